This is an optimization exercise on Yosys and OpenROAD, whose aim is small area and a short achievable clock period, not a production implementation.
At most, simulation tests tie the RTL to the original design; equivalence was not proved.
The runs stand in the order in which they began. Some may have run side by side, so a run need not build on the results above it, and the first need not be the original design.
Not every run is shown, and edits may drop behaviour that the tests do not exercise.
No functional check of the RTL was part of runs 2 to 10 and 27.
No activity file was given, so power comes from the tool's default toggle rates.

==> flow/design.v <==
`timescale 1ns / 1ps
module Register(I, E, FunSel, Clock, Q);
    input wire[15:0] I;
    input wire E;
    input wire[2:0] FunSel;
    input wire Clock;
    output reg[15:0] Q;
    always @(posedge Clock) begin
        if(E == 0)
            begin 
            Q <= Q;
            end
        else
            begin
                if(FunSel == 3'b000) 
                    Q <= Q - 1;
                else if(FunSel == 3'b001) 
                    Q <= Q + 1;
                else if(FunSel == 3'b010)
                    Q <= I;
                else if(FunSel == 3'b011) 
                    Q <= 8'b0000000;
                else if(FunSel == 3'b100)
                    begin
                        Q[15:8] <= 8'b0000000;
                        Q[7:0] <= I[7:0];
                    end
                else if(FunSel == 3'b101) 
                    Q[7:0] <= I[7:0];
                else if(FunSel == 3'b110)
                    Q[15:8] <= I[7:0];
                else if(FunSel == 3'b111)
                    begin
                        Q[15:8] <= {8{I[7]}};
                        Q[7:0] <= I[7:0];
                    end                 
            end
    end
endmodule
`timescale 1ns / 1ps
module RegisterFile(I, OutASel, OutBSel, FunSel, RegSel, ScrSel, Clock, OutA, OutB);
    input wire [15:0] I;
    input wire [2:0] OutASel, OutBSel;
    input wire [2:0] FunSel;
    input wire [3:0] RegSel, ScrSel;
    input wire Clock;
    output reg [15:0] OutA, OutB;
    wire ENR1,ENR2,ENR3,ENR4,ENS1,ENS2,ENS3,ENS4;
    wire [15:0] QR1, QR2, QR3, QR4, QS1, QS2, QS3, QS4;
    assign {ENR1,ENR2,ENR3,ENR4} = ~RegSel;
    assign {ENS1,ENS2,ENS3,ENS4} = ~ScrSel;
    Register R1 (.I(I), .E(ENR1), .FunSel(FunSel), .Clock(Clock), .Q(QR1));
    Register R2 (.I(I), .E(ENR2), .FunSel(FunSel), .Clock(Clock), .Q(QR2));
    Register R3 (.I(I), .E(ENR3), .FunSel(FunSel), .Clock(Clock), .Q(QR3));
    Register R4 (.I(I), .E(ENR4), .FunSel(FunSel), .Clock(Clock), .Q(QR4));
    Register S1 (.I(I), .E(ENS1), .FunSel(FunSel), .Clock(Clock), .Q(QS1));
    Register S2 (.I(I), .E(ENS2), .FunSel(FunSel), .Clock(Clock), .Q(QS2));
    Register S3 (.I(I), .E(ENS3), .FunSel(FunSel), .Clock(Clock), .Q(QS3));
    Register S4 (.I(I), .E(ENS4), .FunSel(FunSel), .Clock(Clock), .Q(QS4));
    always @(*) begin
        case (OutASel)
            3'b000: OutA <= QR1;
            3'b001: OutA <= QR2;
            3'b010: OutA <= QR3;
            3'b011: OutA <= QR4;
            3'b100: OutA <= QS1;
            3'b101: OutA <= QS2;
            3'b110: OutA <= QS3;
            3'b111: OutA <= QS4;
        endcase
        case (OutBSel)
            3'b000: OutB <= QR1;
            3'b001: OutB <= QR2;
            3'b010: OutB <= QR3;
            3'b011: OutB <= QR4;
            3'b100: OutB <= QS1;
            3'b101: OutB <= QS2;
            3'b110: OutB <= QS3;
            3'b111: OutB <= QS4;
        endcase
    end
endmodule
`timescale 1ns / 1ps
module AddressRegisterFile(I, OutCSel, OutDSel, FunSel, RegSel, Clock, OutC, OutD);
    input wire [15:0] I;
    input wire [1:0] OutCSel, OutDSel;
    input wire [2:0] FunSel, RegSel;
    input wire Clock;
    output reg [15:0] OutC, OutD;
    wire EPC,EAR,ESP;
    wire [15:0] QPC, QAR, QSP;
    assign {EPC,EAR,ESP} = ~RegSel;
    Register PC (.I(I), .E(EPC), .FunSel(FunSel), .Clock(Clock), .Q(QPC));
    Register AR (.I(I), .E(EAR), .FunSel(FunSel), .Clock(Clock), .Q(QAR));
    Register SP (.I(I), .E(ESP), .FunSel(FunSel), .Clock(Clock), .Q(QSP));
    always @(*) begin
        case (OutCSel)
            2'b00: OutC <= QPC;
            2'b01: OutC <= QPC;
            2'b10: OutC <= QAR;
            2'b11: OutC <= QSP;
        endcase
        case (OutDSel)
            2'b00: OutD <= QPC;
            2'b01: OutD <= QPC;
            2'b10: OutD <= QAR;
            2'b11: OutD <= QSP;
        endcase
    end
endmodule
`timescale 1ns / 1ps
module InstructionRegister(I, Write, LH, Clock, IROut);
	input [7:0] I;
	input Write, LH, Clock;
	output reg [15:0] IROut;
    always @(posedge Clock) begin
        if(Write == 0) IROut <= IROut;
        else begin
            if(LH == 0)
                IROut[7:0] <= I;
            else
                IROut[15:8] <= I;
        end
    end
endmodule
`timescale 1ns / 1ps
module ArithmeticLogicUnit(A, B, FunSel, WF, Clock, ALUOut, FlagsOut);
    input wire [15:0] A, B;
    input wire [4:0] FunSel;
    input wire WF, Clock;
    output reg [15:0] ALUOut;
    output reg [3:0] FlagsOut;
    wire C = FlagsOut[2];
    wire N = FlagsOut[1];
    wire O = FlagsOut[0];
    reg carry_out;
    reg [3:0] NewFlags;
    always @(*) begin
        ALUOut = 16'd0;
        carry_out = 1'b0;
        case (FunSel)
           5'b00000: ALUOut[7:0] = A[7:0];                                               
           5'b00001: ALUOut[7:0] = B[7:0];                                               
           5'b00010: ALUOut[7:0] = ~A[7:0];                                              
           5'b00011: ALUOut[7:0] = ~B[7:0];                                              
           5'b00100: {carry_out, ALUOut[7:0]} = {1'b0, A[7:0]} + {1'b0, B[7:0]};         
           5'b00101: {carry_out, ALUOut[7:0]} = {1'b0, A[7:0]} + {1'b0, B[7:0]} + {8'b0, C};  
           5'b00110: {carry_out, ALUOut[7:0]} = {1'b0, A[7:0]} + {1'b0, ~B[7:0]} + 9'd1;  
           5'b00111: ALUOut[7:0] = A[7:0] & B[7:0];                                      
           5'b01000: ALUOut[7:0] = A[7:0] | B[7:0];                                      
           5'b01001: ALUOut[7:0] = A[7:0] ^ B[7:0];                                      
           5'b01010: ALUOut[7:0] = ~(A[7:0] & B[7:0]);                                   
           5'b01011: ALUOut[7:0] = {A[6:0], 1'b0};                                       
           5'b01100: ALUOut[7:0] = {1'b0, A[7:1]};                                       
           5'b01101: ALUOut[7:0] = {A[7], A[7:1]};                                       
           5'b01110: ALUOut[7:0] = {A[6:0], A[7]};                                       
           5'b01111: ALUOut[7:0] = {A[0], A[7:1]};                                       
           5'b10000: ALUOut = A;
           5'b10001: ALUOut = B;
           5'b10010: ALUOut = ~A;
           5'b10011: ALUOut = ~B;
           5'b10100: {carry_out, ALUOut} = {1'b0, A} + {1'b0, B};
           5'b10101: {carry_out, ALUOut} = {1'b0, A} + {1'b0, B} + {16'b0, C};
           5'b10110: {carry_out, ALUOut} = {1'b0, A} + {1'b0, ~B} + 17'd1;
           5'b10111: ALUOut = A & B;
           5'b11000: ALUOut = A | B;
           5'b11001: ALUOut = A ^ B;
           5'b11010: ALUOut = ~(A & B);
           5'b11011: ALUOut = {A[14:0], 1'b0};
           5'b11100: ALUOut = {1'b0, A[15:1]};
           5'b11101: ALUOut = {A[15], A[15:1]};
           5'b11110: ALUOut = {A[14:0], C};                                              
           5'b11111: ALUOut = {C, A[15:1]};                                              
        endcase
    end
    always @(*) begin
        case (FunSel)
           5'b00000, 5'b00001, 5'b00010, 5'b00011,
           5'b00111, 5'b01000, 5'b01001, 5'b01010:
               NewFlags = {ALUOut[7:0] == 8'd0, C, ALUOut[7], O};
           5'b00100, 5'b00101:
               NewFlags = {ALUOut[7:0] == 8'd0, carry_out, ALUOut[7], (A[7] == B[7]) && (A[7] != ALUOut[7])};
           5'b00110:
               NewFlags = {ALUOut[7:0] == 8'd0, ~carry_out, ALUOut[7], (A[7] != B[7]) && (A[7] != ALUOut[7])};
           5'b01011, 5'b01110:
               NewFlags = {ALUOut[7:0] == 8'd0, A[7], ALUOut[7], O};
           5'b01100:
               NewFlags = {ALUOut[7:0] == 8'd0, A[0], 1'b0, O};
           5'b01101:
               NewFlags = {ALUOut[7:0] == 8'd0, A[0], N, O};
           5'b01111:
               NewFlags = {ALUOut[7:0] == 8'd0, A[0], ALUOut[7], O};
           5'b10000, 5'b10001, 5'b10010, 5'b10011,
           5'b10111, 5'b11000, 5'b11001, 5'b11010:
               NewFlags = {ALUOut == 16'd0, C, ALUOut[15], O};
           5'b10100, 5'b10101:
               NewFlags = {ALUOut == 16'd0, carry_out, ALUOut[15], (A[15] == B[15]) && (A[15] != ALUOut[15])};
           5'b10110:
               NewFlags = {ALUOut == 16'd0, ~carry_out, ALUOut[15], (A[15] != B[15]) && (A[15] != ALUOut[15])};
           5'b11011, 5'b11110:
               NewFlags = {ALUOut == 16'd0, A[15], ALUOut[15], O};
           5'b11100:
               NewFlags = {ALUOut == 16'd0, A[0], 1'b0, O};
           5'b11101:
               NewFlags = {ALUOut == 16'd0, A[0], N, O};
           default:  
               NewFlags = {ALUOut == 16'd0, A[0], ALUOut[15], O};
        endcase
    end
    always @(posedge Clock) begin
        if (WF)
            FlagsOut <= NewFlags;
    end
endmodule
`timescale 1ns / 1ps
module ArithmeticLogicUnitSystem(
    RF_OutASel, RF_OutBSel, RF_FunSel, RF_RegSel, RF_ScrSel,
    ALU_FunSel, ALU_WF,
    ARF_OutCSel, ARF_OutDSel, ARF_FunSel, ARF_RegSel,
    IR_LH, IR_Write,
    MemOut,
    MuxASel, MuxBSel, MuxCSel, Clock,
    OutA, OutB, ALUOut, Flags_out, OutC, Address, IROut, MuxCOut);
    input wire [2:0] RF_OutASel, RF_OutBSel, RF_FunSel;
    input wire [3:0] RF_RegSel, RF_ScrSel;
    output wire [15:0] OutA, OutB;
    input wire [4:0] ALU_FunSel;
    input wire ALU_WF;
    output wire [15:0] ALUOut;
    output wire [3:0] Flags_out;
    input wire [1:0] ARF_OutCSel, ARF_OutDSel;
    input wire [2:0] ARF_FunSel, ARF_RegSel;
    output wire [15:0] OutC;
    wire [15:0] OutD;
    input wire IR_LH;
    input wire IR_Write;
    output wire [15:0] IROut;
    output wire [15:0] Address;
    input wire [7:0] MemOut;
    input wire [1:0] MuxASel;
    wire [15:0] MuxAOut;
    input wire [1:0] MuxBSel;
    wire [15:0] MuxBOut;
    input wire MuxCSel;
    output wire [7:0] MuxCOut;
    input wire Clock;
    assign Address = OutD;
    assign MuxCOut = (MuxCSel == 1'b0) ? ALUOut[7:0] : ALUOut[15:8];
        ArithmeticLogicUnit ALU(
            .A(OutA),
            .B(OutB),
            .FunSel(ALU_FunSel),
            .WF(ALU_WF),
            .Clock(Clock),
            .ALUOut(ALUOut),
            .FlagsOut(Flags_out)
        );
        assign MuxAOut = (MuxASel == 2'b00) ? ALUOut :
                         (MuxASel == 2'b01) ? OutC :
                         (MuxASel == 2'b10) ? {{8{1'b0}}, MemOut} :
                         IROut;
        assign MuxBOut = (MuxBSel == 2'b00) ? ALUOut :
                 (MuxBSel == 2'b01) ? OutC :
                 (MuxBSel == 2'b10) ? {{8{1'b0}}, MemOut} :
                 IROut;
        InstructionRegister IR(
            .I(MemOut),
            .Write(IR_Write),
            .LH(IR_LH),
            .Clock(Clock),
            .IROut(IROut)
        );
        RegisterFile RF(
            .I(MuxAOut),
            .OutASel(RF_OutASel),
            .OutBSel(RF_OutBSel),
            .FunSel(RF_FunSel),
            .RegSel(RF_RegSel),
            .ScrSel(RF_ScrSel),
            .Clock(Clock),
            .OutA(OutA),
            .OutB(OutB)
        );
        AddressRegisterFile ARF(
            .I(MuxBOut),
            .OutCSel(ARF_OutCSel),
            .OutDSel(ARF_OutDSel),
            .FunSel(ARF_FunSel),
            .RegSel(ARF_RegSel),
            .Clock(Clock),
            .OutC(OutC),
            .OutD(OutD)
        );
endmodule
==> flow/run.sh <==
#!/bin/bash
# synth_recipe.tcl (not shown) runs the flow's synth.tcl, then flattens the netlist and writes it again
# the make line also repeats each setting of config.mk as NAME=value (left out here)
make -C /OpenROAD-flow-scripts/flow DESIGN_CONFIG=/design/flow/config.mk WORK_HOME=/design/flow/orfs CLKGATE_MAP_FILE= SYNTH_SCRIPT=/design/flow/synth_recipe.tcl finish
==> flow/config.mk <==
export PLATFORM = sky130hd
export DESIGN_NAME = ArithmeticLogicUnitSystem
export DESIGN_NICKNAME = ArithmeticLogicUnitSystem
export VERILOG_FILES = /design/flow/design.v
export SDC_FILE = /design/flow/constraint.sdc
export NUM_CORES = 4
export LEC_CHECK = 0
export CAP_MARGIN = 20
export CORE_MARGIN = 2
export CORE_UTILIZATION = 40
export SETUP_SLACK_MARGIN = 0.2
export SLEW_MARGIN = 20
==> flow/constraint.sdc <==
create_clock -name core_clock -period 9.0 [get_ports {Clock}]
set_input_delay 1.8000 -clock core_clock [delete_from_list [all_inputs] [get_ports {Clock}]]
set_output_delay 1.8000 -clock core_clock [all_outputs]
set_load 0.01 [all_outputs]
==> flow_summary.json, run 1 <==
{
  "synth_ff_type": "edfxtp_1",
  "synth_cells": 2905,
  "hp-class": "reg -> reg",
  "die_w_um": 241.3,
  "power_frac_seq_pct": 32.2,
  "critical_path_buf_inv_count": 5,
  "cp-start-kind": "input port",
  "grt_pass1_wl_um": 150500,
  "internal-power_mw": 2.402,
  "cap_violations": 0,
  "grt-ovfl-total": 0,
  "cts_buffers": 17,
  "met2_length_um": 45670,
  "rrSetupSlack_ns": 2.63,
  "synth_cell_types": 93,
  "first_pass_iters": 8,
  "combPwrFrac_pct": 47.1,
  "path_clk_slew_ns": 0.09,
  "crit_fanout": 29,
  "slew_viol_final": 0,
  "crit_family": "compound AO/OA/AOI/OAI gates",
  "finalHoldViolCount": 0,
  "drc_errors": 0,
  "critPathRequiredTime_ns": 7.20,
  "via_per_inst": 6.630,
  "cts_tree": "built",
  "placedInstanceArea_um2": 25180,
  "num-nets-final": 3101,
  "cts_sinks": 196,
  "worst_slew_pin_slew_ns": 1.148,
  "critPathKind": "in -> out",
  "p_total_mw": 4.289,
  "crit_path_max_incr_delay_ns": 0.56,
  "root_buffer": "clkbuf_16",
  "wire_per_inst_um": 27.71,
  "avgSynthCellArea_um2": 7.751,
  "vdd_ir_drop_max_v": 0.0001745,
  "io_pins": 157,
  "fin_area_um2": 26010,
  "yosysTopAreaCell": "edfxtp_1",
  "crit_chain": "clkdlybuf4s50_1, buf_4, buf_12, mux2_2, a32oi_1, a31o_2, ha_1, a21oi_2, o21ai_1, o211a_1, a211o_1, nand2b_1, or4_4, o211a_1, or3_1, buf_4, clkdlybuf4s50_1",
  "post-route-min-period_ns": 8.650,
  "first_global_vias": 22850,
  "fmax_mhz": 115.6,
  "wl_met3_um": 9883,
  "status": "no timing/DRC/antenna violations",
  "top_layer_used": "met5",
  "ys_seq_area_share_pct": 26.14,
  "max_slew_margin_pct": 23.33,
  "finalSetupViolCount": 0,
  "synth_top_cells_by_area": "edfxtp_1, nand2_1, nor2_1",
  "drive_gt1_share_pct": 10.67,
  "die-area_um2": 58210,
  "arrival_ns": 6.85,
  "skew_ns": 0.02091,
  "wl_met1_um": 43800,
  "p_sw_share_pct": 43.98,
  "cp_slowest_cell": "or4_4",
  "rsz0062_at_grt": "no",
  "grt_max_degree": 79,
  "yosys.area.top_type_share_pct": 26.14,
  "hold_buffers": 0,
  "design.core.area_um2": 55420,
  "port_buffers": 156,
  "power_frac_clock_pct": 20.8,
  "dp_hpwl_um": 80630,
  "worstSetupEndpointType": "primary output",
  "antenna_left": 0,
  "track_usage_pct": 34.85,
  "synth_nets": 3028,
  "vias": 24790,
  "min_period_over_period_pct": 96.11,
  "p_leak_nw": 9.630,
  "power_density_nw_per_um2": 164.9,
  "antenna_found_initial": 3,
  "start_util_pct": 40.63,
  "p_switching_mw": 1.886,
  "routed_wirelength_um": 103600,
  "async_flop_share_pct": 0,
  "synth_seq_cells": 196,
  "netlist_area_um2": 22520,
  "clock_latency_ns": 0.53,
  "diodes": 0,
  "ys.warnings.count": 5,
  "gp_congestion": 1.021,
  "die_y_um": 241.3,
  "synth_edf_count": 196,
  "cts_max_path_buffers": 2,
  "row_count": 86,
  "first_iter_violations": 3669,
  "htreeDepth": 4,
  "areaGrowthSynthToFinish_pct": 15.51
}
-- path summary, 6_finish.rpt --
check / from / to / depth (start not counted)
hold reg to reg: RF.S1.Q[3] / RF.S1.Q[3] / 1
hold / removal: RF.S1.Q[3] / RF.S1.Q[3] / 1
setup reg to reg: RF.S1.Q[0] / RF.R1.Q[3] / 20
setup / recovery: RF_OutASel[2] / ALUOut[15] / 17
-- cell usage in the layout (no fill, tap or decap), types with 17 or more instances in the layout --
master           count
or3_1               50
edfxtp_1           196
xor2_1              52
and3_1              44
clkdlybuf4s50_1    147
a22oi_1             68
a221o_1             30
nand4_1             25
nor4_1              27
or2_2               17
nor2b_1             34
nand2_1            296
nand3b_1            17
inv_1              112
nor2_1             286
buf_4              152
o22ai_1             53
mux2_2              29
o221ai_1            48
o21ai_0            139
ha_1                69
a21oi_1            211
a31oi_1             27
o211ai_1            17
a211oi_1            23
nand3_1            109
clkbuf_16           18
xnor2_1            108
mux2i_1             96
nand2b_1            26
a221oi_1            30
and2_1              32
nor3_1              79
-- routing by layer --
metal / track usage [%] / vias to the layer above
met2: 54.00 / 1508
met1: 48.34 / 12100
li1: - / 10950
met4: 13.82 / 2
met3: 5.823 / 231
met5: 0 / -
-- layout make-up --
class	count	area [µm²]
fill	5569	29410
tap	748	935.9
clock buffer	18	429.2
sequential	196	5886
timing repair buffer	314	2803
inverter	118	446.7
multi-input combinational	2331	15310
clock inverter	14	200.2
-- stage by stage --
stage / util, % / hold WS [ns] / TNS (ns) / worst slack [ns] / instances
finish: 46.93 / 0.7177 / 0 / 0.3501 / 3739
global route: 46.93 / 0.7540 / 0 / 0.2055 / 3739
CTS: 46.66 / 0.7140 / 0 / 0.2303 / 3736
detailed placement: 45.44 / 0.6997 / -0.1590 / -0.07037 / 3704
global placement: 45.44 / 0.6603 / -0.06731 / -0.03441 / 3704
floorplan: - / 0.6227 / 0 / 0.9285 / 2905
-- cell families (layout without fill, tap and decap cells) --
| logic type | count (synthesis) | after routing | synth area share [%] |
|---|---|---|---|
| simple gates | 1109 | 1109 | 23.84 |
| compound gates | 846 | 846 | 25.66 |
| buf+inv | 378 | 464 | 6.640 |
| flops | 196 | 196 | 26.14 |
| xor+xnor | 162 | 162 | 6.424 |
| mux | 140 | 140 | 7.113 |
| fa+ha+maj | 74 | 74 | 4.179 |
-- power by group through the flow --
stage	clock network [mW]	logic, mW	registers, mW
floorplan	0	1.26	1.22
global placement	0	1.92	1.39
detailed placement	0	1.93	1.39
CTS	0.895	1.94	1.37
global route	0.923	2.15	1.40
finish	0.890	2.02	1.38
-- worst reg2reg max path, stage by stage (launching register included) --
cell and delay, ns:
edfxtp_1 0.52, inv_1 0.16, o311ai_0 0.34, a22oi_1 0.20, inv_1 0.12, ha_1 0.17
inv_1 0.06, fa_1 0.45, buf_4 0.18, xnor2_1 0.21, and3_1 0.38, xnor3_1 0.27
and2_1 0.19, nor4_1 0.39, o211ai_1 0.41, buf_4 0.33, o221ai_1 0.52, o21a_1 0.53
nand2_1 0.41, o21ai_0 0.20, a21oi_1 0.07
-- sequential cells by signal (all words and copies together), names as in the netlist --
name and cells:
RF.S3.Q 16, RF.R4.Q 16, RF.S1.Q 16, ARF.AR.Q 16, RF.R2.Q 16, RF.R3.Q 16
ALU.FlagsOut 4, RF.R1.Q 16, IR.IROut 16, RF.S4.Q 16, ARF.SP.Q 16, RF.S2.Q 16
ARF.PC.Q 16
-- Yosys cell counts (53+ instances only) --
cell      number
mux2i_1       97
a22oi_1       68
edfxtp_1     196
nor2_1       292
inv_1        113
nand3_1      109
ha_1          72
a21oi_1      215
nand2_1      296
o22ai_1       55
clkbuf_1     206
o21ai_0      139
nor3_1        80
or3_1         53
xnor2_1      108
-- repair_timing --
item                       CTS  global route
setup endpoints to repair    5            10
buffers inserted             0             2
cloned                       0             1
pin swaps                    0             3
gates resized for setup      9            28
==> run 2, diff against run 1 <==
==> flow/design.v (replaced) <==
`timescale 1ns / 1ps
module Register(Clock, L, ld_lo, ld_hi, inc, dec, Q);
    input wire Clock;
    input wire [15:0] L;
    input wire ld_lo, ld_hi, inc, dec;
    output reg [15:0] Q;
    wire id = inc | dec;
    wire [16:0] c;
    wire [15:0] s;
    assign s[0] = Q[0] ^ id;
    assign c[1] = Q[0] & id;
    genvar i;
    generate
        for (i = 1; i < 16; i = i + 1) begin : g_fa
            wire ci = (i == 8) ? ((inc & (&Q[7:0])) | (dec & (|Q[7:0]))) : c[i];
            assign s[i]   = Q[i] ^ dec ^ ci;
            assign c[i+1] = (Q[i] & dec) | (Q[i] & ci) | (dec & ci);
        end
    endgenerate
    always @(posedge Clock) begin
        Q[7:0]  <= ld_lo ? L[7:0]  : s[7:0];
        Q[15:8] <= ld_hi ? L[15:8] : s[15:8];
    end
endmodule
`timescale 1ns / 1ps
module RegLoadCtl(I, FunSel, L, ld_lo, ld_hi, inc, dec);
    input wire [15:0] I;
    input wire [2:0] FunSel;
    output wire [15:0] L;
    output wire ld_lo, ld_hi, inc, dec;
    wire f_clr = (FunSel == 3'b011);
    wire f_ld  = (FunSel == 3'b010);
    wire f_hi  = (FunSel == 3'b110);
    wire f_sx  = (FunSel == 3'b111);
    assign L[7:0]  = f_clr ? 8'h00 : I[7:0];
    assign L[15:8] = ({8{f_ld}} & I[15:8]) | ({8{f_hi}} & I[7:0]) | ({8{f_sx & I[7]}});
    assign inc   = (FunSel == 3'b001);
    assign dec   = (FunSel == 3'b000);
    assign ld_lo = (FunSel[2] | FunSel[1]) & ~f_hi;              
    assign ld_hi = (FunSel[2] | FunSel[1]) & (FunSel != 3'b101);  
endmodule
module RegisterFile(I, OutASel, OutBSel, FunSel, RegSel, ScrSel, Clock, OutA, OutB);
    input wire [15:0] I;
    input wire [2:0] OutASel, OutBSel;
    input wire [2:0] FunSel;
    input wire [3:0] RegSel, ScrSel;
    input wire Clock;
    output wire [15:0] OutA, OutB;
    wire [15:0] L;
    wire lo, hi, inc, dec;
    RegLoadCtl ctl(.I(I), .FunSel(FunSel), .L(L), .ld_lo(lo), .ld_hi(hi), .inc(inc), .dec(dec));
    wire [7:0] en = ~{RegSel, ScrSel};
    wire [15:0] Q [0:7];
    genvar r;
    generate
        for (r = 0; r < 8; r = r + 1) begin : g_r
            Register R(.Clock(Clock), .L(L),
                       .ld_lo(en[7-r] & lo), .ld_hi(en[7-r] & hi),
                       .inc(en[7-r] & inc), .dec(en[7-r] & dec), .Q(Q[r]));
        end
    endgenerate
    reg [15:0] a, b;
    integer k;
    always @(*) begin
        a = 16'h0;
        b = 16'h0;
        for (k = 0; k < 8; k = k + 1) begin
            a = a | ({16{OutASel == k}} & Q[k]);
            b = b | ({16{OutBSel == k}} & Q[k]);
        end
    end
    assign OutA = a;
    assign OutB = b;
endmodule
`timescale 1ns / 1ps
module AddressRegisterFile(I, OutCSel, OutDSel, FunSel, RegSel, Clock, OutC, OutD);
    input wire [15:0] I;
    input wire [1:0] OutCSel, OutDSel;
    input wire [2:0] FunSel, RegSel;
    input wire Clock;
    output wire [15:0] OutC, OutD;
    wire [15:0] L;
    wire lo, hi, inc, dec;
    RegLoadCtl ctl(.I(I), .FunSel(FunSel), .L(L), .ld_lo(lo), .ld_hi(hi), .inc(inc), .dec(dec));
    wire [2:0] en = ~RegSel;  
    wire [15:0] QPC, QAR, QSP;
    Register PC(.Clock(Clock), .L(L), .ld_lo(en[2] & lo), .ld_hi(en[2] & hi),
                .inc(en[2] & inc), .dec(en[2] & dec), .Q(QPC));
    Register AR(.Clock(Clock), .L(L), .ld_lo(en[1] & lo), .ld_hi(en[1] & hi),
                .inc(en[1] & inc), .dec(en[1] & dec), .Q(QAR));
    Register SP(.Clock(Clock), .L(L), .ld_lo(en[0] & lo), .ld_hi(en[0] & hi),
                .inc(en[0] & inc), .dec(en[0] & dec), .Q(QSP));
    assign OutC = ({16{~OutCSel[1]}} & QPC) | ({16{OutCSel == 2'b10}} & QAR) | ({16{OutCSel == 2'b11}} & QSP);
    assign OutD = ({16{~OutDSel[1]}} & QPC) | ({16{OutDSel == 2'b10}} & QAR) | ({16{OutDSel == 2'b11}} & QSP);
endmodule
`timescale 1ns / 1ps
module InstructionRegister(I, Write, LH, Clock, IROut);
    input wire [7:0] I;
    input wire Write, LH, Clock;
    output reg [15:0] IROut;
    always @(posedge Clock) begin
        if (Write & ~LH) IROut[7:0]  <= I;
        if (Write &  LH) IROut[15:8] <= I;
    end
endmodule
`timescale 1ns / 1ps
module ArithmeticLogicUnit(A, B, FunSel, WF, Clock, ALUOut, FlagsOut);
    input wire [15:0] A, B;
    input wire [4:0] FunSel;
    input wire WF, Clock;
    output wire [15:0] ALUOut;
    output reg [3:0] FlagsOut;    
    wire C = FlagsOut[2];
    wire N = FlagsOut[1];
    wire O = FlagsOut[0];
    wire w = FunSel[4];
    wire [3:0] op = FunSel[3:0];
    wire sub = (op == 4'd6);
    wire [15:0] Bx = B ^ {16{sub}};
    wire cin = sub | ((op == 4'd5) & C);
    wire [8:0]  lo = {1'b0, A[7:0]} + {1'b0, Bx[7:0]} + {8'd0, cin};
    wire [8:0]  hi = {1'b0, A[15:8]} + {1'b0, Bx[15:8]} + {8'd0, lo[8]};
    wire [15:0] sum = {hi[7:0], lo[7:0]};
    reg [3:0] t;
    always @(*) begin
        case (op)
            4'd0:  t = 4'b1100;  
            4'd1:  t = 4'b1010;  
            4'd2:  t = 4'b0011;  
            4'd3:  t = 4'b0101;  
            4'd7:  t = 4'b1000;  
            4'd8:  t = 4'b1110;  
            4'd9:  t = 4'b0110;  
            4'd10: t = 4'b0111;  
            default: t = 4'b0000;
        endcase
    end
    wire [15:0] lg = ({16{t[3]}} & A & B) | ({16{t[2]}} & A & ~B) |
                     ({16{t[1]}} & ~A & B) | ({16{t[0]}} & ~A & ~B);
    wire s_add = (op == 4'd4) | (op == 4'd5) | sub;
    wire s_shl = (op == 4'd11) | (op == 4'd14);
    wire s_shr = (op == 4'd12) | (op == 4'd13) | (op == 4'd15);
    wire lsb  = (op == 4'd14) & (w ? C : A[7]);                   
    wire msb16 = (op == 4'd13) ? A[15] : ((op == 4'd15) & C);     
    wire msb8  = (op == 4'd13) ? A[7]  : ((op == 4'd15) & A[0]);  
    wire [15:0] shl = {A[14:0], lsb};
    wire [15:0] shr = {msb16, A[15:9], w ? A[8] : msb8, A[7:1]};
    wire [15:0] r = ({16{s_add}} & sum) | lg | ({16{s_shl}} & shl) | ({16{s_shr}} & shr);
    assign ALUOut = {r[15:8] & {8{w}}, r[7:0]};
    wire cout = w ? hi[8] : lo[8];
    wire am = w ? A[15] : A[7];
    wire bm = w ? Bx[15] : Bx[7];
    wire rm = w ? ALUOut[15] : ALUOut[7];
    wire Zn = ~|ALUOut;
    wire Cn = s_add ? (cout ^ sub) : s_shl ? am : s_shr ? A[0] : C;
    wire Nn = (op == 4'd13) ? N : rm;
    wire On = s_add ? ((am == bm) & (rm != am)) : O;
    always @(posedge Clock)
        if (WF) FlagsOut <= {Zn, Cn, Nn, On};
endmodule
`timescale 1ns / 1ps
module ArithmeticLogicUnitSystem(
    RF_OutASel, RF_OutBSel, RF_FunSel, RF_RegSel, RF_ScrSel,
    ALU_FunSel, ALU_WF,
    ARF_OutCSel, ARF_OutDSel, ARF_FunSel, ARF_RegSel,
    IR_LH, IR_Write,
    MemOut,
    MuxASel, MuxBSel, MuxCSel, Clock,
    OutA, OutB, ALUOut, Flags_out, OutC, Address, IROut, MuxCOut);
    input wire [2:0] RF_OutASel, RF_OutBSel, RF_FunSel;
    input wire [3:0] RF_RegSel, RF_ScrSel;
    output wire [15:0] OutA, OutB;
    input wire [4:0] ALU_FunSel;
    input wire ALU_WF;
    output wire [15:0] ALUOut;
    output wire [3:0] Flags_out;
    input wire [1:0] ARF_OutCSel, ARF_OutDSel;
    input wire [2:0] ARF_FunSel, ARF_RegSel;
    output wire [15:0] OutC;
    wire [15:0] OutD;
    input wire IR_LH;
    input wire IR_Write;
    output wire [15:0] IROut;
    output wire [15:0] Address;
    input wire [7:0] MemOut;
    input wire [1:0] MuxASel;
    wire [15:0] MuxAOut;
    input wire [1:0] MuxBSel;
    wire [15:0] MuxBOut;
    input wire MuxCSel;
    output wire [7:0] MuxCOut;
    input wire Clock;
    assign Address = OutD;
    assign MuxCOut = (MuxCSel == 1'b0) ? ALUOut[7:0] : ALUOut[15:8];
        ArithmeticLogicUnit ALU(
            .A(OutA),
            .B(OutB),
            .FunSel(ALU_FunSel),
            .WF(ALU_WF),
            .Clock(Clock),
            .ALUOut(ALUOut),
            .FlagsOut(Flags_out)
        );
        assign MuxAOut = (MuxASel == 2'b00) ? ALUOut :
                         (MuxASel == 2'b01) ? OutC :
                         (MuxASel == 2'b10) ? {{8{1'b0}}, MemOut} :
                         IROut;
        assign MuxBOut = (MuxBSel == 2'b00) ? ALUOut :
                 (MuxBSel == 2'b01) ? OutC :
                 (MuxBSel == 2'b10) ? {{8{1'b0}}, MemOut} :
                 IROut;
        InstructionRegister IR(
            .I(MemOut),
            .Write(IR_Write),
            .LH(IR_LH),
            .Clock(Clock),
            .IROut(IROut)
        );
        RegisterFile RF(
            .I(MuxAOut),
            .OutASel(RF_OutASel),
            .OutBSel(RF_OutBSel),
            .FunSel(RF_FunSel),
            .RegSel(RF_RegSel),
            .ScrSel(RF_ScrSel),
            .Clock(Clock),
            .OutA(OutA),
            .OutB(OutB)
        );
        AddressRegisterFile ARF(
            .I(MuxBOut),
            .OutCSel(ARF_OutCSel),
            .OutDSel(ARF_OutDSel),
            .FunSel(ARF_FunSel),
            .RegSel(ARF_RegSel),
            .Clock(Clock),
            .OutC(OutC),
            .OutD(OutD)
        );
endmodule
==> run 2 against run 1 <==
Against the previous run:
- register-to-register slack improved by 0.23 ns
- global-route usage fell by 4.3 points
- maximum frequency fell by 0.14%
- sequential share of layout area shrank 2.4 points
- routed wire length down 36%
- clock skew fell by 0.0064 ns
- sequential cell count unchanged
- die area down 24%
- worst hold slack improved by 0.0053 ns
- largest cell class unchanged
==> flow_summary.json, run 2 <==
{
  "status": "no timing/DRC/antenna violations",
  "power_frac_seq_pct": 33.2,
  "design.core.area_um2": 41850,
  "cap_violations": 0,
  "netlist_area_um2": 16910,
  "yosysMostFrequentCell": "nor2_1",
  "dp_hpwl_um": 52690,
  "rrSetupSlack_ns": 2.86,
  "synth_seq_cells": 196,
  "avgSynthCellArea_um2": 9.408,
  "finalHoldViolCount": 0,
  "vdd_ir_drop_max_v": 0.0002289,
  "cts_max_path_buffers": 2,
  "antenna_found_initial": 4,
  "synth_ff_type": "dfxtp_1",
  "yosysTopAreaCell": "dfxtp_1",
  "grt-ovfl-total": 0,
  "cp_slowest_cell": "fa_2",
  "rsz0062_at_grt": "yes",
  "ys_seq_area_share_pct": 24.38,
  "r2r_cells": 23,
  "num-nets-final": 2216,
  "ys.warnings.count": 4,
  "row_count": 75,
  "die-area_um2": 43950,
  "vias": 15770,
  "final_common_cell": "nor2_1",
  "min_period_over_period_pct": 96.24,
  "post-route-min-period_ns": 8.662,
  "cts_buffers": 17,
  "crit_fanout": 4,
  "critPathKind": "in -> out",
  "crit_path_max_incr_delay_ns": 0.39,
  "track_usage_pct": 30.55,
  "crit_family": "compound AO/OA/AOI/OAI gates",
  "areaGrowthSynthToFinish_pct": 20.29,
  "grt_pass1_wl_um": 99350,
  "combPwrFrac_pct": 51.5,
  "crit_chain": "dlygate4sd2_1, buf_4, and2_1, a22oi_1, o21a_2, xor2_1, fa_2, fa_2, a211oi_2, o21bai_1, a21o_1, a21o_1, a21o_1, fa_2, inv_1, fa_1, nor2b_1, o31a_1, o21a_1, o21a_1, o311ai_4, and2_4, mux2_2, dlygate4sd2_1",
  "r2r-start": "RF.g_r[7].R.Q[0]",
  "registers.top_by_ff_count": "RF.g_r.R.Q",
  "min_to": "ARF.AR.Q[15]",
  "first_iter_violations": 1536,
  "first_pass_iters": 6,
  "holdWs_ns": 0.7231,
  "drc_errors": 0,
  "p_leak_nw": 8.368,
  "p_sw_share_pct": 44.51,
  "synth_edf_count": 20,
  "synth_cells": 1798,
  "hp-class": "reg -> reg",
  "yosys.area.top_type_share_pct": 20.83,
  "hold_start": "ARF.AR.Q[15]",
  "port_buffers": 156,
  "layout_common_cells": "nor2_1, dfxtp_1, clkdlybuf4s50_1",
  "p_switching_mw": 2.369,
  "root_buffer": "clkbuf_16",
  "htreeDepth": 4,
  "die_y_um": 209.6,
  "via_per_inst": 6.202,
  "cp-start-kind": "input port",
  "synth_cell_types": 76,
  "finalSetupViolCount": 0,
  "reg2reg_to": "RF.g_r[7].R.Q[14]",
  "hold_depth": 3,
  "path_clk_slew_ns": 0.08,
  "power_frac_clock_pct": 15.3,
  "cts_sinks": 196,
  "first_global_vias": 15170,
  "skew_ns": 0.01452,
  "slew_viol_final": 0,
  "gp_congestion": 0.9676,
  "die_w_um": 209.6,
  "stdcell_count": 2543,
  "async_flop_share_pct": 0,
  "synth_nets": 2024,
  "cts_tree": "built",
  "clock_latency_ns": 0.50,
  "antenna_left": 0,
  "cp_num_cells": 24,
  "routed_wirelength_um": 66800,
  "drive_gt1_share_pct": 16.18,
  "io_pins": 157,
  "fmax_mhz": 115.5,
  "internal-power_mw": 2.953,
  "wire_per_inst_um": 26.27,
  "worst_slew_pin_slew_ns": 1.211,
  "critPathRequiredTime_ns": 7.20,
  "synthTopCellsByCount": "nor2_1, dfxtp_1, fa_1, a21oi_1, mux2i_1",
  "worstSetupEndpointType": "primary output",
  "max_slew_margin_pct": 19.24,
  "arrival_ns": 6.86,
  "place_inst": 2506,
  "largest_register_ffs": 128,
  "critical_path_buf_inv_count": 4,
  "start_util_pct": 40.42,
  "synth_top_cells_by_area": "dfxtp_1, fa_1, mux2i_1",
  "grt_max_degree": 33,
  "power_density_nw_per_um2": 261.6
}
## run 2: logic make-up (layout without fill, tap and decap cells)
| logic type | count (synthesis) | after routing | synth area share, % |
|---|---|---|---|
| XOR/XNOR | 78 | 78 | 4.039 |
| buffers and inverters | 167 | 372 | 4.120 |
| AND/OR/NAND/NOR | 498 | 498 | 14.21 |
| flip-flops | 196 | 196 | 24.38 |
| adder cells (fa/ha/maj) | 177 | 177 | 19.13 |
| AO/OA/AOI/OAI | 466 | 466 | 18.57 |
| other | 0 | 1 | 0 |
| multiplexers | 216 | 216 | 15.55 |
## run 2: area by class of cell
cell class / instances / area, µm²
Inverter: 58 / 217.7
Sequential cell: 196 / 4124
Multi-Input combinational cell: 1435 / 12220
Fill cell: 4002 / 21510
Antenna cell: 1 / 2.502
Tap cell: 539 / 674.4
Clock buffer: 22 / 474.2
Clock inverter: 10 / 118.9
Timing Repair Buffer: 282 / 2516
## run 2: timing repair
item,4_1_cts,5_1_grt
resized for setup,23,15
hold buffers,0,0
pin swaps,4,4
endpoints found under the setup margin,15,13
buffers inserted,2,2
## run 2: layer usage
layer	vias up	global-route usage, %	share of wire, %
met3	164	5.357	8.6
met2	795	48.13	45
met4	2	13.84	4.6
met1	7811	41.14	41
li1	6999	-	-
met5	-	0	0.010
## run 2: worst min-delay path: stages (launching register included)
cell and delay [ns]:
dfxtp_1 0.38, xor2_1 0.10, xnor2_1 0.14, mux2i_1 0.06
## run 2: how the worst max path moves through the flow
| stage | from | endpoint |
|---|---|---|
| floorplan | ALU_FunSel[0] | MuxCOut[6] |
| global placement | RF_OutBSel[1] | MuxCOut[7] |
| detailed placement | RF_OutBSel[1] | MuxCOut[6] |
| CTS | RF_OutBSel[0] | MuxCOut[4] |
| global route | RF_OutBSel[2] | MuxCOut[6] |
| finish | RF_OutBSel[2] | MuxCOut[6] |
## run 2: power by group through the flow
stage          combinational (mW)  clock [mW]  sequential, mW
2_1_floorplan                1.64           0            1.50
3_3_place_gp                 2.62           0            1.76
3_5_place_dp                 2.67           0            1.77
4_1_cts                      2.69       0.830            1.75
5_1_grt                      2.97       0.856            1.79
6_report                     2.74       0.817            1.77
## run 2: metrics by stage
stage	utilization (%)	area (µm²)	setup WS, ns	power [mW]	TNS (ns)
2_1_floorplan	-	16920	0.3439	3.142	0
3_3_place_gp	46.92	19640	-0.4363	4.383	-2.935
3_5_place_dp	46.92	19640	-0.5820	4.434	-4.051
4_1_cts	48.45	20280	0.2004	5.271	0
5_1_grt	48.61	20340	0.1479	5.622	0
6_report	48.62	20350	0.3383	5.323	0
==> run 3, diff against run 2 <==
--- a/flow/config.mk
+++ b/flow/config.mk
@@ -8,5 +8,5 @@
 export CAP_MARGIN = 20
 export CORE_MARGIN = 2
 export CORE_UTILIZATION = 40
-export SETUP_SLACK_MARGIN = 0.2
+export SETUP_SLACK_MARGIN = 2.5
 export SLEW_MARGIN = 20
==> run 3 against run 2 <==
Against the previous run:
- total power up 8.8%
- routed wire length up 4.1%
- register-to-register slack better by 0.13 ns
- worst hold slack worse by 0.0062 ns
- utilization up 2.9 points
- synthesized cell count unchanged
- sequential power about the same
- sequential share of layout area down 1.1 points
- worst setup slack better by 0.29 ns
- die area unchanged
==> flow_summary.json, run 3 <==
{
  "rrSetupSlack_ns": 2.99,
  "cap_violations": 0,
  "synth_ff_type": "dfxtp_1",
  "drc_errors": 0,
  "registers.top_by_ff_count": "RF.g_r.R.Q",
  "cp-start-kind": "input port",
  "post-place-ws_ns": -0.3399,
  "netlist_area_um2": 16910,
  "hp-class": "reg -> reg",
  "p_leak_nw": 8.873,
  "worstSetupEndpointType": "primary output",
  "htreeDepth": 4,
  "critPathKind": "in -> out",
  "synthAdderAreaFrac_pct": 19.13,
  "synth_top_family_by_area": "adder cells",
  "synth_nets": 2024,
  "first_iter_violations": 1762,
  "drive_gt1_share_pct": 23.73,
  "antenna_found_initial": 3,
  "num-nets-final": 2265,
  "hold_buffers": 0,
  "crit_path_max_incr_delay_ns": 0.49,
  "diodes": 0,
  "row_count": 75,
  "place_inst": 2494,
  "dp_hpwl_um": 53230,
  "cp_slowest_cell": "mux4_2",
  "finalSetupViolCount": 0,
  "ys.warnings.count": 4,
  "yosysTopAreaCell": "dfxtp_1",
  "path_clk_slew_ns": 0.08,
  "layout_common_cells": "nor2_1, dfxtp_1, buf_4",
  "grt-ovfl-total": 0,
  "worst_slew_pin_slew_ns": 1.210,
  "critPathRequiredTime_ns": 7.20,
  "die_w_um": 209.6,
  "routed_wirelength_um": 69550,
  "cts_max_path_buffers": 2,
  "n_fill_cell": 3839,
  "port_buffers": 156,
  "gp_congestion": 0.9865,
  "track_usage_pct": 31.42,
  "crit_top_cell": "fa_2",
  "fmax_mhz": 119.5,
  "max_slew_margin_pct": 19.34,
  "synth_edf_count": 20,
  "synth_seq_cells": 196,
  "min_period_over_period_pct": 92.98,
  "synth_cell_types": 76,
  "post-route-min-period_ns": 8.368,
  "slew_viol_final": 0,
  "via_per_inst": 6.254,
  "layout_setup_ws_ns": 0.6321,
  "final_common_cell": "nor2_1",
  "rsz0062_at_grt": "yes",
  "synth-simple-area-share_pct": 14.21,
  "finalHoldViolCount": 0,
  "root_buffer": "clkbuf_16",
  "ys_seq_area_share_pct": 24.38,
  "stdcell_count": 2591,
  "avgSynthCellArea_um2": 9.408,
  "crit_fanout": 4,
  "power_density_nw_per_um2": 268.8,
  "antenna_left": 0,
  "crit_chain": "buf_12, mux4_2, mux2_4, fa_2, fa_2, a211oi_2, o21bai_1, a21o_1, a21o_1, a21o_1, fa_2, inv_2, fa_2, nor2b_2, o31a_1, o21a_1, o21a_1, o311ai_4, and2_4, mux2_4, buf_6",
  "areaGrowthSynthToFinish_pct": 27.35,
  "yosysMostFrequentCell": "nor2_1",
  "first_global_vias": 15660,
  "async_flop_share_pct": 0,
  "synth_compound_area_share_pct": 18.57,
  "cts_sinks": 196,
  "die-area_um2": 43950,
  "design.core.area_um2": 41850,
  "vdd_ir_drop_max_v": 0.0001967,
  "arrival_ns": 6.57,
  "wire_per_inst_um": 26.84,
  "largest_register_ffs": 128,
  "synth_top_cells_by_area": "dfxtp_1, fa_1, mux2i_1",
  "grt_max_degree": 33,
  "status": "no timing/DRC/antenna violations",
  "grt_pass1_wl_um": 102000,
  "clock_latency_ns": 0.48,
  "die_y_um": 209.6,
  "yosys.area.top_type_share_pct": 20.83,
  "synth-xor-area-share_pct": 4.039,
  "vias": 16200,
  "synth_cells": 1798,
  "synthTopCellsByCount": "nor2_1, dfxtp_1, fa_1, a21oi_1, mux2i_1",
  "crit_family": "compound AO/OA/AOI/OAI gates",
  "cts_tree": "built",
  "cts_buffers": 17,
  "synthMuxAreaShare_pct": 15.55,
  "critical_path_buf_inv_count": 3,
  "io_pins": 157,
  "first_pass_iters": 7,
  "start_util_pct": 40.42,
  "skew_ns": 0.01437
}
run 3: changes by cell type in the layout (fill, tap and decap cells not counted), sizes merged:
cell / change
buf: +71
clkbuf: -4
clkdlybuf4s15: -1
clkdlybuf4s50: -22
clkinv: +2
diode: -1
dlygate4sd2: +1
dlymetal6s2s: -1
inv: +2
or2: +1
run 3: path summary, 6_finish.rpt:
check / startpoint / cells past startpoint / end
setup reg to reg: RF.g_r[7].R.Q[0] / 23 / RF.g_r[5].R.Q[14]
hold / removal: ARF.SP.Q[12] / 3 / ARF.SP.Q[12]
setup / recovery: RF_OutASel[0] / 21 / MuxCOut[6]
hold reg to reg: ARF.SP.Q[12] / 3 / ARF.SP.Q[12]
run 3: kinds of logic after synthesis:
kind of cell	Yosys count
xor gates and xnor gates	78
DFF	196
and+or+nand+nor	498
adders and majority gates	177
AOI/OAI and AO/OA	466
muxes	216
buffers and inverters	167
run 3: report_power, final:
part           switching, mW  internal, mW
combinational           1.62          1.59
sequential             0.576          1.20
clock                  0.392         0.413
total                   2.59          3.20
run 3: metal layers:
layer,global-route usage [%],up-vias,share of wire [%]
met3,6.644,184,9.0
met4,14.31,2,4.7
met2,50.26,827,46
met5,0,-,0.019
met1,40.92,8074,40
li1,-,7117,-
run 3: layout make-up:
type,count,area [µm²],share of cell area (%)
Multi-Input combinational cell,1436,12910,59.92
Sequential cell,196,4124,19.14
Timing Repair Buffer,330,3038,14.10
Tap cell,539,674.4,3.131
Clock buffer,18,429.2,1.992
Inverter,58,217.7,1.011
Clock inverter,14,151.4,0.7028
run 3: repair_timing:
action,in CTS,in global routing
buffers inserted,32,32
endpoints found under the setup margin,105,89
gates resized for setup,194,106
gates cloned,1,0
pin swaps,50,44
run 3: tightest hold or removal path, cell delays in order, from the launching register on:
cell	delay [ns]
dfxtp_1	0.37
fa_1	0.17
nor2_1	0.04
a21oi_1	0.09
run 3: per-stage QoR:
stage	TNS [ns]	hold WS, ns	area [µm²]	power [mW]	utilization (%)
6_report	0	0.7169	21540	5.791	51.47
5_1_grt	0	0.7475	21540	6.094	51.47
4_1_cts	0	0.7158	20850	5.485	49.81
3_5_place_dp	-0.9617	0.6831	19730	4.497	47.14
3_3_place_gp	-0.6944	0.6786	19730	4.441	47.14
2_1_floorplan	0	0.6232	17120	3.188	-
==> run 4, diff against run 3 <==
--- a/flow/design.v
+++ b/flow/design.v
@@ -118,9 +118,29 @@
     wire sub = (op == 4'd6);
     wire [15:0] Bx = B ^ {16{sub}};
     wire cin = sub | ((op == 4'd5) & C);
-    wire [8:0]  lo = {1'b0, A[7:0]} + {1'b0, Bx[7:0]} + {8'd0, cin};
-    wire [8:0]  hi = {1'b0, A[15:8]} + {1'b0, Bx[15:8]} + {8'd0, lo[8]};
-    wire [15:0] sum = {hi[7:0], lo[7:0]};
+    wire k = (op == 4'd5) & C & ~sub;           
+    wire [15:0] p = A ^ Bx;
+    wire [16:0] gl [0:5];
+    wire [16:0] pl [0:5];
+    assign gl[0] = {A & Bx, cin};
+    assign pl[0] = {p, 1'b0};
+    genvar l, i;
+    generate
+        for (l = 0; l < 5; l = l + 1) begin : g_lvl
+            for (i = 0; i < 17; i = i + 1) begin : g_bit
+                if (i >= (1 << l)) begin : g_node
+                    assign gl[l+1][i] = gl[l][i] | (pl[l][i] & gl[l][i - (1 << l)]);
+                    assign pl[l+1][i] = pl[l][i] & pl[l][i - (1 << l)];
+                end else begin : g_pass
+                    assign gl[l+1][i] = gl[l][i];
+                    assign pl[l+1][i] = pl[l][i];
+                end
+            end
+        end
+    endgenerate
+    wire [16:0] c = gl[5];
+    wire [15:0] sum = {p[15:1] ^ c[15:1], A[0] ^ B[0] ^ k};
+    wire c8 = c[8], c16 = c[16];
     reg [3:0] t;
     always @(*) begin
         case (op)
@@ -147,7 +167,7 @@
     wire [15:0] shr = {msb16, A[15:9], w ? A[8] : msb8, A[7:1]};
     wire [15:0] r = ({16{s_add}} & sum) | lg | ({16{s_shl}} & shl) | ({16{s_shr}} & shr);
     assign ALUOut = {r[15:8] & {8{w}}, r[7:0]};
-    wire cout = w ? hi[8] : lo[8];
+    wire cout = w ? c16 : c8;
     wire am = w ? A[15] : A[7];
     wire bm = w ? Bx[15] : Bx[7];
     wire rm = w ? ALUOut[15] : ALUOut[7];
--- a/flow/config.mk
+++ b/flow/config.mk
@@ -5,8 +5,9 @@
 export SDC_FILE = /design/flow/constraint.sdc
 export NUM_CORES = 4
 export LEC_CHECK = 0
+export ABC_AREA = 1
 export CAP_MARGIN = 20
 export CORE_MARGIN = 2
 export CORE_UTILIZATION = 40
-export SETUP_SLACK_MARGIN = 2.5
+export SETUP_SLACK_MARGIN = 3.0
 export SLEW_MARGIN = 20
==> run 4 against run 3 <==
Against the previous run:
- register-to-register slack improved by 1.3 ns
- global-route usage grew 3.6 points
- routed wire length rose by 10%
- design area is 2.0% higher
- critical path depth is 3 lower
- sequential share of layout area decreased by 0.37 points
- final cell count up 25%
- utilization grew 0.79 points
- combinational power shrank 16%
- sequential cell count unchanged
- die area rose by 0.98%
==> flow_summary.json, run 4 <==
{
  "synth_seq_cells": 196,
  "synthAdderAreaFrac_pct": 18.54,
  "drc_errors": 0,
  "rsz0062_at_grt": "yes",
  "power_density_nw_per_um2": 229.0,
  "synth_ff_type": "dfxtp_1",
  "gp_congestion": 1.061,
  "yosysMostFrequentCell": "nand2_1",
  "synth_cells": 2419,
  "wire_per_inst_um": 23.81,
  "htreeDepth": 4,
  "avgSynthCellArea_um2": 7.062,
  "min_period_over_period_pct": 71.73,
  "power_frac_clock_pct": 16.0,
  "worstSetupEndpointType": "primary output",
  "vias": 18540,
  "async_flop_share_pct": 0,
  "drive_gt1_share_pct": 20.21,
  "grt_max_degree": 21,
  "start_util_pct": 40.64,
  "finalHoldViolCount": 0,
  "cts_sinks": 196,
  "synth_compound_area_share_pct": 12.85,
  "antenna_left": 0,
  "io_pins": 157,
  "p_switching_mw": 2.464,
  "via_per_inst": 5.746,
  "die_w_um": 210.7,
  "track_usage_pct": 35.05,
  "first_pass_iters": 6,
  "synth_top_cells_by_area": "dfxtp_1, nand2_1, fa_1",
  "final_common_cell": "nand2_1",
  "num-nets-final": 2897,
  "row_count": 75,
  "cap_violations": 0,
  "p_sw_share_pct": 48.97,
  "port_buffers": 156,
  "internal-power_mw": 2.567,
  "die_y_um": 210.7,
  "hold_buffers": 0,
  "vdd_ir_drop_max_v": 0.0001426,
  "ys.warnings.count": 4,
  "clock_latency_ns": 0.52,
  "dp_hpwl_um": 60240,
  "synth_top_family_by_area": "simple AND/OR/NAND/NOR gates",
  "synth_nets": 2642,
  "synthMuxAreaShare_pct": 0,
  "combPwrFrac_pct": 53.6,
  "worst_slew_pin_slew_ns": 0.8863,
  "grt-ovfl-total": 0,
  "finalSetupViolCount": 0,
  "first_iter_violations": 1866,
  "cts_max_path_buffers": 2,
  "p_leak_nw": 10.27,
  "synth-xor-area-share_pct": 3.589,
  "synth_cell_types": 53,
  "skew_ns": 0.01953,
  "ys_seq_area_share_pct": 24.14,
  "post-route-min-period_ns": 6.456,
  "fmax_mhz": 154.9,
  "final.setup.tns_ns": 0,
  "cts_buffers": 17,
  "design.core.area_um2": 42040,
  "hp-class": "reg -> reg",
  "root_buffer": "clkbuf_16",
  "layout_common_cells": "nand2_1, inv_1, o21ai_0",
  "arrival_ns": 4.66,
  "die-area_um2": 44380,
  "cp-start-kind": "input port",
  "crit_fanout": 9,
  "slew_viol_final": 0,
  "netlist_area_um2": 17080,
  "synthTopCellsByCount": "nand2_1, inv_1, o21ai_0, dfxtp_1, nor2_1",
  "synth_edf_count": 20,
  "synth-simple-area-share_pct": 33.40,
  "antenna_found_initial": 1,
  "path_clk_slew_ns": 0.08,
  "p_total_mw": 5.031,
  "grt_pass1_wl_um": 114400,
  "areaGrowthSynthToFinish_pct": 28.60,
  "critPathRequiredTime_ns": 7.20,
  "cts_tree": "built",
  "max_slew_margin_pct": 40.46,
  "critPathKind": "in -> out",
  "status": "no timing/DRC/antenna violations",
  "yosysTopAreaCell": "dfxtp_1",
  "routed_wirelength_um": 76830,
  "largest_register_ffs": 128,
  "registers.top_by_ff_count": "RF.g_r.R.Q",
  "yosys.area.top_type_share_pct": 20.62,
  "n_fill_cell": 4155,
  "first_global_vias": 17840,
  "power_frac_seq_pct": 30.4
}
[run 4: area by class of cell]
cell class / count / area, µm² / share of cell area [%]
timing repair buffer: 284 / 2658 / 12.10
clock inverter: 15 / 160.2 / 0.7290
sequential: 196 / 4124 / 18.77
inverter: 266 / 1100 / 5.006
tap: 539 / 674.4 / 3.070
multi-input combinational: 1906 / 12810 / 58.30
timing repair inverter: 3 / 18.77 / 0.08543
antenna: 1 / 2.502 / 0.01139
clock buffer: 17 / 425.4 / 1.936
[run 4: worst paths after layout]
check             slack [ns]                 to  cells past startpoint             start
hold reg to reg         0.58   RF.g_r[6].R.Q[0]                      3  RF.g_r[6].R.Q[0]
setup reg to reg        4.33  RF.g_r[4].R.Q[15]                     16  RF.g_r[4].R.Q[4]
setup / recovery        2.54         MuxCOut[4]                     18     RF_OutBSel[2]
hold / removal          0.58   RF.g_r[6].R.Q[0]                      3  RF.g_r[6].R.Q[0]
[run 4: repair_timing]
item,CTS,global route
gates resized for setup,377,98
setup endpoints to repair,113,68
setup buffers,81,27
gates cloned,2,1
pin swaps,73,62
[run 4: stage by stage]
step	worst slack, ns	hold slack (ns)	cell area, µm²	utilization [%]	cells
5_1_grt	2.366	0.6302	21970	52.25	3226
4_1_cts	2.540	0.5860	21450	51.02	3198
3_3_place_gp	0.8060	0.5519	19340	46.00	3083
3_5_place_dp	0.8001	0.5657	19340	46.00	3083
6_report	2.544	0.5843	21970	52.26	3227
2_1_floorplan	2.823	0.5386	17220	-	2419
[run 4: kinds of logic after synthesis]
group / count (synthesis)
adders and majority gates: 174
DFF: 196
xor gates and xnor gates: 70
and+or+nand+nor: 1279
AOI/OAI and AO/OA: 383
buffers and inverters: 317
[run 4: per-layer routing]
metal  track usage [%]  share of wire [%]
met1             50.39                 45
met2             52.12                 43
met3             5.233                7.6
met4             15.37                4.3
met5                 0                  0
[run 4: power groups by stage]
| stage | registers, mW | clock network [mW] | logic (mW) |
|---|---|---|---|
| 2_1_floorplan | 1.37 | 0 | 1.33 |
| 3_3_place_gp | 1.52 | 0 | 2.21 |
| 3_5_place_dp | 1.53 | 0 | 2.23 |
| 4_1_cts | 1.51 | 0.818 | 2.52 |
| 5_1_grt | 1.55 | 0.843 | 2.92 |
| 6_report | 1.53 | 0.807 | 2.70 |
[run 4: critical path, cell delays in order]
cell and delay (ns):
buf_6 0.14, inv_6 0.10, nand3_4 0.21, o21ai_0 0.31
nor2_1 0.11, nand2_2 0.18, xor2_1 0.24, ha_4 0.27
a21oi_2 0.18, o21ai_2 0.11, a21oi_2 0.14, nand2_1 0.07
nand2_1 0.06, nand3_1 0.06, nand4_1 0.12, nand2_4 0.12
o21ai_4 0.27, buf_6 0.14
==> run 5, diff against run 4 <==
--- a/flow/config.mk
+++ b/flow/config.mk
@@ -5,7 +5,6 @@
 export SDC_FILE = /design/flow/constraint.sdc
 export NUM_CORES = 4
 export LEC_CHECK = 0
-export ABC_AREA = 1
 export CAP_MARGIN = 20
 export CORE_MARGIN = 2
 export CORE_UTILIZATION = 40
==> run 5 against run 4 <==
Against the previous run:
- maximum frequency shrank 12%
- clock skew down 0.0017 ns
- synthesized cell count shrank 27%
- utilization is 0.17 points lower
- register-to-register slack lost 0.55 ns
- largest cell class unchanged
- global-route usage fell by 5.7 points
- sequential share of layout area is 0.23 points higher
- critical endpoint is now MuxCOut[7]
- critical path depth shrank 2
- still clean
- worst setup slack got worse by 0.88 ns
- combinational power rose by 37%
- design area decreased by 1.2%
- critical path type unchanged
==> flow_summary.json, run 5 <==
{
  "synth_top_cells_by_area": "dfxtp_1, fa_1, mux2i_1",
  "avgSynthCellArea_um2": 9.546,
  "cts_max_path_buffers": 2,
  "crit_path_max_incr_delay_ns": 0.45,
  "diodes": 0,
  "grt-ovfl-total": 0,
  "cts_buffers": 17,
  "num-nets-final": 2224,
  "skew_ns": 0.01779,
  "gp_congestion": 0.9604,
  "dp_hpwl_um": 47710,
  "synthTopCellsByCount": "nor2_1, a21oi_1, dfxtp_1, fa_1, mux2i_1",
  "layout_common_cells": "nor2_1, dfxtp_1, a21oi_1",
  "slew_viol_final": 0,
  "finalHoldViolCount": 0,
  "p_leak_nw": 8.999,
  "via_per_inst": 6.188,
  "finalSetupViolCount": 0,
  "min_period_over_period_pct": 81.57,
  "layout_setup_ws_ns": 1.659,
  "ys.warnings.count": 4,
  "netlist_area_um2": 16800,
  "root_buffer": "clkbuf_16",
  "port_buffers": 156,
  "crit_family": "compound AO/OA/AOI/OAI gates",
  "cap_violations": 0,
  "routed_wirelength_um": 64310,
  "max_slew_margin_pct": 25.46,
  "first_global_vias": 15710,
  "status": "no timing/DRC/antenna violations",
  "synth_edf_count": 20,
  "wire_per_inst_um": 25.19,
  "io_pins": 157,
  "post-place-ws_ns": 0.3906,
  "drc_errors": 0,
  "die_w_um": 208.9,
  "first_pass_iters": 6,
  "cp-start-kind": "input port",
  "die_y_um": 208.9,
  "cts_tree": "built",
  "clock_latency_ns": 0.51,
  "antenna_found_initial": 0,
  "cts_sinks": 196,
  "yosysMostFrequentCell": "nor2_1",
  "synth_cell_types": 83,
  "antenna_left": 0,
  "async_flop_share_pct": 0,
  "registers.top_by_ff_count": "RF.g_r.R.Q",
  "synth_ff_type": "dfxtp_1",
  "synth_seq_cells": 196,
  "die-area_um2": 43660,
  "htreeDepth": 4,
  "areaGrowthSynthToFinish_pct": 29.16,
  "worst_slew_pin_slew_ns": 1.113,
  "synth_cells": 1760,
  "n_fill_cell": 3813,
  "design.core.area_um2": 41670,
  "crit_chain": "clkdlybuf4s15_2, buf_6, and2_1, a221oi_1, o22ai_1, buf_4, ha_2, o211ai_1, buf_4, or4_4, a21oi_2, o21ai_1, a311o_2, and2_4, mux2_2, buf_6",
  "row_count": 75,
  "arrival_ns": 5.54,
  "vdd_ir_drop_max_v": 0.0001889,
  "rsz0062_at_grt": "yes",
  "drive_gt1_share_pct": 26.02,
  "largest_register_ffs": 128,
  "track_usage_pct": 29.35,
  "worstSetupEndpointType": "primary output",
  "crit_fanout": 11,
  "synth_nets": 1983,
  "final.setup.tns_ns": 0,
  "grt_max_degree": 33,
  "yosys.area.top_type_share_pct": 20.97,
  "cp_slowest_cell": "a311o_2",
  "place_inst": 2405,
  "fmax_mhz": 136.2,
  "final_common_cell": "nor2_1",
  "ys_seq_area_share_pct": 24.55,
  "stdcell_count": 2553,
  "critPathKind": "in -> out",
  "critPathRequiredTime_ns": 7.20,
  "critical_path_buf_inv_count": 5,
  "start_util_pct": 40.32,
  "yosysTopAreaCell": "dfxtp_1",
  "vias": 15800,
  "path_clk_slew_ns": 0.07,
  "grt_pass1_wl_um": 96170,
  "power_density_nw_per_um2": 289.8,
  "post-route-min-period_ns": 7.341,
  "first_iter_violations": 1482,
  "hp-class": "reg -> reg"
}
==> run 5: final timing paths <==
kind | startpoint | endpoint | slack [ns] | cells past startpoint
setup / recovery | RF_OutASel[2] | MuxCOut[7] | 1.66 | 16
hold / removal | ARF.SP.Q[14] | ARF.SP.Q[14] | 0.70 | 2
setup reg to reg | RF.g_r[3].R.Q[1] | RF.g_r[7].R.Q[10] | 3.78 | 21
hold reg to reg | ARF.SP.Q[14] | ARF.SP.Q[14] | 0.70 | 2
==> run 5: metrics by stage <==
stage               instance area [µm²]  hold slack [ns]  total power, mW  utilization (%)
floorplan                         17170           0.6305            3.515                -
global placement                  19300           0.6683            4.722            46.32
detailed placement                19300           0.6800            4.775            46.32
CTS                               21430           0.6957            6.050            51.42
global route                      21700           0.7304            6.622            52.08
finish                            21700           0.6995            6.289            52.08
==> run 5: report_power, final <==
part | leakage, nW | internal, mW | switching [mW]
registers | 1.67 | 1.22 | 0.553
clock network | 0.284 | 0.384 | 0.418
logic | 7.04 | 1.82 | 1.89
total | 9.00 | 3.43 | 2.86
==> run 5: final cells by class <==
type                       instances  area, µm²  area share [%]
sequential                       196       4124           19.00
inverter                          55      220.2           1.015
timing repair buffer             325       3110           14.33
multi-input combinational       1406      12990           59.84
clock buffer                      19      454.2           2.093
tap                              539      674.4           3.108
clock inverter                    13      132.6          0.6112
==> run 5: kinds of logic after synthesis <==
kind of cell,count (synthesis),synth area share [%]
adders and majority gates,174,18.86
muxes,240,17.93
and+or+nand+nor,469,13.03
xor gates and xnor gates,82,4.275
AOI/OAI and AO/OA,439,17.43
DFF,196,24.55
buffers and inverters,160,3.932
==> run 5: per-layer routing <==
| metal | part of all wire, % | GRT usage, % |
|---|---|---|
| met3 | 8.4 | 5.876 |
| met4 | 4.4 | 13.15 |
| met5 | 0 | 0 |
| met2 | 47 | 48.21 |
| met1 | 40 | 37.46 |
==> run 5: worst min-delay path, delay by kind of cell, from the launching register on <==
family     cells  cell delay, ns
fa+ha+maj      1            0.17
flops          1            0.37
mux            1            0.13
==> run 5: timing repair <==
action,in CTS,in global routing
gates cloned,8,0
gates resized for setup,262,64
setup buffers,94,12
pin swaps,61,26
hold buffers,0,0
endpoints found under the setup margin,185,59
==> run 6, diff against run 5 <==
==> flow/flow/run.sh (new file) <==
#!/bin/bash
# Standard ORFS layout with small port buffers and power (area) recovery
# after global routing. Each stage's full tool output is in orfs/logs; the
# make output is kept in flow_make.log.
set -euo pipefail
bash standard.sh "BUFFER_PORTS_ARGS=-buffer_cell sky130_fd_sc_hd__buf_2" RECOVER_POWER=100 finish > flow_make.log 2>&1
==> flow/standard.sh (new file) <==
#!/bin/bash
# synth_recipe.tcl (not shown) runs the flow's synth.tcl, then flattens the netlist and writes it again
# the make line also repeats each setting of config.mk as NAME=value (left out here)
make -C /OpenROAD-flow-scripts/flow DESIGN_CONFIG=/design/flow/config.mk WORK_HOME=/design/flow/orfs CLKGATE_MAP_FILE= SYNTH_SCRIPT=/design/flow/synth_recipe.tcl "${@:-finish}"
--- a/flow/config.mk
+++ b/flow/config.mk
@@ -5,6 +5,7 @@
 export SDC_FILE = /design/flow/constraint.sdc
 export NUM_CORES = 4
 export LEC_CHECK = 0
+export ABC_AREA = 1
 export CAP_MARGIN = 20
 export CORE_MARGIN = 2
 export CORE_UTILIZATION = 40
removed: flow/run.sh
==> run 6 against run 5 <==
Against the previous run:
- routed wire length grew 15%
- clock power rose by 5.0%
- combinational power is 35% lower
- critical path type unchanged
- worst setup slack worse by 0.22 ns
- via count grew 16%
- area after synthesis grew 1.7%
- critical path depth up 6
- sequential share of layout area rose by 1.2 points
==> flow_summary.json, run 6 <==
{
  "status": "no timing/DRC/antenna violations",
  "synth_seq_cells": 196,
  "fmax_mhz": 132.2,
  "port_buffers": 156,
  "p_switching_mw": 2.365,
  "drc_errors": 0,
  "stdcell_count": 3205,
  "combPwrFrac_pct": 50.4,
  "row_count": 75,
  "internal-power_mw": 2.404,
  "r2r-start": "RF.g_r[4].R.Q[4]",
  "via_per_inst": 5.696,
  "grt_pass1_wl_um": 110300,
  "slew_viol_final": 0,
  "cts_max_path_buffers": 2,
  "synth_ff_type": "dfxtp_1",
  "post-route-min-period_ns": 7.564,
  "ys_seq_area_share_pct": 24.14,
  "ys.warnings.count": 4,
  "dp_hpwl_um": 57970,
  "cap_violations": 0,
  "crit_top_cell": "nand2_1",
  "gp_congestion": 1.017,
  "die_y_um": 210.7,
  "layout_common_cells": "nand2_1, inv_1, o21ai_0",
  "cts_buffers": 17,
  "crit_chain": "buf_12, nor2_1, nand2_1, clkinvlp_2, clkbuf_1, clkbuf_1, nand2_4, nand3_1, inv_2, nand2_1, xor2_1, inv_1, ha_1, clkbuf_4, nand3_1, nand2_1, nand2_1, nand3_1, nand3_1, nand2_1, o21ai_1, buf_2",
  "synthAdderAreaFrac_pct": 18.54,
  "die-area_um2": 44380,
  "routed_wirelength_um": 73890,
  "max_slew_margin_pct": 39.82,
  "areaGrowthSynthToFinish_pct": 19.28,
  "final.setup.tns_ns": 0,
  "final_util_pct": 48.47,
  "r2r_cells": 15,
  "cp_num_cells": 22,
  "synth_compound_area_share_pct": 12.85,
  "hp-class": "reg -> reg",
  "grt-ovfl-total": 0,
  "min_period_over_period_pct": 84.04,
  "crit_path_max_incr_delay_ns": 0.46,
  "crit_end": "MuxCOut[2]",
  "critPathRequiredTime_ns": 7.20,
  "power_frac_seq_pct": 32.0,
  "vias": 18260,
  "die_w_um": 210.7,
  "io_pins": 157,
  "worstSetupEndpointType": "primary output",
  "antenna_left": 0,
  "skew_ns": 0.01999,
  "synth_top_family_by_area": "simple AND/OR/NAND/NOR gates",
  "first_global_vias": 17730,
  "design.core.area_um2": 42040,
  "reg2reg_to": "RF.g_r[4].R.Q[15]",
  "crit_start": "RF_OutBSel[1]",
  "avgSynthCellArea_um2": 7.062,
  "path_clk_slew_ns": 0.08,
  "p_leak_nw": 9.792,
  "largest_register_ffs": 128,
  "wire_per_inst_um": 23.05,
  "rsz0062_at_grt": "yes",
  "track_usage_pct": 33.74,
  "use_met3_pct": 5.679,
  "busiest_layer": "met2",
  "crit_family": "simple AND/OR/NAND/NOR gates",
  "power_density_nw_per_um2": 234.0,
  "synth_cells": 2419,
  "use_met2_pct": 51.84,
  "grt_max_degree": 23,
  "finalHoldViolCount": 0,
  "cp_slowest_cell": "nand3_1",
  "netlist_area_um2": 17080,
  "arrival_ns": 5.76,
  "cp-start-kind": "input port",
  "gr-usage-met1_pct": 46.10,
  "worst_slew_pin_slew_ns": 0.9002,
  "finalSetupViolCount": 0,
  "power_frac_clock_pct": 17.7,
  "final_common_cell": "nand2_1",
  "first_pass_iters": 6,
  "synth-simple-area-share_pct": 33.40,
  "start_util_pct": 40.64,
  "async_flop_share_pct": 0,
  "drive_gt1_share_pct": 16.66,
  "htreeDepth": 4,
  "critical_path_buf_inv_count": 8,
  "clock_latency_ns": 0.52,
  "num-nets-final": 2875,
  "yosys.area.top_type_share_pct": 20.62,
  "synth-xor-area-share_pct": 3.589,
  "antenna_found_initial": 1,
  "synth_nets": 2642,
  "synth_cell_types": 53,
  "crit_fanout": 8,
  "first_iter_violations": 1943,
  "yosysTopAreaCell": "dfxtp_1",
  "vdd_ir_drop_max_v": 0.0001500,
  "root_buffer": "clkbuf_16",
  "synthMuxAreaShare_pct": 0,
  "critPathKind": "in -> out",
  "place_inst": 3078,
  "rrSetupSlack_ns": 4.09,
  "synthTopCellsByCount": "nand2_1, inv_1, o21ai_0, dfxtp_1, nor2_1",
  "cts_tree": "built",
  "synth_edf_count": 20,
  "p_sw_share_pct": 49.59,
  "yosysMostFrequentCell": "nand2_1",
  "registers.top_by_ff_count": "RF.g_r.R.Q",
  "cts_sinks": 196,
  "synth_top_cells_by_area": "dfxtp_1, nand2_1, fa_1",
  "p_total_mw": 4.768
}
run 6: through the flow:
stage               setup WS [ns]  hold WS (ns)  area, µm²
floorplan                   2.823        0.5386      17220
global placement            1.840        0.5551      18520
detailed placement          1.853        0.5707      18540
CTS                         2.654        0.5927      20410
global route                1.225        0.6242      20370
finish                      1.436        0.5854      20380
run 6: worst min-delay path by stage:
stage,slack (ns),cells past startpoint,end,start
after floorplan,0.54,3,RF.g_r[6].R.Q[0],RF.g_r[6].R.Q[0]
after global placement,0.56,3,RF.g_r[6].R.Q[0],RF.g_r[6].R.Q[0]
after detailed placement,0.57,3,RF.g_r[6].R.Q[0],RF.g_r[6].R.Q[0]
after CTS,0.59,3,RF.g_r[6].R.Q[0],RF.g_r[6].R.Q[0]
after global routing,0.62,3,RF.g_r[6].R.Q[0],RF.g_r[6].R.Q[0]
final,0.59,3,RF.g_r[6].R.Q[0],RF.g_r[6].R.Q[0]
run 6: worst min-delay path, stage by stage, from the launching register on:
cell,delay (ns)
dfxtp_1,0.34
ha_1,0.12
nand2_1,0.04
o21ai_0,0.05
run 6: power by group through the flow:
stage | logic, mW | clock network [mW] | registers, mW
floorplan | 1.33 | 0 | 1.37
global placement | 2.02 | 0 | 1.52
global route | 2.62 | 0.887 | 1.55
CTS | 2.35 | 0.855 | 1.51
finish | 2.40 | 0.842 | 1.52
detailed placement | 2.05 | 0 | 1.53
run 6: cells by family after synthesis:
group,Yosys count
AO/OA/AOI/OAI,383
XOR/XNOR,70
adder cells (fa/ha/maj),174
buffers and inverters,317
flip-flops,196
AND/OR/NAND/NOR,1279
run 6: timing repair:
action | 4_1_cts | 5_1_grt
pin swaps | 67 | 51
cloned | 0 | 0
buffers inserted | 70 | 23
gates resized for setup | 182 | 87
hold buffers | 0 | 0
endpoints found under the setup margin | 33 | 33
run 6: metal layers:
layer  vias to the layer above  part of all wire (%)
li1                       8376                     -
met3                       197                   8.1
met5                         -                 0.015
met4                         2                   5.1
met2                       865                    44
met1                      8816                    43
run 6: layout make-up:
class	instances	area [µm²]
inverter	266	1064
fill	4400	21660
sequential	196	4124
multi-input combinational	1906	12260
clock buffer	19	452.9
clock inverter	13	163.9
timing repair buffer	265	1633
tap	539	674.4
antenna	1	2.502
==> run 7, diff against run 6 <==
==> flow/design.v (replaced) <==
`timescale 1ns / 1ps
module Register(Clock, L, ld_lo, ld_hi, inc, dec, Q);
    input wire Clock;
    input wire [15:0] L;
    input wire ld_lo, ld_hi, inc, dec;
    output reg [15:0] Q;
    wire id = inc | dec;
    wire [16:0] c;
    wire [15:0] s;
    assign s[0] = Q[0] ^ id;
    assign c[1] = Q[0] & id;
    genvar i;
    generate
        for (i = 1; i < 16; i = i + 1) begin : g_fa
            wire ci = (i == 8) ? ((inc & (&Q[7:0])) | (dec & (|Q[7:0]))) : c[i];
            assign s[i]   = Q[i] ^ dec ^ ci;
            assign c[i+1] = (Q[i] & dec) | (Q[i] & ci) | (dec & ci);
        end
    endgenerate
    always @(posedge Clock) begin
        Q[7:0]  <= ld_lo ? L[7:0]  : s[7:0];
        Q[15:8] <= ld_hi ? L[15:8] : s[15:8];
    end
endmodule
`timescale 1ns / 1ps
module Dec3to8(sel, oh);
    input wire [2:0] sel;
    output wire [7:0] oh;
    assign oh = 8'd1 << sel;
endmodule
module RdMux8(oh, d0, d1, d2, d3, d4, d5, d6, d7, out);
    input wire [7:0] oh;
    input wire [15:0] d0, d1, d2, d3, d4, d5, d6, d7;
    output wire [15:0] out;
    assign out = ({16{oh[0]}} & d0) | ({16{oh[1]}} & d1) | ({16{oh[2]}} & d2) | ({16{oh[3]}} & d3) |
                 ({16{oh[4]}} & d4) | ({16{oh[5]}} & d5) | ({16{oh[6]}} & d6) | ({16{oh[7]}} & d7);
endmodule
module RegLoadCtl(ALUOut, OutC, MemOut, IROut, MuxSel, FunSel, L, ld_lo, ld_hi, inc, dec);
    input wire [15:0] ALUOut, OutC, IROut;
    input wire [7:0] MemOut;
    input wire [1:0] MuxSel;
    input wire [2:0] FunSel;
    output wire [15:0] L;
    output wire ld_lo, ld_hi, inc, dec;
    wire [15:0] I = (MuxSel == 2'b00) ? ALUOut :
                    (MuxSel == 2'b01) ? OutC :
                    (MuxSel == 2'b10) ? {8'h00, MemOut} : IROut;
    wire f_clr = (FunSel == 3'b011);
    wire f_ld  = (FunSel == 3'b010);
    wire f_hi  = (FunSel == 3'b110);
    wire f_sx  = (FunSel == 3'b111);
    assign L[7:0]  = f_clr ? 8'h00 : I[7:0];
    assign L[15:8] = ({8{f_ld}} & I[15:8]) | ({8{f_hi}} & I[7:0]) | ({8{f_sx & I[7]}});
    assign inc   = (FunSel == 3'b001);
    assign dec   = (FunSel == 3'b000);
    assign ld_lo = (FunSel[2] | FunSel[1]) & ~f_hi;              
    assign ld_hi = (FunSel[2] | FunSel[1]) & (FunSel != 3'b101);  
endmodule
module RegisterFile(L, ld_lo, ld_hi, inc, dec, OutASel, OutBSel, RegSel, ScrSel, Clock, OutA, OutB);
    input wire [15:0] L;
    input wire ld_lo, ld_hi, inc, dec;
    input wire [2:0] OutASel, OutBSel;
    input wire [3:0] RegSel, ScrSel;
    input wire Clock;
    output wire [15:0] OutA, OutB;
    wire [7:0] en = ~{RegSel, ScrSel};
    wire [15:0] Q [0:7];
    genvar r;
    generate
        for (r = 0; r < 8; r = r + 1) begin : g_r
            Register R(.Clock(Clock), .L(L), .ld_lo(en[7-r] & ld_lo), .ld_hi(en[7-r] & ld_hi),
                       .inc(en[7-r] & inc), .dec(en[7-r] & dec), .Q(Q[r]));
        end
    endgenerate
    wire [7:0] ohA, ohB;
    Dec3to8 decA(.sel(OutASel), .oh(ohA));
    Dec3to8 decB(.sel(OutBSel), .oh(ohB));
    RdMux8 muxA(.oh(ohA), .d0(Q[0]), .d1(Q[1]), .d2(Q[2]), .d3(Q[3]), .d4(Q[4]), .d5(Q[5]), .d6(Q[6]), .d7(Q[7]), .out(OutA));
    RdMux8 muxB(.oh(ohB), .d0(Q[0]), .d1(Q[1]), .d2(Q[2]), .d3(Q[3]), .d4(Q[4]), .d5(Q[5]), .d6(Q[6]), .d7(Q[7]), .out(OutB));
endmodule
`timescale 1ns / 1ps
module RdMux3(oh, d0, d1, d2, out);
    input wire [2:0] oh;
    input wire [15:0] d0, d1, d2;
    output wire [15:0] out;
    assign out = ({16{oh[0]}} & d0) | ({16{oh[1]}} & d1) | ({16{oh[2]}} & d2);
endmodule
module AddressRegisterFile(L, ld_lo, ld_hi, inc, dec, OutCSel, OutDSel, RegSel, Clock, OutC, OutD);
    input wire [15:0] L;
    input wire ld_lo, ld_hi, inc, dec;
    input wire [1:0] OutCSel, OutDSel;
    input wire [2:0] RegSel;
    input wire Clock;
    output wire [15:0] OutC, OutD;
    wire [2:0] en = ~RegSel;  
    wire [15:0] QPC, QAR, QSP;
    Register PC(.Clock(Clock), .L(L), .ld_lo(en[2] & ld_lo), .ld_hi(en[2] & ld_hi),
                .inc(en[2] & inc), .dec(en[2] & dec), .Q(QPC));
    Register AR(.Clock(Clock), .L(L), .ld_lo(en[1] & ld_lo), .ld_hi(en[1] & ld_hi),
                .inc(en[1] & inc), .dec(en[1] & dec), .Q(QAR));
    Register SP(.Clock(Clock), .L(L), .ld_lo(en[0] & ld_lo), .ld_hi(en[0] & ld_hi),
                .inc(en[0] & inc), .dec(en[0] & dec), .Q(QSP));
    wire [2:0] ohC = {OutCSel == 2'b11, OutCSel == 2'b10, ~OutCSel[1]};
    wire [2:0] ohD = {OutDSel == 2'b11, OutDSel == 2'b10, ~OutDSel[1]};
    RdMux3 muxC(.oh(ohC), .d0(QPC), .d1(QAR), .d2(QSP), .out(OutC));
    RdMux3 muxD(.oh(ohD), .d0(QPC), .d1(QAR), .d2(QSP), .out(OutD));
endmodule
`timescale 1ns / 1ps
module InstructionRegister(I, Write, LH, Clock, IROut);
    input wire [7:0] I;
    input wire Write, LH, Clock;
    output reg [15:0] IROut;
    always @(posedge Clock) begin
        if (Write & ~LH) IROut[7:0]  <= I;
        if (Write &  LH) IROut[15:8] <= I;
    end
endmodule
`timescale 1ns / 1ps
module KSCarry(g, t, cin, c);
    input wire [15:0] g, t;
    input wire cin;
    output wire [16:0] c;
    wire [16:0] gl [0:5];
    wire [16:0] pl [0:5];
    assign gl[0] = {g, cin};
    assign pl[0] = {t, 1'b0};
    genvar l, i;
    generate
        for (l = 0; l < 5; l = l + 1) begin : g_lvl
            for (i = 0; i < 17; i = i + 1) begin : g_bit
                if (i >= (1 << l)) begin : g_node
                    assign gl[l+1][i] = gl[l][i] | (pl[l][i] & gl[l][i - (1 << l)]);
                    assign pl[l+1][i] = pl[l][i] & pl[l][i - (1 << l)];
                end else begin : g_pass
                    assign gl[l+1][i] = gl[l][i];
                    assign pl[l+1][i] = pl[l][i];
                end
            end
        end
    endgenerate
    assign c = gl[5];
endmodule
module ArithmeticLogicUnit(A, B, FunSel, WF, Clock, ALUOut, FlagsOut);
    input wire [15:0] A, B;
    input wire [4:0] FunSel;
    input wire WF, Clock;
    output wire [15:0] ALUOut;
    output reg [3:0] FlagsOut;    
    wire C = FlagsOut[2];
    wire N = FlagsOut[1];
    wire O = FlagsOut[0];
    wire w = FunSel[4];
    wire [3:0] op = FunSel[3:0];
    wire sub = (op == 4'd6);
    wire [15:0] Bx = B ^ {16{sub}};
    wire cin = sub | ((op == 4'd5) & C);
    wire [16:0] c;
    KSCarry ks(.g(A & Bx), .t(A | Bx), .cin(cin), .c(c));
    wire [15:0] sum = (A ^ B) ^ (c[15:0] ^ {16{sub}});
    reg [3:0] t;
    always @(*) begin
        case (op)
            4'd0:  t = 4'b1100;  
            4'd1:  t = 4'b1010;  
            4'd2:  t = 4'b0011;  
            4'd3:  t = 4'b0101;  
            4'd7:  t = 4'b1000;  
            4'd8:  t = 4'b1110;  
            4'd9:  t = 4'b0110;  
            4'd10: t = 4'b0111;  
            default: t = 4'b0000;
        endcase
    end
    wire [15:0] lg = ({16{t[3]}} & A & B) | ({16{t[2]}} & A & ~B) |
                     ({16{t[1]}} & ~A & B) | ({16{t[0]}} & ~A & ~B);
    wire s_add = (op == 4'd4) | (op == 4'd5) | sub;
    wire s_shl = (op == 4'd11) | (op == 4'd14);
    wire s_shr = (op == 4'd12) | (op == 4'd13) | (op == 4'd15);
    wire lsb   = (op == 4'd14) & (w ? C : A[7]);                  
    wire msb16 = (op == 4'd13) ? A[15] : ((op == 4'd15) & C);     
    wire msb8  = (op == 4'd13) ? A[7]  : ((op == 4'd15) & A[0]);  
    wire [15:0] shl = {A[14:0], lsb};
    wire [15:0] shr = {msb16, A[15:9], w ? A[8] : msb8, A[7:1]};
    wire [15:0] r = ({16{s_add}} & sum) | lg | ({16{s_shl}} & shl) | ({16{s_shr}} & shr);
    assign ALUOut = {r[15:8] & {8{w}}, r[7:0]};
    wire cout = w ? c[16] : c[8];
    wire am = w ? A[15] : A[7];
    wire bm = w ? Bx[15] : Bx[7];
    wire rm = w ? ALUOut[15] : ALUOut[7];
    wire Zn = ~|ALUOut;
    wire Cn = s_add ? (cout ^ sub) : s_shl ? am : s_shr ? A[0] : C;
    wire Nn = (op == 4'd13) ? N : rm;
    wire On = s_add ? ((am == bm) & (rm != am)) : O;
    always @(posedge Clock)
        if (WF) FlagsOut <= {Zn, Cn, Nn, On};
endmodule
`timescale 1ns / 1ps
module ArithmeticLogicUnitSystem(
    RF_OutASel, RF_OutBSel, RF_FunSel, RF_RegSel, RF_ScrSel,
    ALU_FunSel, ALU_WF,
    ARF_OutCSel, ARF_OutDSel, ARF_FunSel, ARF_RegSel,
    IR_LH, IR_Write,
    MemOut,
    MuxASel, MuxBSel, MuxCSel, Clock,
    OutA, OutB, ALUOut, Flags_out, OutC, Address, IROut, MuxCOut);
    input wire [2:0] RF_OutASel, RF_OutBSel, RF_FunSel;
    input wire [3:0] RF_RegSel, RF_ScrSel;
    output wire [15:0] OutA, OutB;
    input wire [4:0] ALU_FunSel;
    input wire ALU_WF;
    output wire [15:0] ALUOut;
    output wire [3:0] Flags_out;
    input wire [1:0] ARF_OutCSel, ARF_OutDSel;
    input wire [2:0] ARF_FunSel, ARF_RegSel;
    output wire [15:0] OutC;
    input wire IR_LH;
    input wire IR_Write;
    output wire [15:0] IROut;
    output wire [15:0] Address;
    input wire [7:0] MemOut;
    input wire [1:0] MuxASel;
    input wire [1:0] MuxBSel;
    input wire MuxCSel;
    output wire [7:0] MuxCOut;
    input wire Clock;
    assign MuxCOut = MuxCSel ? ALUOut[15:8] : ALUOut[7:0];
    ArithmeticLogicUnit ALU(.A(OutA), .B(OutB), .FunSel(ALU_FunSel), .WF(ALU_WF), .Clock(Clock),
                            .ALUOut(ALUOut), .FlagsOut(Flags_out));
    InstructionRegister IR(.I(MemOut), .Write(IR_Write), .LH(IR_LH), .Clock(Clock), .IROut(IROut));
    wire [15:0] LA;
    wire a_lo, a_hi, a_inc, a_dec;
    RegLoadCtl ctlA(.ALUOut(ALUOut), .OutC(OutC), .MemOut(MemOut), .IROut(IROut), .MuxSel(MuxASel),
                    .FunSel(RF_FunSel), .L(LA), .ld_lo(a_lo), .ld_hi(a_hi), .inc(a_inc), .dec(a_dec));
    RegisterFile RF(.L(LA), .ld_lo(a_lo), .ld_hi(a_hi), .inc(a_inc), .dec(a_dec),
                    .OutASel(RF_OutASel), .OutBSel(RF_OutBSel), .RegSel(RF_RegSel), .ScrSel(RF_ScrSel),
                    .Clock(Clock), .OutA(OutA), .OutB(OutB));
    wire [15:0] LB;
    wire b_lo, b_hi, b_inc, b_dec;
    RegLoadCtl ctlB(.ALUOut(ALUOut), .OutC(OutC), .MemOut(MemOut), .IROut(IROut), .MuxSel(MuxBSel),
                    .FunSel(ARF_FunSel), .L(LB), .ld_lo(b_lo), .ld_hi(b_hi), .inc(b_inc), .dec(b_dec));
    AddressRegisterFile ARF(.L(LB), .ld_lo(b_lo), .ld_hi(b_hi), .inc(b_inc), .dec(b_dec),
                            .OutCSel(ARF_OutCSel), .OutDSel(ARF_OutDSel), .RegSel(ARF_RegSel),
                            .Clock(Clock), .OutC(OutC), .OutD(Address));
endmodule
--- a/flow/config.mk
+++ b/flow/config.mk
@@ -11,3 +11,4 @@
 export CORE_UTILIZATION = 40
 export SETUP_SLACK_MARGIN = 3.0
 export SLEW_MARGIN = 20
+export SYNTH_HIERARCHICAL = 1
==> run 7 against run 6 <==
Against the previous run:
- clock power grew 0.8%
- combinational power grew about 10%
- largest power group unchanged
- still clean
- critical path depth grew 1
- maximum frequency grew 0.83%
- first-iteration DRC count grew 33%
- die area grew 11%
- global-route usage shrank 3.4 points
- register-to-register slack gained 0.39 ns
- utilization shrank 0.81 points
- highest routed layer is now met4
- sequential power grew 8%
- largest cell class unchanged
==> flow_summary.json, run 7 <==
{
  "status": "no timing/DRC/antenna violations",
  "rsz0062_at_grt": "yes",
  "grt_max_degree": 28,
  "synth_compound_area_share_pct": 2.247,
  "gp_congestion": 0.9757,
  "first_iter_violations": 2588,
  "row_count": 79,
  "drive_gt1_share_pct": 16.76,
  "cts_tree": "built",
  "synthMuxAreaShare_pct": 0.05288,
  "async_flop_share_pct": 0,
  "post-route-min-period_ns": 7.501,
  "synth_top_cells_by_area": "nand2_1, dfxtp_1, fa_1",
  "areaGrowthSynthToFinish_pct": 17.47,
  "yosysTopAreaCell": "nand2_1",
  "netlist_area_um2": 18930,
  "stdcell_count": 3908,
  "critPathRequiredTime_ns": 7.20,
  "finalHoldViolCount": 0,
  "drc_errors": 0,
  "synth_cell_types": 40,
  "synth_nets": 3293,
  "crit_fanout": 7,
  "n_fill_cell": 4842,
  "htreeDepth": 4,
  "cts_buffers": 17,
  "port_buffers": 156,
  "synthAdderAreaFrac_pct": 16.18,
  "start_util_pct": 40.58,
  "layout_setup_ws_ns": 1.499,
  "first_pass_iters": 19,
  "die_y_um": 221.5,
  "vias": 20800,
  "final.setup.tns_ns": 0,
  "fmax_mhz": 133.3,
  "final_common_cell": "nand2_1",
  "worst_slew_pin_slew_ns": 1.386,
  "synth_edf_count": 20,
  "synth_cells": 3085,
  "path_clk_slew_ns": 0.09,
  "power_density_nw_per_um2": 230.6,
  "wire_per_inst_um": 19.25,
  "max_slew_margin_pct": 7.146,
  "min_period_over_period_pct": 83.35,
  "cts_max_path_buffers": 2,
  "die_w_um": 221.5,
  "clock_latency_ns": 0.52,
  "largest_register_ffs": 128,
  "synth_top_family_by_area": "simple AND/OR/NAND/NOR gates",
  "antenna_found_initial": 0,
  "track_usage_pct": 30.30,
  "ys_seq_area_share_pct": 21.78,
  "dp_hpwl_um": 54540,
  "slew_viol_final": 0,
  "via_per_inst": 5.323,
  "design.core.area_um2": 46650,
  "critPathKind": "in -> out",
  "synthTopCellsByCount": "nand2_1, nor2_1, nand3_1, inv_1, dfxtp_1",
  "post-place-ws_ns": 1.429,
  "hp-class": "reg -> reg",
  "cp-start-kind": "input port",
  "antenna_left": 0,
  "final_util_pct": 47.66,
  "skew_ns": 0.02307,
  "synth-simple-area-share_pct": 49.12,
  "avgSynthCellArea_um2": 6.136,
  "synth_seq_cells": 196,
  "worstSetupEndpointType": "primary output",
  "layout_common_cells": "nand2_1, nor2_1, nand3_1",
  "io_pins": 157,
  "cap_violations": 0,
  "finalSetupViolCount": 0,
  "first_global_vias": 19270,
  "grt_pass1_wl_um": 113500,
  "vdd_ir_drop_max_v": 0.0001717,
  "die-area_um2": 49080,
  "cts_sinks": 196,
  "hold_buffers": 0,
  "p_leak_nw": 11.75,
  "place_inst": 3772,
  "yosys.area.top_type_share_pct": 31.94,
  "arrival_ns": 5.70,
  "registers.top_by_ff_count": "RF.g_r.R.Q",
  "root_buffer": "clkbuf_16",
  "synth_ff_type": "dfxtp_1",
  "yosysMostFrequentCell": "nand2_1",
  "synth-xor-area-share_pct": 0.9253,
  "grt-ovfl-total": 0,
  "num-nets-final": 3494,
  "ys.warnings.count": 11,
  "routed_wirelength_um": 75220,
  "holdWs_ns": 0.6467
}
[run 7: critical path: stages]
cell,delay (ns)
clkbuf_1,0.17
ha_1,0.32
nand3_1,0.21
clkbuf_1,0.65
xor2_1,0.36
nand2_2,0.10
nand2_1,0.08
nand2_1,0.11
nand2_2,0.07
nand2_1,0.06
nand2_1,0.11
nand2_4,0.08
clkbuf_1,0.12
nand3b_1,0.18
nand2_1,0.07
nand2_1,0.04
nand2_1,0.07
nand2_2,0.05
nor2_1,0.23
clkinvlp_2,0.42
nand2_1,0.17
nand2_1,0.07
clkbuf_1,0.12
[run 7: final timing paths]
check                         from                 to  slack (ns)  depth (start not counted)
setup reg to reg  RF.g_r[0].R.Q[0]  RF.g_r[6].R.Q[14]        4.48                         26
setup / recovery     ALU_FunSel[1]         MuxCOut[7]        1.50                         23
hold / removal        ARF.SP.Q[15]       ARF.SP.Q[15]        0.65                          4
hold reg to reg       ARF.SP.Q[15]       ARF.SP.Q[15]        0.65                          4
[run 7: cell type report]
type                    count  area (µm²)  share of cell area (%)
multi-input cells        2549       13870                   62.38
inverters                 238       965.9                   4.344
flip-flops and latches    196        4124                   18.54
well taps                 607       759.5                   3.415
diodes                      2       5.005                 0.02251
clock inverters            15       196.4                  0.8834
clock buffers              17       425.4                   1.913
repair buffers            284        1891                   8.502
[run 7: cells by family (layout without fill, tap and decap cells)]
family,after synthesis,in the layout
mux,1,1
other cells,0,2
simple gates,2290,2290
xor+xnor,20,20
buf+inv,340,554
flops,196,196
compound gates,79,79
fa+ha+maj,159,159
[run 7: power by group]
| part | internal, mW | total (mW) | leakage, nW | switching [mW] |
|---|---|---|---|---|
| clock | 0.384 | 0.849 | 0.302 | 0.465 |
| sequential | 1.16 | 1.64 | 1.66 | 0.484 |
| combinational | 0.885 | 2.64 | 9.79 | 1.75 |
| total | 2.43 | 5.13 | 11.8 | 2.70 |
[run 7: per-stage QoR]
step / total power [mW] / instance area (µm²)
floorplan: 2.977 / 18940
global placement: 3.828 / 19760
detailed placement: 3.873 / 19760
CTS: 5.033 / 21940
global route: 5.476 / 22230
finish: 5.128 / 22240
[run 7: what timing repair did]
action	CTS	global route
pin swaps	120	80
endpoints found under the setup margin	41	24
resized for setup	272	138
gates cloned	6	2
setup buffers	68	26
[run 7: modules after synthesis (local to each module, per instance)]
| module | flip-flops and latches | cells inside |
|---|---|---|
| ArithmeticLogicUnit | 4 | 619 |
| RdMux8 | 0 | 256 |
| Register | 16 | 113 |
| RegLoadCtl | 0 | 154 |
| KSCarry | 0 | 127 |
| InstructionRegister | 16 | 20 |
| RdMux3 | 0 | 70 |
| RegisterFile | 0 | 36 |
| ArithmeticLogicUnitSystem | 0 | 26 |
| AddressRegisterFile | 0 | 24 |
| Dec3to8 | 0 | 15 |
[run 7: per-layer routing]
layer	up-vias	track usage [%]	share of wire (%)
li1	9799	-	-
met1	9707	40.40	40
met2	1081	47.52	44
met3	215	5.420	9.9
met4	0	14.71	5.1
met5	-	0	0
==> run 8, diff against run 7 <==
--- a/flow/design.v
+++ b/flow/design.v
@@ -116,47 +116,63 @@
     end
 endmodule
 `timescale 1ns / 1ps
-module KSCarry(g, t, cin, c);
-    input wire [15:0] g, t;
-    input wire cin;
-    output wire [16:0] c;
-    wire [16:0] gl [0:5];
-    wire [16:0] pl [0:5];
-    assign gl[0] = {g, cin};
-    assign pl[0] = {t, 1'b0};
-    genvar l, i;
+module AluGT(A, B, sub, ng, nt);
+    input wire [15:0] A, B;
+    input wire sub;
+    output wire [15:0] ng, nt;
+    wire [15:0] Bx = B ^ {16{sub}};
+    assign ng = ~(A & Bx);
+    assign nt = ~(A | Bx);
+endmodule
+module KSLevel #(parameter D = 1, parameter INV = 1) (gi, pi, go, po);
+    input wire [16:0] gi, pi;
+    output wire [16:0] go, po;
+    genvar i;
     generate
-        for (l = 0; l < 5; l = l + 1) begin : g_lvl
-            for (i = 0; i < 17; i = i + 1) begin : g_bit
-                if (i >= (1 << l)) begin : g_node
-                    assign gl[l+1][i] = gl[l][i] | (pl[l][i] & gl[l][i - (1 << l)]);
-                    assign pl[l+1][i] = pl[l][i] & pl[l][i - (1 << l)];
-                end else begin : g_pass
-                    assign gl[l+1][i] = gl[l][i];
-                    assign pl[l+1][i] = pl[l][i];
+        for (i = 0; i < 17; i = i + 1) begin : g_bit
+            if (i >= D) begin : g_node
+                if (INV) begin : g_inv    
+                    assign go[i] = ~(gi[i] & (pi[i] | gi[i-D]));
+                    assign po[i] = ~(pi[i] | pi[i-D]);
+                end else begin : g_true   
+                    assign go[i] = ~(gi[i] | (pi[i] & gi[i-D]));
+                    assign po[i] = ~(pi[i] & pi[i-D]);
                 end
+            end else begin : g_pass
+                assign go[i] = ~gi[i];
+                assign po[i] = ~pi[i];
             end
         end
     endgenerate
-    assign c = gl[5];
-endmodule
-module ArithmeticLogicUnit(A, B, FunSel, WF, Clock, ALUOut, FlagsOut);
+endmodule
+module AluLogic(A, B, t, lg);
+    input wire [15:0] A, B;
+    input wire [3:0] t;
+    output wire [15:0] lg;
+    wire [15:0] u = (B & {16{t[3]}}) | (~B & {16{t[2]}});    
+    wire [15:0] v = (B & {16{t[1]}}) | (~B & {16{t[0]}});    
+    assign lg = (A & u) | (~A & v);
+endmodule
+module AluPreMix(A, B, lg, sub, s_add, s_shl, s_shr, lsb, msb16, msb8, w, r0, r1);
+    input wire [15:0] A, B, lg;
+    input wire sub, s_add, s_shl, s_shr, lsb, msb16, msb8, w;
+    output wire [15:0] r0, r1;
+    wire [15:0] p = A ^ B ^ {16{sub}};
+    wire [15:0] shl = {A[14:0], lsb};
+    wire [15:0] shr = {msb16, A[15:9], w ? A[8] : msb8, A[7:1]};
+    wire [15:0] oth = lg | ({16{s_shl}} & shl) | ({16{s_shr}} & shr);
+    wire [15:0] m = {{8{w}}, 8'hff};
+    assign r0 = m & (({16{s_add}} &  p) | oth);
+    assign r1 = m & (({16{s_add}} & ~p) | oth);
+endmodule
+module AluPre(A, B, FunSel, C, r0, r1);
     input wire [15:0] A, B;
     input wire [4:0] FunSel;
-    input wire WF, Clock;
-    output wire [15:0] ALUOut;
-    output reg [3:0] FlagsOut;    
-    wire C = FlagsOut[2];
-    wire N = FlagsOut[1];
-    wire O = FlagsOut[0];
+    input wire C;
+    output wire [15:0] r0, r1;
     wire w = FunSel[4];
     wire [3:0] op = FunSel[3:0];
     wire sub = (op == 4'd6);
-    wire [15:0] Bx = B ^ {16{sub}};
-    wire cin = sub | ((op == 4'd5) & C);
-    wire [16:0] c;
-    KSCarry ks(.g(A & Bx), .t(A | Bx), .cin(cin), .c(c));
-    wire [15:0] sum = (A ^ B) ^ (c[15:0] ^ {16{sub}});
     reg [3:0] t;
     always @(*) begin
         case (op)
@@ -171,28 +187,71 @@
             default: t = 4'b0000;
         endcase
     end
-    wire [15:0] lg = ({16{t[3]}} & A & B) | ({16{t[2]}} & A & ~B) |
-                     ({16{t[1]}} & ~A & B) | ({16{t[0]}} & ~A & ~B);
+    wire [15:0] lg;
+    AluLogic lu(.A(A), .B(B), .t(t), .lg(lg));
     wire s_add = (op == 4'd4) | (op == 4'd5) | sub;
     wire s_shl = (op == 4'd11) | (op == 4'd14);
     wire s_shr = (op == 4'd12) | (op == 4'd13) | (op == 4'd15);
     wire lsb   = (op == 4'd14) & (w ? C : A[7]);                  
     wire msb16 = (op == 4'd13) ? A[15] : ((op == 4'd15) & C);     
     wire msb8  = (op == 4'd13) ? A[7]  : ((op == 4'd15) & A[0]);  
-    wire [15:0] shl = {A[14:0], lsb};
-    wire [15:0] shr = {msb16, A[15:9], w ? A[8] : msb8, A[7:1]};
-    wire [15:0] r = ({16{s_add}} & sum) | lg | ({16{s_shl}} & shl) | ({16{s_shr}} & shr);
-    assign ALUOut = {r[15:8] & {8{w}}, r[7:0]};
-    wire cout = w ? c[16] : c[8];
+    AluPreMix mix(.A(A), .B(B), .lg(lg), .sub(sub), .s_add(s_add), .s_shl(s_shl), .s_shr(s_shr),
+                  .lsb(lsb), .msb16(msb16), .msb8(msb8), .w(w), .r0(r0), .r1(r1));
+endmodule
+module AluSel(c, r0, r1, r);
+    input wire [15:0] c, r0, r1;
+    output wire [15:0] r;
+    assign r = (c & r1) | (~c & r0);
+endmodule
+module AluFlags(A, B, FunSel, c8, c16, r, F, Fn);
+    input wire [15:0] A, B, r;
+    input wire [4:0] FunSel;
+    input wire c8, c16;
+    input wire [3:0] F;      
+    output wire [3:0] Fn;
+    wire w = FunSel[4];
+    wire [3:0] op = FunSel[3:0];
+    wire sub = (op == 4'd6);
+    wire s_add = (op == 4'd4) | (op == 4'd5) | sub;
+    wire s_shl = (op == 4'd11) | (op == 4'd14);
+    wire s_shr = (op == 4'd12) | (op == 4'd13) | (op == 4'd15);
+    wire cout = w ? c16 : c8;
     wire am = w ? A[15] : A[7];
-    wire bm = w ? Bx[15] : Bx[7];
-    wire rm = w ? ALUOut[15] : ALUOut[7];
-    wire Zn = ~|ALUOut;
-    wire Cn = s_add ? (cout ^ sub) : s_shl ? am : s_shr ? A[0] : C;
-    wire Nn = (op == 4'd13) ? N : rm;
-    wire On = s_add ? ((am == bm) & (rm != am)) : O;
+    wire bm = (w ? B[15] : B[7]) ^ sub;
+    wire rm = w ? r[15] : r[7];
+    wire Zn = ~|r;
+    wire Cn = s_add ? (cout ^ sub) : s_shl ? am : s_shr ? A[0] : F[2];
+    wire Nn = (op == 4'd13) ? F[1] : rm;
+    wire On = s_add ? ((am == bm) & (rm != am)) : F[0];
+    assign Fn = {Zn, Cn, Nn, On};
+endmodule
+module ArithmeticLogicUnit(A, B, FunSel, WF, Clock, ALUOut, FlagsOut);
+    input wire [15:0] A, B;
+    input wire [4:0] FunSel;
+    input wire WF, Clock;
+    output wire [15:0] ALUOut;
+    output reg [3:0] FlagsOut;    
+    wire C = FlagsOut[2];
+    wire [3:0] op = FunSel[3:0];
+    wire sub = (op == 4'd6);
+    wire ncin = ~(sub | ((op == 4'd5) & C));
+    wire [15:0] ng, nt;
+    AluGT gt(.A(A), .B(B), .sub(sub), .ng(ng), .nt(nt));
+    wire [16:0] g0, p0, g1, p1, g2, p2, g3, p3, g4, p4, c, p5;
+    assign g0 = {ng, ncin};
+    assign p0 = {nt, 1'b1};
+    KSLevel #(.D(1),  .INV(1)) l0(.gi(g0), .pi(p0), .go(g1), .po(p1));
+    KSLevel #(.D(2),  .INV(0)) l1(.gi(g1), .pi(p1), .go(g2), .po(p2));
+    KSLevel #(.D(4),  .INV(1)) l2(.gi(g2), .pi(p2), .go(g3), .po(p3));
+    KSLevel #(.D(8),  .INV(0)) l3(.gi(g3), .pi(p3), .go(g4), .po(p4));
+    KSLevel #(.D(16), .INV(1)) l4(.gi(g4), .pi(p4), .go(c),  .po(p5));
+    wire [15:0] r0, r1;
+    AluPre pre(.A(A), .B(B), .FunSel(FunSel), .C(C), .r0(r0), .r1(r1));
+    AluSel sel(.c(c[15:0]), .r0(r0), .r1(r1), .r(ALUOut));
+    wire [3:0] Fn;
+    AluFlags fl(.A(A), .B(B), .FunSel(FunSel), .c8(c[8]), .c16(c[16]), .r(ALUOut), .F(FlagsOut), .Fn(Fn));
     always @(posedge Clock)
-        if (WF) FlagsOut <= {Zn, Cn, Nn, On};
+        if (WF) FlagsOut <= Fn;
 endmodule
 `timescale 1ns / 1ps
 module ArithmeticLogicUnitSystem(
==> flow/run.sh (new file) <==
#!/bin/bash
# synth_recipe.tcl (not shown) runs the flow's synth.tcl, then flattens the netlist and writes it again
# the make line also repeats each setting of config.mk as NAME=value (left out here)
make -C /OpenROAD-flow-scripts/flow DESIGN_CONFIG=/design/flow/config.mk WORK_HOME=/design/flow/orfs CLKGATE_MAP_FILE= SYNTH_SCRIPT=/design/flow/synth_recipe.tcl finish
--- a/flow/config.mk
+++ b/flow/config.mk
@@ -5,7 +5,6 @@
 export SDC_FILE = /design/flow/constraint.sdc
 export NUM_CORES = 4
 export LEC_CHECK = 0
-export ABC_AREA = 1
 export CAP_MARGIN = 20
 export CORE_MARGIN = 2
 export CORE_UTILIZATION = 40
removed: flow/flow/run.sh
removed: flow/standard.sh
==> run 8 against run 7 <==
Against the previous run:
- utilization increased by 5.0 points
- non-clock buffer count increased by 77
- final cell count decreased by 38%
- still clean on timing, DRC and antenna
==> flow_summary.json, run 8 <==
{
  "routed_wirelength_um": 63310,
  "largest_register_ffs": 128,
  "holdWs_ns": 0.6137,
  "num-nets-final": 2084,
  "p_leak_nw": 9.320,
  "final_util_pct": 52.62,
  "first_pass_iters": 10,
  "crit_path_max_incr_delay_ns": 0.34,
  "cts_tree": "built",
  "final_common_cell": "dfxtp_1",
  "p_total_mw": 6.311,
  "grt_pass1_wl_um": 93340,
  "track_usage_pct": 28.07,
  "fmax_mhz": 157.1,
  "antenna_left": 0,
  "seq_area_um2": 4124,
  "layout_common_cells": "dfxtp_1, mux2_2, fa_1",
  "cts_sinks": 196,
  "htreeDepth": 4,
  "skew_ns": 0.02265,
  "rrSetupSlack_ns": 4.24,
  "r2r-start": "RF.g_r[4].R.Q[6]",
  "cp_slowest_cell": "mux4_2",
  "first_global_vias": 14850,
  "min_period_over_period_pct": 70.71,
  "drive_gt1_share_pct": 39.46,
  "drc_errors": 0,
  "die_y_um": 210.7,
  "max_slew_margin_pct": 19.61,
  "cts_buffers": 17,
  "die_w_um": 210.7,
  "diodes": 0,
  "first_iter_violations": 1694,
  "cts_max_path_buffers": 2,
  "crit_fanout": 10,
  "wire_per_inst_um": 26.08,
  "antenna_found_initial": 2,
  "synth_nets": 1802,
  "crit_family": "multiplexers",
  "netlist_area_um2": 17090,
  "critical_path_buf_inv_count": 4,
  "clock_latency_ns": 0.49,
  "n_fill_cell": 3632,
  "reg2reg_to": "ALU.FlagsOut[2]",
  "worstSetupEndpointType": "primary output",
  "gp_congestion": 1.005,
  "synth_cells": 1593,
  "final.setup.tns_ns": 0,
  "crit_start": "RF_OutASel[2]",
  "r2r_cells": 32,
  "cp-start-kind": "input port",
  "power_density_nw_per_um2": 285.3,
  "crit_end": "MuxCOut[3]",
  "vias": 15090,
  "row_count": 75,
  "root_buffer": "clkbuf_16",
  "io_pins": 157,
  "design.core.area_um2": 42040,
  "cp_num_cells": 12,
  "critPathRequiredTime_ns": 7.20,
  "port_buffers": 156,
  "registers.top_by_ff_count": "RF.g_r.R.Q",
  "avgSynthCellArea_um2": 10.73,
  "hp-class": "reg -> reg",
  "grt-ovfl-total": 0,
  "finalHoldViolCount": 0,
  "start_util_pct": 40.65,
  "vdd_ir_drop_max_v": 0.0001474,
  "post-route-min-period_ns": 6.364,
  "status": "no timing/DRC/antenna violations",
  "path_clk_slew_ns": 0.09,
  "cap_violations": 0,
  "dp_hpwl_um": 43810,
  "finalSetupViolCount": 0,
  "die-area_um2": 44390,
  "rsz0062_at_grt": "yes",
  "crit_chain": "buf_4, nor3b_4, buf_2, a22oi_2, nand4_1, buf_4, mux4_2, a221oi_4, o22ai_2, mux2_4, mux2_4, buf_6",
  "arrival_ns": 4.56,
  "areaGrowthSynthToFinish_pct": 29.44,
  "ys.warnings.count": 11,
  "critPathKind": "in -> out",
  "multi_input_area_um2": 12960,
  "slew_viol_final": 0,
  "grt_max_degree": 32,
  "via_per_inst": 6.218,
  "worst_slew_pin_slew_ns": 1.206
}
==> run 8: area by class of cell <==
cell class / count / area share [%]
repair buffers: 361 / 15.83
clock inverters: 14 / 0.7014
well taps: 539 / 3.049
flip-flops and latches: 196 / 18.64
inverters: 70 / 1.199
clock buffers: 18 / 1.985
multi-input cells: 1229 / 58.59
==> run 8: per-stage QoR <==
stage / instances / setup WS [ns] / instance area, µm²
floorplan: 1593 / 2.993 / 17140
global placement: 2203 / 0.9514 / 18720
detailed placement: 2203 / 1.192 / 18740
CTS: 2401 / 2.764 / 21470
global route: 2427 / 2.577 / 22120
finish: 2427 / 2.636 / 22120
==> run 8: timing repair <==
action / CTS / global route
cloned: 12 / 3
pin swaps: 76 / 26
endpoints found under the setup margin: 208 / 39
resized for setup: 370 / 112
setup buffers: 154 / 23
hold buffers: 0 / 0
==> run 8: routing by layer <==
metal  global-route usage [%]  part of all wire [%]  vias to the layer above
li1                         -                     -                     6481
met1                    36.92                    41                     7473
met2                    43.37                    45                      897
met3                    5.233                   8.7                      237
met4                    16.25                   6.2                        2
met5                        0                 0.021                        -
==> run 8: worst min-delay path by stage <==
| stage | start | end | slack (ns) | cells past startpoint |
|---|---|---|---|---|
| 2_1_floorplan | ARF.AR.Q[15] | ARF.AR.Q[15] | 0.63 | 3 |
| 3_3_place_gp | ALU.FlagsOut[1] | ALU.FlagsOut[1] | 0.57 | 1 |
| 3_5_place_dp | ALU.FlagsOut[1] | ALU.FlagsOut[1] | 0.58 | 1 |
| 4_1_cts | ALU.FlagsOut[1] | ALU.FlagsOut[1] | 0.60 | 1 |
| 5_1_grt | ALU.FlagsOut[1] | ALU.FlagsOut[1] | 0.61 | 1 |
| 6_report | ALU.FlagsOut[0] | ALU.FlagsOut[0] | 0.61 | 1 |
==> run 8: worst reg2reg max path, delay by kind of cell, from the launching register on <==
family | cells | cell delay [ns]
multiplexers | 2 | 0.46
XOR/XNOR | 1 | 0.17
AO/OA/AOI/OAI | 5 | 0.78
AND/OR/NAND/NOR | 3 | 0.47
flip-flops | 1 | 0.42
buffers and inverters | 21 | 2.16
==> run 8: power by group <==
part	internal, mW	switching [mW]	leakage, nW
Sequential	1.25	0.626	1.66
Combinational	1.87	1.75	7.36
Clock	0.403	0.411	0.292
==> run 9, diff against run 8 <==
--- a/flow/config.mk
+++ b/flow/config.mk
@@ -8,6 +8,6 @@
 export CAP_MARGIN = 20
 export CORE_MARGIN = 2
 export CORE_UTILIZATION = 40
-export SETUP_SLACK_MARGIN = 3.0
+export SETUP_SLACK_MARGIN = 2.2
 export SLEW_MARGIN = 20
 export SYNTH_HIERARCHICAL = 1
==> run 9 against run 8 <==
Against the previous run:
- routed wire length down 5.0%
- area after synthesis is the same
- critical endpoint is now MuxCOut[6]
- first-iteration DRC count shrank 6.2%
- clock skew shrank 0.011 ns
- critical path depth grew 4
- total power fell by 9.2%
- highest routed layer is now met4
- combinational power is 16% lower
- final cell count fell by 4.1%
- utilization shrank 4.4 points
- count of clock-buffer cells in the layout increased by 5
- die area stayed put
==> flow_summary.json, run 9 <==
{
  "status": "no timing/DRC/antenna violations",
  "clock_latency_ns": 0.47,
  "post-route-min-period_ns": 6.856,
  "finalHoldViolCount": 0,
  "hp-class": "reg -> reg",
  "crit_path_max_incr_delay_ns": 0.48,
  "arrival_ns": 5.06,
  "r2r-start": "ARF.AR.Q[3]",
  "cap_violations": 0,
  "n_fill_cell": 3905,
  "die_w_um": 210.7,
  "grt_max_degree": 32,
  "first_global_vias": 14260,
  "crit_fanout": 11,
  "cts_max_path_buffers": 2,
  "reg2reg_to": "ARF.AR.Q[15]",
  "design.core.area_um2": 42040,
  "path_clk_slew_ns": 0.08,
  "slew_viol_final": 0,
  "largest_register_ffs": 128,
  "wire_per_inst_um": 25.84,
  "worstSetupEndpointType": "primary output",
  "routed_wirelength_um": 60130,
  "critPathKind": "in -> out",
  "io_pins": 157,
  "gp_congestion": 0.9409,
  "grt-ovfl-total": 0,
  "fmax_mhz": 145.9,
  "cp-start-kind": "input port",
  "grt_pass1_wl_um": 91040,
  "hold_buffers": 0,
  "synth_nets": 1802,
  "p_total_mw": 5.731,
  "crit_end": "MuxCOut[6]",
  "min_period_over_period_pct": 76.18,
  "dp_hpwl_um": 45270,
  "crit_chain": "buf_4, nor3b_4, buf_6, a22oi_1, nand4_1, buf_4, xor2_1, nor2_2, nor2_1, nand2_1, o21ai_1, inv_1, inv_1, mux2_4, mux2_4, clkdlybuf4s50_1",
  "crit_family": "buffers and inverters",
  "cts_tree": "built",
  "final_common_cell": "dfxtp_1",
  "root_buffer": "clkbuf_16",
  "ys.warnings.count": 11,
  "avgSynthCellArea_um2": 10.73,
  "vdd_ir_drop_max_v": 0.0001477,
  "cts_sinks": 196,
  "layout_common_cells": "dfxtp_1, mux2_2, fa_1, clkdlybuf4s50_1, a22oi_1",
  "finalSetupViolCount": 0,
  "final.setup.tns_ns": 0,
  "rrSetupSlack_ns": 4.58,
  "die_y_um": 210.7,
  "power_density_nw_per_um2": 283.0,
  "diodes": 0,
  "critPathRequiredTime_ns": 7.20,
  "skew_ns": 0.01186,
  "htreeDepth": 4,
  "num-nets-final": 1984,
  "max_slew_margin_pct": 20.63,
  "via_per_inst": 6.150,
  "cp_slowest_cell": "clkdlybuf4s50_1",
  "areaGrowthSynthToFinish_pct": 18.53,
  "rsz0062_at_grt": "yes",
  "critical_path_buf_inv_count": 6,
  "r2r_cells": 12,
  "first_pass_iters": 9,
  "antenna_left": 0,
  "cts_buffers": 17,
  "start_util_pct": 40.65,
  "die-area_um2": 44390,
  "port_buffers": 156,
  "p_leak_nw": 8.569,
  "synth_cells": 1593,
  "first_iter_violations": 1589,
  "registers.top_by_ff_count": "RF.g_r.R.Q",
  "netlist_area_um2": 17090,
  "worst_slew_pin_slew_ns": 1.188,
  "drive_gt1_share_pct": 28.52,
  "vias": 14310,
  "drc_errors": 0,
  "track_usage_pct": 27.38,
  "row_count": 75,
  "cp_num_cells": 16,
  "antenna_found_initial": 0,
  "crit_start": "RF_OutBSel[2]"
}
==> run 9: what timing repair did <==
action,4_1_cts,5_1_grt
gates cloned,4,0
setup endpoints to repair,24,19
pin swaps,34,7
setup buffers,85,4
resized for setup,73,44
==> run 9: cell type report <==
cell class | count | area (µm²) | share of cell area [%]
sequential | 196 | 4124 | 20.36
clock buffer | 23 | 509.2 | 2.514
clock inverter | 9 | 112.6 | 0.5559
tap | 539 | 674.4 | 3.329
multi-input combinational | 1225 | 12180 | 60.15
timing repair buffer | 265 | 2389 | 11.79
inverter | 70 | 262.8 | 1.297
==> run 9: report_power, final <==
part	switching, mW	internal [mW]	total, mW
Sequential	0.602	1.25	1.85
Combinational	1.49	1.54	3.03
Clock	0.383	0.460	0.843
==> run 9: how the worst min path moves through the flow <==
| stage | start | depth (start not counted) | to |
|---|---|---|---|
| 2_1_floorplan | ARF.AR.Q[15] | 3 | ARF.AR.Q[15] |
| 3_3_place_gp | ALU.FlagsOut[1] | 1 | ALU.FlagsOut[1] |
| 3_5_place_dp | ALU.FlagsOut[0] | 1 | ALU.FlagsOut[0] |
| 4_1_cts | ALU.FlagsOut[0] | 1 | ALU.FlagsOut[0] |
| 5_1_grt | ALU.FlagsOut[1] | 1 | ALU.FlagsOut[1] |
| 6_report | ALU.FlagsOut[1] | 1 | ALU.FlagsOut[1] |
==> run 9: stage by stage <==
| step | utilization [%] | hold WS (ns) | instance area, µm² | worst slack, ns | std cells |
|---|---|---|---|---|---|
| 3_3_place_gp | 44.40 | 0.5872 | 18670 | 1.292 | 2202 |
| 3_5_place_dp | 44.40 | 0.6245 | 18670 | 1.233 | 2202 |
| 4_1_cts | 47.70 | 0.6426 | 20050 | 2.203 | 2323 |
| 2_1_floorplan | - | 0.6312 | 17090 | 2.928 | 1593 |
| 6_report | 48.18 | 0.6385 | 20260 | 2.144 | 2327 |
| 5_1_grt | 48.18 | 0.6664 | 20260 | 2.003 | 2327 |
==> run 9: metal layers <==
layer	global-route usage, %	up-vias	part of all wire [%]
met5	0	-	0
met4	11.27	0	4.5
met3	4.371	156	7.1
met2	45.25	750	47
met1	35.81	7131	41
li1	-	6275	-
==> run 10, diff against run 9 <==
==> flow/flow/run.sh (new file) <==
#!/bin/bash
# Standard ORFS layout with buf_2 port buffers. Each stage's full tool
# output is in orfs/logs; the make output is kept in flow_make.log.
set -euo pipefail
bash standard.sh "BUFFER_PORTS_ARGS=-buffer_cell sky130_fd_sc_hd__buf_2" finish > flow_make.log 2>&1
==> flow/standard.sh (new file) <==
#!/bin/bash
# synth_recipe.tcl (not shown) runs the flow's synth.tcl, then flattens the netlist and writes it again
# the make line also repeats each setting of config.mk as NAME=value (left out here)
make -C /OpenROAD-flow-scripts/flow DESIGN_CONFIG=/design/flow/config.mk WORK_HOME=/design/flow/orfs CLKGATE_MAP_FILE= SYNTH_SCRIPT=/design/flow/synth_recipe.tcl "${@:-finish}"
--- a/flow/config.mk
+++ b/flow/config.mk
@@ -8,6 +8,6 @@
 export CAP_MARGIN = 20
 export CORE_MARGIN = 2
 export CORE_UTILIZATION = 40
-export SETUP_SLACK_MARGIN = 2.2
+export SETUP_SLACK_MARGIN = 3.0
 export SLEW_MARGIN = 20
 export SYNTH_HIERARCHICAL = 1
removed: flow/run.sh
==> run 10 against run 9 <==
Against the previous run:
- critical endpoint is now MuxCOut[4]
- global-route usage is 0.44 points higher
- die area stayed put
- sequential power hardly changed
- highest routed layer is now met5
- area after synthesis stayed put
- design area is 2.9% higher
- via count is 3.1% higher
- total power is 5.1% higher
- first-iteration DRC count is 3.5% lower
- routed wire length is 2.9% higher
- count of clock-buffer cells in the layout is 6 lower
- still clean on timing, DRC and antenna
==> flow_summary.json, run 10 <==
{
  "power_frac_clock_pct": 14.4,
  "placedInstanceArea_um2": 17910,
  "root_buffer": "clkbuf_16",
  "drive_gt1_share_pct": 42.92,
  "status": "no timing/DRC/antenna violations",
  "wire_per_inst_um": 26.05,
  "hold_buffers": 0,
  "n_fill_cell": 3829,
  "die_w_um": 210.7,
  "p_sw_share_pct": 45.11,
  "registers.top_by_ff_count": "RF.g_r.R.Q",
  "layout_setup_ws_ns": 2.615,
  "fmax_mhz": 156.6,
  "critPathRequiredTime_ns": 7.20,
  "cts_tree": "built",
  "final_common_cell": "dfxtp_1",
  "areaGrowthSynthToFinish_pct": 21.99,
  "crit_path_max_incr_delay_ns": 0.54,
  "vdd_ir_drop_max_v": 0.0001469,
  "clock_latency_ns": 0.49,
  "combPwrFrac_pct": 54.7,
  "finalSetupViolCount": 0,
  "p_leak_nw": 9.083,
  "cts_max_path_buffers": 2,
  "dp_hpwl_um": 44330,
  "routed_wirelength_um": 61900,
  "design.core.area_um2": 42040,
  "post-place-ws_ns": 1.858,
  "fin_area_um2": 20850,
  "slew_viol_final": 0,
  "worst_slew_pin_slew_ns": 1.215,
  "post-route-min-period_ns": 6.385,
  "skew_ns": 0.02096,
  "crit_top_cell": "buf_6",
  "min_period_over_period_pct": 70.94,
  "die-area_um2": 44390,
  "final.setup.tns_ns": 0,
  "power_frac_seq_pct": 30.9,
  "internal-power_mw": 3.306,
  "crit_chain": "buf_12, nor3b_4, buf_6, a22oi_1, nand4_1, buf_6, mux4_2, a221oi_4, a21bo_2, mux2_4, mux2_4, buf_6",
  "port_buffers": 156,
  "cts_sinks": 196,
  "grt-ovfl-total": 0,
  "row_count": 75,
  "track_usage_pct": 27.82,
  "synth_cells": 1593,
  "htreeDepth": 4,
  "power_density_nw_per_um2": 288.9,
  "worstSetupEndpointType": "primary output",
  "layout_common_cells": "dfxtp_1, mux2_2, fa_1",
  "arrival_ns": 4.58,
  "antenna_left": 0,
  "netlist_area_um2": 17090,
  "die_y_um": 210.7,
  "avgSynthCellArea_um2": 10.73,
  "num-nets-final": 2032,
  "cp-start-kind": "input port",
  "critPathKind": "in -> out",
  "grt_pass1_wl_um": 92670,
  "path_clk_slew_ns": 0.10,
  "ys.warnings.count": 11,
  "gp_congestion": 0.9211,
  "finalHoldViolCount": 0,
  "first_iter_violations": 1533,
  "rsz0062_at_grt": "yes",
  "grt_max_degree": 32,
  "io_pins": 157,
  "first_global_vias": 14640,
  "cts_buffers": 17,
  "via_per_inst": 6.211,
  "synth_nets": 1802,
  "max_slew_margin_pct": 18.71,
  "start_util_pct": 40.65,
  "antenna_found_initial": 4,
  "cap_violations": 0,
  "cp_slowest_cell": "mux4_2",
  "first_pass_iters": 8,
  "drc_errors": 0,
  "crit_fanout": 5,
  "vias": 14760,
  "p_switching_mw": 2.717,
  "holdWs_ns": 0.6022,
  "hp-class": "reg -> reg",
  "largest_register_ffs": 128
}
-- run 10: cell types whose count changed in the layout (fill, tap and decap cells not counted), sizes merged --
cell	previous run	this run
buf	114	308
clkdlybuf4s50	143	0
clkbuf	25	21
clkdlybuf4s15	4	0
clkinv	2	6
dlymetal6s2s	2	0
and3b	11	12
clkinvlp	0	1
diode	0	1
inv	75	76
-- run 10: cell type report --
type / count / area, µm² / area share (%)
tap: 539 / 674.4 / 3.235
inverter: 70 / 262.8 / 1.260
multi-input combinational: 1226 / 12700 / 60.92
timing repair buffer: 312 / 2446 / 11.73
antenna: 1 / 2.502 / 0.01200
sequential: 196 / 4124 / 19.78
clock buffer: 17 / 425.4 / 2.041
clock inverter: 15 / 212.7 / 1.020
-- run 10: worst paths after layout --
check,cells after the start,start,slack (ns),endpoint
min reg2reg,1,ALU.FlagsOut[0],0.60,ALU.FlagsOut[0]
max,12,RF_OutBSel[0],2.62,MuxCOut[4]
min,1,ALU.FlagsOut[0],0.60,ALU.FlagsOut[0]
max reg2reg,12,RF.g_r[6].R.Q[7],4.67,RF.g_r[6].R.Q[15]
-- run 10: stage by stage --
step / power (mW) / utilization (%) / instances
floorplan: 3.436 / - / 1593
global placement: 4.301 / 42.56 / 2196
detailed placement: 4.370 / 42.61 / 2196
CTS: 5.768 / 48.15 / 2353
global route: 6.370 / 49.58 / 2375
finish: 6.024 / 49.59 / 2376
-- run 10: repair_timing --
item / in CTS / in global routing
setup buffers: 117 / 21
resized for setup: 154 / 81
pin swaps: 66 / 30
setup endpoints to repair: 31 / 31
cloned: 8 / 1
-- run 10: power groups by stage --
stage	Clock, mW	Sequential, mW	Combinational, mW
6_report	0.866	1.86	3.30
5_1_grt	0.898	1.94	3.54
2_1_floorplan	0	1.66	1.77
4_1_cts	0.868	1.84	3.06
3_3_place_gp	0	1.84	2.46
3_5_place_dp	0	1.85	2.52
-- run 10: per-layer routing --
layer	routed length [µm]	part of all wire [%]	track usage [%]
met5	23	0.037	0
met4	2914	4.7	13.16
met3	4897	7.9	5.204
met2	28640	46	44.54
met1	25430	41	36.43
-- run 10: critical path: cells and delay by family --
family / cells / cell delay [ns]
buffers and inverters: 4 / 0.58
AND/OR/NAND/NOR: 2 / 0.49
AO/OA/AOI/OAI: 3 / 0.56
multiplexers: 3 / 1.15
==> run 11, diff against run 10 <==
--- a/flow/design.v
+++ b/flow/design.v
@@ -35,26 +35,52 @@
     assign out = ({16{oh[0]}} & d0) | ({16{oh[1]}} & d1) | ({16{oh[2]}} & d2) | ({16{oh[3]}} & d3) |
                  ({16{oh[4]}} & d4) | ({16{oh[5]}} & d5) | ({16{oh[6]}} & d6) | ({16{oh[7]}} & d7);
 endmodule
-module RegLoadCtl(ALUOut, OutC, MemOut, IROut, MuxSel, FunSel, L, ld_lo, ld_hi, inc, dec);
-    input wire [15:0] ALUOut, OutC, IROut;
-    input wire [7:0] MemOut;
+module RegLoadDec(MuxSel, FunSel, slo, shi, s_hl, s_sx, ld_lo, ld_hi, inc, dec);
     input wire [1:0] MuxSel;
     input wire [2:0] FunSel;
-    output wire [15:0] L;
+    output wire [3:0] slo;    
+    output wire [2:0] shi;    
+    output wire s_hl, s_sx;   
     output wire ld_lo, ld_hi, inc, dec;
-    wire [15:0] I = (MuxSel == 2'b00) ? ALUOut :
-                    (MuxSel == 2'b01) ? OutC :
-                    (MuxSel == 2'b10) ? {8'h00, MemOut} : IROut;
+    wire [3:0] ms = 4'd1 << MuxSel;
     wire f_clr = (FunSel == 3'b011);
     wire f_ld  = (FunSel == 3'b010);
-    wire f_hi  = (FunSel == 3'b110);
-    wire f_sx  = (FunSel == 3'b111);
-    assign L[7:0]  = f_clr ? 8'h00 : I[7:0];
-    assign L[15:8] = ({8{f_ld}} & I[15:8]) | ({8{f_hi}} & I[7:0]) | ({8{f_sx & I[7]}});
+    assign slo = ms & {4{~f_clr}};
+    assign shi = {ms[3], ms[1], ms[0]} & {3{f_ld}};
+    assign s_hl = (FunSel == 3'b110);
+    assign s_sx = (FunSel == 3'b111);
     assign inc   = (FunSel == 3'b001);
     assign dec   = (FunSel == 3'b000);
-    assign ld_lo = (FunSel[2] | FunSel[1]) & ~f_hi;              
-    assign ld_hi = (FunSel[2] | FunSel[1]) & (FunSel != 3'b101);  
+    assign ld_lo = (FunSel[2] | FunSel[1]) & ~s_hl;                
+    assign ld_hi = (FunSel[2] | FunSel[1]) & (FunSel != 3'b101);   
+endmodule
+module RegLoadMux(ALUOut, OutC, MemOut, IROut, slo, shi, s_hl, s_sx, L);
+    input wire [15:0] ALUOut, OutC, IROut;
+    input wire [7:0] MemOut;
+    input wire [3:0] slo;
+    input wire [2:0] shi;
+    input wire s_hl, s_sx;
+    output wire [15:0] L;
+    wire [7:0] J = ({8{slo[0]}} & ALUOut[7:0]) | ({8{slo[1]}} & OutC[7:0]) |
+                   ({8{slo[2]}} & MemOut)      | ({8{slo[3]}} & IROut[7:0]);
+    assign L[7:0]  = J;
+    assign L[15:8] = ({8{shi[0]}} & ALUOut[15:8]) | ({8{shi[1]}} & OutC[15:8]) |
+                     ({8{shi[2]}} & IROut[15:8]) | ({8{s_hl}} & J) | {8{s_sx & J[7]}};
+endmodule
+module RegLoadCtl(ALUOut, OutC, MemOut, IROut, MuxSel, FunSel, L, ld_lo, ld_hi, inc, dec);
+    input wire [15:0] ALUOut, OutC, IROut;
+    input wire [7:0] MemOut;
+    input wire [1:0] MuxSel;
+    input wire [2:0] FunSel;
+    output wire [15:0] L;
+    output wire ld_lo, ld_hi, inc, dec;
+    wire [3:0] slo;
+    wire [2:0] shi;
+    wire s_hl, s_sx;
+    RegLoadDec d(.MuxSel(MuxSel), .FunSel(FunSel), .slo(slo), .shi(shi), .s_hl(s_hl), .s_sx(s_sx),
+                 .ld_lo(ld_lo), .ld_hi(ld_hi), .inc(inc), .dec(dec));
+    RegLoadMux m(.ALUOut(ALUOut), .OutC(OutC), .MemOut(MemOut), .IROut(IROut),
+                 .slo(slo), .shi(shi), .s_hl(s_hl), .s_sx(s_sx), .L(L));
 endmodule
 module RegisterFile(L, ld_lo, ld_hi, inc, dec, OutASel, OutBSel, RegSel, ScrSel, Clock, OutA, OutB);
     input wire [15:0] L;
@@ -145,35 +171,27 @@
         end
     endgenerate
 endmodule
-module AluLogic(A, B, t, lg);
+module AluX(A, B, t, s_shl, s_shr, lsb, msb16, msb8, w, X);
     input wire [15:0] A, B;
     input wire [3:0] t;
-    output wire [15:0] lg;
+    input wire s_shl, s_shr, lsb, msb16, msb8, w;
+    output wire [15:0] X;
     wire [15:0] u = (B & {16{t[3]}}) | (~B & {16{t[2]}});    
     wire [15:0] v = (B & {16{t[1]}}) | (~B & {16{t[0]}});    
-    assign lg = (A & u) | (~A & v);
-endmodule
-module AluPreMix(A, B, lg, sub, s_add, s_shl, s_shr, lsb, msb16, msb8, w, r0, r1);
-    input wire [15:0] A, B, lg;
-    input wire sub, s_add, s_shl, s_shr, lsb, msb16, msb8, w;
-    output wire [15:0] r0, r1;
-    wire [15:0] p = A ^ B ^ {16{sub}};
+    wire [15:0] lg = (A & u) | (~A & v);
     wire [15:0] shl = {A[14:0], lsb};
     wire [15:0] shr = {msb16, A[15:9], w ? A[8] : msb8, A[7:1]};
-    wire [15:0] oth = lg | ({16{s_shl}} & shl) | ({16{s_shr}} & shr);
     wire [15:0] m = {{8{w}}, 8'hff};
-    assign r0 = m & (({16{s_add}} &  p) | oth);
-    assign r1 = m & (({16{s_add}} & ~p) | oth);
+    assign X = m & (lg | ({16{s_shl}} & shl) | ({16{s_shr}} & shr));
 endmodule
-module AluPre(A, B, FunSel, C, r0, r1);
-    input wire [15:0] A, B;
+module AluDec(FunSel, C, A7, A0, A15, t, s_add, s_shl, s_shr, lsb, msb16, msb8, sub, ncin, k);
     input wire [4:0] FunSel;
-    input wire C;
-    output wire [15:0] r0, r1;
+    input wire C, A7, A0, A15;
+    output reg [3:0] t;
+    output wire s_add, s_shl, s_shr, lsb, msb16, msb8, sub, ncin;
+    output wire [1:0] k;     
     wire w = FunSel[4];
     wire [3:0] op = FunSel[3:0];
-    wire sub = (op == 4'd6);
-    reg [3:0] t;
     always @(*) begin
         case (op)
             4'd0:  t = 4'b1100;  
@@ -184,24 +202,26 @@
             4'd8:  t = 4'b1110;  
             4'd9:  t = 4'b0110;  
             4'd10: t = 4'b0111;  
+            4'd4, 4'd5: t = 4'b0110;  
+            4'd6:  t = 4'b1001;  
             default: t = 4'b0000;
         endcase
     end
-    wire [15:0] lg;
-    AluLogic lu(.A(A), .B(B), .t(t), .lg(lg));
-    wire s_add = (op == 4'd4) | (op == 4'd5) | sub;
-    wire s_shl = (op == 4'd11) | (op == 4'd14);
-    wire s_shr = (op == 4'd12) | (op == 4'd13) | (op == 4'd15);
-    wire lsb   = (op == 4'd14) & (w ? C : A[7]);                  
-    wire msb16 = (op == 4'd13) ? A[15] : ((op == 4'd15) & C);     
-    wire msb8  = (op == 4'd13) ? A[7]  : ((op == 4'd15) & A[0]);  
-    AluPreMix mix(.A(A), .B(B), .lg(lg), .sub(sub), .s_add(s_add), .s_shl(s_shl), .s_shr(s_shr),
-                  .lsb(lsb), .msb16(msb16), .msb8(msb8), .w(w), .r0(r0), .r1(r1));
-endmodule
-module AluSel(c, r0, r1, r);
-    input wire [15:0] c, r0, r1;
+    assign sub   = (op == 4'd6);
+    assign s_add = (op == 4'd4) | (op == 4'd5) | sub;
+    assign s_shl = (op == 4'd11) | (op == 4'd14);
+    assign s_shr = (op == 4'd12) | (op == 4'd13) | (op == 4'd15);
+    assign lsb   = (op == 4'd14) & (w ? C : A7);                  
+    assign msb16 = (op == 4'd13) ? A15 : ((op == 4'd15) & C);     
+    assign msb8  = (op == 4'd13) ? A7  : ((op == 4'd15) & A0);    
+    assign ncin  = ~(sub | ((op == 4'd5) & C));
+    assign k     = {s_add & w, s_add};
+endmodule
+module AluSel(c, X, k, r);
+    input wire [15:0] c, X;
+    input wire [1:0] k;
     output wire [15:0] r;
-    assign r = (c & r1) | (~c & r0);
+    assign r = X ^ (c & {{8{k[1]}}, {8{k[0]}}});
 endmodule
 module AluFlags(A, B, FunSel, c8, c16, r, F, Fn);
     input wire [15:0] A, B, r;
@@ -231,10 +251,12 @@
     input wire WF, Clock;
     output wire [15:0] ALUOut;
     output reg [3:0] FlagsOut;    
-    wire C = FlagsOut[2];
-    wire [3:0] op = FunSel[3:0];
-    wire sub = (op == 4'd6);
-    wire ncin = ~(sub | ((op == 4'd5) & C));
+    wire [3:0] t;
+    wire s_add, s_shl, s_shr, lsb, msb16, msb8, sub, ncin;
+    wire [1:0] k;
+    AluDec dec(.FunSel(FunSel), .C(FlagsOut[2]), .A7(A[7]), .A0(A[0]), .A15(A[15]), .t(t),
+               .s_add(s_add), .s_shl(s_shl), .s_shr(s_shr), .lsb(lsb), .msb16(msb16), .msb8(msb8),
+               .sub(sub), .ncin(ncin), .k(k));
     wire [15:0] ng, nt;
     AluGT gt(.A(A), .B(B), .sub(sub), .ng(ng), .nt(nt));
     wire [16:0] g0, p0, g1, p1, g2, p2, g3, p3, g4, p4, c, p5;
@@ -245,9 +267,10 @@
     KSLevel #(.D(4),  .INV(1)) l2(.gi(g2), .pi(p2), .go(g3), .po(p3));
     KSLevel #(.D(8),  .INV(0)) l3(.gi(g3), .pi(p3), .go(g4), .po(p4));
     KSLevel #(.D(16), .INV(1)) l4(.gi(g4), .pi(p4), .go(c),  .po(p5));
-    wire [15:0] r0, r1;
-    AluPre pre(.A(A), .B(B), .FunSel(FunSel), .C(C), .r0(r0), .r1(r1));
-    AluSel sel(.c(c[15:0]), .r0(r0), .r1(r1), .r(ALUOut));
+    wire [15:0] X;
+    AluX x(.A(A), .B(B), .t(t), .s_shl(s_shl), .s_shr(s_shr), .lsb(lsb),
+           .msb16(msb16), .msb8(msb8), .w(FunSel[4]), .X(X));
+    AluSel sel(.c(c[15:0]), .X(X), .k(k), .r(ALUOut));
     wire [3:0] Fn;
     AluFlags fl(.A(A), .B(B), .FunSel(FunSel), .c8(c[8]), .c16(c[16]), .r(ALUOut), .F(FlagsOut), .Fn(Fn));
     always @(posedge Clock)
==> run 11 against run 10 <==
Against the previous run:
- maximum frequency decreased by 0.48%
- largest cell class unchanged
- combinational power decreased by 23%
- worst hold slack got worse by 0.0045 ns
- routed wire length decreased by 4.3%
- count of clock-buffer cells in the layout unchanged
- non-clock buffer count decreased by 4
- sequential share of layout area increased by 0.90 points
- first-iteration DRC count increased by 4.4%
- die area decreased by 4.9%
- design area decreased by 4.4%
- area after synthesis decreased by 5.0%
- synthesized cell count decreased by 2.8%
==> flow_summary.json, run 11 <==
{
  "status": "no timing/DRC/antenna violations",
  "power_density_nw_per_um2": 257.2,
  "track_usage_pct": 28.21,
  "first_pass_iters": 8,
  "path_clk_slew_ns": 0.07,
  "post-route-min-period_ns": 6.416,
  "via_per_inst": 6.139,
  "power_frac_clock_pct": 15.9,
  "n_fill_cell": 3614,
  "first_iter_violations": 1601,
  "routed_wirelength_um": 59230,
  "rsz0062_at_grt": "yes",
  "avgSynthCellArea_um2": 10.48,
  "die_w_um": 205.5,
  "worstSetupEndpointType": "primary output",
  "arrival_ns": 4.62,
  "slew_viol_final": 0,
  "wire_per_inst_um": 25.48,
  "antenna_found_initial": 1,
  "dp_hpwl_um": 44220,
  "row_count": 73,
  "cts_max_path_buffers": 2,
  "p_switching_mw": 2.273,
  "crit_fanout": 6,
  "max_slew_margin_pct": 28.35,
  "grt_pass1_wl_um": 87860,
  "p_leak_nw": 8.809,
  "gp_congestion": 0.9853,
  "drive_gt1_share_pct": 41.86,
  "areaGrowthSynthToFinish_pct": 22.79,
  "design.core.area_um2": 39910,
  "cts_tree": "built",
  "vias": 14270,
  "final_common_cell": "dfxtp_1",
  "num-nets-final": 1994,
  "start_util_pct": 40.68,
  "die-area_um2": 42220,
  "holdWs_ns": 0.5977,
  "fmax_mhz": 155.9,
  "largest_register_ffs": 128,
  "cp-start-kind": "input port",
  "vdd_ir_drop_max_v": 0.0001371,
  "io_pins": 157,
  "critPathRequiredTime_ns": 7.20,
  "ys.warnings.count": 11,
  "combPwrFrac_pct": 49.7,
  "antenna_left": 0,
  "synth_nets": 1757,
  "registers.top_by_ff_count": "RF.g_r.R.Q",
  "cap_violations": 0,
  "final.setup.tns_ns": 0,
  "min_period_over_period_pct": 71.29,
  "root_buffer": "clkbuf_16",
  "skew_ns": 0.01368,
  "layout_common_cells": "dfxtp_1, mux2_2, fa_1",
  "grt-ovfl-total": 0,
  "synth_cells": 1549,
  "cts_sinks": 196,
  "finalHoldViolCount": 0,
  "internal-power_mw": 2.856,
  "hp-class": "reg -> reg",
  "htreeDepth": 4,
  "port_buffers": 156,
  "netlist_area_um2": 16240,
  "first_global_vias": 13930,
  "drc_errors": 0,
  "worst_slew_pin_slew_ns": 1.071,
  "die_y_um": 205.5,
  "critPathKind": "in -> out",
  "cts_buffers": 17,
  "clock_latency_ns": 0.50,
  "grt_max_degree": 19,
  "finalSetupViolCount": 0,
  "p_sw_share_pct": 44.32,
  "power_frac_seq_pct": 34.4
}
## run 11: timing repair
action	4_1_cts	5_1_grt
pin swaps	72	58
hold buffers	0	0
setup endpoints to repair	24	24
cloned	6	3
gates resized for setup	146	87
setup buffers	99	32
## run 11: critical path, stage by stage
cell     delay (ns)
buf_12         0.11
and3b_2        0.29
buf_12         0.15
a22oi_2        0.21
nand4_1        0.33
xor2_2         0.27
nor2_2         0.07
nor2_1         0.21
nand2_1        0.13
o21ai_1        0.19
a21oi_2        0.05
inv_1          0.05
nand2_1        0.06
xnor2_1        0.15
buf_4          0.14
mux2_4         0.25
buf_6          0.12
## run 11: metrics by stage
stage / utilization [%] / worst slack (ns) / instances / total power, mW / area [µm²]
final: 49.95 / 2.584 / 2325 / 5.129 / 19940
after floorplan: - / 3.006 / 1549 / 2.913 / 16250
after detailed placement: 42.82 / 1.516 / 2152 / 3.706 / 17090
after global routing: 49.95 / 2.458 / 2325 / 5.425 / 19940
after CTS: 48.43 / 2.737 / 2289 / 4.910 / 19330
after global placement: 42.81 / 1.479 / 2152 / 3.628 / 17090
## run 11: final cells by class
cell class,count,area (µm²),area share (%)
sequential,196,4124,20.68
clock buffer,17,425.4,2.134
tap,525,656.9,3.294
timing repair buffer,308,2310,11.58
antenna,1,2.502,0.01255
inverter,70,262.8,1.318
multi-input combinational,1193,11990,60.11
clock inverter,15,172.7,0.8660
## run 11: power by group through the flow
| stage | logic, mW | registers, mW | clock network, mW |
|---|---|---|---|
| after floorplan | 1.32 | 1.59 | 0 |
| after global placement | 1.88 | 1.75 | 0 |
| after detailed placement | 1.95 | 1.76 | 0 |
| after CTS | 2.33 | 1.75 | 0.829 |
| after global routing | 2.74 | 1.83 | 0.853 |
| final | 2.55 | 1.76 | 0.814 |
## run 11: final timing paths
kind / startpoint / cells past startpoint / slack (ns) / to
worst max-delay path: RF_OutBSel[2] / 17 / 2.58 / MuxCOut[7]
worst max register to register: ARF.PC.Q[3] / 12 / 4.65 / ARF.PC.Q[15]
worst min register to register: ALU.FlagsOut[1] / 1 / 0.60 / ALU.FlagsOut[1]
worst min-delay path: ALU.FlagsOut[1] / 1 / 0.60 / ALU.FlagsOut[1]
## run 11: layer usage
metal | routed length [µm] | GRT usage, %
met3 | 5258 | 6.684
met5 | 0 | 0
met2 | 27090 | 44.28
met4 | 2151 | 11.00
met1 | 24730 | 37.56
==> run 12, diff against run 11 <==
--- a/flow/config.mk
+++ b/flow/config.mk
@@ -8,6 +8,7 @@
 export CAP_MARGIN = 20
 export CORE_MARGIN = 2
 export CORE_UTILIZATION = 40
+export CTS_BUF_LIST = sky130_fd_sc_hd__clkbuf_4 sky130_fd_sc_hd__clkbuf_8
 export SETUP_SLACK_MARGIN = 3.0
 export SLEW_MARGIN = 20
 export SYNTH_HIERARCHICAL = 1
==> run 12 against run 11 <==
Against the previous run:
- sequential power about the same
- still clean
- critical path depth stayed put
- die area did not move
- via count shrank 0.65%
- critical path type unchanged
- utilization decreased by 1.1 points
- area after synthesis stayed put
- largest power group unchanged
==> flow_summary.json, run 12 <==
{
  "status": "no timing/DRC/antenna violations",
  "synth_cells": 1549,
  "vdd_ir_drop_max_v": 0.0001229,
  "avgSynthCellArea_um2": 10.48,
  "wire_per_inst_um": 25.43,
  "critPathKind": "in -> out",
  "crit_fanout": 12,
  "ys.warnings.count": 11,
  "start_util_pct": 40.68,
  "antenna_found_initial": 0,
  "root_buffer": "clkbuf_8",
  "post-place-ws_ns": 1.516,
  "cts_max_path_buffers": 2,
  "routed_wirelength_um": 58710,
  "antenna_left": 0,
  "arrival_ns": 4.60,
  "max_slew_margin_pct": 25.84,
  "vias": 14180,
  "clock_latency_ns": 0.57,
  "stdcell_count": 2309,
  "num-nets-final": 1979,
  "cts_buffers": 17,
  "gp_congestion": 0.9853,
  "worst_slew_pin_slew_ns": 1.108,
  "netlist_area_um2": 16240,
  "row_count": 73,
  "areaGrowthSynthToFinish_pct": 19.98,
  "die_w_um": 205.5,
  "post-route-min-period_ns": 6.400,
  "layout_common_cells": "dfxtp_1, mux2_2, fa_1",
  "finalSetupViolCount": 0,
  "cts_sinks": 196,
  "die-area_um2": 42220,
  "drive_gt1_share_pct": 39.80,
  "p_leak_nw": 8.617,
  "worstSetupEndpointType": "primary output",
  "place_inst": 2152,
  "cp-start-kind": "input port",
  "first_pass_iters": 10,
  "io_pins": 157,
  "fmax_mhz": 156.2,
  "cp_slowest_cell": "xor2_1",
  "via_per_inst": 6.141,
  "finalHoldViolCount": 0,
  "fin_area_um2": 19480,
  "grt-ovfl-total": 0,
  "die_y_um": 205.5,
  "final_common_cell": "dfxtp_1",
  "crit_chain": "buf_12, nor3b_4, buf_12, a22oi_2, nand4_1, xor2_1, nor2_2, nor2_2, nand2_1, o21ai_2, inv_1, inv_1, nand2_1, xnor2_1, buf_4, mux2_4, buf_6",
  "grt_max_degree": 19,
  "power_density_nw_per_um2": 249.3,
  "layout_setup_ws_ns": 2.600,
  "final.setup.tns_ns": 0,
  "min_period_over_period_pct": 71.12,
  "first_iter_violations": 1686,
  "drc_errors": 0,
  "hold_buffers": 0,
  "synth_nets": 1757,
  "placedInstanceArea_um2": 17090,
  "largest_register_ffs": 128,
  "cts_tree": "built",
  "path_clk_slew_ns": 0.10,
  "cap_violations": 0,
  "registers.top_by_ff_count": "RF.g_r.R.Q",
  "diodes": 0,
  "rsz0062_at_grt": "yes",
  "skew_ns": 0.02162,
  "critical_path_buf_inv_count": 6,
  "port_buffers": 156,
  "crit_path_max_incr_delay_ns": 0.34,
  "slew_viol_final": 0,
  "dp_hpwl_um": 44220,
  "design.core.area_um2": 39910,
  "grt_pass1_wl_um": 87590,
  "first_global_vias": 13840,
  "hp-class": "reg -> reg",
  "crit_family": "simple AND/OR/NAND/NOR gates",
  "critPathRequiredTime_ns": 7.20,
  "htreeDepth": 4,
  "track_usage_pct": 28.10
}
==> run 12: cell types whose count changed in the layout (fill, tap and decap cells not counted), moves of 3 or more <==
cell       before  now
a21oi_1        13   16
a21oi_2        16   13
buf_4         126  122
buf_6          30   21
clkbuf_16      17    0
clkbuf_8        0   17
inv_1          62   70
inv_2           8    0
nand2_1       110  116
nand2_2        13    8
nor2_4          8    4
==> run 12: timing repair <==
item	in CTS	in global routing
gates resized for setup	146	41
endpoints found under the setup margin	24	24
buffers inserted	99	20
pin swaps	72	37
cloned	6	0
==> run 12: metal layers <==
| layer | vias to the layer above | wire [µm] | GRT usage [%] |
|---|---|---|---|
| met1 | 7191 | 24270 | 37.76 |
| li1 | 6148 | - | - |
| met5 | - | 0 | 0 |
| met4 | 0 | 1922 | 10.79 |
| met3 | 110 | 5565 | 5.923 |
| met2 | 731 | 26960 | 44.29 |
==> run 12: path summary, 6_finish.rpt <==
kind | start | slack, ns | endpoint | depth (start not counted)
worst max-delay path | RF_OutBSel[1] | 2.60 | MuxCOut[6] | 17
worst min-delay path | ALU.FlagsOut[1] | 0.60 | ALU.FlagsOut[1] | 1
worst max register to register | ARF.AR.Q[3] | 4.63 | ARF.AR.Q[15] | 12
worst min register to register | ALU.FlagsOut[1] | 0.60 | ALU.FlagsOut[1] | 1
==> run 12: final cells by class <==
| type | instances | area [µm²] |
|---|---|---|
| clock buffers | 17 | 234.0 |
| repair buffers | 295 | 2176 |
| flip-flops and latches | 196 | 4124 |
| multi-input cells | 1191 | 11860 |
| inverters | 70 | 262.8 |
| fillers | 3658 | 20430 |
| well taps | 525 | 656.9 |
| clock inverters | 15 | 172.7 |
==> run 12: per-stage QoR <==
step	hold slack, ns	utilization, %	power, mW
after detailed placement	0.5765	42.82	3.706
after global routing	0.6284	48.81	5.142
after floorplan	0.6312	-	2.913
after global placement	0.5656	42.81	3.628
after CTS	0.6018	47.95	4.717
final	0.6042	48.81	4.857
==> run 12: power breakdown <==
part | leakage [nW] | switching (mW) | internal (mW)
registers | 1.66 | 0.550 | 1.21
clock network | 0.188 | 0.376 | 0.252
logic | 6.77 | 1.29 | 1.17
total | 8.62 | 2.22 | 2.64
==> run 13, diff against run 12 <==
--- a/flow/design.v
+++ b/flow/design.v
@@ -217,6 +217,16 @@
     assign ncin  = ~(sub | ((op == 4'd5) & C));
     assign k     = {s_add & w, s_add};
 endmodule
+module AluMuxC(c, X, k, sel, out);
+    input wire [15:0] c, X;
+    input wire [1:0] k;
+    input wire sel;
+    output wire [7:0] out;
+    wire [7:0] Xs = sel ? X[15:8] : X[7:0];
+    wire [7:0] cs = sel ? c[15:8] : c[7:0];
+    wire ks = sel ? k[1] : k[0];
+    assign out = Xs ^ (cs & {8{ks}});
+endmodule
 module AluSel(c, X, k, r);
     input wire [15:0] c, X;
     input wire [1:0] k;
@@ -245,12 +255,13 @@
     wire On = s_add ? ((am == bm) & (rm != am)) : F[0];
     assign Fn = {Zn, Cn, Nn, On};
 endmodule
-module ArithmeticLogicUnit(A, B, FunSel, WF, Clock, ALUOut, FlagsOut);
+module ArithmeticLogicUnit(A, B, FunSel, WF, Clock, MuxCSel, ALUOut, FlagsOut, MuxCOut);
     input wire [15:0] A, B;
     input wire [4:0] FunSel;
-    input wire WF, Clock;
+    input wire WF, Clock, MuxCSel;
     output wire [15:0] ALUOut;
     output reg [3:0] FlagsOut;    
+    output wire [7:0] MuxCOut;
     wire [3:0] t;
     wire s_add, s_shl, s_shr, lsb, msb16, msb8, sub, ncin;
     wire [1:0] k;
@@ -271,6 +282,7 @@
     AluX x(.A(A), .B(B), .t(t), .s_shl(s_shl), .s_shr(s_shr), .lsb(lsb),
            .msb16(msb16), .msb8(msb8), .w(FunSel[4]), .X(X));
     AluSel sel(.c(c[15:0]), .X(X), .k(k), .r(ALUOut));
+    AluMuxC mc(.c(c[15:0]), .X(X), .k(k), .sel(MuxCSel), .out(MuxCOut));
     wire [3:0] Fn;
     AluFlags fl(.A(A), .B(B), .FunSel(FunSel), .c8(c[8]), .c16(c[16]), .r(ALUOut), .F(FlagsOut), .Fn(Fn));
     always @(posedge Clock)
@@ -305,9 +317,8 @@
     input wire MuxCSel;
     output wire [7:0] MuxCOut;
     input wire Clock;
-    assign MuxCOut = MuxCSel ? ALUOut[15:8] : ALUOut[7:0];
     ArithmeticLogicUnit ALU(.A(OutA), .B(OutB), .FunSel(ALU_FunSel), .WF(ALU_WF), .Clock(Clock),
-                            .ALUOut(ALUOut), .FlagsOut(Flags_out));
+                            .MuxCSel(MuxCSel), .ALUOut(ALUOut), .FlagsOut(Flags_out), .MuxCOut(MuxCOut));
     InstructionRegister IR(.I(MemOut), .Write(IR_Write), .LH(IR_LH), .Clock(Clock), .IROut(IROut));
     wire [15:0] LA;
     wire a_lo, a_hi, a_inc, a_dec;
--- a/flow/config.mk
+++ b/flow/config.mk
@@ -8,7 +8,7 @@
 export CAP_MARGIN = 20
 export CORE_MARGIN = 2
 export CORE_UTILIZATION = 40
-export CTS_BUF_LIST = sky130_fd_sc_hd__clkbuf_4 sky130_fd_sc_hd__clkbuf_8
+export CTS_BUF_LIST = sky130_fd_sc_hd__clkbuf_8
 export SETUP_SLACK_MARGIN = 3.0
 export SLEW_MARGIN = 20
 export SYNTH_HIERARCHICAL = 1
==> run 13 against run 12 <==
Against the previous run:
- still clean on timing, DRC and antenna
- design area is 0.84% higher
- maximum frequency up 2.5%
- worst hold slack got worse by 0.0076 ns
- critical endpoint is now MuxCOut[7]
- largest cell class unchanged
==> flow_summary.json, run 13 <==
{
  "status": "no timing/DRC/antenna violations",
  "hp-class": "reg -> reg",
  "worst_slew_pin_slew_ns": 1.136,
  "netlist_area_um2": 16410,
  "num-nets-final": 1998,
  "drc_errors": 0,
  "via_per_inst": 6.156,
  "post-route-min-period_ns": 6.244,
  "start_util_pct": 40.38,
  "fin_area_um2": 19650,
  "dp_hpwl_um": 44850,
  "grt_max_degree": 19,
  "row_count": 74,
  "cts_buffers": 17,
  "htreeDepth": 4,
  "path_clk_slew_ns": 0.12,
  "io_pins": 157,
  "first_pass_iters": 10,
  "antenna_found_initial": 3,
  "die_y_um": 206.6,
  "skew_ns": 0.02483,
  "power_density_nw_per_um2": 248.3,
  "min_period_over_period_pct": 69.38,
  "track_usage_pct": 28.35,
  "crit_fanout": 8,
  "grt-ovfl-total": 0,
  "port_buffers": 156,
  "worstSetupEndpointType": "primary output",
  "gp_congestion": 1.004,
  "arrival_ns": 4.44,
  "rsz0062_at_grt": "yes",
  "avgSynthCellArea_um2": 10.36,
  "cap_violations": 0,
  "root_buffer": "clkbuf_8",
  "max_slew_margin_pct": 23.84,
  "registers.top_by_ff_count": "RF.g_r.R.Q",
  "cts_max_path_buffers": 2,
  "areaGrowthSynthToFinish_pct": 19.69,
  "critPathKind": "in -> out",
  "slew_viol_final": 0,
  "layout_common_cells": "dfxtp_1, mux2_2, fa_1, buf_2, a22oi_1",
  "drive_gt1_share_pct": 41.15,
  "final_common_cell": "dfxtp_1",
  "clock_latency_ns": 0.54,
  "die-area_um2": 42670,
  "routed_wirelength_um": 60430,
  "design.core.area_um2": 40650,
  "vias": 14380,
  "critPathRequiredTime_ns": 7.20,
  "grt_pass1_wl_um": 89530,
  "first_iter_violations": 1604,
  "cts_sinks": 196,
  "vdd_ir_drop_max_v": 0.0001869,
  "cp-start-kind": "input port",
  "wire_per_inst_um": 25.87,
  "finalHoldViolCount": 0,
  "fmax_mhz": 160.1,
  "first_global_vias": 14030,
  "placedInstanceArea_um2": 17210,
  "synth_nets": 1792,
  "p_leak_nw": 8.596,
  "n_fill_cell": 3746,
  "ys.warnings.count": 11,
  "largest_register_ffs": 128,
  "final.setup.tns_ns": 0,
  "cts_tree": "built",
  "finalSetupViolCount": 0,
  "die_w_um": 206.6,
  "synth_cells": 1584,
  "antenna_left": 0
}
## run 13: changes by cell type in the layout (fill, tap and decap cells not counted), moves of 10 or more
| cell | delta |
|---|---|
| nor2_4 | +17 |
| nor2_2 | -13 |
| xor2_1 | +13 |
| buf_4 | -12 |
| nand2_1 | +10 |
| xnor2_2 | +10 |
## run 13: routing by layer
| layer | vias up | track usage [%] | part of all wire, % |
|---|---|---|---|
| met2 | 795 | 44.83 | 45 |
| met5 | - | 0 | 0 |
| met1 | 7190 | 37.64 | 41 |
| met3 | 180 | 6.484 | 8.7 |
| met4 | 0 | 11.17 | 5.1 |
| li1 | 6216 | - | - |
## run 13: report_power, final
group / total (mW) / internal, mW / switching [mW] / leakage [nW]
logic: 2.52 / 1.15 / 1.37 / 6.75
registers: 1.78 / 1.21 / 0.569 / 1.66
clock network: 0.576 / 0.206 / 0.370 / 0.187
total: 4.88 / 2.57 / 2.31 / 8.60
## run 13: stage by stage
stage               power, mW  instances  hold slack [ns]  worst slack [ns]  util (%)
floorplan               2.924       1584           0.6312             3.204         -
global placement        3.681       2183           0.5609             1.588     42.29
detailed placement      3.742       2183           0.5686             1.779     42.33
CTS                     4.639       2313           0.5983             2.839     46.85
global route            5.175       2335           0.6353             2.661     48.33
finish                  4.879       2336           0.5966             2.756     48.33
## run 13: final timing paths
check	endpoint	slack (ns)	cells after the start	startpoint
hold / removal	ALU.FlagsOut[1]	0.60	1	ALU.FlagsOut[1]
hold reg to reg	ALU.FlagsOut[1]	0.60	1	ALU.FlagsOut[1]
setup / recovery	MuxCOut[7]	2.76	9	RF_OutBSel[1]
setup reg to reg	RF.g_r[4].R.Q[15]	4.66	12	RF.g_r[4].R.Q[2]
## run 13: critical path: stages
cell and delay (ns):
buf_12 0.11, and3b_2 0.30, a22oi_1 0.33, nand4_1 0.46, mux4_2 0.60, o21a_1 0.29
xor2_1 0.19, mux2i_1 0.19, buf_2 0.17
## run 13: layout make-up
class                   instances  area (µm²)  share of cell area (%)
clock buffers                  18       247.7                   1.261
repair buffers                281        1973                   10.04
flip-flops and latches        196        4124                   20.99
well taps                     532       665.6                   3.388
inverters                      70       262.8                   1.337
diodes                          1       2.502                 0.01274
clock inverters                14       120.1                  0.6114
multi-input cells            1224       12250                   62.36
## run 13: timing repair
item | in CTS | in global routing
buffers inserted | 93 | 21
pin swaps | 71 | 47
gates cloned | 5 | 1
hold buffers | 0 | 0
setup endpoints to repair | 24 | 26
gates resized for setup | 146 | 106
==> run 14, diff against run 13 <==
--- a/flow/config.mk
+++ b/flow/config.mk
@@ -8,7 +8,7 @@
 export CAP_MARGIN = 20
 export CORE_MARGIN = 2
 export CORE_UTILIZATION = 40
-export CTS_BUF_LIST = sky130_fd_sc_hd__clkbuf_8
-export SETUP_SLACK_MARGIN = 3.0
+export CTS_BUF_LIST = sky130_fd_sc_hd__clkbuf_4 sky130_fd_sc_hd__clkbuf_8
+export SETUP_SLACK_MARGIN = 3.6
 export SLEW_MARGIN = 20
 export SYNTH_HIERARCHICAL = 1
==> run 14 against run 13 <==
Against the previous run:
- worst setup slack better by 0.052 ns
- global-route usage is 0.40 points lower
- via count is 1.6% higher
- critical endpoint is now MuxCOut[6]
- largest power group unchanged
- highest routed layer is now met5
==> flow_summary.json, run 14 <==
{
  "cts_sinks": 196,
  "first_iter_violations": 1560,
  "clock_latency_ns": 0.54,
  "worst_slew_pin_slew_ns": 1.103,
  "fmax_mhz": 161.5,
  "cts_tree": "built",
  "avgSynthCellArea_um2": 10.36,
  "arrival_ns": 4.39,
  "cp-start-kind": "input port",
  "min_period_over_period_pct": 68.80,
  "netlist_area_um2": 16410,
  "rrSetupSlack_ns": 4.76,
  "layout_common_cells": "dfxtp_1, mux2_2, buf_4",
  "grt_max_degree": 19,
  "place_inst": 2179,
  "post-place-ws_ns": 1.915,
  "crit_end": "MuxCOut[6]",
  "antenna_left": 0,
  "cp_slowest_cell": "o21ai_2",
  "crit_chain": "buf_12, nor3b_4, buf_12, buf_4, a22oi_1, nand4_1, buf_6, xor2_2, nand2_2, o21ai_2, a21oi_2, o21ai_4, a21oi_2, inv_2, nand2_2, xor2_1, mux2i_1, buf_2",
  "holdWs_ns": 0.6057,
  "start_util_pct": 40.38,
  "rsz0062_at_grt": "yes",
  "track_usage_pct": 27.94,
  "crit_path_max_incr_delay_ns": 0.25,
  "hp-class": "reg -> reg",
  "cts_buffers": 17,
  "areaGrowthSynthToFinish_pct": 24.59,
  "critPathRequiredTime_ns": 7.20,
  "hold_buffers": 0,
  "power_density_nw_per_um2": 244.4,
  "worstSetupEndpointType": "primary output",
  "slew_viol_final": 0,
  "htreeDepth": 4,
  "synth_cells": 1584,
  "multi_input_area_um2": 12590,
  "critical_path_buf_inv_count": 6,
  "largest_register_ffs": 128,
  "layout_setup_ws_ns": 2.808,
  "cp_num_cells": 18,
  "diodes": 0,
  "finalSetupViolCount": 0,
  "seq_area_um2": 4124,
  "crit_family": "compound AO/OA/AOI/OAI gates",
  "row_count": 74,
  "registers.top_by_ff_count": "RF.g_r.R.Q",
  "r2r_cells": 12,
  "die_y_um": 206.6,
  "grt_pass1_wl_um": 88510,
  "grt-ovfl-total": 0,
  "routed_wirelength_um": 60400,
  "port_buffers": 156,
  "die-area_um2": 42670,
  "ys.warnings.count": 11,
  "n_fill_cell": 3728,
  "finalHoldViolCount": 0,
  "antenna_found_initial": 1,
  "vdd_ir_drop_max_v": 0.0001099,
  "max_slew_margin_pct": 26.32,
  "num-nets-final": 2048,
  "skew_ns": 0.02271,
  "fin_area_um2": 20450,
  "placedInstanceArea_um2": 17460,
  "dp_hpwl_um": 44380,
  "first_global_vias": 13980,
  "wire_per_inst_um": 25.33,
  "reg2reg_to": "ARF.AR.Q[15]",
  "critPathKind": "in -> out",
  "vias": 14620,
  "p_leak_nw": 8.785,
  "gp_congestion": 0.9555,
  "crit_start": "RF_OutBSel[1]",
  "r2r-start": "ARF.AR.Q[3]",
  "hold_depth": 1,
  "drc_errors": 0,
  "stdcell_count": 2384,
  "final_common_cell": "dfxtp_1",
  "root_buffer": "clkbuf_8",
  "via_per_inst": 6.131,
  "crit_fanout": 7,
  "synth_nets": 1792,
  "status": "no timing/DRC/antenna violations",
  "first_pass_iters": 7,
  "cts_max_path_buffers": 2,
  "final.setup.tns_ns": 0,
  "post-route-min-period_ns": 6.192,
  "die_w_um": 206.6,
  "cap_violations": 0,
  "drive_gt1_share_pct": 47.03,
  "design.core.area_um2": 40650,
  "path_clk_slew_ns": 0.11,
  "io_pins": 157
}
run 14: final cells by class:
class,instances,share of cell area (%)
tap,532,3.255
clock inverter,13,0.7953
clock buffer,18,1.211
multi-input combinational,1226,61.58
sequential,196,20.17
timing repair buffer,329,11.71
inverter,70,1.285
run 14: power breakdown:
part | internal [mW] | switching [mW] | leakage, nW
combinational | 1.20 | 1.37 | 6.92
clock | 0.263 | 0.374 | 0.206
sequential | 1.21 | 0.580 | 1.66
total | 2.67 | 2.33 | 8.79
run 14: stage by stage:
stage	utilization (%)	power, mW
CTS	48.17	4.770
floorplan	-	2.985
finish	50.31	4.999
global route	50.31	5.297
global placement	42.92	3.714
detailed placement	42.95	3.775
run 14: worst min-delay path by stage:
stage | startpoint | end | slack [ns]
2_1_floorplan | ARF.AR.Q[15] | ARF.AR.Q[15] | 0.63
3_5_place_dp | ALU.FlagsOut[1] | ALU.FlagsOut[1] | 0.58
3_3_place_gp | ALU.FlagsOut[1] | ALU.FlagsOut[1] | 0.57
6_report | ALU.FlagsOut[1] | ALU.FlagsOut[1] | 0.61
5_1_grt | ALU.FlagsOut[1] | ALU.FlagsOut[1] | 0.64
4_1_cts | ALU.FlagsOut[1] | ALU.FlagsOut[1] | 0.61
run 14: metal layers:
layer	up-vias	routed length, µm	track usage (%)	part of all wire [%]
met2	740	28040	44.73	46
met4	2	1647	8.393	2.7
met1	7452	25530	38.46	42
met3	108	5170	5.165	8.6
li1	6315	-	-	-
met5	-	13	0	0.022
run 14: repair_timing:
item | 4_1_cts | 5_1_grt
endpoints found under the setup margin | 150 | 89
buffers inserted | 121 | 46
cloned | 6 | 1
resized for setup | 171 | 117
pin swaps | 107 | 72
==> run 15, diff against run 14 <==
--- a/flow/config.mk
+++ b/flow/config.mk
@@ -9,6 +9,6 @@
 export CORE_MARGIN = 2
 export CORE_UTILIZATION = 40
 export CTS_BUF_LIST = sky130_fd_sc_hd__clkbuf_4 sky130_fd_sc_hd__clkbuf_8
-export SETUP_SLACK_MARGIN = 3.6
+export SETUP_SLACK_MARGIN = 2.8
 export SLEW_MARGIN = 20
 export SYNTH_HIERARCHICAL = 1
==> run 15 against run 14 <==
Against the previous run:
- still clean on timing, DRC and antenna
- sequential share of layout area grew 1.2 points
- maximum frequency shrank 1.9%
- routed wire length shrank 1.3%
- clock power shrank 9.3%
- register-to-register slack lost 0.13 ns
- critical path depth shrank 3
- sequential cell count is the same
- sequential power is essentially flat
- worst hold slack lost 0.0089 ns
- largest power group unchanged
==> flow_summary.json, run 15 <==
{
  "via_per_inst": 6.128,
  "netlist_area_um2": 16410,
  "finalSetupViolCount": 0,
  "ys.warnings.count": 11,
  "io_pins": 157,
  "cp-start-kind": "input port",
  "grt_pass1_wl_um": 88440,
  "dp_hpwl_um": 44850,
  "rsz0062_at_grt": "yes",
  "die-area_um2": 42670,
  "grt_max_degree": 19,
  "first_pass_iters": 8,
  "design.core.area_um2": 40650,
  "synth_nets": 1792,
  "critPathRequiredTime_ns": 7.20,
  "power_density_nw_per_um2": 245.3,
  "synth_cells": 1584,
  "registers.top_by_ff_count": "RF.g_r.R.Q",
  "clock_latency_ns": 0.54,
  "die_y_um": 206.6,
  "cts_max_path_buffers": 2,
  "final.setup.tns_ns": 0,
  "cts_buffers": 17,
  "cts_sinks": 196,
  "final_common_cell": "dfxtp_1",
  "first_global_vias": 13810,
  "avgSynthCellArea_um2": 10.36,
  "start_util_pct": 40.38,
  "skew_ns": 0.02476,
  "htreeDepth": 4,
  "finalHoldViolCount": 0,
  "crit_fanout": 16,
  "critPathKind": "in -> out",
  "cts_tree": "built",
  "grt-ovfl-total": 0,
  "first_iter_violations": 1715,
  "largest_register_ffs": 128,
  "hp-class": "reg -> reg",
  "worst_slew_pin_slew_ns": 1.136,
  "vias": 14220,
  "row_count": 74,
  "die_w_um": 206.6,
  "status": "no timing/DRC/antenna violations",
  "arrival_ns": 4.51,
  "wire_per_inst_um": 25.69,
  "antenna_found_initial": 3,
  "p_leak_nw": 8.493,
  "p_total_mw": 4.738,
  "areaGrowthSynthToFinish_pct": 17.67,
  "num-nets-final": 1982,
  "post-route-min-period_ns": 6.314,
  "gp_congestion": 1.004,
  "fmax_mhz": 158.4,
  "antenna_left": 0,
  "drc_errors": 0,
  "layout_common_cells": "dfxtp_1, mux2_2, buf_2",
  "port_buffers": 156,
  "drive_gt1_share_pct": 38.16,
  "vdd_ir_drop_max_v": 0.0001834,
  "track_usage_pct": 28.01,
  "n_fill_cell": 3792,
  "path_clk_slew_ns": 0.12,
  "slew_viol_final": 0,
  "cap_violations": 0,
  "routed_wirelength_um": 59610,
  "worstSetupEndpointType": "primary output",
  "root_buffer": "clkbuf_8",
  "max_slew_margin_pct": 24.00,
  "min_period_over_period_pct": 70.16
}
[run 15: critical path, stage by stage]
cell and delay [ns]:
buf_12 0.12, and3_4 0.26, a22oi_1 0.30, nand4_1 0.35, xor2_2 0.30, nor2_4 0.24, o21ai_2 0.11, a21oi_2 0.14
o21ai_1 0.10, a21oi_1 0.15, inv_1 0.07, nand2_1 0.08, xor2_1 0.08, mux2i_1 0.23, buf_2 0.18
[run 15: worst paths after layout]
check,startpoint,end,slack [ns],cells after the start
max,RF_OutBSel[0],MuxCOut[3],2.69,15
min,ALU.FlagsOut[1],ALU.FlagsOut[1],0.60,1
max reg2reg,RF.g_r[4].R.Q[2],RF.g_r[4].R.Q[15],4.63,12
min reg2reg,ALU.FlagsOut[1],ALU.FlagsOut[1],0.60,1
[run 15: cell type report]
type                    instances  area (µm²)  share of cell area, %
clock inverters                13       116.4                 0.6024
inverters                      70       262.8                  1.360
diodes                          1       2.502                0.01296
well taps                     532       665.6                  3.446
repair buffers                266        1826                  9.451
clock buffers                  19       255.2                  1.321
multi-input cells            1223       12060                  62.45
flip-flops and latches        196        4124                  21.35
[run 15: report_power, final]
group	total, mW	switching (mW)	internal [mW]	leakage, nW
Sequential	1.78	0.563	1.21	1.66
Clock	0.578	0.368	0.210	0.187
Combinational	2.38	1.31	1.08	6.65
[run 15: repair_timing]
item,in CTS,in global routing
endpoints found under the setup margin,24,24
pin swaps,55,37
resized for setup,83,98
hold buffers,0,0
setup buffers,75,23
gates cloned,3,3
[run 15: per-layer routing]
| metal | global-route usage, % | vias up | wire [µm] |
|---|---|---|---|
| met5 | 0 | - | 0 |
| met4 | 11.63 | 0 | 2756 |
| met3 | 6.028 | 140 | 5064 |
| met2 | 43.71 | 754 | 27170 |
| met1 | 37.69 | 7141 | 24620 |
| li1 | - | 6183 | - |
[run 15: metrics by stage]
stage	util [%]	hold slack [ns]	area [µm²]	setup WS (ns)	std cells
2_1_floorplan	-	0.6312	16410	3.204	1584
3_3_place_gp	42.29	0.5609	17190	1.588	2183
3_5_place_dp	42.33	0.5686	17210	1.779	2183
4_1_cts	45.92	0.5984	18670	2.772	2293
5_1_grt	47.51	0.6359	19310	2.569	2319
6_report	47.52	0.5968	19310	2.686	2320
==> run 16, diff against run 15 <==
--- a/flow/config.mk
+++ b/flow/config.mk
@@ -9,6 +9,7 @@
 export CORE_MARGIN = 2
 export CORE_UTILIZATION = 40
 export CTS_BUF_LIST = sky130_fd_sc_hd__clkbuf_4 sky130_fd_sc_hd__clkbuf_8
-export SETUP_SLACK_MARGIN = 2.8
+export CTS_CLUSTER_SIZE = 12
+export SETUP_SLACK_MARGIN = 3.0
 export SLEW_MARGIN = 20
 export SYNTH_HIERARCHICAL = 1
==> run 16 against run 15 <==
Against the previous run:
- still clean on timing, DRC and antenna
- design area up 1.2%
- sequential power about the same
- worst hold slack better by 0.0012 ns
- sequential share of layout area down 0.25 points
- worst setup slack better by 0.078 ns
- final cell count up 0.69%
==> flow_summary.json, run 16 <==
{
  "critPathRequiredTime_ns": 7.20,
  "crit_start": "RF_OutBSel[1]",
  "drc_errors": 0,
  "synth_nets": 1792,
  "cts_max_path_buffers": 2,
  "final.setup.tns_ns": 0,
  "arrival_ns": 4.44,
  "final_common_cell": "dfxtp_1",
  "first_pass_iters": 9,
  "layout_common_cells": "dfxtp_1, mux2_2, buf_2",
  "min_period_over_period_pct": 69.29,
  "cp_slowest_cell": "xor2_2",
  "cp-start-kind": "input port",
  "port_buffers": 156,
  "hold_buffers": 0,
  "finalSetupViolCount": 0,
  "antenna_found_initial": 3,
  "rsz0062_at_grt": "yes",
  "path_clk_slew_ns": 0.12,
  "crit_fanout": 8,
  "avgSynthCellArea_um2": 10.36,
  "vdd_ir_drop_max_v": 0.0001867,
  "cap_violations": 0,
  "die_y_um": 206.6,
  "crit_top_cell": "o21ai_2",
  "finalHoldViolCount": 0,
  "num-nets-final": 1998,
  "netlist_area_um2": 16410,
  "r2r-start": "RF.g_r[4].R.Q[2]",
  "crit_chain": "buf_12, and3b_4, a22oi_2, nand4_1, xor2_2, nand2_2, o21ai_2, a21oi_2, o21ai_2, a21oi_1, inv_1, nand2_1, xor2_1, mux2i_1, buf_2",
  "root_buffer": "clkbuf_8",
  "wire_per_inst_um": 25.80,
  "routed_wirelength_um": 60260,
  "dp_hpwl_um": 44850,
  "htreeDepth": 4,
  "row_count": 74,
  "first_iter_violations": 1731,
  "ys.warnings.count": 11,
  "cts_buffers": 17,
  "gp_congestion": 1.004,
  "post-route-min-period_ns": 6.236,
  "design.core.area_um2": 40650,
  "final_util_pct": 48.07,
  "slew_viol_final": 0,
  "drive_gt1_share_pct": 41.04,
  "antenna_left": 0,
  "max_slew_margin_pct": 25.97,
  "cts_sinks": 196,
  "grt-ovfl-total": 0,
  "cts_tree": "built",
  "first_global_vias": 14060,
  "status": "no timing/DRC/antenna violations",
  "critPathKind": "in -> out",
  "areaGrowthSynthToFinish_pct": 19.04,
  "hold_start": "ALU.FlagsOut[1]",
  "grt_pass1_wl_um": 89630,
  "registers.top_by_ff_count": "RF.g_r.R.Q",
  "power_density_nw_per_um2": 248.3,
  "io_pins": 157,
  "hp-class": "reg -> reg",
  "synth_cells": 1584,
  "die-area_um2": 42670,
  "via_per_inst": 6.139,
  "largest_register_ffs": 128,
  "worst_slew_pin_slew_ns": 1.106,
  "p_leak_nw": 8.571,
  "fmax_mhz": 160.4,
  "skew_ns": 0.02437,
  "start_util_pct": 40.38,
  "n_fill_cell": 3770,
  "track_usage_pct": 28.37,
  "worstSetupEndpointType": "primary output",
  "vias": 14340,
  "crit_path_max_incr_delay_ns": 0.31,
  "die_w_um": 206.6,
  "grt_max_degree": 19,
  "clock_latency_ns": 0.54
}
## run 16: metal layers
metal | track usage [%] | part of all wire, % | up-vias
met5 | 0 | 0 | -
met4 | 11.43 | 4.5 | 0
met3 | 6.248 | 8.5 | 150
met2 | 45.00 | 46 | 787
met1 | 37.63 | 41 | 7187
li1 | - | - | 6217
## run 16: worst paths after layout
| path | cells past startpoint | endpoint | slack, ns |
|---|---|---|---|
| max | 15 | MuxCOut[7] | 2.76 |
| min | 1 | ALU.FlagsOut[1] | 0.60 |
| min reg2reg | 1 | ALU.FlagsOut[1] | 0.60 |
| max reg2reg | 12 | RF.g_r[4].R.Q[15] | 4.63 |
## run 16: cell type report
| cell class | instances | area, µm² | area share (%) |
|---|---|---|---|
| inverter | 70 | 262.8 | 1.345 |
| timing repair buffer | 282 | 1962 | 10.04 |
| tap | 532 | 665.6 | 3.407 |
| multi-input combinational | 1223 | 12150 | 62.19 |
| sequential | 196 | 4124 | 21.11 |
| antenna | 1 | 2.502 | 0.01281 |
| clock inverter | 13 | 116.4 | 0.5955 |
| clock buffer | 19 | 255.2 | 1.306 |
## run 16: report_power, final
part           internal [mW]  switching (mW)  total (mW)  leakage [nW]
sequential              1.21           0.567        1.78          1.66
combinational           1.14            1.36        2.50          6.72
clock                  0.210           0.366       0.576         0.187
total                   2.56            2.29        4.85          8.57
## run 16: per-stage QoR
step	hold slack [ns]	area, µm²	setup slack (ns)	instances	power [mW]
after floorplan	0.6312	16410	3.204	1584	2.924
after global placement	0.5609	17190	1.588	2183	3.681
after detailed placement	0.5686	17210	1.779	2183	3.742
after CTS	0.5984	19050	2.839	2313	4.643
after global routing	0.6352	19540	2.689	2335	5.146
final	0.5981	19540	2.764	2336	4.851
## run 16: worst max-delay path, delay by kind of cell
family | cells | cell delay [ns]
muxes | 1 | 0.20
buffers and inverters | 3 | 0.36
AOI/OAI and AO/OA | 5 | 0.84
and+or+nand+nor | 4 | 0.75
xor gates and xnor gates | 2 | 0.47
## run 16: timing repair
item                                    in CTS  in global routing
resized for setup                          146                 87
pin swaps                                   71                 45
setup buffers                               93                 22
endpoints found under the setup margin      24                 27
cloned                                       5                  0
==> run 17, diff against run 16 <==
--- a/flow/config.mk
+++ b/flow/config.mk
@@ -9,7 +9,6 @@
 export CORE_MARGIN = 2
 export CORE_UTILIZATION = 40
 export CTS_BUF_LIST = sky130_fd_sc_hd__clkbuf_4 sky130_fd_sc_hd__clkbuf_8
-export CTS_CLUSTER_SIZE = 12
 export SETUP_SLACK_MARGIN = 3.0
 export SLEW_MARGIN = 20
 export SYNTH_HIERARCHICAL = 1
==> run 17 against run 16 <==
Against the previous run:
- still clean
- clock power is essentially flat
- design area is the same
- total power is the same
- combinational power is essentially flat
- sequential power is essentially flat
- largest cell class unchanged
- highest routed layer unchanged
==> flow_summary.json, run 17 <==
{
  "cts_max_path_buffers": 2,
  "synth_nets": 1792,
  "crit_fanout": 8,
  "power_density_nw_per_um2": 248.3,
  "p_total_mw": 4.851,
  "wire_per_inst_um": 25.80,
  "max_slew_margin_pct": 25.97,
  "antenna_found_initial": 3,
  "cts_buffers": 17,
  "fin_area_um2": 19540,
  "netlist_area_um2": 16410,
  "cts_tree": "built",
  "synth_cells": 1584,
  "layout_setup_ws_ns": 2.764,
  "die_w_um": 206.6,
  "worstSetupEndpointType": "primary output",
  "die-area_um2": 42670,
  "n_fill_cell": 3770,
  "registers.top_by_ff_count": "RF.g_r.R.Q",
  "via_per_inst": 6.139,
  "rrSetupSlack_ns": 4.63,
  "first_global_vias": 14060,
  "clock_latency_ns": 0.54,
  "die_y_um": 206.6,
  "grt_pass1_wl_um": 89630,
  "final_util_pct": 48.07,
  "hold_depth": 1,
  "avgSynthCellArea_um2": 10.36,
  "critPathKind": "in -> out",
  "dp_hpwl_um": 44850,
  "worst_slew_pin_slew_ns": 1.106,
  "min_period_over_period_pct": 69.29,
  "row_count": 74,
  "finalHoldViolCount": 0,
  "stdcell_count": 2336,
  "vias": 14340,
  "hold_buffers": 0,
  "rsz0062_at_grt": "yes",
  "largest_register_ffs": 128,
  "status": "no timing/DRC/antenna violations",
  "r2r-start": "RF.g_r[4].R.Q[2]",
  "place_inst": 2183,
  "layout_common_cells": "dfxtp_1, mux2_2, buf_2",
  "p_leak_nw": 8.571,
  "crit_path_max_incr_delay_ns": 0.31,
  "areaGrowthSynthToFinish_pct": 19.04,
  "crit_top_cell": "o21ai_2",
  "first_pass_iters": 9,
  "antenna_left": 0,
  "drive_gt1_share_pct": 41.04,
  "htreeDepth": 4,
  "track_usage_pct": 28.37,
  "crit_chain": "buf_12, and3b_4, a22oi_2, nand4_1, xor2_2, nand2_2, o21ai_2, a21oi_2, o21ai_2, a21oi_1, inv_1, nand2_1, xor2_1, mux2i_1, buf_2",
  "arrival_ns": 4.44,
  "start_util_pct": 40.38,
  "grt-ovfl-total": 0,
  "placedInstanceArea_um2": 17210,
  "finalSetupViolCount": 0,
  "skew_ns": 0.02437,
  "grt_max_degree": 19,
  "final_common_cell": "dfxtp_1",
  "reg2reg_to": "RF.g_r[4].R.Q[15]",
  "drc_errors": 0,
  "port_buffers": 156,
  "design.core.area_um2": 40650,
  "gp_congestion": 1.004,
  "hold_start": "ALU.FlagsOut[1]",
  "min_to": "ALU.FlagsOut[1]",
  "vdd_ir_drop_max_v": 0.0001867,
  "num-nets-final": 1998,
  "post-route-min-period_ns": 6.236,
  "post-place-ws_ns": 1.779,
  "slew_viol_final": 0,
  "cts_sinks": 196,
  "ys.warnings.count": 11,
  "first_iter_violations": 1731,
  "root_buffer": "clkbuf_8",
  "holdWs_ns": 0.5981,
  "io_pins": 157,
  "cap_violations": 0,
  "fmax_mhz": 160.4,
  "r2r_cells": 12,
  "critPathRequiredTime_ns": 7.20,
  "path_clk_slew_ns": 0.12,
  "hp-class": "reg -> reg",
  "cp-start-kind": "input port",
  "final.setup.tns_ns": 0,
  "routed_wirelength_um": 60260,
  "cp_slowest_cell": "xor2_2"
}
==> run 17: timing repair <==
action / in CTS / in global routing
setup endpoints to repair: 24 / 27
resized for setup: 146 / 87
gates cloned: 5 / 0
buffers inserted: 93 / 22
pin swaps: 71 / 45
==> run 17: worst max-delay path by stage <==
stage	from	to	slack [ns]	cells after the start
3_5_place_dp	RF_OutASel[0]	ALUOut[8]	1.78	13
2_1_floorplan	RF_OutASel[2]	ALUOut[7]	3.20	10
3_3_place_gp	RF_OutASel[2]	ALUOut[8]	1.59	13
4_1_cts	RF_OutBSel[1]	MuxCOut[6]	2.84	15
5_1_grt	RF_OutBSel[0]	MuxCOut[7]	2.69	15
6_report	RF_OutBSel[1]	MuxCOut[7]	2.76	15
==> run 17: worst max-delay path: cells and delay by family <==
kind            cells  cell delay, ns
compound gates      5            0.84
mux                 1            0.20
xor+xnor            2            0.47
buf+inv             3            0.36
simple gates        4            0.75
==> run 17: cell type report <==
type / count / area (µm²) / share of cell area, %
Clock buffer: 19 / 255.2 / 1.306
Inverter: 70 / 262.8 / 1.345
Clock inverter: 13 / 116.4 / 0.5955
Multi-Input combinational cell: 1223 / 12150 / 62.19
Timing Repair Buffer: 282 / 1962 / 10.04
Tap cell: 532 / 665.6 / 3.407
Sequential cell: 196 / 4124 / 21.11
Antenna cell: 1 / 2.502 / 0.01281
==> run 17: power breakdown <==
group / switching, mW / internal (mW) / leakage, nW
clock: 0.366 / 0.210 / 0.187
sequential: 0.567 / 1.21 / 1.66
combinational: 1.36 / 1.14 / 6.72
total: 2.29 / 2.56 / 8.57
==> run 17: layer usage <==
layer	global-route usage, %	wire [µm]	vias to the layer above
met2	45.00	27660	787
met5	0	0	-
met1	37.63	24730	7187
met3	6.248	5149	150
li1	-	-	6217
met4	11.43	2725	0
==> run 18, diff against run 17 <==
--- a/flow/config.mk
+++ b/flow/config.mk
@@ -9,6 +9,7 @@
 export CORE_MARGIN = 2
 export CORE_UTILIZATION = 40
 export CTS_BUF_LIST = sky130_fd_sc_hd__clkbuf_4 sky130_fd_sc_hd__clkbuf_8
+export CTS_CLUSTER_DIAMETER = 25
 export SETUP_SLACK_MARGIN = 3.0
 export SLEW_MARGIN = 20
 export SYNTH_HIERARCHICAL = 1
==> run 18 against run 17 <==
Against the previous run:
- total power unchanged
- utilization unchanged
- first-iteration DRC count stayed put
==> flow_summary.json, run 18 <==
{
  "grt_max_degree": 19,
  "cts_tree": "built",
  "avgSynthCellArea_um2": 10.36,
  "post-route-min-period_ns": 6.236,
  "cts_max_path_buffers": 2,
  "antenna_found_initial": 3,
  "critPathRequiredTime_ns": 7.20,
  "synth_cells": 1584,
  "largest_register_ffs": 128,
  "post-place-ws_ns": 1.779,
  "worstSetupEndpointType": "primary output",
  "min_period_over_period_pct": 69.29,
  "cp-start-kind": "input port",
  "gp_congestion": 1.004,
  "worst_slew_pin_slew_ns": 1.106,
  "power_density_nw_per_um2": 248.3,
  "die-area_um2": 42670,
  "holdWs_ns": 0.5981,
  "first_global_vias": 14060,
  "clock_latency_ns": 0.54,
  "io_pins": 157,
  "row_count": 74,
  "r2r_cells": 12,
  "synth_nets": 1792,
  "netlist_area_um2": 16410,
  "track_usage_pct": 28.37,
  "layout_common_cells": "dfxtp_1, mux2_2, buf_2",
  "finalSetupViolCount": 0,
  "max_slew_margin_pct": 25.97,
  "die_w_um": 206.6,
  "first_iter_violations": 1731,
  "vias": 14340,
  "vdd_ir_drop_max_v": 0.0001867,
  "final_util_pct": 48.07,
  "p_total_mw": 4.851,
  "p_leak_nw": 8.571,
  "hp-class": "reg -> reg",
  "rsz0062_at_grt": "yes",
  "drc_errors": 0,
  "via_per_inst": 6.139,
  "root_buffer": "clkbuf_8",
  "layout_setup_ws_ns": 2.764,
  "place_inst": 2183,
  "design.core.area_um2": 40650,
  "crit_fanout": 8,
  "num-nets-final": 1998,
  "arrival_ns": 4.44,
  "cts_sinks": 196,
  "placedInstanceArea_um2": 17210,
  "antenna_left": 0,
  "finalHoldViolCount": 0,
  "port_buffers": 156,
  "htreeDepth": 4,
  "dp_hpwl_um": 44850,
  "status": "no timing/DRC/antenna violations",
  "path_clk_slew_ns": 0.12,
  "routed_wirelength_um": 60260,
  "ys.warnings.count": 11,
  "die_y_um": 206.6,
  "registers.top_by_ff_count": "RF.g_r.R.Q",
  "slew_viol_final": 0,
  "final_common_cell": "dfxtp_1",
  "areaGrowthSynthToFinish_pct": 19.04,
  "skew_ns": 0.02437,
  "start_util_pct": 40.38,
  "cts_buffers": 17,
  "drive_gt1_share_pct": 41.04,
  "final.setup.tns_ns": 0,
  "hold_depth": 1,
  "critPathKind": "in -> out",
  "stdcell_count": 2336,
  "first_pass_iters": 9,
  "hold_buffers": 0,
  "cap_violations": 0,
  "fmax_mhz": 160.4,
  "wire_per_inst_um": 25.80,
  "grt-ovfl-total": 0,
  "grt_pass1_wl_um": 89630,
  "fin_area_um2": 19540
}
[run 18: cell counts in the layout (fill, tap and decap cells not counted)]
Identical to the previous run, type by type.
[run 18: final timing paths]
kind                                        from           endpoint  slack, ns
worst max register to register  RF.g_r[4].R.Q[2]  RF.g_r[4].R.Q[15]       4.63
worst min register to register   ALU.FlagsOut[1]    ALU.FlagsOut[1]       0.60
worst min-delay path             ALU.FlagsOut[1]    ALU.FlagsOut[1]       0.60
worst max-delay path               RF_OutBSel[1]         MuxCOut[7]       2.76
[run 18: timing repair]
item                                    in CTS  in global routing
gates resized for setup                    146                 87
pin swaps                                   71                 45
buffers inserted                            93                 22
cloned                                       5                  0
endpoints found under the setup margin      24                 27
[run 18: worst max-delay path, cell delays in order]
cell     delay (ns)
buf_12         0.11
and3b_4        0.25
a22oi_2        0.28
nand4_1        0.29
xor2_2         0.31
nand2_2        0.14
o21ai_2        0.23
a21oi_2        0.08
o21ai_2        0.16
a21oi_1        0.09
inv_1          0.08
nand2_1        0.07
xor2_1         0.16
mux2i_1        0.20
buf_2          0.17
[run 18: layout make-up]
type                            instances  area, µm²
Fill cell                            3770      21110
Inverter                               70      262.8
Multi-Input combinational cell       1223      12150
Clock inverter                         13      116.4
Tap cell                              532      665.6
Clock buffer                           19      255.2
Timing Repair Buffer                  282       1962
Sequential cell                       196       4124
Antenna cell                            1      2.502
[run 18: metal layers]
layer | wire length [µm] | global-route usage, %
met5 | 0 | 0
met2 | 27660 | 45.00
met3 | 5149 | 6.248
met1 | 24730 | 37.63
met4 | 2725 | 11.43
[run 18: where the power goes]
part | internal [mW] | switching (mW)
logic | 1.14 | 1.36
registers | 1.21 | 0.567
clock network | 0.210 | 0.366
total | 2.56 | 2.29
==> run 19, diff against run 18 <==
--- a/flow/config.mk
+++ b/flow/config.mk
@@ -9,7 +9,7 @@
 export CORE_MARGIN = 2
 export CORE_UTILIZATION = 40
 export CTS_BUF_LIST = sky130_fd_sc_hd__clkbuf_4 sky130_fd_sc_hd__clkbuf_8
-export CTS_CLUSTER_DIAMETER = 25
 export SETUP_SLACK_MARGIN = 3.0
 export SLEW_MARGIN = 20
 export SYNTH_HIERARCHICAL = 1
+export TNS_END_PERCENT = 0
==> run 19 against run 18 <==
Against the previous run:
- still clean
- non-clock buffer count decreased by 31
- routed wire length down 1.5%
- design area is 2.5% lower
- die area did not move
- final cell count is 1.3% lower
- sequential power is essentially flat
- global-route usage shrank 0.40 points
- maximum frequency fell by 0.88%
- utilization shrank 1.2 points
- count of clock-buffer cells in the layout did not move
- highest routed layer unchanged
==> flow_summary.json, run 19 <==
{
  "status": "no timing/DRC/antenna violations",
  "cts_max_path_buffers": 2,
  "antenna_left": 0,
  "gp_congestion": 1.004,
  "synth_nets": 1792,
  "root_buffer": "clkbuf_8",
  "die_w_um": 206.6,
  "largest_register_ffs": 128,
  "io_pins": 157,
  "routed_wirelength_um": 59340,
  "row_count": 74,
  "first_global_vias": 13760,
  "clock_latency_ns": 0.55,
  "cts_tree": "built",
  "via_per_inst": 6.126,
  "holdWs_ns": 0.5973,
  "grt_pass1_wl_um": 88310,
  "rsz0062_at_grt": "yes",
  "hold_buffers": 0,
  "start_util_pct": 40.38,
  "crit_fanout": 8,
  "die-area_um2": 42670,
  "skew_ns": 0.02737,
  "fin_area_um2": 19050,
  "design.core.area_um2": 40650,
  "cts_sinks": 196,
  "finalHoldViolCount": 0,
  "avgSynthCellArea_um2": 10.36,
  "arrival_ns": 4.49,
  "first_pass_iters": 10,
  "placedInstanceArea_um2": 17210,
  "slew_viol_final": 0,
  "path_clk_slew_ns": 0.13,
  "cap_violations": 0,
  "drc_errors": 0,
  "cp-start-kind": "input port",
  "ys.warnings.count": 11,
  "finalSetupViolCount": 0,
  "seq_area_um2": 4124,
  "final_common_cell": "dfxtp_1",
  "antenna_found_initial": 3,
  "final.setup.tns_ns": 0,
  "worstSetupEndpointType": "primary output",
  "multi_input_area_um2": 11940,
  "drive_gt1_share_pct": 36.85,
  "vias": 14120,
  "critPathKind": "in -> out",
  "synth_cells": 1584,
  "port_buffers": 156,
  "max_slew_margin_pct": 27.37,
  "fmax_mhz": 158.9,
  "first_iter_violations": 1731,
  "worst_slew_pin_slew_ns": 1.084,
  "final_util_pct": 46.87,
  "power_density_nw_per_um2": 244.8,
  "p_total_mw": 4.663,
  "num-nets-final": 1967,
  "wire_per_inst_um": 25.74,
  "registers.top_by_ff_count": "RF.g_r.R.Q",
  "die_y_um": 206.6,
  "areaGrowthSynthToFinish_pct": 16.06,
  "htreeDepth": 4,
  "cts_buffers": 17,
  "grt-ovfl-total": 0,
  "post-route-min-period_ns": 6.292,
  "track_usage_pct": 27.97,
  "n_fill_cell": 3822,
  "min_period_over_period_pct": 69.91,
  "layout_common_cells": "dfxtp_1, mux2_2, buf_2",
  "netlist_area_um2": 16410,
  "critPathRequiredTime_ns": 7.20,
  "p_leak_nw": 8.388,
  "hp-class": "reg -> reg",
  "dp_hpwl_um": 44850,
  "vdd_ir_drop_max_v": 0.0001826,
  "grt_max_degree": 19
}
-- run 19: routing by layer --
metal | vias to the layer above | share of wire (%) | track usage (%)
met5 | - | 0 | 0
met4 | 0 | 4.8 | 11.40
met3 | 160 | 8.1 | 6.358
met2 | 739 | 45 | 43.80
met1 | 7067 | 42 | 37.39
li1 | 6155 | - | -
-- run 19: layout make-up --
| class | instances | area share (%) |
|---|---|---|
| Clock buffer | 19 | 1.340 |
| Multi-Input combinational cell | 1223 | 62.66 |
| Tap cell | 532 | 3.494 |
| Antenna cell | 1 | 0.01314 |
| Clock inverter | 13 | 0.6108 |
| Inverter | 70 | 1.379 |
| Sequential cell | 196 | 21.65 |
| Timing Repair Buffer | 251 | 8.860 |
-- run 19: metrics by stage --
step,instances,worst slack (ns)
global placement,2183,1.588
detailed placement,2183,1.779
finish,2305,2.708
floorplan,1584,3.204
CTS,2292,2.817
global route,2304,2.636
-- run 19: final timing paths --
kind | endpoint | depth (start not counted) | slack [ns] | start
max | MuxCOut[6] | 15 | 2.71 | RF_OutBSel[2]
min | ALU.FlagsOut[1] | 1 | 0.60 | ALU.FlagsOut[1]
max reg2reg | RF.g_r[4].R.Q[15] | 12 | 4.62 | RF.g_r[4].R.Q[2]
min reg2reg | ALU.FlagsOut[1] | 1 | 0.60 | ALU.FlagsOut[1]
-- run 19: worst max-delay path: stages --
cell,delay [ns]
clkbuf_16,0.14
and3b_2,0.31
a22oi_1,0.32
nand4_1,0.30
xor2_2,0.31
nor2_4,0.09
nor2_2,0.22
nand2_2,0.11
o21ai_2,0.16
a21oi_2,0.06
inv_1,0.07
nand2_1,0.06
xor2_1,0.17
mux2i_1,0.20
buf_2,0.17
-- run 19: power breakdown --
part           total (mW)  internal, mW  switching [mW]  leakage [nW]
logic                2.30          1.03            1.27          6.54
registers            1.78          1.21           0.566          1.66
clock network       0.580         0.210           0.370         0.187
-- run 19: timing repair --
action,CTS,global route
gates cloned,2,3
pin swaps,51,26
setup endpoints to repair,24,27
resized for setup,88,61
buffers inserted,75,9
==> run 20, diff against run 19 <==
--- a/flow/config.mk
+++ b/flow/config.mk
@@ -12,4 +12,4 @@
 export SETUP_SLACK_MARGIN = 3.0
 export SLEW_MARGIN = 20
 export SYNTH_HIERARCHICAL = 1
-export TNS_END_PERCENT = 0
+export TNS_END_PERCENT = 20
==> run 20 against run 19 <==
Against the previous run:
- still clean on timing, DRC and antenna
- first-iteration DRC count increased by 0.12%
- clock skew barely moved
- design area shrank 0.83%
- via count increased by 0.16%
- final cell count is essentially flat
- maximum frequency increased by 0.29%
- sequential share of layout area increased by 0.18 points
- die area is the same
- global-route usage is essentially flat
- combinational power about the same
- area after synthesis unchanged
- synthesized cell count did not move
==> flow_summary.json, run 20 <==
{
  "largest_register_ffs": 128,
  "antenna_found_initial": 3,
  "n_fill_cell": 3848,
  "cts_max_path_buffers": 2,
  "first_global_vias": 13830,
  "critPathKind": "in -> out",
  "r2r-start": "RF.g_r[4].R.Q[2]",
  "layout_common_cells": "dfxtp_1, mux2_2, buf_2",
  "htreeDepth": 4,
  "path_clk_slew_ns": 0.13,
  "synth_cells": 1584,
  "track_usage_pct": 28.00,
  "first_iter_violations": 1733,
  "netlist_area_um2": 16410,
  "areaGrowthSynthToFinish_pct": 15.09,
  "antenna_left": 0,
  "routed_wirelength_um": 59100,
  "dp_hpwl_um": 44850,
  "finalSetupViolCount": 0,
  "die_y_um": 206.6,
  "io_pins": 157,
  "status": "no timing/DRC/antenna violations",
  "avgSynthCellArea_um2": 10.36,
  "final_common_cell": "dfxtp_1",
  "final_util_pct": 46.48,
  "max_slew_margin_pct": 24.86,
  "crit_path_max_incr_delay_ns": 0.34,
  "reg2reg_to": "RF.g_r[4].R.Q[15]",
  "die_w_um": 206.6,
  "power_density_nw_per_um2": 245.4,
  "synth_nets": 1792,
  "die-area_um2": 42670,
  "hold_depth": 1,
  "rsz0062_at_grt": "yes",
  "critPathRequiredTime_ns": 7.20,
  "num-nets-final": 1966,
  "cap_violations": 0,
  "placedInstanceArea_um2": 17210,
  "min_to": "ALU.FlagsOut[1]",
  "drive_gt1_share_pct": 35.80,
  "cts_sinks": 196,
  "design.core.area_um2": 40650,
  "wire_per_inst_um": 25.65,
  "first_pass_iters": 9,
  "cp-start-kind": "input port",
  "grt_max_degree": 19,
  "root_buffer": "clkbuf_8",
  "start_util_pct": 40.38,
  "cts_buffers": 17,
  "crit_fanout": 16,
  "seq_area_um2": 4124,
  "finalHoldViolCount": 0,
  "grt-ovfl-total": 0,
  "crit_start": "RF_OutASel[0]",
  "min_period_over_period_pct": 69.70,
  "port_buffers": 156,
  "multi_input_area_um2": 11840,
  "cts_tree": "built",
  "clock_latency_ns": 0.55,
  "hold_buffers": 0,
  "slew_viol_final": 0,
  "post-route-min-period_ns": 6.273,
  "vdd_ir_drop_max_v": 0.0001821,
  "arrival_ns": 4.47,
  "gp_congestion": 1.004,
  "grt_pass1_wl_um": 88460,
  "cp_slowest_cell": "and3b_4",
  "row_count": 74,
  "worst_slew_pin_slew_ns": 1.121,
  "registers.top_by_ff_count": "RF.g_r.R.Q",
  "crit_chain": "buf_2, and3b_4, a22oi_2, nand4_1, buf_4, nor2_1, o21ai_1, a21oi_1, o21ai_1, a21oi_1, inv_1, nand2_1, xor2_1, mux2i_1, buf_2",
  "hold_start": "ALU.FlagsOut[1]",
  "fin_area_um2": 18890,
  "fmax_mhz": 159.4,
  "ys.warnings.count": 11,
  "holdWs_ns": 0.5976,
  "p_leak_nw": 8.346,
  "final.setup.tns_ns": 0,
  "skew_ns": 0.02739,
  "hp-class": "reg -> reg",
  "vias": 14140,
  "worstSetupEndpointType": "primary output",
  "r2r_cells": 12,
  "rrSetupSlack_ns": 4.62,
  "via_per_inst": 6.138,
  "drc_errors": 0
}
-- run 20: changes by cell type in the layout (fill, tap and decap cells not counted), sizes merged --
cell / delta
buf: +1
clkbuf: -2
-- run 20: metal layers --
layer  GRT usage (%)  share of wire [%]  vias up
met5               0                  0        -
met4           11.76                4.7        0
met3           6.075                8.4      139
met2           43.86                 45      739
met1           37.46                 41     7109
li1                -                  -     6156
-- run 20: worst max-delay path by stage --
stage	to	slack [ns]	cells past startpoint
6_report	MuxCOut[2]	2.73	15
2_1_floorplan	ALUOut[7]	3.20	10
3_3_place_gp	ALUOut[8]	1.59	13
4_1_cts	MuxCOut[6]	2.82	15
3_5_place_dp	ALUOut[8]	1.78	13
5_1_grt	MuxCOut[5]	2.63	14
-- run 20: stage by stage --
stage	worst slack (ns)	cells	power (mW)
after floorplan	3.204	1584	2.924
after global placement	1.588	2183	3.681
after detailed placement	1.779	2183	3.742
after CTS	2.817	2294	4.540
after global routing	2.629	2303	4.932
final	2.727	2304	4.636
-- run 20: cell type report --
cell class | count | share of cell area (%)
repair buffers | 250 | 8.603
multi-input cells | 1223 | 62.67
clock buffers | 19 | 1.351
inverters | 70 | 1.391
well taps | 532 | 3.523
diodes | 1 | 0.01325
flip-flops and latches | 196 | 21.83
clock inverters | 13 | 0.6159
-- run 20: timing repair --
| item | in CTS | in global routing |
|---|---|---|
| pin swaps | 54 | 17 |
| gates resized for setup | 91 | 33 |
| setup buffers | 77 | 8 |
| endpoints found under the setup margin | 24 | 27 |
| gates cloned | 2 | 1 |
-- run 20: report_power, final --
| group | leakage, nW | switching, mW | internal [mW] |
|---|---|---|---|
| combinational | 6.50 | 1.26 | 1.03 |
| clock | 0.187 | 0.368 | 0.210 |
| sequential | 1.66 | 0.562 | 1.21 |
-- run 20: critical path, delay by kind of cell --
kind | cells | cell delay, ns
AND/OR/NAND/NOR | 4 | 0.76
buffers and inverters | 4 | 0.67
multiplexers | 1 | 0.19
AO/OA/AOI/OAI | 5 | 0.98
XOR/XNOR | 1 | 0.07
==> run 21, diff against run 20 <==
--- a/flow/config.mk
+++ b/flow/config.mk
@@ -8,8 +8,8 @@
 export CAP_MARGIN = 20
 export CORE_MARGIN = 2
 export CORE_UTILIZATION = 40
-export CTS_BUF_LIST = sky130_fd_sc_hd__clkbuf_4 sky130_fd_sc_hd__clkbuf_8
+export CTS_BUF_LIST = sky130_fd_sc_hd__clkbuf_8 sky130_fd_sc_hd__clkbuf_16
 export SETUP_SLACK_MARGIN = 3.0
 export SLEW_MARGIN = 20
 export SYNTH_HIERARCHICAL = 1
-export TNS_END_PERCENT = 20
+export TNS_END_PERCENT = 0
==> run 21 against run 20 <==
Against the previous run:
- area after synthesis did not move
- clock power rose by 32%
- non-clock buffer count up 6
- highest routed layer unchanged
- routed wire length is 1.3% higher
- synthesized cell count unchanged
- design area is 2.3% higher
- critical path depth did not move
- critical endpoint is now MuxCOut[5]
- die area unchanged
==> flow_summary.json, run 21 <==
{
  "crit_fanout": 8,
  "die-area_um2": 42670,
  "cp_slowest_cell": "a22oi_2",
  "cts_sinks": 196,
  "grt-ovfl-total": 0,
  "row_count": 74,
  "worst_slew_pin_slew_ns": 1.109,
  "final_util_pct": 47.53,
  "wl_met3_um": 5006,
  "root_buffer": "clkbuf_16",
  "wl_met1_um": 24910,
  "final_common_cell": "dfxtp_1",
  "final.setup.tns_ns": 0,
  "vdd_ir_drop_max_v": 0.0002039,
  "cp-start-kind": "input port",
  "antenna_left": 0,
  "design.core.area_um2": 40650,
  "min_period_over_period_pct": 70.02,
  "antenna_found_initial": 3,
  "cts_max_path_buffers": 2,
  "stdcell_count": 2310,
  "critPathRequiredTime_ns": 7.20,
  "finalHoldViolCount": 0,
  "power_density_nw_per_um2": 252.5,
  "start_util_pct": 40.38,
  "port_buffers": 156,
  "first_iter_violations": 1791,
  "ys.warnings.count": 11,
  "path_clk_slew_ns": 0.09,
  "cts_buffers": 17,
  "gp_congestion": 1.004,
  "crit_top_cell": "nand2_1",
  "hold_buffers": 0,
  "max_slew_margin_pct": 25.65,
  "post-route-min-period_ns": 6.302,
  "cts_tree": "built",
  "registers.top_by_ff_count": "RF.g_r.R.Q",
  "io_pins": 157,
  "grt_max_degree": 19,
  "largest_register_ffs": 128,
  "fmax_mhz": 158.7,
  "num-nets-final": 1972,
  "htreeDepth": 4,
  "met2_length_um": 27090,
  "rsz0062_at_grt": "yes",
  "areaGrowthSynthToFinish_pct": 17.68,
  "place_inst": 2183,
  "crit_chain": "clkbuf_16, and3b_4, a22oi_2, nand4_1, xor2_2, nand2_1, o21ai_2, a21oi_1, o21ai_1, a21oi_2, inv_1, nand2_1, xor2_1, mux2i_1, buf_2",
  "synth_cells": 1584,
  "worstSetupEndpointType": "primary output",
  "holdWs_ns": 0.5878,
  "synth_nets": 1792,
  "avgSynthCellArea_um2": 10.36,
  "fin_area_um2": 19320,
  "routed_wirelength_um": 59880,
  "die_w_um": 206.6,
  "vias": 14190,
  "skew_ns": 0.01780,
  "track_usage_pct": 28.04,
  "top_layer_used": "met4",
  "netlist_area_um2": 16410,
  "first_global_vias": 13800,
  "first_pass_iters": 9,
  "grt_pass1_wl_um": 88370,
  "layout_common_cells": "dfxtp_1, mux2_2, buf_2",
  "arrival_ns": 4.50,
  "status": "no timing/DRC/antenna violations",
  "wire_per_inst_um": 25.92,
  "dp_hpwl_um": 44850,
  "drive_gt1_share_pct": 37.37,
  "crit_path_max_incr_delay_ns": 0.31,
  "hp-class": "reg -> reg",
  "clock_latency_ns": 0.48,
  "critPathKind": "in -> out",
  "finalSetupViolCount": 0,
  "via_per_inst": 6.141,
  "slew_viol_final": 0,
  "cap_violations": 0,
  "p_leak_nw": 8.508,
  "placedInstanceArea_um2": 17210,
  "die_y_um": 206.6,
  "drc_errors": 0
}
run 21: through the flow:
step / setup slack, ns / total power, mW
2_1_floorplan: 3.204 / 2.924
3_3_place_gp: 1.588 / 3.681
3_5_place_dp: 1.779 / 3.742
4_1_cts: 2.817 / 4.720
5_1_grt: 2.636 / 5.166
6_report: 2.698 / 4.877
run 21: report_power, final:
| part | switching [mW] | leakage, nW | internal [mW] |
|---|---|---|---|
| logic | 1.29 | 6.57 | 1.04 |
| registers | 0.565 | 1.66 | 1.21 |
| clock network | 0.395 | 0.275 | 0.369 |
| total | 2.25 | 8.51 | 2.63 |
run 21: what timing repair did:
item                                    in CTS  in global routing
endpoints found under the hold margin        0                  0
setup buffers                               75                 13
endpoints found under the setup margin      24                 31
pin swaps                                   51                 32
resized for setup                           88                 69
cloned                                       2                  4
run 21: worst max-delay path, delay by kind of cell:
family          cells  cell delay (ns)
mux                 1             0.17
compound gates      5             0.90
xor+xnor            2             0.47
simple gates        4             0.76
buf+inv             3             0.38
run 21: layer usage:
layer	track usage, %	vias to the layer above
met3	6.499	160
met4	11.56	0
met2	43.88	767
met5	0	-
met1	37.37	7087
li1	-	6171
run 21: area by class of cell:
cell class	count	area, µm²
Clock inverter	14	120.1
Antenna cell	1	2.502
Inverter	70	262.8
Fill cell	3792	21330
Multi-Input combinational cell	1223	11980
Clock buffer	18	439.2
Sequential cell	196	4124
Tap cell	532	665.6
Timing Repair Buffer	256	1719
run 21: worst paths after layout:
| kind | end | cells after the start | start | slack [ns] |
|---|---|---|---|---|
| worst max register to register | RF.g_r[4].R.Q[15] | 12 | RF.g_r[4].R.Q[2] | 4.64 |
| worst min register to register | ALU.FlagsOut[1] | 1 | ALU.FlagsOut[1] | 0.59 |
| worst max-delay path | MuxCOut[5] | 15 | RF_OutBSel[2] | 2.70 |
| worst min-delay path | ALU.FlagsOut[1] | 1 | ALU.FlagsOut[1] | 0.59 |
==> run 22, diff against run 21 <==
--- a/flow/config.mk
+++ b/flow/config.mk
@@ -9,7 +9,7 @@
 export CORE_MARGIN = 2
 export CORE_UTILIZATION = 40
 export CTS_BUF_LIST = sky130_fd_sc_hd__clkbuf_8 sky130_fd_sc_hd__clkbuf_16
-export SETUP_SLACK_MARGIN = 3.0
+export SETUP_SLACK_MARGIN = 3.4
 export SLEW_MARGIN = 20
 export SYNTH_HIERARCHICAL = 1
 export TNS_END_PERCENT = 0
==> run 22 against run 21 <==
Against the previous run:
- design area is 1.2% higher
- sequential share of layout area shrank 0.25 points
- worst hold slack better by 0.013 ns
- worst setup slack better by 0.099 ns
- routed wire length decreased by 3.3%
- count of clock-buffer cells in the layout unchanged
- sequential cell count did not move
- critical path type unchanged
- critical endpoint is now MuxCOut[0]
- highest routed layer unchanged
==> flow_summary.json, run 22 <==
{
  "arrival_ns": 4.40,
  "min_period_over_period_pct": 68.91,
  "cts_max_path_buffers": 2,
  "cts_buffers": 17,
  "layout_setup_ws_ns": 2.798,
  "wire_per_inst_um": 24.94,
  "cap_violations": 0,
  "max_slew_margin_pct": 24.72,
  "p_total_mw": 4.955,
  "largest_register_ffs": 128,
  "final_common_cell": "dfxtp_1",
  "cts_sinks": 196,
  "synth_nets": 1792,
  "worstSetupEndpointType": "primary output",
  "htreeDepth": 4,
  "gp_congestion": 0.9279,
  "fmax_mhz": 161.2,
  "min_to": "ALU.FlagsOut[0]",
  "grt_pass1_wl_um": 86920,
  "vdd_ir_drop_max_v": 0.0001727,
  "final.setup.tns_ns": 0,
  "holdWs_ns": 0.6005,
  "die_y_um": 206.6,
  "ys.warnings.count": 11,
  "hold_buffers": 0,
  "cp-start-kind": "input port",
  "multi_input_area_um2": 12110,
  "start_util_pct": 40.38,
  "die-area_um2": 42670,
  "design.core.area_um2": 40650,
  "seq_area_um2": 4124,
  "registers.top_by_ff_count": "RF.g_r.R.Q",
  "grt-ovfl-total": 0,
  "hp-class": "reg -> reg",
  "avgSynthCellArea_um2": 10.36,
  "rrSetupSlack_ns": 4.64,
  "cts_tree": "built",
  "drive_gt1_share_pct": 38.51,
  "final_util_pct": 48.09,
  "skew_ns": 0.01777,
  "crit_fanout": 8,
  "netlist_area_um2": 16410,
  "rsz0062_at_grt": "yes",
  "worst_slew_pin_slew_ns": 1.121,
  "drc_errors": 0,
  "first_pass_iters": 10,
  "clock_latency_ns": 0.51,
  "grt_max_degree": 20,
  "n_fill_cell": 3738,
  "vias": 14010,
  "via_per_inst": 6.036,
  "critPathKind": "in -> out",
  "layout_common_cells": "dfxtp_1, mux2_2, buf_2",
  "dp_hpwl_um": 43370,
  "num-nets-final": 1979,
  "antenna_left": 0,
  "first_global_vias": 13580,
  "areaGrowthSynthToFinish_pct": 19.08,
  "antenna_found_initial": 4,
  "path_clk_slew_ns": 0.08,
  "routed_wirelength_um": 57880,
  "finalSetupViolCount": 0,
  "finalHoldViolCount": 0,
  "power_density_nw_per_um2": 253.5,
  "hold_start": "ALU.FlagsOut[0]",
  "r2r_cells": 12,
  "status": "no timing/DRC/antenna violations",
  "post-route-min-period_ns": 6.202,
  "slew_viol_final": 0,
  "row_count": 74,
  "p_leak_nw": 8.594,
  "port_buffers": 156,
  "synth_cells": 1584,
  "reg2reg_to": "RF.g_r[2].R.Q[15]",
  "post-place-ws_ns": 1.749,
  "hold_depth": 1,
  "critPathRequiredTime_ns": 7.20,
  "io_pins": 157,
  "track_usage_pct": 27.46,
  "die_w_um": 206.6,
  "r2r-start": "RF.g_r[2].R.Q[3]",
  "root_buffer": "clkbuf_16",
  "first_iter_violations": 1493
}
[run 22: cell count changes in the layout (fill, tap and decap cells not counted), sizes merged]
cell,change
buf,+4
diode,+4
and3b,+2
bufinv,+1
clkbuf,+1
clkinvlp,-1
[run 22: layout make-up]
class	count	area share, %
Multi-Input combinational cell	1225	61.95
Sequential cell	196	21.10
Timing Repair Buffer	261	9.045
Tap cell	532	3.405
Clock buffer	18	2.247
Inverter	70	1.344
Clock inverter	14	0.8450
Antenna cell	5	0.06401
[run 22: stage by stage]
| step | instances | cell area, µm² |
|---|---|---|
| CTS | 2309 | 19300 |
| floorplan | 1584 | 16440 |
| detailed placement | 2180 | 17220 |
| finish | 2321 | 19550 |
| global route | 2319 | 19540 |
| global placement | 2180 | 17190 |
[run 22: per-layer routing]
metal	wire, µm	track usage [%]	vias to the layer above
li1	-	-	6205
met1	24610	37.25	7079
met2	26920	42.98	630
met3	4779	6.703	95
met4	1570	9.056	0
met5	0	0	-
[run 22: how the worst max path moves through the flow]
stage	from	to	slack, ns	cells past startpoint
after floorplan	RF_OutBSel[2]	MuxCOut[0]	3.25	15
after global placement	RF_OutBSel[1]	ALUOut[14]	1.66	14
after detailed placement	RF_OutASel[0]	ALUOut[15]	1.75	13
after CTS	RF_OutASel[1]	MuxCOut[6]	2.90	17
after global routing	RF_OutBSel[2]	MuxCOut[6]	2.66	17
final	RF_OutASel[1]	MuxCOut[0]	2.80	13
[run 22: repair_timing]
item                                    in CTS  in global routing
pin swaps                                   84                 21
gates resized for setup                    144                 39
endpoints found under the setup margin     117                 53
setup buffers                               90                  7
gates cloned                                 7                  0
[run 22: where the power goes]
| part | leakage [nW] | switching (mW) | internal, mW | total, mW |
|---|---|---|---|---|
| sequential | 1.66 | 0.574 | 1.21 | 1.79 |
| clock | 0.295 | 0.419 | 0.404 | 0.822 |
| combinational | 6.64 | 1.27 | 1.08 | 2.34 |
[run 22: critical path, cell delays in order]
cell      delay, ns
clkbuf_4       0.19
nor3b_4        0.18
buf_4          0.16
buf_12         0.13
a22oi_1        0.15
nand4_1        0.31
buf_4          0.26
buf_4          0.15
a22o_1         0.21
o21a_1         0.31
xor2_2         0.24
mux2i_1        0.15
buf_2          0.15
==> run 23, diff against run 22 <==
--- a/flow/config.mk
+++ b/flow/config.mk
@@ -8,8 +8,8 @@
 export CAP_MARGIN = 20
 export CORE_MARGIN = 2
 export CORE_UTILIZATION = 40
-export CTS_BUF_LIST = sky130_fd_sc_hd__clkbuf_8 sky130_fd_sc_hd__clkbuf_16
-export SETUP_SLACK_MARGIN = 3.4
+export CTS_BUF_LIST = sky130_fd_sc_hd__clkbuf_4 sky130_fd_sc_hd__clkbuf_8 sky130_fd_sc_hd__clkbuf_16
+export SETUP_SLACK_MARGIN = 3.0
 export SLEW_MARGIN = 20
 export SYNTH_HIERARCHICAL = 1
-export TNS_END_PERCENT = 0
+export TNS_END_PERCENT = 20
==> run 23 against run 22 <==
Against the previous run:
- still clean on timing, DRC and antenna
- clock skew shrank 0.0017 ns
- combinational power shrank 2%
- routed wire length grew 2.7%
- largest cell class unchanged
- highest routed layer unchanged
==> flow_summary.json, run 23 <==
{
  "crit_family": "simple AND/OR/NAND/NOR gates",
  "reg2reg_to": "RF.g_r[4].R.Q[15]",
  "crit_path_max_incr_delay_ns": 0.35,
  "cts_buffers": 17,
  "finalHoldViolCount": 0,
  "row_count": 74,
  "dp_hpwl_um": 44850,
  "worst_slew_pin_slew_ns": 1.157,
  "finalSetupViolCount": 0,
  "critPathKind": "in -> out",
  "path_clk_slew_ns": 0.08,
  "die_y_um": 206.6,
  "first_pass_iters": 9,
  "post-route-min-period_ns": 6.317,
  "skew_ns": 0.01603,
  "vdd_ir_drop_max_v": 0.0002017,
  "design.core.area_um2": 40650,
  "cp-start-kind": "input port",
  "min_period_over_period_pct": 70.19,
  "first_global_vias": 13850,
  "n_fill_cell": 3816,
  "power_density_nw_per_um2": 253.0,
  "stdcell_count": 2305,
  "rsz0062_at_grt": "yes",
  "largest_register_ffs": 128,
  "via_per_inst": 6.154,
  "drc_errors": 0,
  "start_util_pct": 40.38,
  "netlist_area_um2": 16410,
  "layout_common_cells": "dfxtp_1, mux2_2, buf_2",
  "clock_latency_ns": 0.48,
  "hp-class": "reg -> reg",
  "crit_fanout": 16,
  "critical_path_buf_inv_count": 3,
  "cts_max_path_buffers": 2,
  "final_common_cell": "dfxtp_1",
  "r2r_cells": 12,
  "avgSynthCellArea_um2": 10.36,
  "num-nets-final": 1966,
  "critPathRequiredTime_ns": 7.20,
  "min_to": "ALU.FlagsOut[1]",
  "grt_pass1_wl_um": 88490,
  "antenna_left": 0,
  "place_inst": 2183,
  "grt-ovfl-total": 0,
  "ys.warnings.count": 11,
  "root_buffer": "clkbuf_16",
  "cp_slowest_cell": "nand4_1",
  "worstSetupEndpointType": "primary output",
  "synth_cells": 1584,
  "hold_depth": 1,
  "arrival_ns": 4.52,
  "p_leak_nw": 8.442,
  "rrSetupSlack_ns": 4.63,
  "registers.top_by_ff_count": "RF.g_r.R.Q",
  "port_buffers": 156,
  "hold_buffers": 0,
  "slew_viol_final": 0,
  "areaGrowthSynthToFinish_pct": 16.55,
  "cap_violations": 0,
  "antenna_found_initial": 4,
  "hold_start": "ALU.FlagsOut[1]",
  "io_pins": 157,
  "cts_sinks": 196,
  "drive_gt1_share_pct": 36.36,
  "first_iter_violations": 1638,
  "die-area_um2": 42670,
  "synth_nets": 1792,
  "final.setup.tns_ns": 0,
  "grt_max_degree": 19,
  "wire_per_inst_um": 25.79,
  "r2r-start": "RF.g_r[4].R.Q[2]",
  "crit_chain": "buf_12, and3_4, a22oi_1, nand4_1, xor2_2, nor2_4, o21ai_2, a21oi_2, o21ai_1, a21oi_1, inv_1, nand2_1, xor2_1, mux2i_1, buf_2",
  "track_usage_pct": 28.06,
  "status": "no timing/DRC/antenna violations",
  "fmax_mhz": 158.3,
  "cts_tree": "built",
  "max_slew_margin_pct": 22.44,
  "vias": 14190,
  "gp_congestion": 1.004,
  "die_w_um": 206.6,
  "htreeDepth": 4,
  "routed_wirelength_um": 59450,
  "p_total_mw": 4.841
}
[run 23: through the flow]
| stage | cell area (µm²) | hold slack [ns] | setup slack (ns) | util (%) |
|---|---|---|---|---|
| floorplan | 16410 | 0.6312 | 3.204 | - |
| global placement | 17190 | 0.5609 | 1.588 | 42.29 |
| detailed placement | 17210 | 0.5686 | 1.779 | 42.33 |
| CTS | 18850 | 0.5888 | 2.817 | 46.37 |
| global route | 19130 | 0.6261 | 2.617 | 47.06 |
| finish | 19130 | 0.5871 | 2.683 | 47.07 |
[run 23: report_power, final]
part / total, mW / internal [mW] / switching, mW
sequential: 1.78 / 1.21 / 0.562
combinational: 2.30 / 1.03 / 1.27
clock: 0.768 / 0.373 / 0.395
total: 4.84 / 2.61 / 2.23
[run 23: metal layers]
metal	vias to the layer above	part of all wire (%)	wire [µm]	track usage, %
met5	-	0	0	0
met4	0	4.9	2939	11.40
met3	168	8.7	5176	6.217
met2	768	45	26840	44.16
met1	7091	41	24490	37.44
li1	6159	-	-	-
[run 23: area by class of cell]
cell class	count	area (µm²)	area share, %
Tap cell	532	665.6	3.479
Inverter	70	262.8	1.373
Multi-Input combinational cell	1223	11890	62.13
Clock buffer	19	446.7	2.335
Clock inverter	13	116.4	0.6082
Timing Repair Buffer	250	1625	8.496
Antenna cell	2	5.005	0.02616
Sequential cell	196	4124	21.56
[run 23: how the worst max path moves through the flow]
stage	depth (start not counted)	startpoint	end	slack, ns
detailed placement	13	RF_OutASel[0]	ALUOut[8]	1.78
global placement	13	RF_OutASel[2]	ALUOut[8]	1.59
floorplan	10	RF_OutASel[2]	ALUOut[7]	3.20
CTS	15	RF_OutBSel[0]	MuxCOut[6]	2.82
finish	15	RF_OutBSel[0]	MuxCOut[3]	2.68
global route	14	RF_OutASel[0]	MuxCOut[5]	2.62
[run 23: repair_timing]
| action | in CTS | in global routing |
|---|---|---|
| pin swaps | 54 | 24 |
| endpoints found under the setup margin | 24 | 31 |
| buffers inserted | 77 | 8 |
| hold endpoints to repair | 0 | 0 |
| gates resized for setup | 91 | 45 |
| cloned | 2 | 1 |
[run 23: worst register-to-register path: cells and delay by family, from the launching register on]
family | cells | cell delay (ns)
flip-flops | 1 | 0.40
AO/OA/AOI/OAI | 2 | 0.35
AND/OR/NAND/NOR | 1 | 0.33
XOR/XNOR | 2 | 0.31
adder cells (fa/ha/maj) | 7 | 2.92
==> run 24, diff against run 23 <==
--- a/flow/config.mk
+++ b/flow/config.mk
@@ -9,7 +9,7 @@
 export CORE_MARGIN = 2
 export CORE_UTILIZATION = 40
 export CTS_BUF_LIST = sky130_fd_sc_hd__clkbuf_4 sky130_fd_sc_hd__clkbuf_8 sky130_fd_sc_hd__clkbuf_16
-export SETUP_SLACK_MARGIN = 3.0
+export SETUP_SLACK_MARGIN = 3.2
 export SLEW_MARGIN = 20
 export SYNTH_HIERARCHICAL = 1
-export TNS_END_PERCENT = 20
+export TNS_END_PERCENT = 5
==> run 24 against run 23 <==
Against the previous run:
- via count decreased by 0.51%
- sequential share of layout area increased by 0.065 points
- register-to-register slack about the same
- sequential power about the same
- final cell count decreased by 0.22%
- worst setup slack got worse by 0.00076 ns
- first-iteration DRC count increased by 9.7%
- largest power group unchanged
==> flow_summary.json, run 24 <==
{
  "finalSetupViolCount": 0,
  "cp-start-kind": "input port",
  "synth_nets": 1792,
  "root_buffer": "clkbuf_16",
  "htreeDepth": 4,
  "antenna_left": 0,
  "via_per_inst": 6.137,
  "port_buffers": 156,
  "crit_path_max_incr_delay_ns": 0.35,
  "min_period_over_period_pct": 70.20,
  "areaGrowthSynthToFinish_pct": 16.20,
  "crit_chain": "buf_12, and3_4, a22oi_1, nand4_1, xor2_2, nor2_4, o21ai_2, a21oi_2, o21ai_1, a21oi_1, inv_1, nand2_1, xor2_1, mux2i_1, buf_2",
  "post-route-min-period_ns": 6.318,
  "cp_slowest_cell": "nand4_1",
  "final_common_cell": "dfxtp_1",
  "row_count": 74,
  "path_clk_slew_ns": 0.08,
  "gp_congestion": 1.004,
  "max_slew_margin_pct": 25.15,
  "design.core.area_um2": 40650,
  "grt-ovfl-total": 0,
  "drc_errors": 0,
  "post-place-ws_ns": 1.779,
  "slew_viol_final": 0,
  "final.setup.tns_ns": 0,
  "vias": 14110,
  "avgSynthCellArea_um2": 10.36,
  "registers.top_by_ff_count": "RF.g_r.R.Q",
  "critPathRequiredTime_ns": 7.20,
  "die-area_um2": 42670,
  "hp-class": "reg -> reg",
  "synth_cells": 1584,
  "vdd_ir_drop_max_v": 0.0001987,
  "num-nets-final": 1962,
  "first_global_vias": 13850,
  "p_leak_nw": 8.420,
  "start_util_pct": 40.38,
  "clock_latency_ns": 0.48,
  "finalHoldViolCount": 0,
  "hold_buffers": 0,
  "grt_pass1_wl_um": 88500,
  "drive_gt1_share_pct": 35.94,
  "crit_family": "simple AND/OR/NAND/NOR gates",
  "first_pass_iters": 10,
  "io_pins": 157,
  "wire_per_inst_um": 25.75,
  "dp_hpwl_um": 44850,
  "critPathKind": "in -> out",
  "n_fill_cell": 3825,
  "rrSetupSlack_ns": 4.63,
  "cts_buffers": 17,
  "status": "no timing/DRC/antenna violations",
  "cts_max_path_buffers": 2,
  "antenna_found_initial": 4,
  "first_iter_violations": 1797,
  "fmax_mhz": 158.3,
  "track_usage_pct": 28.06,
  "cap_violations": 0,
  "multi_input_area_um2": 11860,
  "die_w_um": 206.6,
  "netlist_area_um2": 16410,
  "layout_common_cells": "dfxtp_1, mux2_2, buf_2",
  "cts_sinks": 196,
  "worstSetupEndpointType": "primary output",
  "rsz0062_at_grt": "yes",
  "power_density_nw_per_um2": 253.1,
  "arrival_ns": 4.52,
  "final_util_pct": 46.92,
  "worst_slew_pin_slew_ns": 1.119,
  "cts_tree": "built",
  "largest_register_ffs": 128,
  "routed_wirelength_um": 59220,
  "critical_path_buf_inv_count": 3,
  "skew_ns": 0.01664,
  "layout_setup_ws_ns": 2.682,
  "die_y_um": 206.6,
  "seq_area_um2": 4124,
  "grt_max_degree": 19,
  "ys.warnings.count": 11,
  "crit_fanout": 16
}
==> run 24: worst reg2reg max path: cells and delay by family (launching register included) <==
kind | cells | cell delay (ns)
AOI/OAI and AO/OA | 2 | 0.35
xor gates and xnor gates | 2 | 0.31
adders and majority gates | 7 | 2.90
DFF | 1 | 0.40
and+or+nand+nor | 1 | 0.34
==> run 24: repair_timing <==
action | CTS | global route
endpoints found under the setup margin | 69 | 46
resized for setup | 88 | 42
gates cloned | 2 | 1
setup buffers | 77 | 4
pin swaps | 53 | 18
==> run 24: area by class of cell <==
type | instances | share of cell area, %
multi-input combinational | 1223 | 62.18
sequential | 196 | 21.62
timing repair buffer | 246 | 8.364
tap | 532 | 3.490
clock buffer | 19 | 2.342
inverter | 70 | 1.378
clock inverter | 13 | 0.6101
antenna | 1 | 0.01312
==> run 24: per-stage QoR <==
stage                     power (mW)  cells  area, µm²  hold WS (ns)
after CTS                      4.728   2294      18840        0.5888
after floorplan                2.924   1584      16410        0.6312
after global placement         3.681   2183      17190        0.5609
final                          4.827   2300      19070        0.5875
after detailed placement       3.742   2183      17210        0.5686
after global routing           5.121   2299      19070        0.6261
==> run 24: path summary, 6_finish.rpt <==
check | from | end | cells past startpoint
worst max register to register | RF.g_r[4].R.Q[2] | RF.g_r[4].R.Q[15] | 12
worst min register to register | ALU.FlagsOut[1] | ALU.FlagsOut[1] | 1
worst max-delay path | RF_OutBSel[0] | MuxCOut[3] | 15
worst min-delay path | ALU.FlagsOut[1] | ALU.FlagsOut[1] | 1
==> run 24: layer usage <==
layer	GRT usage (%)	wire length [µm]	up-vias
met3	6.060	5122	154
met1	37.50	24370	7074
met5	0	13	-
met2	44.22	26860	735
li1	-	-	6149
met4	11.38	2842	2
==> run 24: report_power, final <==
group          switching (mW)  total (mW)  internal (mW)
Sequential              0.561        1.78           1.21
Combinational            1.26        2.28           1.02
Clock                   0.396       0.769          0.373
Total                    2.22        4.83           2.61
==> run 25, diff against run 24 <==
--- a/flow/design.v
+++ b/flow/design.v
@@ -30,10 +30,10 @@
 endmodule
 module RdMux8(oh, d0, d1, d2, d3, d4, d5, d6, d7, out);
     input wire [7:0] oh;
-    input wire [15:0] d0, d1, d2, d3, d4, d5, d6, d7;
-    output wire [15:0] out;
-    assign out = ({16{oh[0]}} & d0) | ({16{oh[1]}} & d1) | ({16{oh[2]}} & d2) | ({16{oh[3]}} & d3) |
-                 ({16{oh[4]}} & d4) | ({16{oh[5]}} & d5) | ({16{oh[6]}} & d6) | ({16{oh[7]}} & d7);
+    input wire [7:0] d0, d1, d2, d3, d4, d5, d6, d7;
+    output wire [7:0] out;
+    assign out = ({8{oh[0]}} & d0) | ({8{oh[1]}} & d1) | ({8{oh[2]}} & d2) | ({8{oh[3]}} & d3) |
+                 ({8{oh[4]}} & d4) | ({8{oh[5]}} & d5) | ({8{oh[6]}} & d6) | ({8{oh[7]}} & d7);
 endmodule
 module RegLoadDec(MuxSel, FunSel, slo, shi, s_hl, s_sx, ld_lo, ld_hi, inc, dec);
     input wire [1:0] MuxSel;
@@ -98,11 +98,19 @@
                        .inc(en[7-r] & inc), .dec(en[7-r] & dec), .Q(Q[r]));
         end
     endgenerate
-    wire [7:0] ohA, ohB;
-    Dec3to8 decA(.sel(OutASel), .oh(ohA));
-    Dec3to8 decB(.sel(OutBSel), .oh(ohB));
-    RdMux8 muxA(.oh(ohA), .d0(Q[0]), .d1(Q[1]), .d2(Q[2]), .d3(Q[3]), .d4(Q[4]), .d5(Q[5]), .d6(Q[6]), .d7(Q[7]), .out(OutA));
-    RdMux8 muxB(.oh(ohB), .d0(Q[0]), .d1(Q[1]), .d2(Q[2]), .d3(Q[3]), .d4(Q[4]), .d5(Q[5]), .d6(Q[6]), .d7(Q[7]), .out(OutB));
+    wire [7:0] ohAl, ohAh, ohBl, ohBh;
+    Dec3to8 decAl(.sel(OutASel), .oh(ohAl));
+    Dec3to8 decAh(.sel(OutASel), .oh(ohAh));
+    Dec3to8 decBl(.sel(OutBSel), .oh(ohBl));
+    Dec3to8 decBh(.sel(OutBSel), .oh(ohBh));
+    RdMux8 muxAl(.oh(ohAl), .d0(Q[0][7:0]), .d1(Q[1][7:0]), .d2(Q[2][7:0]), .d3(Q[3][7:0]),
+                 .d4(Q[4][7:0]), .d5(Q[5][7:0]), .d6(Q[6][7:0]), .d7(Q[7][7:0]), .out(OutA[7:0]));
+    RdMux8 muxAh(.oh(ohAh), .d0(Q[0][15:8]), .d1(Q[1][15:8]), .d2(Q[2][15:8]), .d3(Q[3][15:8]),
+                 .d4(Q[4][15:8]), .d5(Q[5][15:8]), .d6(Q[6][15:8]), .d7(Q[7][15:8]), .out(OutA[15:8]));
+    RdMux8 muxBl(.oh(ohBl), .d0(Q[0][7:0]), .d1(Q[1][7:0]), .d2(Q[2][7:0]), .d3(Q[3][7:0]),
+                 .d4(Q[4][7:0]), .d5(Q[5][7:0]), .d6(Q[6][7:0]), .d7(Q[7][7:0]), .out(OutB[7:0]));
+    RdMux8 muxBh(.oh(ohBh), .d0(Q[0][15:8]), .d1(Q[1][15:8]), .d2(Q[2][15:8]), .d3(Q[3][15:8]),
+                 .d4(Q[4][15:8]), .d5(Q[5][15:8]), .d6(Q[6][15:8]), .d7(Q[7][15:8]), .out(OutB[15:8]));
 endmodule
 `timescale 1ns / 1ps
 module RdMux3(oh, d0, d1, d2, out);
--- a/flow/config.mk
+++ b/flow/config.mk
@@ -9,7 +9,7 @@
 export CORE_MARGIN = 2
 export CORE_UTILIZATION = 40
 export CTS_BUF_LIST = sky130_fd_sc_hd__clkbuf_4 sky130_fd_sc_hd__clkbuf_8 sky130_fd_sc_hd__clkbuf_16
-export SETUP_SLACK_MARGIN = 3.2
+export SETUP_SLACK_MARGIN = 3.0
 export SLEW_MARGIN = 20
 export SYNTH_HIERARCHICAL = 1
-export TNS_END_PERCENT = 5
+export TNS_END_PERCENT = 20
==> run 25 against run 24 <==
Against the previous run:
- maximum frequency grew 1.9%
- synthesized cell count rose by 1.0%
- worst setup slack improved by 0.12 ns
- still clean
- routed wire length shrank 2.5%
- largest power group unchanged
- register-to-register slack better by 0.03 ns
==> flow_summary.json, run 25 <==
{
  "vias": 14070,
  "use_met3_pct": 6.610,
  "r2r_cells": 12,
  "holdWs_ns": 0.5897,
  "hp-class": "reg -> reg",
  "htreeDepth": 4,
  "diodes": 0,
  "crit_chain": "buf_2, nand2b_4, a21boi_0, o21bai_4, buf_4, mux4_2, o21a_1, xor2_1, mux2i_1, buf_2",
  "port_buffers": 156,
  "die-area_um2": 42900,
  "p_leak_nw": 8.582,
  "final_common_cell": "dfxtp_1",
  "use_met2_pct": 41.13,
  "clock_latency_ns": 0.50,
  "wire_per_inst_um": 24.86,
  "status": "no timing/DRC/antenna violations",
  "synth_nets": 1808,
  "crit_fanout": 16,
  "gr-usage-met1_pct": 36.38,
  "path_clk_slew_ns": 0.08,
  "track_usage_pct": 26.63,
  "power_density_nw_per_um2": 251.6,
  "cp_slowest_cell": "mux4_2",
  "areaGrowthSynthToFinish_pct": 17.29,
  "drive_gt1_share_pct": 36.31,
  "fmax_mhz": 161.3,
  "io_pins": 157,
  "gp_congestion": 0.9721,
  "max_slew_margin_pct": 28.60,
  "first_global_vias": 13780,
  "place_inst": 2201,
  "antenna_left": 0,
  "registers.top_by_ff_count": "RF.g_r.R.Q",
  "cp_num_cells": 10,
  "cts_tree": "built",
  "stdcell_count": 2322,
  "crit_path_max_incr_delay_ns": 0.45,
  "layout_setup_ws_ns": 2.800,
  "cts_buffers": 17,
  "post-place-ws_ns": 1.816,
  "first_iter_violations": 1292,
  "root_buffer": "clkbuf_16",
  "arrival_ns": 4.40,
  "final.setup.tns_ns": 0,
  "die_y_um": 207.1,
  "n_fill_cell": 3883,
  "grt_pass1_wl_um": 87110,
  "die_w_um": 207.1,
  "routed_wirelength_um": 57730,
  "design.core.area_um2": 40740,
  "vdd_ir_drop_max_v": 0.0001318,
  "grt_max_degree": 20,
  "row_count": 74,
  "cts_max_path_buffers": 2,
  "first_pass_iters": 10,
  "crit_family": "compound AO/OA/AOI/OAI gates",
  "worst_slew_pin_slew_ns": 1.069,
  "cap_violations": 0,
  "hold_depth": 1,
  "antenna_found_initial": 0,
  "skew_ns": 0.01642,
  "finalSetupViolCount": 0,
  "start_util_pct": 40.51,
  "p_total_mw": 4.870,
  "crit_top_cell": "buf_2",
  "dp_hpwl_um": 44860,
  "synth_cells": 1600,
  "rsz0062_at_grt": "yes",
  "drc_errors": 0,
  "post-route-min-period_ns": 6.200,
  "layout_common_cells": "dfxtp_1, mux2_2, buf_2",
  "cp-start-kind": "input port",
  "avgSynthCellArea_um2": 10.31,
  "finalHoldViolCount": 0,
  "critPathKind": "in -> out",
  "largest_register_ffs": 128,
  "min_period_over_period_pct": 68.88,
  "cts_sinks": 196,
  "slew_viol_final": 0,
  "grt-ovfl-total": 0,
  "netlist_area_um2": 16500,
  "num-nets-final": 1985,
  "busiest_layer": "met2",
  "worstSetupEndpointType": "primary output",
  "critical_path_buf_inv_count": 3,
  "ys.warnings.count": 11,
  "critPathRequiredTime_ns": 7.20,
  "via_per_inst": 6.061
}
run 25: repair_timing:
action / CTS / global route
buffers inserted: 63 / 23
endpoints found under the setup margin: 24 / 24
pin swaps: 45 / 39
cloned: 0 / 3
resized for setup: 87 / 56
hold buffers: 0 / 0
run 25: final cells by class:
cell class                 instances  area (µm²)  share of cell area [%]
multi-input combinational       1237       12030                   62.13
tap                              532       665.6                   3.439
timing repair buffer             255        1699                   8.778
inverter                          70       262.8                   1.357
sequential                       196        4124                   21.31
clock buffer                      19       446.7                   2.308
clock inverter                    13       131.4                  0.6787
run 25: path summary, 6_finish.rpt:
check	startpoint	to	slack, ns
max	ALU_FunSel[3]	MuxCOut[5]	2.80
min	ALU.FlagsOut[1]	ALU.FlagsOut[1]	0.59
max reg2reg	ARF.AR.Q[7]	ARF.AR.Q[15]	4.66
min reg2reg	ALU.FlagsOut[1]	ALU.FlagsOut[1]	0.59
run 25: metrics by stage:
stage | util [%] | instance area (µm²)
final | 47.51 | 19360
after global routing | 47.51 | 19360
after CTS | 46.24 | 18840
after detailed placement | 42.55 | 17340
after global placement | 42.52 | 17320
after floorplan | - | 16500
run 25: where the power goes:
part / switching (mW) / internal [mW] / total, mW
registers: 0.590 / 1.21 / 1.80
clock network: 0.417 / 0.380 / 0.797
logic: 1.23 / 1.04 / 2.27
total: 2.24 / 2.63 / 4.87
run 25: per-layer routing:
metal	up-vias	part of all wire, %
met4	0	2.8
met5	-	0
met3	88	8.1
met1	7121	43
met2	637	46
li1	6227	-
==> run 26, diff against run 25 <==
--- a/flow/config.mk
+++ b/flow/config.mk
@@ -12,4 +12,4 @@
 export SETUP_SLACK_MARGIN = 3.0
 export SLEW_MARGIN = 20
 export SYNTH_HIERARCHICAL = 1
-export TNS_END_PERCENT = 20
+export TNS_END_PERCENT = 0
==> run 26 against run 25 <==
Against the previous run:
- global-route usage about the same
- design area decreased by 0.49%
- total power shrank 0.50%
- combinational power about the same
- via count barely moved
==> flow_summary.json, run 26 <==
{
  "status": "no timing/DRC/antenna violations",
  "final_common_cell": "dfxtp_1",
  "skew_ns": 0.01691,
  "critPathKind": "in -> out",
  "cp_slowest_cell": "mux4_1",
  "synth_nets": 1808,
  "slew_viol_final": 0,
  "rrSetupSlack_ns": 4.66,
  "max_slew_margin_pct": 29.97,
  "cts_tree": "built",
  "r2r-start": "ARF.AR.Q[7]",
  "cp-start-kind": "input port",
  "first_iter_violations": 1363,
  "wire_per_inst_um": 24.82,
  "crit_fanout": 8,
  "finalSetupViolCount": 0,
  "crit_path_max_incr_delay_ns": 0.53,
  "hold_depth": 1,
  "holdWs_ns": 0.5896,
  "clock_latency_ns": 0.50,
  "path_clk_slew_ns": 0.08,
  "die-area_um2": 42900,
  "via_per_inst": 6.076,
  "design.core.area_um2": 40740,
  "first_global_vias": 13730,
  "crit_top_cell": "buf_4",
  "arrival_ns": 4.43,
  "port_buffers": 156,
  "largest_register_ffs": 128,
  "layout_common_cells": "dfxtp_1, mux2_2, buf_2",
  "rsz0062_at_grt": "yes",
  "root_buffer": "clkbuf_16",
  "io_pins": 157,
  "start_util_pct": 40.51,
  "routed_wirelength_um": 57460,
  "ys.warnings.count": 11,
  "worst_slew_pin_slew_ns": 1.048,
  "min_period_over_period_pct": 69.17,
  "antenna_found_initial": 0,
  "r2r_cells": 12,
  "worstSetupEndpointType": "primary output",
  "die_y_um": 207.1,
  "areaGrowthSynthToFinish_pct": 16.73,
  "cap_violations": 0,
  "grt_pass1_wl_um": 86960,
  "netlist_area_um2": 16500,
  "power_density_nw_per_um2": 251.6,
  "crit_chain": "clkbuf_16, nor3_4, buf_4, a22oi_1, nand4_1, buf_4, mux4_1, a221o_1, xor2_1, mux2i_1, buf_2",
  "row_count": 74,
  "final_util_pct": 47.28,
  "dp_hpwl_um": 44860,
  "hold_start": "ALU.FlagsOut[1]",
  "post-route-min-period_ns": 6.226,
  "hp-class": "reg -> reg",
  "p_leak_nw": 8.534,
  "htreeDepth": 4,
  "finalHoldViolCount": 0,
  "drive_gt1_share_pct": 35.69,
  "final.setup.tns_ns": 0,
  "gp_congestion": 0.9721,
  "cts_sinks": 196,
  "track_usage_pct": 26.59,
  "drc_errors": 0,
  "critPathRequiredTime_ns": 7.20,
  "reg2reg_to": "ARF.AR.Q[15]",
  "die_w_um": 207.1,
  "cts_buffers": 17,
  "cts_max_path_buffers": 2,
  "registers.top_by_ff_count": "RF.g_r.R.Q",
  "vdd_ir_drop_max_v": 0.0001315,
  "grt_max_degree": 20,
  "first_pass_iters": 9,
  "synth_cells": 1600,
  "vias": 14070,
  "avgSynthCellArea_um2": 10.31,
  "fmax_mhz": 160.6,
  "antenna_left": 0,
  "num-nets-final": 1977,
  "min_to": "ALU.FlagsOut[1]",
  "grt-ovfl-total": 0
}
==> run 26: report_power, final <==
part	leakage, nW	internal, mW	switching [mW]
Combinational	6.59	1.03	1.22
Clock	0.284	0.380	0.418
Sequential	1.66	1.21	0.589
Total	8.53	2.62	2.23
==> run 26: worst max-delay path by stage <==
stage	from	to	cells past startpoint
4_1_cts	RF_OutBSel[1]	MuxCOut[7]	15
5_1_grt	RF_OutBSel[2]	MuxCOut[0]	15
3_3_place_gp	RF_OutBSel[2]	ALUOut[7]	14
6_report	RF_OutBSel[2]	MuxCOut[4]	11
3_5_place_dp	RF_OutBSel[1]	ALUOut[14]	14
2_1_floorplan	ARF_FunSel[0]	ARF.SP.Q[15]	13
==> run 26: final cells by class <==
type | count | area, µm²
flip-flops and latches | 196 | 4124
diodes | 1 | 2.502
clock buffers | 19 | 446.7
well taps | 532 | 665.6
clock inverters | 13 | 131.4
inverters | 70 | 262.8
multi-input cells | 1237 | 12010
repair buffers | 247 | 1624
fillers | 3881 | 21480
==> run 26: metrics by stage <==
stage | setup slack, ns | power, mW | area, µm² | std cells
finish | 2.774 | 4.846 | 19260 | 2315
global placement | 1.832 | 3.684 | 17320 | 2201
global route | 2.700 | 5.146 | 19260 | 2314
detailed placement | 1.816 | 3.749 | 17340 | 2201
floorplan | 3.303 | 2.928 | 16500 | 1600
CTS | 2.834 | 4.736 | 18810 | 2293
==> run 26: timing repair <==
item	in CTS	in global routing
endpoints found under the setup margin	24	24
hold endpoints to repair	0	0
pin swaps	42	32
gates resized for setup	85	51
buffers inserted	60	18
hold buffers	0	0
gates cloned	0	3
==> run 26: per-layer routing <==
layer | global-route usage (%) | vias to the layer above | wire [µm]
li1 | - | 6208 | -
met1 | 36.35 | 7114 | 24740
met2 | 41.16 | 644 | 26430
met3 | 6.595 | 101 | 4667
met4 | 8.892 | 0 | 1627
met5 | 0 | - | 0
==> run 26: critical path: cells and delay by family <==
family                 cells  cell delay, ns
AND/OR/NAND/NOR            2            0.50
XOR/XNOR                   1            0.20
AO/OA/AOI/OAI              2            0.49
buffers and inverters      4            0.70
multiplexers               2            0.72
==> run 27, diff against run 26 <==
--- a/flow/design.v
+++ b/flow/design.v
@@ -179,27 +179,30 @@
         end
     endgenerate
 endmodule
-module AluX(A, B, t, s_shl, s_shr, lsb, msb16, msb8, w, X);
+module AluX(A, B, tl, th, shl_l, shl_h, shr_l, shr_h, lsb, msb16, msb8, w, X);
     input wire [15:0] A, B;
-    input wire [3:0] t;
-    input wire s_shl, s_shr, lsb, msb16, msb8, w;
+    input wire [3:0] tl, th;             
+    input wire shl_l, shl_h, shr_l, shr_h;
+    input wire lsb, msb16, msb8, w;
     output wire [15:0] X;
-    wire [15:0] u = (B & {16{t[3]}}) | (~B & {16{t[2]}});    
-    wire [15:0] v = (B & {16{t[1]}}) | (~B & {16{t[0]}});    
+    wire [15:0] t3 = {{8{th[3]}}, {8{tl[3]}}};
+    wire [15:0] t2 = {{8{th[2]}}, {8{tl[2]}}};
+    wire [15:0] t1 = {{8{th[1]}}, {8{tl[1]}}};
+    wire [15:0] t0 = {{8{th[0]}}, {8{tl[0]}}};
+    wire [15:0] u = (B & t3) | (~B & t2);    
+    wire [15:0] v = (B & t1) | (~B & t0);    
     wire [15:0] lg = (A & u) | (~A & v);
     wire [15:0] shl = {A[14:0], lsb};
     wire [15:0] shr = {msb16, A[15:9], w ? A[8] : msb8, A[7:1]};
     wire [15:0] m = {{8{w}}, 8'hff};
-    assign X = m & (lg | ({16{s_shl}} & shl) | ({16{s_shr}} & shr));
+    wire [15:0] s_shl = {{8{shl_h}}, {8{shl_l}}};
+    wire [15:0] s_shr = {{8{shr_h}}, {8{shr_l}}};
+    assign X = m & (lg | (s_shl & shl) | (s_shr & shr));
 endmodule
-module AluDec(FunSel, C, A7, A0, A15, t, s_add, s_shl, s_shr, lsb, msb16, msb8, sub, ncin, k);
-    input wire [4:0] FunSel;
-    input wire C, A7, A0, A15;
+module AluTDec(op, t, s_shl, s_shr);
+    input wire [3:0] op;
     output reg [3:0] t;
-    output wire s_add, s_shl, s_shr, lsb, msb16, msb8, sub, ncin;
-    output wire [1:0] k;     
-    wire w = FunSel[4];
-    wire [3:0] op = FunSel[3:0];
+    output wire s_shl, s_shr;
     always @(*) begin
         case (op)
             4'd0:  t = 4'b1100;  
@@ -215,10 +218,18 @@
             default: t = 4'b0000;
         endcase
     end
-    assign sub   = (op == 4'd6);
-    assign s_add = (op == 4'd4) | (op == 4'd5) | sub;
     assign s_shl = (op == 4'd11) | (op == 4'd14);
     assign s_shr = (op == 4'd12) | (op == 4'd13) | (op == 4'd15);
+endmodule
+module AluDec(FunSel, C, A7, A0, A15, s_add, lsb, msb16, msb8, sub, ncin, k);
+    input wire [4:0] FunSel;
+    input wire C, A7, A0, A15;
+    output wire s_add, lsb, msb16, msb8, sub, ncin;
+    output wire [1:0] k;     
+    wire w = FunSel[4];
+    wire [3:0] op = FunSel[3:0];
+    assign sub   = (op == 4'd6);
+    assign s_add = (op == 4'd4) | (op == 4'd5) | sub;
     assign lsb   = (op == 4'd14) & (w ? C : A7);                  
     assign msb16 = (op == 4'd13) ? A15 : ((op == 4'd15) & C);     
     assign msb8  = (op == 4'd13) ? A7  : ((op == 4'd15) & A0);    
@@ -270,12 +281,15 @@
     output wire [15:0] ALUOut;
     output reg [3:0] FlagsOut;    
     output wire [7:0] MuxCOut;
-    wire [3:0] t;
-    wire s_add, s_shl, s_shr, lsb, msb16, msb8, sub, ncin;
+    wire s_add, lsb, msb16, msb8, sub, ncin;
     wire [1:0] k;
-    AluDec dec(.FunSel(FunSel), .C(FlagsOut[2]), .A7(A[7]), .A0(A[0]), .A15(A[15]), .t(t),
-               .s_add(s_add), .s_shl(s_shl), .s_shr(s_shr), .lsb(lsb), .msb16(msb16), .msb8(msb8),
+    AluDec dec(.FunSel(FunSel), .C(FlagsOut[2]), .A7(A[7]), .A0(A[0]), .A15(A[15]),
+               .s_add(s_add), .lsb(lsb), .msb16(msb16), .msb8(msb8),
                .sub(sub), .ncin(ncin), .k(k));
+    wire [3:0] tl, th;
+    wire shl_l, shl_h, shr_l, shr_h;
+    AluTDec tdl(.op(FunSel[3:0]), .t(tl), .s_shl(shl_l), .s_shr(shr_l));
+    AluTDec tdh(.op(FunSel[3:0]), .t(th), .s_shl(shl_h), .s_shr(shr_h));
     wire [15:0] ng, nt;
     AluGT gt(.A(A), .B(B), .sub(sub), .ng(ng), .nt(nt));
     wire [16:0] g0, p0, g1, p1, g2, p2, g3, p3, g4, p4, c, p5;
@@ -287,7 +301,7 @@
     KSLevel #(.D(8),  .INV(0)) l3(.gi(g3), .pi(p3), .go(g4), .po(p4));
     KSLevel #(.D(16), .INV(1)) l4(.gi(g4), .pi(p4), .go(c),  .po(p5));
     wire [15:0] X;
-    AluX x(.A(A), .B(B), .t(t), .s_shl(s_shl), .s_shr(s_shr), .lsb(lsb),
+    AluX x(.A(A), .B(B), .tl(tl), .th(th), .shl_l(shl_l), .shl_h(shl_h), .shr_l(shr_l), .shr_h(shr_h), .lsb(lsb),
            .msb16(msb16), .msb8(msb8), .w(FunSel[4]), .X(X));
     AluSel sel(.c(c[15:0]), .X(X), .k(k), .r(ALUOut));
     AluMuxC mc(.c(c[15:0]), .X(X), .k(k), .sel(MuxCSel), .out(MuxCOut));
--- a/flow/config.mk
+++ b/flow/config.mk
@@ -12,4 +12,4 @@
 export SETUP_SLACK_MARGIN = 3.0
 export SLEW_MARGIN = 20
 export SYNTH_HIERARCHICAL = 1
-export TNS_END_PERCENT = 0
+export TNS_END_PERCENT = 20
==> run 27 against run 26 <==
Against the previous run:
- still clean
- area after synthesis increased by 0.57%
- clock skew down 0.0038 ns
- worst setup slack gained 0.028 ns
- global-route usage is essentially flat
- via count is 2.0% higher
- synthesized cell count grew 1.1%
- count of clock-buffer cells in the layout decreased by 2
- clock power shrank 2.9%
- largest power group unchanged
- highest routed layer unchanged
==> flow_summary.json, run 27 <==
{
  "status": "no timing/DRC/antenna violations",
  "cp_num_cells": 12,
  "grt_max_degree": 28,
  "crit_top_cell": "buf_4",
  "vias": 14350,
  "final_common_cell": "dfxtp_1",
  "power_frac_clock_pct": 15.5,
  "wire_per_inst_um": 24.58,
  "fmax_mhz": 161.3,
  "die_w_um": 207.7,
  "cp-start-kind": "input port",
  "drc_errors": 0,
  "antenna_left": 0,
  "path_clk_slew_ns": 0.07,
  "worstSetupEndpointType": "primary output",
  "p_switching_mw": 2.293,
  "finalHoldViolCount": 0,
  "io_pins": 157,
  "critPathRequiredTime_ns": 7.20,
  "registers.top_by_ff_count": "RF.g_r.R.Q",
  "cap_violations": 0,
  "combPwrFrac_pct": 49.1,
  "grt_pass1_wl_um": 87720,
  "cts_tree": "built",
  "die-area_um2": 43140,
  "cts_sinks": 196,
  "first_iter_violations": 1476,
  "netlist_area_um2": 16600,
  "power_frac_seq_pct": 35.3,
  "ys.warnings.count": 11,
  "arrival_ns": 4.40,
  "p_leak_nw": 8.724,
  "htreeDepth": 4,
  "power_density_nw_per_um2": 251.2,
  "hp-class": "reg -> reg",
  "design.core.area_um2": 40920,
  "post-route-min-period_ns": 6.198,
  "placedInstanceArea_um2": 17410,
  "synth_cells": 1618,
  "routed_wirelength_um": 57700,
  "antenna_found_initial": 1,
  "track_usage_pct": 26.64,
  "p_sw_share_pct": 45.96,
  "p_total_mw": 4.990,
  "layout_setup_ws_ns": 2.802,
  "start_util_pct": 40.55,
  "skew_ns": 0.01314,
  "port_buffers": 156,
  "via_per_inst": 6.112,
  "cts_max_path_buffers": 2,
  "hold_depth": 1,
  "post-place-ws_ns": 1.951,
  "slew_viol_final": 0,
  "drive_gt1_share_pct": 39.45,
  "num-nets-final": 2013,
  "cp_slowest_cell": "mux4_2",
  "vdd_ir_drop_max_v": 0.0001626,
  "internal-power_mw": 2.697,
  "root_buffer": "clkbuf_16",
  "crit_path_max_incr_delay_ns": 0.42,
  "clock_latency_ns": 0.50,
  "row_count": 74,
  "layout_common_cells": "dfxtp_1, mux2_2, buf_2",
  "first_global_vias": 14110,
  "crit_chain": "buf_16, nor3b_4, buf_4, a22oi_2, nand4_1, buf_4, buf_4, mux4_2, o21a_1, xor2_1, mux2i_1, buf_2",
  "crit_family": "buffers and inverters",
  "grt-ovfl-total": 0,
  "synth_nets": 1829,
  "largest_register_ffs": 128,
  "finalSetupViolCount": 0,
  "min_period_over_period_pct": 68.87,
  "final_util_pct": 48.54,
  "areaGrowthSynthToFinish_pct": 19.70,
  "max_slew_margin_pct": 23.84,
  "gp_congestion": 0.9622,
  "first_pass_iters": 7,
  "diodes": 0,
  "cts_buffers": 17,
  "crit_fanout": 8,
  "worst_slew_pin_slew_ns": 1.140,
  "hold_buffers": 0,
  "dp_hpwl_um": 43450,
  "r2r_cells": 12,
  "die_y_um": 207.7,
  "fin_area_um2": 19870,
  "critPathKind": "in -> out",
  "critical_path_buf_inv_count": 5,
  "final.setup.tns_ns": 0,
  "rsz0062_at_grt": "yes",
  "avgSynthCellArea_um2": 10.26
}
## run 27: per-layer routing
layer	vias to the layer above	global-route usage, %	share of wire [%]
li1	6317	-	-
met3	103	6.536	9.7
met2	742	40.56	45
met1	7183	36.56	42
met4	0	10.10	3.3
met5	-	0	0
## run 27: stage by stage
step | cells | hold WS, ns
6_report | 2347 | 0.5770
5_1_grt | 2347 | 0.5922
4_1_cts | 2332 | 0.5822
3_5_place_dp | 2216 | 0.5647
3_3_place_gp | 2216 | 0.5661
2_1_floorplan | 1618 | 0.6312
## run 27: cell type report
type | count | area, µm²
Clock buffer | 17 | 425.4
Clock inverter | 15 | 141.4
Fill cell | 3785 | 21060
Inverter | 76 | 285.3
Multi-Input combinational cell | 1251 | 12460
Sequential cell | 196 | 4124
Tap cell | 532 | 665.6
Timing Repair Buffer | 260 | 1763
## run 27: final timing paths
| kind | from | end | slack, ns |
|---|---|---|---|
| worst max register to register | RF.g_r[1].R.Q[6] | RF.g_r[1].R.Q[15] | 4.67 |
| worst min register to register | ALU.FlagsOut[1] | ALU.FlagsOut[1] | 0.58 |
| worst max-delay path | RF_OutBSel[0] | MuxCOut[2] | 2.80 |
| worst min-delay path | ALU.FlagsOut[1] | ALU.FlagsOut[1] | 0.58 |
## run 27: power groups by stage
stage	Sequential, mW	Clock [mW]	Combinational (mW)
detailed placement	1.75	0	1.97
global placement	1.74	0	1.91
CTS	1.75	0.796	2.30
global route	1.83	0.816	2.64
floorplan	1.59	0	1.35
finish	1.76	0.774	2.45
## run 27: repair_timing
item | CTS | global route
resized for setup | 141 | 78
endpoints found under the setup margin | 24 | 25
cloned | 3 | 0
pin swaps | 81 | 32
setup buffers | 81 | 14
==> run 28, diff against run 27 <==
==> flow/design.v: back to that of run 25 <==
--- a/flow/config.mk
+++ b/flow/config.mk
@@ -9,6 +9,8 @@
 export CORE_MARGIN = 2
 export CORE_UTILIZATION = 40
 export CTS_BUF_LIST = sky130_fd_sc_hd__clkbuf_4 sky130_fd_sc_hd__clkbuf_8 sky130_fd_sc_hd__clkbuf_16
+export GPL_ROUTABILITY_DRIVEN = 0
+export PLACE_DENSITY = 0.7
 export SETUP_SLACK_MARGIN = 3.0
 export SLEW_MARGIN = 20
 export SYNTH_HIERARCHICAL = 1
==> run 28 against run 27 <==
Against the previous run:
- still clean on timing, DRC and antenna
- die area down 0.55%
- count of clock-buffer cells in the layout up 1
- critical path depth increased by 4
- sequential share of layout area rose by 0.41 points
- design area shrank 1.9%
- sequential cell count unchanged
- non-clock buffer count shrank 20
- critical path type unchanged
- largest cell class unchanged
==> flow_summary.json, run 28 <==
{
  "status": "no timing/DRC/antenna violations",
  "power_density_nw_per_um2": 254.3,
  "io_pins": 157,
  "finalHoldViolCount": 0,
  "layout_common_cells": "dfxtp_1, mux2_2, buf_2",
  "worstSetupEndpointType": "primary output",
  "final_common_cell": "dfxtp_1",
  "cts_sinks": 196,
  "synth_cells": 1600,
  "ys.warnings.count": 11,
  "grt_pass1_wl_um": 86970,
  "cts_tree": "built",
  "wire_per_inst_um": 25.29,
  "first_iter_violations": 2274,
  "r2r-start": "RF.g_r[6].R.Q[6]",
  "finalSetupViolCount": 0,
  "critPathKind": "in -> out",
  "internal-power_mw": 2.655,
  "p_sw_share_pct": 46.41,
  "first_pass_iters": 11,
  "slew_viol_final": 0,
  "critPathRequiredTime_ns": 7.20,
  "design.core.area_um2": 40740,
  "synth_nets": 1808,
  "skew_ns": 0.01913,
  "arrival_ns": 4.50,
  "drive_gt1_share_pct": 37.27,
  "cts_buffers": 17,
  "hp-class": "reg -> reg",
  "netlist_area_um2": 16500,
  "registers.top_by_ff_count": "RF.g_r.R.Q",
  "crit_fanout": 16,
  "p_leak_nw": 8.545,
  "path_clk_slew_ns": 0.07,
  "max_slew_margin_pct": 28.13,
  "track_usage_pct": 26.19,
  "grt-ovfl-total": 0,
  "largest_register_ffs": 128,
  "post-route-min-period_ns": 6.303,
  "row_count": 74,
  "worst_slew_pin_slew_ns": 1.070,
  "start_util_pct": 40.51,
  "clock_latency_ns": 0.48,
  "final.setup.tns_ns": 0,
  "cp-start-kind": "input port",
  "drc_errors": 0,
  "fmax_mhz": 158.7,
  "cap_violations": 0,
  "grt_max_degree": 20,
  "power_frac_seq_pct": 36.0,
  "placedInstanceArea_um2": 17280,
  "die-area_um2": 42900,
  "min_period_over_period_pct": 70.03,
  "hold_start": "ALU.FlagsOut[0]",
  "fin_area_um2": 19480,
  "rsz0062_at_grt": "yes",
  "htreeDepth": 4,
  "antenna_left": 0,
  "root_buffer": "clkbuf_16",
  "power_frac_clock_pct": 15.9,
  "port_buffers": 156,
  "crit_start": "RF_OutBSel[2]",
  "dp_hpwl_um": 42670,
  "layout_setup_ws_ns": 2.697,
  "cts_max_path_buffers": 2,
  "avgSynthCellArea_um2": 10.31,
  "antenna_found_initial": 6,
  "combPwrFrac_pct": 48.1,
  "die_y_um": 207.1,
  "p_switching_mw": 2.299,
  "vias": 14880,
  "num-nets-final": 1971,
  "post-place-ws_ns": 1.760,
  "final_util_pct": 47.82,
  "vdd_ir_drop_max_v": 0.0001431,
  "die_w_um": 207.1,
  "areaGrowthSynthToFinish_pct": 18.05,
  "via_per_inst": 6.441,
  "first_global_vias": 14240,
  "routed_wirelength_um": 58430
}
==> run 28: cell count changes in the layout (fill, tap and decap cells not counted), moves of 5 or more <==
cell     previous run  this run
a22oi_2            43        26
inv_1              76        69
nor2_4             12         7
mux4_1              0         6
mux2i_1            20        12
a22oi_1           125       142
buf_4              98        71
mux4_2             16        10
buf_6               5        12
o21ai_1            25        30
==> run 28: power by group through the flow <==
stage                     combinational [mW]  sequential (mW)  clock, mW
after floorplan                         1.34             1.59          0
after global placement                  1.87             1.75          0
after detailed placement                1.94             1.77          0
after CTS                               2.20             1.76      0.793
after global routing                    2.55             1.84      0.823
final                                   2.38             1.78      0.788
==> run 28: repair_timing <==
action                                  4_1_cts  5_1_grt
pin swaps                                    48       28
resized for setup                           134       55
buffers inserted                             61       17
gates cloned                                  2        1
endpoints found under the setup margin       24       25
hold buffers                                  0        0
==> run 28: per-stage QoR <==
step / cells / hold slack (ns) / power [mW]
2_1_floorplan: 1600 / 0.6312 / 2.928
3_3_place_gp: 2195 / 0.5779 / 3.617
3_5_place_dp: 2195 / 0.5852 / 3.708
4_1_cts: 2290 / 0.6177 / 4.744
5_1_grt: 2310 / 0.6453 / 5.217
6_report: 2310 / 0.6100 / 4.954
==> run 28: cell type report <==
| class | instances | area (µm²) |
|---|---|---|
| Clock buffer | 18 | 432.9 |
| Timing Repair Buffer | 240 | 1619 |
| Multi-Input combinational cell | 1238 | 12230 |
| Inverter | 70 | 262.8 |
| Tap cell | 532 | 665.6 |
| Fill cell | 3630 | 21260 |
| Antenna cell | 2 | 5.005 |
| Sequential cell | 196 | 4124 |
| Clock inverter | 14 | 138.9 |
==> run 28: per-layer routing <==
metal	part of all wire, %	track usage, %	routed length, µm
met5	0	0	0
met4	6.3	13.52	3684
met3	11	6.777	6601
met2	45	40.83	26220
met1	38	33.53	21920
==> run 28: final timing paths <==
path | end | slack (ns) | depth (start not counted)
hold / removal | ALU.FlagsOut[0] | 0.61 | 1
setup reg to reg | RF.g_r[6].R.Q[15] | 4.59 | 12
hold reg to reg | ALU.FlagsOut[0] | 0.61 | 1
setup / recovery | MuxCOut[1] | 2.70 | 16
==> run 28: critical path, stage by stage <==
cell and delay, ns:
buf_12 0.14, and3b_2 0.29, a22oi_1 0.26, nand4_1 0.14
buf_4 0.19, xor2_2 0.22, nor2_2 0.09, nor2_1 0.26
nand2_1 0.16, nor2_1 0.16, a21oi_1 0.10, inv_1 0.08
nand2_1 0.07, xor2_1 0.17, mux2i_1 0.20, buf_2 0.18

## afterwards: timing with drivers on the ports
No port has a modelled driver above. Below, the same layouts with a new extraction and two added sets of constraints. Step 1: set_driving_cell puts a clkbuf_16 on Clock and a buf_2 on each other input, an assumption about the parent block. Step 2, shift: input delay + t, output delay - t, t = (earliest + latest rising clock arrival at the registers) / 2. This alone moves slack from input paths to output paths. Three values: ideal, step 1, step 2; two values: the first two.
| run | t (ns) | slack for setup (ns) | latest minus earliest clock arrival (ns) | cell pins on the clock port's net |
|---|---|---|---|---|
| run 1 | 0.577 | 0.350 / 0.319 / 0.319 | 0.021 / 0.021 | 1 |
| run 2 | 0.550 | 0.338 / 0.289 / 0.289 | 0.015 / 0.015 | 1 |
| run 3 | 0.529 | 0.632 / 0.556 / 0.556 | 0.014 / 0.014 | 1 |
| run 4 | 0.566 | 2.544 / 2.481 / 2.481 | 0.019 / 0.019 | 1 |
| run 5 | 0.560 | 1.659 / 1.499 / 1.499 | 0.017 / 0.018 | 1 |
| run 6 | 0.575 | 1.436 / 1.380 / 1.380 | 0.020 / 0.020 | 1 |
| run 7 | 0.570 | 1.499 / 1.474 / 1.474 | 0.023 / 0.023 | 1 |
| run 8 | 0.529 | 2.636 / 2.570 / 2.338 | 0.023 / 0.022 | 1 |
| run 9 | 0.518 | 2.144 / 2.106 / 2.012 | 0.012 / 0.012 | 1 |
| run 10 | 0.538 | 2.615 / 2.460 / 2.460 | 0.021 / 0.021 | 1 |
| run 11 | 0.551 | 2.584 / 2.413 / 2.413 | 0.014 / 0.014 | 1 |
| run 12 | 0.617 | 2.600 / 2.471 / 2.471 | 0.022 / 0.022 | 1 |
| run 13 | 0.583 | 2.756 / 2.626 / 2.593 | 0.025 / 0.025 | 1 |
| run 14 | 0.583 | 2.808 / 2.741 / 2.741 | 0.022 / 0.022 | 1 |
| run 15 | 0.584 | 2.686 / 2.556 / 2.556 | 0.026 / 0.026 | 1 |
| run 16 | 0.581 | 2.764 / 2.619 / 2.590 | 0.026 / 0.025 | 1 |
| run 17 | 0.581 | 2.764 / 2.619 / 2.590 | 0.026 / 0.025 | 1 |
| run 18 | 0.581 | 2.764 / 2.619 / 2.590 | 0.026 / 0.025 | 1 |
| run 19 | 0.591 | 2.708 / 2.594 / 2.594 | 0.029 / 0.029 | 1 |
| run 20 | 0.584 | 2.727 / 2.664 / 2.605 | 0.030 / 0.030 | 1 |
| run 21 | 0.528 | 2.698 / 2.601 / 2.599 | 0.018 / 0.018 | 1 |
| run 22 | 0.559 | 2.798 / 2.686 / 2.606 | 0.018 / 0.018 | 1 |
| run 23 | 0.527 | 2.683 / 2.614 / 2.585 | 0.016 / 0.016 | 1 |
| run 24 | 0.530 | 2.682 / 2.615 / 2.602 | 0.016 / 0.017 | 1 |
| run 25 | 0.553 | 2.800 / 2.664 / 2.664 | 0.016 / 0.016 | 1 |
| run 26 | 0.554 | 2.774 / 2.646 / 2.646 | 0.017 / 0.017 | 1 |
| run 27 | 0.548 | 2.802 / 2.621 / 2.561 | 0.013 / 0.013 | 1 |
| run 28 | 0.526 | 2.697 / 2.538 / 2.476 | 0.019 / 0.019 | 1 |
After both steps setup and hold are still met in every run listed. For run 8, which loses most, drivers alone change the setup slack by -0.066 ns; drivers and shift together by -0.298 ns.
